Background: an optimization exercise with open tools, aiming at small area, a short achievable clock period and few clock cycles. Do not read the settings as production practice. At most, simulation tests tie the RTL to the original design; equivalence was not proved. The runs stand in the order in which they began. Some may have run side by side, so a run need not build on the results above it, and the first need not be the original design. Not every run is shown, and edits may drop behaviour that the tests do not exercise. Only the layout flow was run in runs 15 and 16; the RTL was not checked for function there. Power figures rest on the tool's default switching activity, not on a simulated workload.

$ cat run.sh
#!/bin/bash
# synth_recipe.tcl (not shown) runs the flow's synth.tcl, then flattens the netlist and writes it again
# the make line also repeats each setting of config.mk as NAME=value (left out here)
make -C /OpenROAD-flow-scripts/flow DESIGN_CONFIG=/design/flow/config.mk WORK_HOME=/design/flow/orfs CLKGATE_MAP_FILE= SYNTH_SCRIPT=/design/flow/synth_recipe.tcl finish
$ cat config.mk
export PLATFORM = sky130hd
export DESIGN_NAME = top
export DESIGN_NICKNAME = top
export VERILOG_FILES = /design/flow/design.v
export SDC_FILE = /design/flow/constraint.sdc
export NUM_CORES = 4
export LEC_CHECK = 0
export CAP_MARGIN = 20
export CORE_MARGIN = 2
export CORE_UTILIZATION = 40
export SLEW_MARGIN = 20
$ cat constraint.sdc
create_clock -name core_clock -period 7.0 [get_ports {clk}]
set_input_delay 1.4000 -clock core_clock [delete_from_list [all_inputs] [get_ports {clk}]]
set_output_delay 1.4000 -clock core_clock [all_outputs]
set_load 0.01 [all_outputs]
$ cat design.v
module top (
	input		start,
	input		reset,
	input 	clk,
	input			load,
	input	[5:0]	load_addr,
	input	[7:0]	a_data,
	input	[7:0]	b_data,
	input	[5:0]	c_addr,
	output reg		done,
	output	[18:0]	c_data
	);
	reg [7:0] wa [0:63];
	reg [7:0] wb [0:63];
	reg [7:0] xa [0:63];
	reg [7:0] xb [0:63];
	reg busy;
	integer n;
	always @(posedge clk) begin
		if (load) begin
			wa[load_addr] <= a_data;
			wb[load_addr] <= b_data;
		end
		if (start)
			for (n = 0; n < 64; n = n + 1) begin
				xa[n] <= wa[n];
				xb[n] <= wb[n];
			end
	end
	always @(posedge clk) begin
		if (reset) begin
			done <= 1'b0;
			busy <= 1'b0;
		end else if (start) begin
			done <= 1'b0;
			busy <= 1'b1;
		end else if (busy) begin
			done <= 1'b1;
			busy <= 1'b0;
		end
	end
	wire [2:0] k = c_addr[2:0];
	wire [2:0] j = c_addr[5:3];
	reg signed [7:0] ra [0:7];
	reg signed [7:0] rb [0:7];
	reg signed [15:0] p [0:7];
	integer i;
	always @(*)
		for (i = 0; i < 8; i = i + 1) begin
			ra[i] = xa[{i[2:0], k}];
			rb[i] = xb[{j, i[2:0]}];
		end
	always @(posedge clk)
		for (i = 0; i < 8; i = i + 1)
			p[i] <= ra[i] * rb[i];
	assign c_data = p[0] + p[1] + p[2] + p[3] + p[4] + p[5] + p[6] + p[7];
endmodule
==> impl_metrics.tcl, run 1 <==
set metrics [dict create \
    status "finished clean" \
    r2r_cells 20 \
    vias_per_cell 5.06 \
    holdWs_ns 0.395 \
    regToRegSetupSlack_ns 1.50 \
    synth_cells 5900 \
    overflow 0 \
    cp_common_cell "fa_1" \
    cts_hold_buf 0 \
    drt_iter0_markers 5337 \
    relSlewSlack_pct 25.3 \
    numPortBuffers 51 \
    yosys.area_share.xor_xnor_pct 1.25 \
    path_cells "fa_1 > inv_1 > fa_1 > fa_1 > fa_2 > inv_1 > ha_1 > a211oi_2 > o21a_2 > a21oi_4 > a41oi_2 > o2bb2ai_1 > xnor2_1 > clkdlybuf4s50_1" \
    mostFrequentLayoutCells "edfxtp_1, inv_1, buf_4" \
    grt.total_usage_pct 19.9 \
    drc 0 \
    ys_seq_elements 2178 \
    first_pass_iters 6 \
    insertion_delay_ns 0.86 \
    r2r-end "p[1][14]$_DFF_P_" \
    synthFlopType "edfxtp_1" \
    fin_crit_ns 6.72 \
    die_x_um 494 \
    holdPathStages 0 \
    syn_area_um2 95900 \
    cts_tree "built" \
    cts_root_buffer "clkbuf_16" \
    synthAdderAreaFrac_pct 14.6 \
    yosysSeqAreaShare_pct 66.9 \
    antenna_found_initial 17 \
    wl_mm 242 \
    path_max_fanout 3 \
    tightest_slew_ns 1.12 \
    syn-num-nets 6722 \
    synth-compound-area-share_pct 4.78 \
    final_common_cell "edfxtp_1" \
    routedWlPerCell_um 24.3 \
    grt_pass1_wl_mm 353 \
    synth.area.top_cells "edfxtp_1, fa_1, ha_1" \
    synthSimpleGateAreaFrac_pct 4.87 \
    cp.required_ns 5.60 \
    worst_slack_ns 0.283 \
    areaGrowthSynthToFinish_pct 16.9 \
    fin_util_pct 47.1 \
    synth_top_family_by_area "adder cells" \
    slew_violations 0 \
    grt_max_degree 175 \
    die_y_um 494 \
    io_pins 52 \
    final.setup_skew_ns 0.0395 \
    cts_max_path_buffers 3 \
    cp_slowest_stage_delay_ns 0.60 \
    placed_cells 9583 \
    rsz0062_at_grt "yes" \
    start_kind "flip-flop" \
    min_path_type "reg -> reg" \
    multi_input_area_um2 28300 \
    crit_path_start "p[1][3]$_DFF_P_" \
    critPathKind "reg -> out" \
    critPathCapture "c_data[17]" \
    dp_slack_ns -0.110 \
    worstSetupEndpointType "output pin" \
    syn_avg_cell_area_um2 16.2 \
    path_clk_slew_ns 0.07 \
    htreeDepth 4 \
    fin_cells 9978 \
    antenna_left 0 \
    grt_pass1_vias 51800 \
    layout-drive-gt1-share_pct 19.7 \
    layout.nets 7448 \
    rows 179 \
    critical_path_buf_inv_count 3 \
    ys_types 87 \
    yosysWarnings 6 \
    gp_congestion 0.874 \
    cp_top_family "adder cells" \
    synth-edff-count 2048 \
    fillers 20100 \
    slowest_stage "fa_2" \
    path_depth 14 \
    synthArstFlopShare_pct 0 \
    period_share_pct 96.0 \
    cts_buffers 206 \
    regArea_um2 64100 \
    core-area_um2 238000 \
    cp.arrival_ns 5.32 \
    setup_viol 0 \
    hold_viol_final 0 \
    post-synth-top-area-cell "edfxtp_1" \
    num_vias 50500 \
    min_from "wb[41][5]$_DFFE_PP_" \
    max_clock_freq_ghz 0.149 \
    r2r-start "xb[57][0]$_DFFE_PP_" \
    drv_cap 0 \
    cts.sinks 2178 \
    synth_mux_area_share_pct 3.64 \
    yosys.area.top_type_share_pct 64.2 \
    hpwl_mm 168 \
    initial_utilization_pct 40.3 \
    dieArea_um2 244000 \
]
-- state kept, by name (all words and copies together), names as in the netlist --
name  cells
wa      512
p       128
busy      1
xb      512
xa      512
wb      512
done      1
-- repair_timing --
action,4_1_cts,5_1_grt
endpoints found under the setup margin,8,8
setup buffers,1,1
resized for setup,11,9
pin swaps,1,5
hold endpoints to repair,0,0
-- per-stage QoR --
stage,setup TNS [ns],instance area [um^2]
final,0,112000
after global routing,-0.00842,112000
after CTS,0,112000
after detailed placement,-0.218,105000
after global placement,-0.244,105000
after floorplan,0,95900
-- synth_stat cells (83+ instances only) --
master and number:
edfxtp_1 2048, inv_1 781, nor2_1 549, fa_1 546
ha_1 244, nand2_1 148, dfxtp_1 130, xnor2_1 120
o22ai_1 107, a21oi_1 101, mux2_2 83, nor2b_1 83
-- per-layer routing --
metal	part of all wire, %	vias up	track usage (%)
li1	-	22500	-
met1	43	26100	27.7
met2	48	1676	32.9
met3	6.4	308	2.73
met4	2.4	10	5.33
met5	0.027	-	0
-- final cells by class --
cell class | instances | area share, %
flip-flops and latches | 2178 | 57.2
multi-input cells | 2798 | 25.2
repair buffers | 651 | 5.07
clock buffers | 243 | 4.82
well taps | 3167 | 3.54
inverters | 791 | 2.65
clock inverters | 145 | 1.48
diodes | 5 | 0.0112
-- worst register-to-register path: cells and delay by family (launching register included) --
family | cells | cell delay, ns
muxes | 1 | 0.52
AOI/OAI and AO/OA | 6 | 1.02
and+or+nand+nor | 3 | 0.69
DFF | 1 | 0.37
buffers and inverters | 5 | 0.46
adders and majority gates | 5 | 2.36
-- cells by family (layout without fill, tap and decap cells) --
logic type	after synthesis	in the layout
compound gates	614	614
mux	226	226
flops	2178	2178
simple gates	1031	1031
buf+inv	924	1830
other cells	0	5
xor+xnor	137	137
fa+ha+maj	790	790
-- worst min path at each step --
stage | end | slack, ns
floorplan | xa[0][0]$_DFFE_PP_ | 0.40
global placement | xa[54][1]$_DFFE_PP_ | 0.40
detailed placement | xa[12][6]$_DFFE_PP_ | 0.40
CTS | xb[41][6]$_DFFE_PP_ | 0.40
global route | xb[41][6]$_DFFE_PP_ | 0.41
finish | xb[41][5]$_DFFE_PP_ | 0.39
Testbench counts, summed over its fixed seeds: cycles 3,680.
Power of run 1 is not shown: the default activity estimate is doubtful for this run.
==> run 2: changes to the inputs <==
==> design.v (replaced) <==
module top (
	input		start,
	input		reset,
	input 	clk,
	input			load,
	input	[5:0]	load_addr,
	input	[7:0]	a_data,
	input	[7:0]	b_data,
	input	[5:0]	c_addr,
	output reg		done,
	output	[18:0]	c_data
	);
	reg [7:0] wa [0:63];
	reg [7:0] wb [0:63];
	reg [7:0] xa [0:63];
	reg [7:0] xb [0:63];
	reg busy;
	integer n;
	always @(posedge clk) begin
		if (load) begin
			wa[load_addr] <= a_data;
			wb[load_addr] <= b_data;
		end
		if (start)
			for (n = 0; n < 64; n = n + 1) begin
				xa[n] <= wa[n];
				xb[n] <= wb[n];
			end
	end
	always @(posedge clk) begin
		if (reset) begin
			done <= 1'b0;
			busy <= 1'b0;
		end else if (start) begin
			done <= 1'b0;
			busy <= 1'b1;
		end else if (busy) begin
			done <= 1'b1;
			busy <= 1'b0;
		end
	end
	wire [2:0] k = c_addr[2:0];
	wire [2:0] j = c_addr[5:3];
	wire [7:0] ra0 = xa[{3'd0, k}], ra1 = xa[{3'd1, k}], ra2 = xa[{3'd2, k}], ra3 = xa[{3'd3, k}];
	wire [7:0] ra4 = xa[{3'd4, k}], ra5 = xa[{3'd5, k}], ra6 = xa[{3'd6, k}], ra7 = xa[{3'd7, k}];
	wire [7:0] rb0 = xb[{j, 3'd0}], rb1 = xb[{j, 3'd1}], rb2 = xb[{j, 3'd2}], rb3 = xb[{j, 3'd3}];
	wire [7:0] rb4 = xb[{j, 3'd4}], rb5 = xb[{j, 3'd5}], rb6 = xb[{j, 3'd6}], rb7 = xb[{j, 3'd7}];
	wire [8:0] pp0_0, pp0_1, pp0_2, pp0_3;
	wire [3:0] ng0;
	booth_row br0 (.a(ra0), .b(rb0), .p0(pp0_0), .p1(pp0_1), .p2(pp0_2), .p3(pp0_3), .ng(ng0));
	wire [8:0] pp1_0, pp1_1, pp1_2, pp1_3;
	wire [3:0] ng1;
	booth_row br1 (.a(ra1), .b(rb1), .p0(pp1_0), .p1(pp1_1), .p2(pp1_2), .p3(pp1_3), .ng(ng1));
	wire [8:0] pp2_0, pp2_1, pp2_2, pp2_3;
	wire [3:0] ng2;
	booth_row br2 (.a(ra2), .b(rb2), .p0(pp2_0), .p1(pp2_1), .p2(pp2_2), .p3(pp2_3), .ng(ng2));
	wire [8:0] pp3_0, pp3_1, pp3_2, pp3_3;
	wire [3:0] ng3;
	booth_row br3 (.a(ra3), .b(rb3), .p0(pp3_0), .p1(pp3_1), .p2(pp3_2), .p3(pp3_3), .ng(ng3));
	wire [8:0] pp4_0, pp4_1, pp4_2, pp4_3;
	wire [3:0] ng4;
	booth_row br4 (.a(ra4), .b(rb4), .p0(pp4_0), .p1(pp4_1), .p2(pp4_2), .p3(pp4_3), .ng(ng4));
	wire [8:0] pp5_0, pp5_1, pp5_2, pp5_3;
	wire [3:0] ng5;
	booth_row br5 (.a(ra5), .b(rb5), .p0(pp5_0), .p1(pp5_1), .p2(pp5_2), .p3(pp5_3), .ng(ng5));
	wire [8:0] pp6_0, pp6_1, pp6_2, pp6_3;
	wire [3:0] ng6;
	booth_row br6 (.a(ra6), .b(rb6), .p0(pp6_0), .p1(pp6_1), .p2(pp6_2), .p3(pp6_3), .ng(ng6));
	wire [8:0] pp7_0, pp7_1, pp7_2, pp7_3;
	wire [3:0] ng7;
	booth_row br7 (.a(ra7), .b(rb7), .p0(pp7_0), .p1(pp7_1), .p2(pp7_2), .p3(pp7_3), .ng(ng7));
	wire s1 = pp0_0[0] ^ ng0[0] ^ pp1_0[0];
	wire k2 = (pp0_0[0] & ng0[0]) | (pp0_0[0] & pp1_0[0]) | (ng0[0] & pp1_0[0]);
	wire s3 = ng1[0] ^ pp2_0[0] ^ ng2[0];
	wire k4 = (ng1[0] & pp2_0[0]) | (ng1[0] & ng2[0]) | (pp2_0[0] & ng2[0]);
	wire s5 = pp3_0[0] ^ ng3[0] ^ pp4_0[0];
	wire k6 = (pp3_0[0] & ng3[0]) | (pp3_0[0] & pp4_0[0]) | (ng3[0] & pp4_0[0]);
	wire s7 = ng4[0] ^ pp5_0[0] ^ ng5[0];
	wire k8 = (ng4[0] & pp5_0[0]) | (ng4[0] & ng5[0]) | (pp5_0[0] & ng5[0]);
	wire s9 = pp6_0[0] ^ ng6[0] ^ pp7_0[0];
	wire k10 = (pp6_0[0] & ng6[0]) | (pp6_0[0] & pp7_0[0]) | (ng6[0] & pp7_0[0]);
	wire s11 = pp0_0[1] ^ pp1_0[1] ^ pp2_0[1];
	wire k12 = (pp0_0[1] & pp1_0[1]) | (pp0_0[1] & pp2_0[1]) | (pp1_0[1] & pp2_0[1]);
	wire s13 = pp3_0[1] ^ pp4_0[1] ^ pp5_0[1];
	wire k14 = (pp3_0[1] & pp4_0[1]) | (pp3_0[1] & pp5_0[1]) | (pp4_0[1] & pp5_0[1]);
	wire s15 = pp0_0[2] ^ pp0_1[0] ^ ng0[1];
	wire k16 = (pp0_0[2] & pp0_1[0]) | (pp0_0[2] & ng0[1]) | (pp0_1[0] & ng0[1]);
	wire s17 = pp1_0[2] ^ pp1_1[0] ^ ng1[1];
	wire k18 = (pp1_0[2] & pp1_1[0]) | (pp1_0[2] & ng1[1]) | (pp1_1[0] & ng1[1]);
	wire s19 = pp2_0[2] ^ pp2_1[0] ^ ng2[1];
	wire k20 = (pp2_0[2] & pp2_1[0]) | (pp2_0[2] & ng2[1]) | (pp2_1[0] & ng2[1]);
	wire s21 = pp3_0[2] ^ pp3_1[0] ^ ng3[1];
	wire k22 = (pp3_0[2] & pp3_1[0]) | (pp3_0[2] & ng3[1]) | (pp3_1[0] & ng3[1]);
	wire s23 = pp4_0[2] ^ pp4_1[0] ^ ng4[1];
	wire k24 = (pp4_0[2] & pp4_1[0]) | (pp4_0[2] & ng4[1]) | (pp4_1[0] & ng4[1]);
	wire s25 = pp5_0[2] ^ pp5_1[0] ^ ng5[1];
	wire k26 = (pp5_0[2] & pp5_1[0]) | (pp5_0[2] & ng5[1]) | (pp5_1[0] & ng5[1]);
	wire s27 = pp6_0[2] ^ pp6_1[0] ^ ng6[1];
	wire k28 = (pp6_0[2] & pp6_1[0]) | (pp6_0[2] & ng6[1]) | (pp6_1[0] & ng6[1]);
	wire s29 = pp7_0[2] ^ pp7_1[0] ^ ng7[1];
	wire k30 = (pp7_0[2] & pp7_1[0]) | (pp7_0[2] & ng7[1]) | (pp7_1[0] & ng7[1]);
	wire s31 = pp0_0[3] ^ pp0_1[1] ^ pp1_0[3];
	wire k32 = (pp0_0[3] & pp0_1[1]) | (pp0_0[3] & pp1_0[3]) | (pp0_1[1] & pp1_0[3]);
	wire s33 = pp1_1[1] ^ pp2_0[3] ^ pp2_1[1];
	wire k34 = (pp1_1[1] & pp2_0[3]) | (pp1_1[1] & pp2_1[1]) | (pp2_0[3] & pp2_1[1]);
	wire s35 = pp3_0[3] ^ pp3_1[1] ^ pp4_0[3];
	wire k36 = (pp3_0[3] & pp3_1[1]) | (pp3_0[3] & pp4_0[3]) | (pp3_1[1] & pp4_0[3]);
	wire s37 = pp4_1[1] ^ pp5_0[3] ^ pp5_1[1];
	wire k38 = (pp4_1[1] & pp5_0[3]) | (pp4_1[1] & pp5_1[1]) | (pp5_0[3] & pp5_1[1]);
	wire s39 = pp6_0[3] ^ pp6_1[1] ^ pp7_0[3];
	wire k40 = (pp6_0[3] & pp6_1[1]) | (pp6_0[3] & pp7_0[3]) | (pp6_1[1] & pp7_0[3]);
	wire s41 = pp0_0[4] ^ pp0_1[2] ^ pp0_2[0];
	wire k42 = (pp0_0[4] & pp0_1[2]) | (pp0_0[4] & pp0_2[0]) | (pp0_1[2] & pp0_2[0]);
	wire s43 = ng0[2] ^ pp1_0[4] ^ pp1_1[2];
	wire k44 = (ng0[2] & pp1_0[4]) | (ng0[2] & pp1_1[2]) | (pp1_0[4] & pp1_1[2]);
	wire s45 = pp1_2[0] ^ ng1[2] ^ pp2_0[4];
	wire k46 = (pp1_2[0] & ng1[2]) | (pp1_2[0] & pp2_0[4]) | (ng1[2] & pp2_0[4]);
	wire s47 = pp2_1[2] ^ pp2_2[0] ^ ng2[2];
	wire k48 = (pp2_1[2] & pp2_2[0]) | (pp2_1[2] & ng2[2]) | (pp2_2[0] & ng2[2]);
	wire s49 = pp3_0[4] ^ pp3_1[2] ^ pp3_2[0];
	wire k50 = (pp3_0[4] & pp3_1[2]) | (pp3_0[4] & pp3_2[0]) | (pp3_1[2] & pp3_2[0]);
	wire s51 = ng3[2] ^ pp4_0[4] ^ pp4_1[2];
	wire k52 = (ng3[2] & pp4_0[4]) | (ng3[2] & pp4_1[2]) | (pp4_0[4] & pp4_1[2]);
	wire s53 = pp4_2[0] ^ ng4[2] ^ pp5_0[4];
	wire k54 = (pp4_2[0] & ng4[2]) | (pp4_2[0] & pp5_0[4]) | (ng4[2] & pp5_0[4]);
	wire s55 = pp5_1[2] ^ pp5_2[0] ^ ng5[2];
	wire k56 = (pp5_1[2] & pp5_2[0]) | (pp5_1[2] & ng5[2]) | (pp5_2[0] & ng5[2]);
	wire s57 = pp6_0[4] ^ pp6_1[2] ^ pp6_2[0];
	wire k58 = (pp6_0[4] & pp6_1[2]) | (pp6_0[4] & pp6_2[0]) | (pp6_1[2] & pp6_2[0]);
	wire s59 = ng6[2] ^ pp7_0[4] ^ pp7_1[2];
	wire k60 = (ng6[2] & pp7_0[4]) | (ng6[2] & pp7_1[2]) | (pp7_0[4] & pp7_1[2]);
	wire s61 = pp0_0[5] ^ pp0_1[3] ^ pp0_2[1];
	wire k62 = (pp0_0[5] & pp0_1[3]) | (pp0_0[5] & pp0_2[1]) | (pp0_1[3] & pp0_2[1]);
	wire s63 = pp1_0[5] ^ pp1_1[3] ^ pp1_2[1];
	wire k64 = (pp1_0[5] & pp1_1[3]) | (pp1_0[5] & pp1_2[1]) | (pp1_1[3] & pp1_2[1]);
	wire s65 = pp2_0[5] ^ pp2_1[3] ^ pp2_2[1];
	wire k66 = (pp2_0[5] & pp2_1[3]) | (pp2_0[5] & pp2_2[1]) | (pp2_1[3] & pp2_2[1]);
	wire s67 = pp3_0[5] ^ pp3_1[3] ^ pp3_2[1];
	wire k68 = (pp3_0[5] & pp3_1[3]) | (pp3_0[5] & pp3_2[1]) | (pp3_1[3] & pp3_2[1]);
	wire s69 = pp4_0[5] ^ pp4_1[3] ^ pp4_2[1];
	wire k70 = (pp4_0[5] & pp4_1[3]) | (pp4_0[5] & pp4_2[1]) | (pp4_1[3] & pp4_2[1]);
	wire s71 = pp5_0[5] ^ pp5_1[3] ^ pp5_2[1];
	wire k72 = (pp5_0[5] & pp5_1[3]) | (pp5_0[5] & pp5_2[1]) | (pp5_1[3] & pp5_2[1]);
	wire s73 = pp6_0[5] ^ pp6_1[3] ^ pp6_2[1];
	wire k74 = (pp6_0[5] & pp6_1[3]) | (pp6_0[5] & pp6_2[1]) | (pp6_1[3] & pp6_2[1]);
	wire s75 = pp7_0[5] ^ pp7_1[3] ^ pp7_2[1];
	wire k76 = (pp7_0[5] & pp7_1[3]) | (pp7_0[5] & pp7_2[1]) | (pp7_1[3] & pp7_2[1]);
	wire s77 = pp0_0[6] ^ pp0_1[4] ^ pp0_2[2];
	wire k78 = (pp0_0[6] & pp0_1[4]) | (pp0_0[6] & pp0_2[2]) | (pp0_1[4] & pp0_2[2]);
	wire s79 = pp0_3[0] ^ ng0[3] ^ pp1_0[6];
	wire k80 = (pp0_3[0] & ng0[3]) | (pp0_3[0] & pp1_0[6]) | (ng0[3] & pp1_0[6]);
	wire s81 = pp1_1[4] ^ pp1_2[2] ^ pp1_3[0];
	wire k82 = (pp1_1[4] & pp1_2[2]) | (pp1_1[4] & pp1_3[0]) | (pp1_2[2] & pp1_3[0]);
	wire s83 = ng1[3] ^ pp2_0[6] ^ pp2_1[4];
	wire k84 = (ng1[3] & pp2_0[6]) | (ng1[3] & pp2_1[4]) | (pp2_0[6] & pp2_1[4]);
	wire s85 = pp2_2[2] ^ pp2_3[0] ^ ng2[3];
	wire k86 = (pp2_2[2] & pp2_3[0]) | (pp2_2[2] & ng2[3]) | (pp2_3[0] & ng2[3]);
	wire s87 = pp3_0[6] ^ pp3_1[4] ^ pp3_2[2];
	wire k88 = (pp3_0[6] & pp3_1[4]) | (pp3_0[6] & pp3_2[2]) | (pp3_1[4] & pp3_2[2]);
	wire s89 = pp3_3[0] ^ ng3[3] ^ pp4_0[6];
	wire k90 = (pp3_3[0] & ng3[3]) | (pp3_3[0] & pp4_0[6]) | (ng3[3] & pp4_0[6]);
	wire s91 = pp4_1[4] ^ pp4_2[2] ^ pp4_3[0];
	wire k92 = (pp4_1[4] & pp4_2[2]) | (pp4_1[4] & pp4_3[0]) | (pp4_2[2] & pp4_3[0]);
	wire s93 = ng4[3] ^ pp5_0[6] ^ pp5_1[4];
	wire k94 = (ng4[3] & pp5_0[6]) | (ng4[3] & pp5_1[4]) | (pp5_0[6] & pp5_1[4]);
	wire s95 = pp5_2[2] ^ pp5_3[0] ^ ng5[3];
	wire k96 = (pp5_2[2] & pp5_3[0]) | (pp5_2[2] & ng5[3]) | (pp5_3[0] & ng5[3]);
	wire s97 = pp6_0[6] ^ pp6_1[4] ^ pp6_2[2];
	wire k98 = (pp6_0[6] & pp6_1[4]) | (pp6_0[6] & pp6_2[2]) | (pp6_1[4] & pp6_2[2]);
	wire s99 = pp6_3[0] ^ ng6[3] ^ pp7_0[6];
	wire k100 = (pp6_3[0] & ng6[3]) | (pp6_3[0] & pp7_0[6]) | (ng6[3] & pp7_0[6]);
	wire s101 = pp7_1[4] ^ pp7_2[2] ^ pp7_3[0];
	wire k102 = (pp7_1[4] & pp7_2[2]) | (pp7_1[4] & pp7_3[0]) | (pp7_2[2] & pp7_3[0]);
	wire s103 = pp0_0[7] ^ pp0_1[5] ^ pp0_2[3];
	wire k104 = (pp0_0[7] & pp0_1[5]) | (pp0_0[7] & pp0_2[3]) | (pp0_1[5] & pp0_2[3]);
	wire s105 = pp0_3[1] ^ pp1_0[7] ^ pp1_1[5];
	wire k106 = (pp0_3[1] & pp1_0[7]) | (pp0_3[1] & pp1_1[5]) | (pp1_0[7] & pp1_1[5]);
	wire s107 = pp1_2[3] ^ pp1_3[1] ^ pp2_0[7];
	wire k108 = (pp1_2[3] & pp1_3[1]) | (pp1_2[3] & pp2_0[7]) | (pp1_3[1] & pp2_0[7]);
	wire s109 = pp2_1[5] ^ pp2_2[3] ^ pp2_3[1];
	wire k110 = (pp2_1[5] & pp2_2[3]) | (pp2_1[5] & pp2_3[1]) | (pp2_2[3] & pp2_3[1]);
	wire s111 = pp3_0[7] ^ pp3_1[5] ^ pp3_2[3];
	wire k112 = (pp3_0[7] & pp3_1[5]) | (pp3_0[7] & pp3_2[3]) | (pp3_1[5] & pp3_2[3]);
	wire s113 = pp3_3[1] ^ pp4_0[7] ^ pp4_1[5];
	wire k114 = (pp3_3[1] & pp4_0[7]) | (pp3_3[1] & pp4_1[5]) | (pp4_0[7] & pp4_1[5]);
	wire s115 = pp4_2[3] ^ pp4_3[1] ^ pp5_0[7];
	wire k116 = (pp4_2[3] & pp4_3[1]) | (pp4_2[3] & pp5_0[7]) | (pp4_3[1] & pp5_0[7]);
	wire s117 = pp5_1[5] ^ pp5_2[3] ^ pp5_3[1];
	wire k118 = (pp5_1[5] & pp5_2[3]) | (pp5_1[5] & pp5_3[1]) | (pp5_2[3] & pp5_3[1]);
	wire s119 = pp6_0[7] ^ pp6_1[5] ^ pp6_2[3];
	wire k120 = (pp6_0[7] & pp6_1[5]) | (pp6_0[7] & pp6_2[3]) | (pp6_1[5] & pp6_2[3]);
	wire s121 = pp6_3[1] ^ pp7_0[7] ^ pp7_1[5];
	wire k122 = (pp6_3[1] & pp7_0[7]) | (pp6_3[1] & pp7_1[5]) | (pp7_0[7] & pp7_1[5]);
	wire s123 = ~pp0_0[8] ^ pp0_1[6] ^ pp0_2[4];
	wire k124 = (~pp0_0[8] & pp0_1[6]) | (~pp0_0[8] & pp0_2[4]) | (pp0_1[6] & pp0_2[4]);
	wire s125 = pp0_3[2] ^ ~pp1_0[8] ^ pp1_1[6];
	wire k126 = (pp0_3[2] & ~pp1_0[8]) | (pp0_3[2] & pp1_1[6]) | (~pp1_0[8] & pp1_1[6]);
	wire s127 = pp1_2[4] ^ pp1_3[2] ^ ~pp2_0[8];
	wire k128 = (pp1_2[4] & pp1_3[2]) | (pp1_2[4] & ~pp2_0[8]) | (pp1_3[2] & ~pp2_0[8]);
	wire s129 = pp2_1[6] ^ pp2_2[4] ^ pp2_3[2];
	wire k130 = (pp2_1[6] & pp2_2[4]) | (pp2_1[6] & pp2_3[2]) | (pp2_2[4] & pp2_3[2]);
	wire s131 = ~pp3_0[8] ^ pp3_1[6] ^ pp3_2[4];
	wire k132 = (~pp3_0[8] & pp3_1[6]) | (~pp3_0[8] & pp3_2[4]) | (pp3_1[6] & pp3_2[4]);
	wire s133 = pp3_3[2] ^ ~pp4_0[8] ^ pp4_1[6];
	wire k134 = (pp3_3[2] & ~pp4_0[8]) | (pp3_3[2] & pp4_1[6]) | (~pp4_0[8] & pp4_1[6]);
	wire s135 = pp4_2[4] ^ pp4_3[2] ^ ~pp5_0[8];
	wire k136 = (pp4_2[4] & pp4_3[2]) | (pp4_2[4] & ~pp5_0[8]) | (pp4_3[2] & ~pp5_0[8]);
	wire s137 = pp5_1[6] ^ pp5_2[4] ^ pp5_3[2];
	wire k138 = (pp5_1[6] & pp5_2[4]) | (pp5_1[6] & pp5_3[2]) | (pp5_2[4] & pp5_3[2]);
	wire s139 = ~pp6_0[8] ^ pp6_1[6] ^ pp6_2[4];
	wire k140 = (~pp6_0[8] & pp6_1[6]) | (~pp6_0[8] & pp6_2[4]) | (pp6_1[6] & pp6_2[4]);
	wire s141 = pp6_3[2] ^ ~pp7_0[8] ^ pp7_1[6];
	wire k142 = (pp6_3[2] & ~pp7_0[8]) | (pp6_3[2] & pp7_1[6]) | (~pp7_0[8] & pp7_1[6]);
	wire s143 = pp0_1[7] ^ pp0_2[5] ^ pp0_3[3];
	wire k144 = (pp0_1[7] & pp0_2[5]) | (pp0_1[7] & pp0_3[3]) | (pp0_2[5] & pp0_3[3]);
	wire s145 = pp1_1[7] ^ pp1_2[5] ^ pp1_3[3];
	wire k146 = (pp1_1[7] & pp1_2[5]) | (pp1_1[7] & pp1_3[3]) | (pp1_2[5] & pp1_3[3]);
	wire s147 = pp2_1[7] ^ pp2_2[5] ^ pp2_3[3];
	wire k148 = (pp2_1[7] & pp2_2[5]) | (pp2_1[7] & pp2_3[3]) | (pp2_2[5] & pp2_3[3]);
	wire s149 = pp3_1[7] ^ pp3_2[5] ^ pp3_3[3];
	wire k150 = (pp3_1[7] & pp3_2[5]) | (pp3_1[7] & pp3_3[3]) | (pp3_2[5] & pp3_3[3]);
	wire s151 = pp4_1[7] ^ pp4_2[5] ^ pp4_3[3];
	wire k152 = (pp4_1[7] & pp4_2[5]) | (pp4_1[7] & pp4_3[3]) | (pp4_2[5] & pp4_3[3]);
	wire s153 = pp5_1[7] ^ pp5_2[5] ^ pp5_3[3];
	wire k154 = (pp5_1[7] & pp5_2[5]) | (pp5_1[7] & pp5_3[3]) | (pp5_2[5] & pp5_3[3]);
	wire s155 = pp6_1[7] ^ pp6_2[5] ^ pp6_3[3];
	wire k156 = (pp6_1[7] & pp6_2[5]) | (pp6_1[7] & pp6_3[3]) | (pp6_2[5] & pp6_3[3]);
	wire s157 = pp7_1[7] ^ pp7_2[5] ^ pp7_3[3];
	wire k158 = (pp7_1[7] & pp7_2[5]) | (pp7_1[7] & pp7_3[3]) | (pp7_2[5] & pp7_3[3]);
	wire s159 = ~pp0_1[8] ^ pp0_2[6] ^ pp0_3[4];
	wire k160 = (~pp0_1[8] & pp0_2[6]) | (~pp0_1[8] & pp0_3[4]) | (pp0_2[6] & pp0_3[4]);
	wire s161 = ~pp1_1[8] ^ pp1_2[6] ^ pp1_3[4];
	wire k162 = (~pp1_1[8] & pp1_2[6]) | (~pp1_1[8] & pp1_3[4]) | (pp1_2[6] & pp1_3[4]);
	wire s163 = ~pp2_1[8] ^ pp2_2[6] ^ pp2_3[4];
	wire k164 = (~pp2_1[8] & pp2_2[6]) | (~pp2_1[8] & pp2_3[4]) | (pp2_2[6] & pp2_3[4]);
	wire s165 = ~pp3_1[8] ^ pp3_2[6] ^ pp3_3[4];
	wire k166 = (~pp3_1[8] & pp3_2[6]) | (~pp3_1[8] & pp3_3[4]) | (pp3_2[6] & pp3_3[4]);
	wire s167 = ~pp4_1[8] ^ pp4_2[6] ^ pp4_3[4];
	wire k168 = (~pp4_1[8] & pp4_2[6]) | (~pp4_1[8] & pp4_3[4]) | (pp4_2[6] & pp4_3[4]);
	wire s169 = ~pp5_1[8] ^ pp5_2[6] ^ pp5_3[4];
	wire k170 = (~pp5_1[8] & pp5_2[6]) | (~pp5_1[8] & pp5_3[4]) | (pp5_2[6] & pp5_3[4]);
	wire s171 = ~pp6_1[8] ^ pp6_2[6] ^ pp6_3[4];
	wire k172 = (~pp6_1[8] & pp6_2[6]) | (~pp6_1[8] & pp6_3[4]) | (pp6_2[6] & pp6_3[4]);
	wire s173 = ~pp7_1[8] ^ pp7_2[6] ^ pp7_3[4];
	wire k174 = (~pp7_1[8] & pp7_2[6]) | (~pp7_1[8] & pp7_3[4]) | (pp7_2[6] & pp7_3[4]);
	wire s175 = pp0_2[7] ^ pp0_3[5] ^ pp1_2[7];
	wire k176 = (pp0_2[7] & pp0_3[5]) | (pp0_2[7] & pp1_2[7]) | (pp0_3[5] & pp1_2[7]);
	wire s177 = pp1_3[5] ^ pp2_2[7] ^ pp2_3[5];
	wire k178 = (pp1_3[5] & pp2_2[7]) | (pp1_3[5] & pp2_3[5]) | (pp2_2[7] & pp2_3[5]);
	wire s179 = pp3_2[7] ^ pp3_3[5] ^ pp4_2[7];
	wire k180 = (pp3_2[7] & pp3_3[5]) | (pp3_2[7] & pp4_2[7]) | (pp3_3[5] & pp4_2[7]);
	wire s181 = pp4_3[5] ^ pp5_2[7] ^ pp5_3[5];
	wire k182 = (pp4_3[5] & pp5_2[7]) | (pp4_3[5] & pp5_3[5]) | (pp5_2[7] & pp5_3[5]);
	wire s183 = pp6_2[7] ^ pp6_3[5] ^ pp7_2[7];
	wire k184 = (pp6_2[7] & pp6_3[5]) | (pp6_2[7] & pp7_2[7]) | (pp6_3[5] & pp7_2[7]);
	wire s185 = ~pp0_2[8] ^ pp0_3[6] ^ ~pp1_2[8];
	wire k186 = (~pp0_2[8] & pp0_3[6]) | (~pp0_2[8] & ~pp1_2[8]) | (pp0_3[6] & ~pp1_2[8]);
	wire s187 = pp1_3[6] ^ ~pp2_2[8] ^ pp2_3[6];
	wire k188 = (pp1_3[6] & ~pp2_2[8]) | (pp1_3[6] & pp2_3[6]) | (~pp2_2[8] & pp2_3[6]);
	wire s189 = ~pp3_2[8] ^ pp3_3[6] ^ ~pp4_2[8];
	wire k190 = (~pp3_2[8] & pp3_3[6]) | (~pp3_2[8] & ~pp4_2[8]) | (pp3_3[6] & ~pp4_2[8]);
	wire s191 = pp4_3[6] ^ ~pp5_2[8] ^ pp5_3[6];
	wire k192 = (pp4_3[6] & ~pp5_2[8]) | (pp4_3[6] & pp5_3[6]) | (~pp5_2[8] & pp5_3[6]);
	wire s193 = ~pp6_2[8] ^ pp6_3[6] ^ ~pp7_2[8];
	wire k194 = (~pp6_2[8] & pp6_3[6]) | (~pp6_2[8] & ~pp7_2[8]) | (pp6_3[6] & ~pp7_2[8]);
	wire s195 = pp0_3[7] ^ pp1_3[7] ^ pp2_3[7];
	wire k196 = (pp0_3[7] & pp1_3[7]) | (pp0_3[7] & pp2_3[7]) | (pp1_3[7] & pp2_3[7]);
	wire s197 = pp3_3[7] ^ pp4_3[7] ^ pp5_3[7];
	wire k198 = (pp3_3[7] & pp4_3[7]) | (pp3_3[7] & pp5_3[7]) | (pp4_3[7] & pp5_3[7]);
	wire s199 = ~pp0_3[8] ^ ~pp1_3[8] ^ ~pp2_3[8];
	wire k200 = (~pp0_3[8] & ~pp1_3[8]) | (~pp0_3[8] & ~pp2_3[8]) | (~pp1_3[8] & ~pp2_3[8]);
	wire s201 = ~pp3_3[8] ^ ~pp4_3[8] ^ ~pp5_3[8];
	wire k202 = (~pp3_3[8] & ~pp4_3[8]) | (~pp3_3[8] & ~pp5_3[8]) | (~pp4_3[8] & ~pp5_3[8]);
	wire s203 = ~pp6_3[8] ^ ~pp7_3[8] ^ 1'b1;
	wire k204 = (~pp6_3[8] & ~pp7_3[8]) | (~pp6_3[8] & 1'b1) | (~pp7_3[8] & 1'b1);
	wire s205 = s1 ^ s3 ^ s5;
	wire k206 = (s1 & s3) | (s1 & s5) | (s3 & s5);
	wire s207 = s7 ^ s9 ^ ng7[0];
	wire k208 = (s7 & s9) | (s7 & ng7[0]) | (s9 & ng7[0]);
	wire s209 = k2 ^ k4 ^ k6;
	wire k210 = (k2 & k4) | (k2 & k6) | (k4 & k6);
	wire s211 = k8 ^ k10 ^ s11;
	wire k212 = (k8 & k10) | (k8 & s11) | (k10 & s11);
	wire s213 = s13 ^ pp6_0[1] ^ pp7_0[1];
	wire k214 = (s13 & pp6_0[1]) | (s13 & pp7_0[1]) | (pp6_0[1] & pp7_0[1]);
	wire s215 = k12 ^ k14 ^ s15;
	wire k216 = (k12 & k14) | (k12 & s15) | (k14 & s15);
	wire s217 = s17 ^ s19 ^ s21;
	wire k218 = (s17 & s19) | (s17 & s21) | (s19 & s21);
	wire s219 = s23 ^ s25 ^ s27;
	wire k220 = (s23 & s25) | (s23 & s27) | (s25 & s27);
	wire s221 = k16 ^ k18 ^ k20;
	wire k222 = (k16 & k18) | (k16 & k20) | (k18 & k20);
	wire s223 = k22 ^ k24 ^ k26;
	wire k224 = (k22 & k24) | (k22 & k26) | (k24 & k26);
	wire s225 = k28 ^ k30 ^ s31;
	wire k226 = (k28 & k30) | (k28 & s31) | (k30 & s31);
	wire s227 = s33 ^ s35 ^ s37;
	wire k228 = (s33 & s35) | (s33 & s37) | (s35 & s37);
	wire s229 = k32 ^ k34 ^ k36;
	wire k230 = (k32 & k34) | (k32 & k36) | (k34 & k36);
	wire s231 = k38 ^ k40 ^ s41;
	wire k232 = (k38 & k40) | (k38 & s41) | (k40 & s41);
	wire s233 = s43 ^ s45 ^ s47;
	wire k234 = (s43 & s45) | (s43 & s47) | (s45 & s47);
	wire s235 = s49 ^ s51 ^ s53;
	wire k236 = (s49 & s51) | (s49 & s53) | (s51 & s53);
	wire s237 = s55 ^ s57 ^ s59;
	wire k238 = (s55 & s57) | (s55 & s59) | (s57 & s59);
	wire s239 = k42 ^ k44 ^ k46;
	wire k240 = (k42 & k44) | (k42 & k46) | (k44 & k46);
	wire s241 = k48 ^ k50 ^ k52;
	wire k242 = (k48 & k50) | (k48 & k52) | (k50 & k52);
	wire s243 = k54 ^ k56 ^ k58;
	wire k244 = (k54 & k56) | (k54 & k58) | (k56 & k58);
	wire s245 = k60 ^ s61 ^ s63;
	wire k246 = (k60 & s61) | (k60 & s63) | (s61 & s63);
	wire s247 = s65 ^ s67 ^ s69;
	wire k248 = (s65 & s67) | (s65 & s69) | (s67 & s69);
	wire s249 = s71 ^ s73 ^ s75;
	wire k250 = (s71 & s73) | (s71 & s75) | (s73 & s75);
	wire s251 = k62 ^ k64 ^ k66;
	wire k252 = (k62 & k64) | (k62 & k66) | (k64 & k66);
	wire s253 = k68 ^ k70 ^ k72;
	wire k254 = (k68 & k70) | (k68 & k72) | (k70 & k72);
	wire s255 = k74 ^ k76 ^ s77;
	wire k256 = (k74 & k76) | (k74 & s77) | (k76 & s77);
	wire s257 = s79 ^ s81 ^ s83;
	wire k258 = (s79 & s81) | (s79 & s83) | (s81 & s83);
	wire s259 = s85 ^ s87 ^ s89;
	wire k260 = (s85 & s87) | (s85 & s89) | (s87 & s89);
	wire s261 = s91 ^ s93 ^ s95;
	wire k262 = (s91 & s93) | (s91 & s95) | (s93 & s95);
	wire s263 = s97 ^ s99 ^ s101;
	wire k264 = (s97 & s99) | (s97 & s101) | (s99 & s101);
	wire s265 = k78 ^ k80 ^ k82;
	wire k266 = (k78 & k80) | (k78 & k82) | (k80 & k82);
	wire s267 = k84 ^ k86 ^ k88;
	wire k268 = (k84 & k86) | (k84 & k88) | (k86 & k88);
	wire s269 = k90 ^ k92 ^ k94;
	wire k270 = (k90 & k92) | (k90 & k94) | (k92 & k94);
	wire s271 = k96 ^ k98 ^ k100;
	wire k272 = (k96 & k98) | (k96 & k100) | (k98 & k100);
	wire s273 = k102 ^ s103 ^ s105;
	wire k274 = (k102 & s103) | (k102 & s105) | (s103 & s105);
	wire s275 = s107 ^ s109 ^ s111;
	wire k276 = (s107 & s109) | (s107 & s111) | (s109 & s111);
	wire s277 = s113 ^ s115 ^ s117;
	wire k278 = (s113 & s115) | (s113 & s117) | (s115 & s117);
	wire s279 = s119 ^ s121 ^ pp7_2[3];
	wire k280 = (s119 & s121) | (s119 & pp7_2[3]) | (s121 & pp7_2[3]);
	wire s281 = k104 ^ k106 ^ k108;
	wire k282 = (k104 & k106) | (k104 & k108) | (k106 & k108);
	wire s283 = k110 ^ k112 ^ k114;
	wire k284 = (k110 & k112) | (k110 & k114) | (k112 & k114);
	wire s285 = k116 ^ k118 ^ k120;
	wire k286 = (k116 & k118) | (k116 & k120) | (k118 & k120);
	wire s287 = k122 ^ s123 ^ s125;
	wire k288 = (k122 & s123) | (k122 & s125) | (s123 & s125);
	wire s289 = s127 ^ s129 ^ s131;
	wire k290 = (s127 & s129) | (s127 & s131) | (s129 & s131);
	wire s291 = s133 ^ s135 ^ s137;
	wire k292 = (s133 & s135) | (s133 & s137) | (s135 & s137);
	wire s293 = s139 ^ s141 ^ pp7_2[4];
	wire k294 = (s139 & s141) | (s139 & pp7_2[4]) | (s141 & pp7_2[4]);
	wire s295 = k124 ^ k126 ^ k128;
	wire k296 = (k124 & k126) | (k124 & k128) | (k126 & k128);
	wire s297 = k130 ^ k132 ^ k134;
	wire k298 = (k130 & k132) | (k130 & k134) | (k132 & k134);
	wire s299 = k136 ^ k138 ^ k140;
	wire k300 = (k136 & k138) | (k136 & k140) | (k138 & k140);
	wire s301 = k142 ^ s143 ^ s145;
	wire k302 = (k142 & s143) | (k142 & s145) | (s143 & s145);
	wire s303 = s147 ^ s149 ^ s151;
	wire k304 = (s147 & s149) | (s147 & s151) | (s149 & s151);
	wire s305 = s153 ^ s155 ^ s157;
	wire k306 = (s153 & s155) | (s153 & s157) | (s155 & s157);
	wire s307 = k144 ^ k146 ^ k148;
	wire k308 = (k144 & k146) | (k144 & k148) | (k146 & k148);
	wire s309 = k150 ^ k152 ^ k154;
	wire k310 = (k150 & k152) | (k150 & k154) | (k152 & k154);
	wire s311 = k156 ^ k158 ^ s159;
	wire k312 = (k156 & k158) | (k156 & s159) | (k158 & s159);
	wire s313 = s161 ^ s163 ^ s165;
	wire k314 = (s161 & s163) | (s161 & s165) | (s163 & s165);
	wire s315 = s167 ^ s169 ^ s171;
	wire k316 = (s167 & s169) | (s167 & s171) | (s169 & s171);
	wire s317 = k160 ^ k162 ^ k164;
	wire k318 = (k160 & k162) | (k160 & k164) | (k162 & k164);
	wire s319 = k166 ^ k168 ^ k170;
	wire k320 = (k166 & k168) | (k166 & k170) | (k168 & k170);
	wire s321 = k172 ^ k174 ^ s175;
	wire k322 = (k172 & k174) | (k172 & s175) | (k174 & s175);
	wire s323 = s177 ^ s179 ^ s181;
	wire k324 = (s177 & s179) | (s177 & s181) | (s179 & s181);
	wire s325 = s183 ^ pp7_3[5] ^ 1'b1;
	wire k326 = (s183 & pp7_3[5]) | (s183 & 1'b1) | (pp7_3[5] & 1'b1);
	wire s327 = k176 ^ k178 ^ k180;
	wire k328 = (k176 & k178) | (k176 & k180) | (k178 & k180);
	wire s329 = k182 ^ k184 ^ s185;
	wire k330 = (k182 & k184) | (k182 & s185) | (k184 & s185);
	wire s331 = s187 ^ s189 ^ s191;
	wire k332 = (s187 & s189) | (s187 & s191) | (s189 & s191);
	wire s333 = s193 ^ pp7_3[6] ^ 1'b1;
	wire k334 = (s193 & pp7_3[6]) | (s193 & 1'b1) | (pp7_3[6] & 1'b1);
	wire s335 = k186 ^ k188 ^ k190;
	wire k336 = (k186 & k188) | (k186 & k190) | (k188 & k190);
	wire s337 = k192 ^ k194 ^ s195;
	wire k338 = (k192 & k194) | (k192 & s195) | (k194 & s195);
	wire s339 = s197 ^ pp6_3[7] ^ pp7_3[7];
	wire k340 = (s197 & pp6_3[7]) | (s197 & pp7_3[7]) | (pp6_3[7] & pp7_3[7]);
	wire s341 = k196 ^ k198 ^ s199;
	wire k342 = (k196 & k198) | (k196 & s199) | (k198 & s199);
	wire s343 = k200 ^ k202 ^ k204;
	wire k344 = (k200 & k202) | (k200 & k204) | (k202 & k204);
	wire s345 = k206 ^ k208 ^ s209;
	wire k346 = (k206 & k208) | (k206 & s209) | (k208 & s209);
	wire s347 = k210 ^ k212 ^ k214;
	wire k348 = (k210 & k212) | (k210 & k214) | (k212 & k214);
	wire s349 = s215 ^ s217 ^ s219;
	wire k350 = (s215 & s217) | (s215 & s219) | (s217 & s219);
	wire s351 = k216 ^ k218 ^ k220;
	wire k352 = (k216 & k218) | (k216 & k220) | (k218 & k220);
	wire s353 = s221 ^ s223 ^ s225;
	wire k354 = (s221 & s223) | (s221 & s225) | (s223 & s225);
	wire s355 = s227 ^ s39 ^ pp7_1[1];
	wire k356 = (s227 & s39) | (s227 & pp7_1[1]) | (s39 & pp7_1[1]);
	wire s357 = k222 ^ k224 ^ k226;
	wire k358 = (k222 & k224) | (k222 & k226) | (k224 & k226);
	wire s359 = k228 ^ s229 ^ s231;
	wire k360 = (k228 & s229) | (k228 & s231) | (s229 & s231);
	wire s361 = s233 ^ s235 ^ s237;
	wire k362 = (s233 & s235) | (s233 & s237) | (s235 & s237);
	wire s363 = k230 ^ k232 ^ k234;
	wire k364 = (k230 & k232) | (k230 & k234) | (k232 & k234);
	wire s365 = k236 ^ k238 ^ s239;
	wire k366 = (k236 & k238) | (k236 & s239) | (k238 & s239);
	wire s367 = s241 ^ s243 ^ s245;
	wire k368 = (s241 & s243) | (s241 & s245) | (s243 & s245);
	wire s369 = k240 ^ k242 ^ k244;
	wire k370 = (k240 & k242) | (k240 & k244) | (k242 & k244);
	wire s371 = k246 ^ k248 ^ k250;
	wire k372 = (k246 & k248) | (k246 & k250) | (k248 & k250);
	wire s373 = s251 ^ s253 ^ s255;
	wire k374 = (s251 & s253) | (s251 & s255) | (s253 & s255);
	wire s375 = s257 ^ s259 ^ s261;
	wire k376 = (s257 & s259) | (s257 & s261) | (s259 & s261);
	wire s377 = k252 ^ k254 ^ k256;
	wire k378 = (k252 & k254) | (k252 & k256) | (k254 & k256);
	wire s379 = k258 ^ k260 ^ k262;
	wire k380 = (k258 & k260) | (k258 & k262) | (k260 & k262);
	wire s381 = k264 ^ s265 ^ s267;
	wire k382 = (k264 & s265) | (k264 & s267) | (s265 & s267);
	wire s383 = s269 ^ s271 ^ s273;
	wire k384 = (s269 & s271) | (s269 & s273) | (s271 & s273);
	wire s385 = s275 ^ s277 ^ s279;
	wire k386 = (s275 & s277) | (s275 & s279) | (s277 & s279);
	wire s387 = k266 ^ k268 ^ k270;
	wire k388 = (k266 & k268) | (k266 & k270) | (k268 & k270);
	wire s389 = k272 ^ k274 ^ k276;
	wire k390 = (k272 & k274) | (k272 & k276) | (k274 & k276);
	wire s391 = k278 ^ k280 ^ s281;
	wire k392 = (k278 & k280) | (k278 & s281) | (k280 & s281);
	wire s393 = s283 ^ s285 ^ s287;
	wire k394 = (s283 & s285) | (s283 & s287) | (s285 & s287);
	wire s395 = s289 ^ s291 ^ s293;
	wire k396 = (s289 & s291) | (s289 & s293) | (s291 & s293);
	wire s397 = k282 ^ k284 ^ k286;
	wire k398 = (k282 & k284) | (k282 & k286) | (k284 & k286);
	wire s399 = k288 ^ k290 ^ k292;
	wire k400 = (k288 & k290) | (k288 & k292) | (k290 & k292);
	wire s401 = k294 ^ s295 ^ s297;
	wire k402 = (k294 & s295) | (k294 & s297) | (s295 & s297);
	wire s403 = s299 ^ s301 ^ s303;
	wire k404 = (s299 & s301) | (s299 & s303) | (s301 & s303);
	wire s405 = k296 ^ k298 ^ k300;
	wire k406 = (k296 & k298) | (k296 & k300) | (k298 & k300);
	wire s407 = k302 ^ k304 ^ k306;
	wire k408 = (k302 & k304) | (k302 & k306) | (k304 & k306);
	wire s409 = s307 ^ s309 ^ s311;
	wire k410 = (s307 & s309) | (s307 & s311) | (s309 & s311);
	wire s411 = s313 ^ s315 ^ s173;
	wire k412 = (s313 & s315) | (s313 & s173) | (s315 & s173);
	wire s413 = k308 ^ k310 ^ k312;
	wire k414 = (k308 & k310) | (k308 & k312) | (k310 & k312);
	wire s415 = k314 ^ k316 ^ s317;
	wire k416 = (k314 & k316) | (k314 & s317) | (k316 & s317);
	wire s417 = s319 ^ s321 ^ s323;
	wire k418 = (s319 & s321) | (s319 & s323) | (s321 & s323);
	wire s419 = k318 ^ k320 ^ k322;
	wire k420 = (k318 & k320) | (k318 & k322) | (k320 & k322);
	wire s421 = k324 ^ k326 ^ s327;
	wire k422 = (k324 & k326) | (k324 & s327) | (k326 & s327);
	wire s423 = s329 ^ s331 ^ s333;
	wire k424 = (s329 & s331) | (s329 & s333) | (s331 & s333);
	wire s425 = k328 ^ k330 ^ k332;
	wire k426 = (k328 & k330) | (k328 & k332) | (k330 & k332);
	wire s427 = k334 ^ s335 ^ s337;
	wire k428 = (k334 & s335) | (k334 & s337) | (s335 & s337);
	wire s429 = k336 ^ k338 ^ k340;
	wire k430 = (k336 & k338) | (k336 & k340) | (k338 & k340);
	wire s431 = s341 ^ s201 ^ s203;
	wire k432 = (s341 & s201) | (s341 & s203) | (s201 & s203);
	wire s433 = s345 ^ s211 ^ s213;
	wire k434 = (s345 & s211) | (s345 & s213) | (s211 & s213);
	wire s435 = k346 ^ s347 ^ s349;
	wire k436 = (k346 & s347) | (k346 & s349) | (s347 & s349);
	wire s437 = k348 ^ k350 ^ s351;
	wire k438 = (k348 & k350) | (k348 & s351) | (k350 & s351);
	wire s439 = k352 ^ k354 ^ k356;
	wire k440 = (k352 & k354) | (k352 & k356) | (k354 & k356);
	wire s441 = s357 ^ s359 ^ s361;
	wire k442 = (s357 & s359) | (s357 & s361) | (s359 & s361);
	wire s443 = k358 ^ k360 ^ k362;
	wire k444 = (k358 & k360) | (k358 & k362) | (k360 & k362);
	wire s445 = s363 ^ s365 ^ s367;
	wire k446 = (s363 & s365) | (s363 & s367) | (s365 & s367);
	wire s447 = k364 ^ k366 ^ k368;
	wire k448 = (k364 & k366) | (k364 & k368) | (k366 & k368);
	wire s449 = s369 ^ s371 ^ s373;
	wire k450 = (s369 & s371) | (s369 & s373) | (s371 & s373);
	wire s451 = s375 ^ s263 ^ ng7[3];
	wire k452 = (s375 & s263) | (s375 & ng7[3]) | (s263 & ng7[3]);
	wire s453 = k370 ^ k372 ^ k374;
	wire k454 = (k370 & k372) | (k370 & k374) | (k372 & k374);
	wire s455 = k376 ^ s377 ^ s379;
	wire k456 = (k376 & s377) | (k376 & s379) | (s377 & s379);
	wire s457 = s381 ^ s383 ^ s385;
	wire k458 = (s381 & s383) | (s381 & s385) | (s383 & s385);
	wire s459 = k378 ^ k380 ^ k382;
	wire k460 = (k378 & k380) | (k378 & k382) | (k380 & k382);
	wire s461 = k384 ^ k386 ^ s387;
	wire k462 = (k384 & k386) | (k384 & s387) | (k386 & s387);
	wire s463 = s389 ^ s391 ^ s393;
	wire k464 = (s389 & s391) | (s389 & s393) | (s391 & s393);
	wire s465 = k388 ^ k390 ^ k392;
	wire k466 = (k388 & k390) | (k388 & k392) | (k390 & k392);
	wire s467 = k394 ^ k396 ^ s397;
	wire k468 = (k394 & k396) | (k394 & s397) | (k396 & s397);
	wire s469 = s399 ^ s401 ^ s403;
	wire k470 = (s399 & s401) | (s399 & s403) | (s401 & s403);
	wire s471 = k398 ^ k400 ^ k402;
	wire k472 = (k398 & k400) | (k398 & k402) | (k400 & k402);
	wire s473 = k404 ^ s405 ^ s407;
	wire k474 = (k404 & s405) | (k404 & s407) | (s405 & s407);
	wire s475 = k406 ^ k408 ^ k410;
	wire k476 = (k406 & k408) | (k406 & k410) | (k408 & k410);
	wire s477 = k412 ^ s413 ^ s415;
	wire k478 = (k412 & s413) | (k412 & s415) | (s413 & s415);
	wire s479 = k414 ^ k416 ^ k418;
	wire k480 = (k414 & k416) | (k414 & k418) | (k416 & k418);
	wire s481 = s419 ^ s421 ^ s423;
	wire k482 = (s419 & s421) | (s419 & s423) | (s421 & s423);
	wire s483 = k420 ^ k422 ^ k424;
	wire k484 = (k420 & k422) | (k420 & k424) | (k422 & k424);
	wire s485 = s425 ^ s427 ^ s339;
	wire k486 = (s425 & s427) | (s425 & s339) | (s427 & s339);
	wire s487 = k426 ^ k428 ^ s429;
	wire k488 = (k426 & k428) | (k426 & s429) | (k428 & s429);
	wire s489 = k430 ^ k432 ^ k342;
	wire k490 = (k430 & k432) | (k430 & k342) | (k432 & k342);
	wire s491 = k434 ^ s435 ^ s29;
	wire k492 = (k434 & s435) | (k434 & s29) | (s435 & s29);
	wire s493 = k436 ^ s437 ^ s353;
	wire k494 = (k436 & s437) | (k436 & s353) | (s437 & s353);
	wire s495 = k438 ^ s439 ^ s441;
	wire k496 = (k438 & s439) | (k438 & s441) | (s439 & s441);
	wire s497 = k440 ^ k442 ^ s443;
	wire k498 = (k440 & k442) | (k440 & s443) | (k442 & s443);
	wire s499 = s445 ^ s247 ^ s249;
	wire k500 = (s445 & s247) | (s445 & s249) | (s247 & s249);
	wire s501 = k444 ^ k446 ^ s447;
	wire k502 = (k444 & k446) | (k444 & s447) | (k446 & s447);
	wire s503 = k448 ^ k450 ^ k452;
	wire k504 = (k448 & k450) | (k448 & k452) | (k450 & k452);
	wire s505 = s453 ^ s455 ^ s457;
	wire k506 = (s453 & s455) | (s453 & s457) | (s455 & s457);
	wire s507 = k454 ^ k456 ^ k458;
	wire k508 = (k454 & k456) | (k454 & k458) | (k456 & k458);
	wire s509 = s459 ^ s461 ^ s463;
	wire k510 = (s459 & s461) | (s459 & s463) | (s461 & s463);
	wire s511 = k460 ^ k462 ^ k464;
	wire k512 = (k460 & k462) | (k460 & k464) | (k462 & k464);
	wire s513 = s465 ^ s467 ^ s469;
	wire k514 = (s465 & s467) | (s465 & s469) | (s467 & s469);
	wire s515 = k466 ^ k468 ^ k470;
	wire k516 = (k466 & k468) | (k466 & k470) | (k468 & k470);
	wire s517 = s471 ^ s473 ^ s409;
	wire k518 = (s471 & s473) | (s471 & s409) | (s473 & s409);
	wire s519 = k472 ^ k474 ^ s475;
	wire k520 = (k472 & k474) | (k472 & s475) | (k474 & s475);
	wire s521 = s477 ^ s417 ^ s325;
	wire k522 = (s477 & s417) | (s477 & s325) | (s417 & s325);
	wire s523 = k476 ^ k478 ^ s479;
	wire k524 = (k476 & k478) | (k476 & s479) | (k478 & s479);
	wire s525 = k480 ^ k482 ^ s483;
	wire k526 = (k480 & k482) | (k480 & s483) | (k482 & s483);
	wire s527 = k484 ^ k486 ^ s487;
	wire k528 = (k484 & k486) | (k484 & s487) | (k486 & s487);
	wire s529 = k488 ^ s489 ^ s343;
	wire k530 = (k488 & s489) | (k488 & s343) | (s489 & s343);
	wire s531 = k490 ^ k344 ^ 1'b1;
	wire k532 = (k490 & k344) | (k490 & 1'b1) | (k344 & 1'b1);
	reg q0;
	reg q1;
	reg q2;
	reg q3;
	reg q4;
	reg q5;
	reg q6;
	reg q7;
	reg q8;
	reg q9;
	reg q10;
	reg q11;
	reg q12;
	reg q13;
	reg q14;
	reg q15;
	reg q16;
	reg q17;
	reg q18;
	reg q19;
	reg q20;
	reg q21;
	reg q22;
	reg q23;
	reg q24;
	reg q25;
	reg q26;
	reg q27;
	reg q28;
	reg q29;
	reg q30;
	reg q31;
	reg q32;
	reg q33;
	reg q34;
	reg q35;
	reg q36;
	reg q37;
	reg q38;
	reg q39;
	reg q40;
	reg q41;
	reg q42;
	reg q43;
	reg q44;
	reg q45;
	reg q46;
	reg q47;
	reg q48;
	reg q49;
	reg q50;
	reg q51;
	reg q52;
	reg q53;
	reg q54;
	reg q55;
	reg q56;
	reg q57;
	always @(posedge clk) begin
		q0 <= s205;
		q1 <= s207;
		q2 <= s433;
		q3 <= s491;
		q4 <= k492;
		q5 <= s493;
		q6 <= s355;
		q7 <= k494;
		q8 <= s495;
		q9 <= pp7_2[0];
		q10 <= ng7[2];
		q11 <= k496;
		q12 <= s497;
		q13 <= s499;
		q14 <= k498;
		q15 <= k500;
		q16 <= s501;
		q17 <= s449;
		q18 <= s451;
		q19 <= k502;
		q20 <= s503;
		q21 <= s505;
		q22 <= pp7_3[1];
		q23 <= k504;
		q24 <= k506;
		q25 <= s507;
		q26 <= s509;
		q27 <= s395;
		q28 <= pp7_3[2];
		q29 <= k508;
		q30 <= k510;
		q31 <= s511;
		q32 <= s513;
		q33 <= s305;
		q34 <= k512;
		q35 <= k514;
		q36 <= s515;
		q37 <= s517;
		q38 <= s411;
		q39 <= k516;
		q40 <= k518;
		q41 <= s519;
		q42 <= s521;
		q43 <= k520;
		q44 <= k522;
		q45 <= s523;
		q46 <= s481;
		q47 <= k524;
		q48 <= s525;
		q49 <= s485;
		q50 <= k526;
		q51 <= s527;
		q52 <= s431;
		q53 <= k528;
		q54 <= s529;
		q55 <= k530;
		q56 <= s531;
		q57 <= k532;
	end
	wire s533 = q14 ^ q15;
	wire k534 = q14 & q15;
	wire s535 = q19 ^ q20;
	wire k536 = q19 & q20;
	wire s537 = q23 ^ q24 ^ q25;
	wire k538 = (q23 & q24) | (q23 & q25) | (q24 & q25);
	wire s539 = q26 ^ q27;
	wire k540 = q26 & q27;
	wire s541 = q29 ^ q30 ^ q31;
	wire k542 = (q29 & q30) | (q29 & q31) | (q30 & q31);
	wire s543 = q32 ^ q33;
	wire k544 = q32 & q33;
	wire s545 = q34 ^ q35 ^ q36;
	wire k546 = (q34 & q35) | (q34 & q36) | (q35 & q36);
	wire s547 = q37 ^ q38;
	wire k548 = q37 & q38;
	wire s549 = q39 ^ q40 ^ q41;
	wire k550 = (q39 & q40) | (q39 & q41) | (q40 & q41);
	wire s551 = q43 ^ q44;
	wire k552 = q43 & q44;
	wire s553 = q7 ^ q8;
	wire k554 = q7 & q8;
	wire s555 = q11 ^ q12;
	wire k556 = q11 & q12;
	wire s557 = s533 ^ q16 ^ q17;
	wire k558 = (s533 & q16) | (s533 & q17) | (q16 & q17);
	wire s559 = k534 ^ s535 ^ q21;
	wire k560 = (k534 & s535) | (k534 & q21) | (s535 & q21);
	wire s561 = k536 ^ s537 ^ s539;
	wire k562 = (k536 & s537) | (k536 & s539) | (s537 & s539);
	wire s563 = k538 ^ k540 ^ s541;
	wire k564 = (k538 & k540) | (k538 & s541) | (k540 & s541);
	wire s565 = k542 ^ k544 ^ s545;
	wire k566 = (k542 & k544) | (k542 & s545) | (k544 & s545);
	wire s567 = k546 ^ k548 ^ s549;
	wire k568 = (k546 & k548) | (k546 & s549) | (k548 & s549);
	wire s569 = k550 ^ s551 ^ q45;
	wire k570 = (k550 & s551) | (k550 & q45) | (s551 & q45);
	wire s571 = k552 ^ q47 ^ q48;
	wire k572 = (k552 & q47) | (k552 & q48) | (q47 & q48);
	wire s573 = q50 ^ q51;
	wire k574 = q50 & q51;
	wire s575 = q4 ^ q5;
	wire k576 = q4 & q5;
	wire s577 = s553 ^ q9 ^ q10;
	wire k578 = (s553 & q9) | (s553 & q10) | (q9 & q10);
	wire s579 = k554 ^ s555 ^ q13;
	wire k580 = (k554 & s555) | (k554 & q13) | (s555 & q13);
	wire s581 = k556 ^ s557 ^ q18;
	wire k582 = (k556 & s557) | (k556 & q18) | (s557 & q18);
	wire s583 = k558 ^ s559 ^ q22;
	wire k584 = (k558 & s559) | (k558 & q22) | (s559 & q22);
	wire s585 = k560 ^ s561 ^ q28;
	wire k586 = (k560 & s561) | (k560 & q28) | (s561 & q28);
	wire s587 = k562 ^ s563 ^ s543;
	wire k588 = (k562 & s563) | (k562 & s543) | (s563 & s543);
	wire s589 = k564 ^ s565 ^ s547;
	wire k590 = (k564 & s565) | (k564 & s547) | (s565 & s547);
	wire s591 = k566 ^ s567 ^ q42;
	wire k592 = (k566 & s567) | (k566 & q42) | (s567 & q42);
	wire s593 = k568 ^ s569 ^ q46;
	wire k594 = (k568 & s569) | (k568 & q46) | (s569 & q46);
	wire s595 = k570 ^ s571 ^ q49;
	wire k596 = (k570 & s571) | (k570 & q49) | (s571 & q49);
	wire s597 = k572 ^ s573 ^ q52;
	wire k598 = (k572 & s573) | (k572 & q52) | (s573 & q52);
	wire s599 = k574 ^ q53 ^ q54;
	wire k600 = (k574 & q53) | (k574 & q54) | (q53 & q54);
	wire s601 = q55 ^ q56;
	wire k602 = q55 & q56;
	assign c_data = {1'b1, k602, k600, k598, k596, k594, k592, k590, k588, k586, k584, k582, k580, k578, k576, s575, q3, q2, q0} + {1'b0, q57, s601, s599, s597, s595, s593, s591, s589, s587, s585, s583, s581, s579, s577, q6, 1'b0, 1'b0, q1};
endmodule
module booth_row (
	input	[7:0]	a,
	input	[7:0]	b,
	output	[8:0]	p0, p1, p2, p3,
	output	[3:0]	ng
	);
	wire [8:0] b9 = {b, 1'b0};
	wire [8:0] a1 = {a[7], a};
	wire [8:0] a2 = {a, 1'b0};
	wire [8:0] p [0:3];
	genvar r;
	generate
		for (r = 0; r < 4; r = r + 1) begin : g
			wire lo = b9[2*r], mid = b9[2*r+1], hi = b9[2*r+2];
			wire one = lo ^ mid;
			wire two = (hi & ~mid & ~lo) | (~hi & mid & lo);
			wire [8:0] mag = one ? a1 : (two ? a2 : 9'd0);
			assign p[r] = mag ^ {9{hi}};
			assign ng[r] = hi;
		end
	endgenerate
	assign p0 = p[0];
	assign p1 = p[1];
	assign p2 = p[2];
	assign p3 = p[3];
endmodule
==> impl_metrics.tcl, run 2 <==
set metrics [dict create \
    status "finished clean" \
    min_path_type "reg -> reg" \
    synthFlopType "edfxtp_1" \
    start_kind "flip-flop" \
    hpwl_mm 193 \
    wl_mm 277 \
    path_max_fanout 6 \
    slowest_stage "fa_1" \
    drt_iter0_markers 7056 \
    power_leakage_uw 0.0360 \
    setup_viol 0 \
    cp_common_cell "fa_1" \
    syn_area_um2 87700 \
    worstSetupEndpointType "output pin" \
    gp_congestion 0.952 \
    yosysSeqAreaShare_pct 71.5 \
    dp_slack_ns -0.142 \
    areaGrowthSynthToFinish_pct 17.7 \
    post-synth-top-area-cell "edfxtp_1" \
    path_cells "fa_1 > fa_1 > inv_1 > fa_1 > inv_1 > ha_1 > a21o_1 > a21o_1 > a21oi_1 > o21ai_0 > a2111oi_0 > nor3_1 > xor2_1 > clkdlybuf4s50_1" \
    cts_root_buffer "clkbuf_16" \
    initial_utilization_pct 40.3 \
    cts_setup_buffers 0 \
    critical_path_buf_inv_count 3 \
    syn_avg_cell_area_um2 16.4 \
    period_share_pct 92.3 \
    antenna_left 0 \
    grt_pass1_wl_mm 385 \
    placed_cells 8553 \
    slew_violations 0 \
    holdPathStages 0 \
    rows 171 \
    antenna_found_initial 12 \
    layout.nets 6232 \
    cts_resized 0 \
    synth.area.top_cells "edfxtp_1, fa_1, mux4_2" \
    drv_cap 0 \
    routedWlPerCell_um 31.0 \
    path_clk_slew_ns 0.07 \
    fin_cells 8933 \
    crit_path_start "q34$_DFF_P_" \
    vdd_drop_max_mv 0.946 \
    stdcell_area_um2 103000 \
    fin_util_pct 47.4 \
    rsz0062_at_grt "no" \
    max_clock_freq_ghz 0.155 \
    regToRegSetupSlack_ns 1.48 \
    cts_hold_buf 0 \
    layout-drive-gt1-share_pct 20.4 \
    min_from "wb[37][0]$_DFFE_PP_" \
    critPathKind "reg -> out" \
    final.setup_skew_ns 0.0507 \
    yosysWarnings 4 \
    r2r-end "q26$_DFF_P_" \
    grt_pass1_vias 49400 \
    overflow 0 \
    final_common_cell "edfxtp_1" \
    grt_max_degree 195 \
    fillers 18200 \
    hold_viol_final 0 \
    yosys.area.top_type_share_pct 70.1 \
    cp_slowest_stage_delay_ns 0.58 \
    synth-edff-count 2048 \
    mostFrequentLayoutCells "edfxtp_1, buf_4, inv_1" \
    core-area_um2 218000 \
    tns_ns 0 \
    power.density_nw_per_um2 397 \
    drc 0 \
    postPlaceCellArea_um2 96200 \
    ys_types 95 \
    relSlewSlack_pct 19.7 \
    insertion_delay_ns 0.87 \
    ys_seq_elements 2108 \
    htreeDepth 4 \
    yosysMostFrequentCell "edfxtp_1" \
    vias_per_cell 5.71 \
    worst_slack_ns 0.537 \
    die_y_um 472 \
    cts.sinks 2108 \
    cp.required_ns 5.60 \
    first_pass_iters 6 \
    synth_cells 5337 \
    grt.total_usage_pct 24.6 \
    synthTopCellsByCount "edfxtp_1, inv_1, nor2_1" \
    fin_crit_ns 6.46 \
    cts_max_path_buffers 3 \
    io_pins 52 \
    numPortBuffers 51 \
    min_to "xb[37][0]$_DFFE_PP_" \
    tightest_slew_ns 1.20 \
    r2r-start "xb[32][3]$_DFFE_PP_" \
    r2r_cells 16 \
    dieArea_um2 223000 \
    synthArstFlopShare_pct 0 \
    cts_tree "built" \
    syn-num-nets 5665 \
    die_x_um 472 \
    cts_buffers 203 \
    num_vias 51000 \
    cp_top_family "adder cells" \
    cp.arrival_ns 5.06 \
]
run 2: cell types whose count changed after synthesis, moves of 58 or more:
cell | before | now
a21oi_1 | 101 | 218
a221oi_1 | 11 | 121
dfxtp_1 | 130 | 60
nand2_1 | 148 | 243
mux2i_1 | 53 | 127
nor2b_1 | 83 | 25
inv_1 | 781 | 293
clkbuf_1 | 24 | 149
fa_1 | 546 | 264
nor2_1 | 549 | 279
a22oi_1 | 21 | 105
ha_1 | 244 | 32
o21ai_0 | 78 | 178
run 2: logic make-up (layout without fill, tap and decap cells):
group	Yosys count	count (layout)	synth area share [%]
AOI/OAI and AO/OA	1127	1127	9.13
xor gates and xnor gates	92	92	0.919
adders and majority gates	333	333	6.91
buffers and inverters	590	1328	2.87
DFF	2108	2108	71.5
muxes	291	291	4.50
other	0	4	0
and+or+nand+nor	796	796	4.19
run 2: stage by stage:
step                      hold slack (ns)  power, uW
after floorplan                     0.400      23600
after global placement              0.400      30000
after detailed placement            0.405      30100
after CTS                           0.372      41300
after global routing                0.393      43400
final                               0.367      41000
run 2: final cells by class:
cell class	instances	area, um^2	share of cell area (%)
Timing Repair Buffer	653	5920	5.73
Clock buffer	235	5280	5.12
Antenna cell	4	10.0	0.00970
Sequential cell	2108	62700	60.8
Inverter	299	1120	1.09
Tap cell	2854	3570	3.46
Multi-Input combinational cell	2639	22900	22.2
Clock inverter	141	1660	1.61
run 2: worst max path at each step:
stage                  end  depth (start not counted)
2_1_floorplan  q26$_DFF_P_                         19
3_3_place_gp   q16$_DFF_P_                         19
3_5_place_dp   q13$_DFF_P_                         19
4_1_cts         c_data[17]                         14
5_1_grt         c_data[17]                         14
6_report        c_data[17]                         14
run 2: layer usage:
metal | share of wire [%] | global-route usage [%] | routed length [um] | vias to the layer above
li1 | - | - | - | 21800
met1 | 43 | 35.4 | 118000 | 26500
met2 | 46 | 38.8 | 128000 | 2398
met3 | 7.9 | 3.66 | 22000 | 345
met4 | 3.1 | 7.43 | 8520 | 6
met5 | 0.015 | 0 | 41 | -
run 2: power breakdown:
group	leakage [uW]	internal [uW]	switching (uW)
Clock	0.00338	6460	4830
Sequential	0.0197	14400	137
Combinational	0.0128	6610	8530
Total	0.0360	27500	13500
Testbench counts for the RTL of run 2, summed over its fixed seeds: cycles 3,680.
==> run 3: changes to the inputs <==
--- a/config.mk
+++ b/config.mk
@@ -7,5 +7,7 @@
 export LEC_CHECK = 0
 export CAP_MARGIN = 20
 export CORE_MARGIN = 2
-export CORE_UTILIZATION = 40
+export CORE_UTILIZATION = 60
+export CTS_BUF_LIST = sky130_fd_sc_hd__clkbuf_4 sky130_fd_sc_hd__clkbuf_8
+export PLACE_DENSITY = 0.72
 export SLEW_MARGIN = 20
==> impl_metrics.tcl, run 3 <==
set metrics [dict create \
    path_clk_slew_ns 0.06 \
    vdd_drop_max_mv 0.476 \
    rows 140 \
    initial_utilization_pct 60.3 \
    synthFlopType "edfxtp_1" \
    routedWlPerCell_um 32.6 \
    critPathKind "reg -> out" \
    worst_slack_ns 0.531 \
    hpwl_mm 186 \
    core-area_um2 145000 \
    cp_slowest_stage_delay_ns 0.56 \
    r2r-start "xb[28][3]$_DFFE_PP_" \
    min_path_type "reg -> reg" \
    syn_avg_cell_area_um2 16.4 \
    max_clock_freq_ghz 0.155 \
    numPortBuffers 51 \
    htreeDepth 5 \
    cts.sinks 2108 \
    final_common_cell "edfxtp_1" \
    relSlewSlack_pct 17.4 \
    cp_top_family "adder cells" \
    regToRegSetupSlack_ns 1.55 \
    cp_common_cell "fa_1" \
    yosysSeqAreaShare_pct 71.5 \
    worstSetupEndpointType "output pin" \
    critical_path_buf_inv_count 3 \
    areaGrowthSynthToFinish_pct 14.9 \
    syn_area_um2 87700 \
    grt_pass1_vias 50000 \
    r2r_cells 16 \
    drt_iter0_markers 8423 \
    drc 0 \
    num_vias 52900 \
    yosysWarnings 4 \
    yosysMostFrequentCell "edfxtp_1" \
    synthTopCellsByCount "edfxtp_1, inv_1, nor2_1" \
    slew_violations 0 \
    synthArstFlopShare_pct 0 \
    min_to "xb[42][5]$_DFFE_PP_" \
    layout.nets 6347 \
    vias_per_cell 6.48 \
    cts_setup_buffers 0 \
    ys_seq_elements 2108 \
    cts_resized 0 \
    dp_slack_ns -0.0216 \
    yosys.area.top_type_share_pct 70.1 \
    holdPathStages 0 \
    grt_max_degree 158 \
    postPlaceCellArea_um2 94500 \
    synth_cells 5337 \
    final.setup_skew_ns 0.108 \
    path_cells "fa_1 > fa_1 > inv_1 > fa_1 > inv_1 > ha_1 > a21o_1 > a21o_1 > a21oi_1 > o21ai_0 > a2111oi_0 > nor3_1 > xor2_1 > clkdlybuf4s50_1" \
    io_pins 52 \
    start_kind "flip-flop" \
    cts_max_path_buffers 4 \
    cts_root_buffer "clkbuf_8" \
    first_pass_iters 6 \
    antenna_left 0 \
    insertion_delay_ns 1.05 \
    drv_cap 0 \
    gp_congestion 1.02 \
    hold_viol_final 0 \
    slowest_stage "clkdlybuf4s50_1" \
    power_leakage_uw 0.0357 \
    post-synth-top-area-cell "edfxtp_1" \
    setup_viol 0 \
    cts_tree "built" \
    ys_types 95 \
    overflow 0 \
    path_max_fanout 6 \
    min_from "wb[42][5]$_DFFE_PP_" \
    layout-drive-gt1-share_pct 22.4 \
    synth.area.top_cells "edfxtp_1, fa_1, mux4_2" \
    cp.required_ns 5.60 \
    period_share_pct 92.4 \
    mostFrequentLayoutCells "edfxtp_1, buf_4, clkbuf_8" \
    die_y_um 386 \
    cts_hold_buf 0 \
    rsz0062_at_grt "no" \
    fin_crit_ns 6.47 \
    cts_buffers 338 \
    syn-num-nets 5665 \
    power.density_nw_per_um2 393 \
    cp.arrival_ns 5.07 \
    wl_mm 266 \
    grt.total_usage_pct 35.8 \
    dieArea_um2 149000 \
    antenna_found_initial 10 \
    stdcell_area_um2 101000 \
    die_x_um 386 \
    r2r-end "q45$_DFF_P_" \
    fin_util_pct 69.3 \
    status "finished clean" \
    synth-edff-count 2048 \
    crit_path_start "q34$_DFF_P_" \
    tightest_slew_ns 1.24 \
    grt_pass1_wl_mm 369 \
]
run 3: cell count changes in the layout (fill, tap and decap cells not counted), sizes merged:
cell | before | now
clkbuf | 236 | 439
bufinv | 27 | 5
buf | 624 | 604
clkinv | 100 | 115
clkinvlp | 8 | 4
inv | 305 | 301
diode | 4 | 5
run 3: worst max-delay path by stage:
stage               slack (ns)          end  cells past startpoint
finish                    0.53   c_data[17]                     14
global route              0.21   c_data[17]                     14
CTS                       0.44   c_data[17]                     14
detailed placement       -0.02  q32$_DFF_P_                     19
global placement         -0.15  q21$_DFF_P_                     15
floorplan                 0.75  q26$_DFF_P_                     19
run 3: metal layers:
layer	GRT usage, %	share of wire [%]	vias up
li1	-	-	22000
met1	52.6	39	26700
met2	53.3	45	3637
met3	7.81	12	580
met4	13.3	4.0	2
met5	0	0.0049	-
run 3: per-stage QoR:
stage	cells	hold slack, ns	TNS [ns]	power, uW
after floorplan	5337	0.400	0	23600
after global placement	7591	0.400	-0.273	29600
after detailed placement	7593	0.405	-0.0216	30100
after CTS	8157	0.315	0	39700
after global routing	8162	0.343	0	42000
final	8165	0.325	0	39600
run 3: kinds of logic after synthesis:
kind of cell | Yosys count | synth area share (%)
flip-flops | 2108 | 71.5
AO/OA/AOI/OAI | 1127 | 9.13
AND/OR/NAND/NOR | 796 | 4.19
buffers and inverters | 590 | 2.87
adder cells (fa/ha/maj) | 333 | 6.91
multiplexers | 291 | 4.50
XOR/XNOR | 92 | 0.919
run 3: area by class of cell:
class                   instances  area [um^2]
diodes                          5         12.5
clock buffers                 438         5430
clock inverters               126          742
fillers                      9375        44600
inverters                     299         1120
multi-input cells            2639        22900
flip-flops and latches       2108        62700
well taps                    1917         2400
repair buffers                633         5500
run 3: where the power goes:
part	switching, uW	internal [uW]
Combinational	8560	6640
Sequential	153	14400
Clock	4600	5220
Total	13300	26300
==> run 4: changes to the inputs <==
--- a/config.mk
+++ b/config.mk
@@ -7,7 +7,6 @@
 export LEC_CHECK = 0
 export CAP_MARGIN = 20
 export CORE_MARGIN = 2
-export CORE_UTILIZATION = 60
-export CTS_BUF_LIST = sky130_fd_sc_hd__clkbuf_4 sky130_fd_sc_hd__clkbuf_8
-export PLACE_DENSITY = 0.72
+export CORE_UTILIZATION = 40
+export SETUP_SLACK_MARGIN = 1.0
 export SLEW_MARGIN = 20
==> impl_metrics.tcl, run 4 <==
set metrics [dict create \
    status "finished clean" \
    routedWlPerCell_um 31.1 \
    num_vias 51200 \
    grt.total_usage_pct 24.7 \
    synth_cells 5337 \
    slowest_stage "o31ai_1" \
    synthSimpleGateAreaFrac_pct 4.19 \
    critPathCapture "q54$_DFF_P_" \
    ys_types 95 \
    rsz0062_at_grt "yes" \
    regToRegSetupSlack_ns 1.63 \
    cts_max_path_buffers 3 \
    multi_input_area_um2 23600 \
    fin_cells 8970 \
    gp_congestion 0.988 \
    cp_top_family "adder cells" \
    synth_top_family_by_area "compound AO/OA/AOI/OAI gates" \
    fin_crit_ns 5.96 \
    final.setup_skew_ns 0.0473 \
    power.density_nw_per_um2 401 \
    cp.required_ns 7.71 \
    syn_area_um2 87700 \
    cp_common_cell "fa_1" \
    die_y_um 472 \
    htreeDepth 4 \
    fin_util_pct 47.8 \
    synthTopCellsByCount "edfxtp_1, inv_1, nor2_1" \
    cts_root_buffer "clkbuf_16" \
    start_kind "input pin" \
    yosysSeqAreaShare_pct 71.5 \
    yosys.area.top_type_share_pct 70.1 \
    post-synth-top-area-cell "edfxtp_1" \
    yosysWarnings 4 \
    relSlewSlack_pct 21.0 \
    first_pass_iters 6 \
    io_pins 52 \
    hold_viol_final 0 \
    ys_seq_elements 2108 \
    grt_max_degree 170 \
    path_depth 18 \
    rows 171 \
    overflow 0 \
    holdWs_ns 0.400 \
    layout.nets 6273 \
    crit_path_start "c_addr[3]" \
    tns_ns 0 \
    wl_mm 279 \
    synthAdderAreaFrac_pct 6.91 \
    insertion_delay_ns 0.88 \
    vias_per_cell 5.70 \
    max_clock_freq_ghz 0.168 \
    antenna_found_initial 7 \
    syn-num-nets 5665 \
    grt_pass1_wl_mm 386 \
    layout-drive-gt1-share_pct 22.6 \
    synth-compound-area-share_pct 9.13 \
    power_leakage_uw 0.0363 \
    cp_slowest_stage_delay_ns 0.77 \
    cts_buffers 201 \
    min_path_type "reg -> reg" \
    synth_mux_area_share_pct 4.50 \
    critPathKind "in -> reg" \
    critical_path_buf_inv_count 7 \
    vdd_drop_max_mv 0.614 \
    core-area_um2 218000 \
    r2r_cells 16 \
    yosysMostFrequentCell "edfxtp_1" \
    tightest_slew_ns 1.18 \
    die_x_um 472 \
    yosys.area_share.xor_xnor_pct 0.919 \
    setup_viol 0 \
    path_cells "clkbuf_8 > buf_12 > mux2i_4 > o22ai_1 > a221o_1 > buf_12 > nor2_2 > buf_4 > nor2_1 > buf_4 > o31ai_1 > fa_1 > inv_1 > fa_1 > fa_1 > fa_1 > inv_1 > fa_1" \
    cts_tree "built" \
    areaGrowthSynthToFinish_pct 18.6 \
    drt_iter0_markers 6260 \
    path_max_fanout 14 \
    synthFlopType "edfxtp_1" \
    drc 0 \
    final_common_cell "edfxtp_1" \
    path_clk_slew_ns 0.06 \
    synth.area.top_cells "edfxtp_1, fa_1, mux4_2" \
    antenna_left 0 \
    regArea_um2 62700 \
    cts_hold_buf 0 \
    period_share_pct 85.2 \
    hpwl_mm 196 \
    cp.arrival_ns 6.67 \
    drv_cap 0 \
    synthArstFlopShare_pct 0 \
    worstSetupEndpointType "flip-flop" \
    holdPathStages 0 \
    slew_violations 0 \
    dieArea_um2 223000 \
    cts.sinks 2108 \
    syn_avg_cell_area_um2 16.4 \
    r2r-end "q54$_DFF_P_" \
    initial_utilization_pct 40.3 \
    r2r-start "xb[18][5]$_DFFE_PP_" \
    mostFrequentLayoutCells "edfxtp_1, buf_4, inv_1" \
    numPortBuffers 51 \
    placed_cells 8573 \
    synth-edff-count 2048 \
    grt_pass1_vias 49700 \
    fillers 18100 \
]
-- run 4: repair_timing --
item                       in CTS  in global routing
setup endpoints to repair      12                 37
resized for setup              24                 84
setup buffers                   3                 18
pin swaps                       6                 17
gates cloned                    0                  1
hold endpoints to repair        0                  0
-- run 4: layout make-up --
| cell class | count | area share, % |
|---|---|---|
| Clock inverter | 140 | 1.42 |
| Sequential cell | 2108 | 60.3 |
| Timing Repair Buffer | 696 | 6.13 |
| Clock buffer | 232 | 4.97 |
| Multi-Input combinational cell | 2639 | 22.7 |
| Inverter | 299 | 1.08 |
| Antenna cell | 2 | 0.00481 |
| Tap cell | 2854 | 3.43 |
-- run 4: power by group --
group          switching [uW]  total (uW)  leakage (uW)  internal [uW]
combinational            9180       16100        0.0133           6950
sequential                153       14600        0.0197          14400
clock                    4780       11000       0.00325           6210
-- run 4: stage by stage --
stage / cell area (um^2) / setup WS [ns] / total power [uW]
2_1_floorplan: 88200 / 0.988 / 23700
3_3_place_gp: 96700 / 0.0496 / 30300
3_5_place_dp: 96800 / 0.0743 / 30600
4_1_cts: 103000 / 0.848 / 41600
5_1_grt: 104000 / 0.908 / 44000
6_report: 104000 / 1.04 / 41700
-- run 4: worst min-delay path by stage --
stage / startpoint / endpoint / slack [ns]
after floorplan: wa[0][0]$_DFFE_PP_ / xa[0][0]$_DFFE_PP_ / 0.40
after global placement: wb[32][3]$_DFFE_PP_ / xb[32][3]$_DFFE_PP_ / 0.40
after detailed placement: wa[11][6]$_DFFE_PP_ / xa[11][6]$_DFFE_PP_ / 0.40
after CTS: wb[31][5]$_DFFE_PP_ / xb[31][5]$_DFFE_PP_ / 0.40
after global routing: wb[31][5]$_DFFE_PP_ / xb[31][5]$_DFFE_PP_ / 0.40
final: wb[40][1]$_DFFE_PP_ / xb[40][1]$_DFFE_PP_ / 0.40
-- run 4: cell families after synthesis --
family / count (synthesis)
xor gates and xnor gates: 92
and+or+nand+nor: 796
buffers and inverters: 590
DFF: 2108
AOI/OAI and AO/OA: 1127
adders and majority gates: 333
muxes: 291
-- run 4: worst reg2reg max path: stages, from the launching register on --
cell and delay [ns]:
edfxtp_1 0.42, mux2i_4 0.19, o22ai_1 0.11, a221o_1 0.41
buf_12 0.16, nor2_2 0.11, buf_4 0.17, nor2_1 0.10
buf_4 0.17, o31ai_1 0.77, fa_1 0.57, inv_1 0.13
fa_1 0.44, fa_1 0.42, fa_1 0.54, inv_1 0.06
fa_1 0.45
-- run 4: layer usage --
metal	wire length (um)	GRT usage [%]	vias to the layer above
li1	-	-	21900
met4	10400	8.24	2
met5	13	0	-
met1	119000	35.1	26600
met2	129000	38.7	2332
met3	20900	3.98	397
==> run 5: changes to the inputs <==
--- a/config.mk
+++ b/config.mk
@@ -8,5 +8,5 @@
 export CAP_MARGIN = 20
 export CORE_MARGIN = 2
 export CORE_UTILIZATION = 40
-export SETUP_SLACK_MARGIN = 1.0
+export SETUP_SLACK_MARGIN = 2.0
 export SLEW_MARGIN = 20
==> impl_metrics.tcl, run 5 <==
set metrics [dict create \
    status "finished clean" \
    path_max_fanout 8 \
    period_share_pct 81.6 \
    cp.required_ns 7.81 \
    cp_top_family "adder cells" \
    rows 171 \
    power.density_nw_per_um2 396 \
    cts_buffers 203 \
    slew_violations 0 \
    r2r-end "q32$_DFF_P_" \
    die_x_um 472 \
    cts_tree "built" \
    regToRegSetupSlack_ns 1.83 \
    final.setup_skew_ns 0.0445 \
    clockPowerShare_pct 24.7 \
    tightest_slew_ns 1.21 \
    yosysSeqAreaShare_pct 71.5 \
    path_cells "clkbuf_16 > buf_12 > buf_12 > buf_16 > mux2i_4 > mux4_2 > nand2_4 > nand2b_4 > buf_6 > buf_6 > o21ai_2 > nor2_1 > a221o_1 > fa_2 > inv_2 > fa_2 > fa_2 > inv_2 > fa_2 > inv_1 > fa_2" \
    cp_common_cell "fa_2" \
    critical_path_buf_inv_count 9 \
    power_leakage_uw 0.0384 \
    slowest_stage "mux4_2" \
    grt.total_usage_pct 25.9 \
    multi_input_area_um2 26800 \
    fin_util_pct 50.7 \
    hold_viol_final 0 \
    worst_slack_ns 1.28 \
    drt_iter0_markers 6928 \
    r2r-start "xb[40][5]$_DFFE_PP_" \
    fin_crit_ns 5.72 \
    yosysWarnings 4 \
    yosysMostFrequentCell "edfxtp_1" \
    synth.area.top_cells "edfxtp_1, fa_1, mux4_2" \
    power_uw 43700 \
    htreeDepth 4 \
    fillers 17600 \
    ys_types 95 \
    intPower_uw 28900 \
    dp_slack_ns -0.258 \
    layout.nets 6482 \
    io_pins 52 \
    wl_mm 294 \
    final_common_cell "edfxtp_1" \
    post-synth-top-area-cell "edfxtp_1" \
    grt_max_degree 171 \
    cts.sinks 2108 \
    min_to "xa[19][1]$_DFFE_PP_" \
    holdPathStages 0 \
    ys_seq_elements 2108 \
    vias_per_cell 5.78 \
    synthFlopType "edfxtp_1" \
    syn_area_um2 87700 \
    pwr-share-seq_pct 33.4 \
    comb_power_share_pct 41.9 \
    grt_pass1_vias 51400 \
    initial_utilization_pct 40.3 \
    tns_ns 0 \
    p_switching_uw 14800 \
    synth-edff-count 2048 \
    cp_slowest_stage_delay_ns 0.65 \
    dieArea_um2 223000 \
    path_clk_slew_ns 0.06 \
    drv_cap 0 \
    rsz0062_at_grt "yes" \
    insertion_delay_ns 0.88 \
    start_kind "input pin" \
    regArea_um2 62700 \
    mostFrequentLayoutCells "edfxtp_1, buf_4, clkbuf_16" \
    numPortBuffers 51 \
    synthArstFlopShare_pct 0 \
    max_clock_freq_ghz 0.175 \
    overflow 0 \
    switching_share_pct 33.8 \
    r2r_cells 17 \
    vdd_drop_max_mv 0.876 \
    yosys.area.top_type_share_pct 70.1 \
    cts_hold_buf 0 \
    cp.arrival_ns 6.52 \
    synth_cells 5337 \
    routedWlPerCell_um 32.0 \
    min_path_type "reg -> reg" \
    syn-num-nets 5665 \
    hpwl_mm 196 \
    first_pass_iters 5 \
    cts_max_path_buffers 3 \
    layout-drive-gt1-share_pct 34.7 \
    die_y_um 472 \
    syn_avg_cell_area_um2 16.4 \
    antenna_left 0 \
    grt_pass1_wl_mm 403 \
    gp_congestion 0.966 \
    areaGrowthSynthToFinish_pct 25.9 \
    num_vias 53100 \
    worstSetupEndpointType "flip-flop" \
    relSlewSlack_pct 19.5 \
    drc 0 \
    cts_root_buffer "clkbuf_16" \
    min_from "wa[19][1]$_DFFE_PP_" \
    antenna_found_initial 9 \
    core-area_um2 218000 \
    synthTopCellsByCount "edfxtp_1, inv_1, nor2_1" \
    critPathKind "in -> reg" \
    setup_viol 0 \
]
## run 5: metal layers
layer,GRT usage (%),vias up,part of all wire [%]
li1,-,22300,-
met1,36.7,27800,42
met2,41.5,2499,47
met3,4.44,431,8.3
met4,7.16,10,3.3
met5,0,-,0.022
## run 5: layout make-up
cell class	instances	share of cell area (%)
Antenna cell	1	0.00227
Clock buffer	247	4.87
Clock inverter	131	1.05
Inverter	299	1.06
Multi-Input combinational cell	2640	24.3
Sequential cell	2108	56.8
Tap cell	2854	3.23
Timing Repair Buffer	902	8.72
## run 5: worst max path at each step
stage / startpoint / end / slack (ns) / cells past startpoint
finish: c_addr[3] / q32$_DFF_P_ / 1.28 / 21
global route: q14$_DFF_P_ / c_data[17] / 1.19 / 14
CTS: q19$_DFF_P_ / c_data[16] / 1.30 / 15
detailed placement: c_addr[4] / q41$_DFF_P_ / -0.26 / 20
global placement: c_addr[4] / q41$_DFF_P_ / -0.16 / 20
floorplan: c_addr[4] / q32$_DFF_P_ / 1.10 / 19
## run 5: power groups by stage
stage	combinational, uW	sequential [uW]	clock, uW
floorplan	9070	14800	0
global placement	15000	14800	0
detailed placement	15200	14900	0
CTS	17000	14600	10900
global route	20100	14600	11400
finish	18300	14600	10800
## run 5: cell families after synthesis
| kind of cell | after synthesis | synth area share, % |
|---|---|---|
| and+or+nand+nor | 796 | 4.19 |
| xor gates and xnor gates | 92 | 0.919 |
| buffers and inverters | 590 | 2.87 |
| muxes | 291 | 4.50 |
| DFF | 2108 | 71.5 |
| AOI/OAI and AO/OA | 1127 | 9.13 |
| adders and majority gates | 333 | 6.91 |
## run 5: through the flow
step                      hold slack [ns]  area, um^2  cells
after global routing                0.393      110000   9182
final                               0.393      110000   9182
after floorplan                     0.400       89000   5337
after CTS                           0.394      109000   9081
after global placement              0.400       96200   8474
after detailed placement            0.405       96300   8477
## run 5: repair_timing
action,4_1_cts,5_1_grt
cloned,28,3
setup buffers,198,97
endpoints found under the setup margin,63,56
pin swaps,205,217
resized for setup,786,265
==> run 6: changes to the inputs <==
==> flow/run.sh (new file) <==
#!/bin/bash
# The standard layout, with Yosys's synth run without its early ABC pass
# (-noabc). That pass remaps the compressor tree before extract_fa and leaves
# inverters between the full-adder cells; the flow's own later ABC pass still
# maps all remaining logic. Everything else is the standard flow.
set -euo pipefail
bash standard.sh SYNTH_ARGS=-noabc finish > standard_flow.log 2>&1
==> standard.sh (new file) <==
#!/bin/bash
# synth_recipe.tcl (not shown) runs the flow's synth.tcl, then flattens the netlist and writes it again
# the make line also repeats each setting of config.mk as NAME=value (left out here)
make -C /OpenROAD-flow-scripts/flow DESIGN_CONFIG=/design/flow/config.mk WORK_HOME=/design/flow/orfs CLKGATE_MAP_FILE= SYNTH_SCRIPT=/design/flow/synth_recipe.tcl "${@:-finish}"
--- a/config.mk
+++ b/config.mk
@@ -8,5 +8,5 @@
 export CAP_MARGIN = 20
 export CORE_MARGIN = 2
 export CORE_UTILIZATION = 40
-export SETUP_SLACK_MARGIN = 2.0
+export SETUP_SLACK_MARGIN = 1.0
 export SLEW_MARGIN = 20
removed: run.sh
==> impl_metrics.tcl, run 6 <==
set metrics [dict create \
    power_leakage_uw 0.0353 \
    slowest_stage "fa_1" \
    cp_top_family "adder cells" \
    areaGrowthSynthToFinish_pct 17.1 \
    hold_viol_final 0 \
    first_pass_iters 8 \
    holdWs_ns 0.390 \
    power.density_nw_per_um2 400 \
    post-synth-top-area-cell "edfxtp_1" \
    path_cells "buf_4 > buf_12 > buf_12 > mux2i_1 > o22ai_1 > or3_1 > buf_4 > xnor2_1 > and2_1 > a211oi_1 > buf_4 > fa_1 > fa_1 > fa_1 > fa_1 > fa_1" \
    cts_hold_buf 0 \
    die_y_um 472 \
    postPlaceCellArea_um2 95700 \
    path_max_fanout 18 \
    cts.sinks 2108 \
    dieArea_um2 223000 \
    htreeDepth 4 \
    num_vias 50300 \
    rsz0062_at_grt "yes" \
    ys_types 110 \
    syn_avg_cell_area_um2 17.2 \
    max_clock_freq_ghz 0.165 \
    grt.total_usage_pct 24.4 \
    wl_mm 275 \
    cts_root_buffer "clkbuf_16" \
    path_clk_slew_ns 0.06 \
    drt_iter0_markers 6672 \
    stdcell_area_um2 103000 \
    tns_ns 0 \
    holdPathStages 0 \
    min_path_type "reg -> reg" \
    grt_max_degree 164 \
    critical_path_buf_inv_count 5 \
    numPortBuffers 51 \
    synthFlopType "edfxtp_1" \
    syn-num-nets 5462 \
    hpwl_mm 192 \
    synth_cells 5090 \
    placed_cells 8299 \
    grt_pass1_vias 48500 \
    drc 0 \
    r2r-start "xb[57][1]$_DFFE_PP_" \
    period_share_pct 86.3 \
    r2r-end "q21$_DFF_P_" \
    cp_slowest_stage_delay_ns 0.57 \
    final.setup_skew_ns 0.0409 \
    relSlewSlack_pct 23.3 \
    start_kind "input pin" \
    core-area_um2 217000 \
    mostFrequentLayoutCells "edfxtp_1, buf_4, fa_1" \
    cp_common_cell "fa_1" \
    synth-edff-count 2048 \
    synthArstFlopShare_pct 0 \
    vias_per_cell 5.78 \
    antenna_left 0 \
    fin_util_pct 47.2 \
    yosysMostFrequentCell "edfxtp_1" \
    ys_seq_elements 2108 \
    critPathKind "in -> reg" \
    fin_cells 8694 \
    slew_violations 0 \
    syn_area_um2 87600 \
    worstSetupEndpointType "flip-flop" \
    cts_max_path_buffers 3 \
    cp.arrival_ns 6.76 \
    cts_tree "built" \
    io_pins 52 \
    synth.area.top_cells "edfxtp_1, fa_1, mux2i_1" \
    r2r_cells 12 \
    yosysWarnings 4 \
    grt_pass1_wl_mm 380 \
    layout.nets 6033 \
    fin_crit_ns 6.04 \
    cp.required_ns 7.71 \
    yosysSeqAreaShare_pct 71.6 \
    antenna_found_initial 11 \
    yosys.area.top_type_share_pct 70.2 \
    insertion_delay_ns 0.86 \
    tightest_slew_ns 1.15 \
    cts_buffers 205 \
    final_common_cell "edfxtp_1" \
    status "finished clean" \
    synthTopCellsByCount "edfxtp_1, fa_1, nand2_1" \
    gp_congestion 0.974 \
    routedWlPerCell_um 31.6 \
    layout-drive-gt1-share_pct 21.9 \
    rows 171 \
    die_x_um 472 \
    setup_viol 0 \
    vdd_drop_max_mv 0.717 \
    min_to "xb[4][1]$_DFFE_PP_" \
    overflow 0 \
    drv_cap 0 \
    initial_utilization_pct 40.3 \
    min_from "wb[4][1]$_DFFE_PP_" \
    regToRegSetupSlack_ns 1.66 \
]
-- run 6: cell types whose count changed after synthesis, moves of 38 or more --
cell | before | now
inv_1 | 293 | 129
nor2_1 | 279 | 198
a22oi_1 | 105 | 48
clkbuf_1 | 149 | 99
mux2i_1 | 127 | 175
a21oi_1 | 218 | 175
xnor2_1 | 74 | 36
-- run 6: logic make-up (layout without fill, tap and decap cells) --
| family | Yosys count | count (layout) | share of synthesized area [%] |
|---|---|---|---|
| adders and majority gates | 346 | 346 | 7.38 |
| and+or+nand+nor | 727 | 727 | 4.03 |
| xor gates and xnor gates | 43 | 43 | 0.447 |
| buffers and inverters | 416 | 1162 | 2.19 |
| other | 0 | 4 | 0 |
| DFF | 2108 | 2108 | 71.6 |
| muxes | 347 | 347 | 4.88 |
| AOI/OAI and AO/OA | 1103 | 1103 | 9.47 |
-- run 6: power breakdown --
group / internal [uW] / total (uW) / switching [uW]
logic: 6970 / 15500 / 8570
clock network: 6120 / 10900 / 4770
registers: 14500 / 14600 / 153
total: 27500 / 41000 / 13500
-- run 6: worst reg2reg max path: cells and delay by family, from the launching register on --
kind / cells / cell delay, ns
AOI/OAI and AO/OA: 3 / 1.34
muxes: 1 / 0.39
buffers and inverters: 1 / 0.22
and+or+nand+nor: 1 / 0.20
DFF: 1 / 0.35
xor gates and xnor gates: 1 / 0.23
adders and majority gates: 5 / 2.50
-- run 6: layout make-up --
cell class | instances | area, um^2
inverters | 140 | 529
clock buffers | 247 | 5330
repair buffers | 640 | 5550
multi-input cells | 2566 | 23600
clock inverters | 135 | 1310
diodes | 4 | 10.0
fillers | 18400 | 115000
flip-flops and latches | 2108 | 62700
well taps | 2854 | 3570
-- run 6: how the worst max path moves through the flow --
stage,from,endpoint,slack (ns),cells after the start
after detailed placement,c_addr[3],q42$_DFF_P_,-0.20,16
final,c_addr[4],q21$_DFF_P_,0.96,16
after global routing,c_addr[3],q21$_DFF_P_,0.93,15
after global placement,c_addr[3],q42$_DFF_P_,-0.16,16
after CTS,q23$_DFF_P_,c_data[17],0.99,11
after floorplan,c_addr[5],q21$_DFF_P_,0.97,14
-- run 6: metal layers --
metal	share of wire, %	up-vias	routed length [um]	track usage, %
met5	0.020	-	56	0
met4	3.7	8	10300	8.64
met3	7.6	395	21000	3.93
met2	46	2374	126000	37.6
met1	43	26100	118000	35.1
li1	-	21400	-	-
-- run 6: timing repair --
item | CTS | global route
resized for setup | 21 | 34
endpoints found under the setup margin | 27 | 46
pin swaps | 4 | 9
setup buffers | 5 | 4
-- run 6: stage by stage --
step	power [uW]	setup slack, ns
2_1_floorplan	23500	0.966
3_3_place_gp	29900	-0.161
3_5_place_dp	30200	-0.197
4_1_cts	41100	0.990
5_1_grt	43300	0.932
6_report	41000	0.956
==> run 7: changes to the inputs <==
==> run.sh (new file) <==
#!/bin/bash
# synth_recipe.tcl (not shown) runs the flow's synth.tcl, then flattens the netlist and writes it again
# the make line also repeats each setting of config.mk as NAME=value (left out here)
make -C /OpenROAD-flow-scripts/flow DESIGN_CONFIG=/design/flow/config.mk WORK_HOME=/design/flow/orfs CLKGATE_MAP_FILE= SYNTH_SCRIPT=/design/flow/synth_recipe.tcl finish
--- a/config.mk
+++ b/config.mk
@@ -8,5 +8,7 @@
 export CAP_MARGIN = 20
 export CORE_MARGIN = 2
 export CORE_UTILIZATION = 40
+export CTS_CLUSTER_DIAMETER = 90
+export CTS_CLUSTER_SIZE = 28
 export SETUP_SLACK_MARGIN = 1.0
 export SLEW_MARGIN = 20
removed: flow/run.sh
removed: standard.sh
==> impl_metrics.tcl, run 7 <==
set metrics [dict create \
    synth.area.top_cells "edfxtp_1, fa_1, mux4_2" \
    dp_slack_ns 0.0743 \
    first_pass_iters 6 \
    mostFrequentLayoutCells "edfxtp_1, buf_4, inv_1" \
    r2r-end "q21$_DFF_P_" \
    power_uw 36900 \
    dieArea_um2 223000 \
    yosys.area_share.xor_xnor_pct 0.919 \
    synth_mux_area_share_pct 4.50 \
    status "finished clean" \
    cts_root_buffer "clkbuf_16" \
    ys_types 95 \
    stdcell_area_um2 100000 \
    tns_ns 0 \
    max_clock_freq_ghz 0.167 \
    critPathKind "in -> reg" \
    gp_congestion 0.988 \
    power_leakage_uw 0.0344 \
    postPlaceCellArea_um2 96800 \
    overflow 0 \
    worstSetupEndpointType "flip-flop" \
    final.setup_skew_ns 0.0646 \
    die_y_um 472 \
    synthSimpleGateAreaFrac_pct 4.19 \
    synthArstFlopShare_pct 0 \
    numPortBuffers 51 \
    cts_max_path_buffers 3 \
    grt_pass1_vias 48600 \
    path_max_fanout 13 \
    synth_cells 5337 \
    layout-drive-gt1-share_pct 20.9 \
    hold_viol_final 0 \
    drv_cap 0 \
    cts.sinks 2108 \
    drc 0 \
    layout.nets 6166 \
    num_vias 50400 \
    syn-num-nets 5665 \
    insertion_delay_ns 0.81 \
    wl_mm 276 \
    synthFlopType "edfxtp_1" \
    regToRegSetupSlack_ns 1.74 \
    post-synth-top-area-cell "edfxtp_1" \
    cts_buffers 89 \
    r2r_cells 17 \
    slew_violations 0 \
    synth-compound-area-share_pct 9.13 \
    min_from "wb[43][0]$_DFFE_PP_" \
    period_share_pct 85.7 \
    tightest_slew_ns 1.19 \
    grt_pass1_wl_mm 381 \
    rows 171 \
    synthAdderAreaFrac_pct 6.91 \
    synthTopCellsByCount "edfxtp_1, inv_1, nor2_1" \
    synth_top_family_by_area "compound AO/OA/AOI/OAI gates" \
    yosysMostFrequentCell "edfxtp_1" \
    r2r-start "xb[18][5]$_DFFE_PP_" \
    htreeDepth 3 \
    drt_iter0_markers 6289 \
    grt.total_usage_pct 24.3 \
    vdd_drop_max_mv 0.639 \
    power.density_nw_per_um2 368 \
    start_kind "input pin" \
    hpwl_mm 196 \
    synth-edff-count 2048 \
    fin_crit_ns 6.00 \
    vias_per_cell 5.78 \
    core-area_um2 218000 \
    die_x_um 472 \
    min_to "xb[43][0]$_DFFE_PP_" \
    areaGrowthSynthToFinish_pct 14.3 \
    io_pins 52 \
    antenna_found_initial 11 \
    yosysWarnings 4 \
    relSlewSlack_pct 20.9 \
    min_path_type "reg -> reg" \
    syn_avg_cell_area_um2 16.4 \
    yosys.area.top_type_share_pct 70.1 \
    antenna_left 0 \
    routedWlPerCell_um 31.7 \
    ys_seq_elements 2108 \
    cts_tree "built" \
    syn_area_um2 87700 \
    grt_max_degree 170 \
    yosysSeqAreaShare_pct 71.5 \
    path_clk_slew_ns 0.11 \
    rsz0062_at_grt "yes" \
    setup_viol 0 \
    initial_utilization_pct 40.3 \
    cp.arrival_ns 6.63 \
    holdPathStages 0 \
    worst_slack_ns 0.998 \
    final_common_cell "edfxtp_1" \
    cp.required_ns 7.63 \
]
## run 7: power breakdown
group	internal [uW]	total [uW]	switching (uW)
registers	14400	14600	152
clock network	2490	6290	3800
logic	6920	16000	9090
## run 7: critical path, stage by stage
cell	delay, ns
buf_8	0.18
buf_12	0.18
buf_16	0.14
mux2_2	0.37
a221o_1	0.33
a221o_1	0.44
buf_12	0.19
xnor2_4	0.19
nand2_2	0.14
o221ai_2	0.23
buf_4	0.16
fa_2	0.46
fa_2	0.64
fa_1	0.46
fa_1	0.55
inv_1	0.05
fa_1	0.48
## run 7: worst max path at each step
stage / startpoint / endpoint / slack [ns]
after global placement: c_addr[4] / q32$_DFF_P_ / 0.05
after detailed placement: c_addr[4] / q26$_DFF_P_ / 0.07
final: c_addr[3] / q21$_DFF_P_ / 1.0
after global routing: c_addr[3] / q21$_DFF_P_ / 0.92
after floorplan: c_addr[0] / q8$_DFF_P_ / 0.99
after CTS: q19$_DFF_P_ / c_data[16] / 0.88
## run 7: area by class of cell
class                      instances  area (um^2)
tap                             2854         3570
sequential                      2108        62700
clock inverter                    23          359
timing repair buffer             701         6550
inverter                         299         1130
fill                           18400       117000
multi-input combinational       2639        23700
clock buffer                      93         2240
antenna                            3         7.51
## run 7: routing by layer
metal / global-route usage, % / part of all wire (%) / vias to the layer above
met5: 0 / 0.0098 / -
met4: 7.08 / 3.1 / 4
met3: 3.11 / 7.2 / 309
met2: 38.8 / 47 / 2143
met1: 35.0 / 43 / 26500
li1: - / - / 21500
## run 7: repair_timing
| action | 4_1_cts | 5_1_grt |
|---|---|---|
| buffers inserted | 4 | 19 |
| endpoints found under the setup margin | 20 | 39 |
| pin swaps | 5 | 20 |
| hold endpoints to repair | 0 | 0 |
| cloned | 0 | 4 |
| hold buffers | 0 | 0 |
| gates resized for setup | 35 | 108 |
## run 7: through the flow
stage                     util, %  hold WS [ns]  std cells
final                        46.1         0.381       8720
after detailed placement     44.5         0.405       8573
after floorplan                 -         0.400       5337
after CTS                    45.7         0.391       8693
after global routing         46.1         0.395       8718
after global placement       44.4         0.400       8570
## run 7: kinds of logic after synthesis
| family | Yosys count |
|---|---|
| xor gates and xnor gates | 92 |
| muxes | 291 |
| adders and majority gates | 333 |
| AOI/OAI and AO/OA | 1127 |
| and+or+nand+nor | 796 |
| DFF | 2108 |
| buffers and inverters | 590 |
==> run 8: changes to the inputs <==
==> flow/run.sh (new file) <==
#!/bin/bash
# The standard layout, with Yosys's synth run without its early ABC pass
# (-noabc). That pass remaps the compressor tree before extract_fa and leaves
# inverters between the full-adder cells; the flow's own later ABC pass still
# maps all remaining logic. Everything else is the standard flow.
set -euo pipefail
bash standard.sh SYNTH_ARGS=-noabc finish > standard_flow.log 2>&1
==> standard.sh (new file) <==
#!/bin/bash
# synth_recipe.tcl (not shown) runs the flow's synth.tcl, then flattens the netlist and writes it again
# the make line also repeats each setting of config.mk as NAME=value (left out here)
make -C /OpenROAD-flow-scripts/flow DESIGN_CONFIG=/design/flow/config.mk WORK_HOME=/design/flow/orfs CLKGATE_MAP_FILE= SYNTH_SCRIPT=/design/flow/synth_recipe.tcl "${@:-finish}"
removed: run.sh
==> impl_metrics.tcl, run 8 <==
set metrics [dict create \
    vdd_drop_max_mv 0.718 \
    gp_congestion 0.974 \
    power_uw 36500 \
    top_layer "met5" \
    final_common_cell "edfxtp_1" \
    synthArstFlopShare_pct 0 \
    syn-num-nets 5462 \
    cts_root_buffer "clkbuf_16" \
    cp.required_ns 7.65 \
    placed_cells 8299 \
    htreeDepth 3 \
    cp.arrival_ns 6.62 \
    period_share_pct 85.3 \
    slew_violations 0 \
    tightest_slew_ns 1.16 \
    hold_viol_final 0 \
    cts_tree "built" \
    critPathKind "in -> reg" \
    wl_met1_mm 119 \
    worst_slack_ns 1.03 \
    hpwl_mm 192 \
    met3_length_mm 18.7 \
    synth.area.top_cells "edfxtp_1, fa_1, mux2i_1" \
    status "finished clean" \
    drc 0 \
    rsz0062_at_grt "yes" \
    dp_slack_ns -0.197 \
    antenna_left 0 \
    wl_mm 272 \
    power_leakage_uw 0.0334 \
    drt_iter0_markers 6723 \
    dieArea_um2 223000 \
    min_to "xb[30][5]$_DFFE_PP_" \
    min_path_type "reg -> reg" \
    syn_avg_cell_area_um2 17.2 \
    grt_pass1_vias 47400 \
    ys_types 110 \
    holdWs_ns 0.385 \
    path_cells "buf_6 > buf_4 > and2_1 > buf_12 > a22oi_1 > o221ai_1 > a21oi_1 > a221oi_1 > o221ai_1 > fa_1 > fa_1 > fa_1 > fa_1 > fa_1" \
    cp_common_cell "fa_1" \
    relSlewSlack_pct 22.2 \
    max_clock_freq_ghz 0.168 \
    core-area_um2 217000 \
    cts_max_path_buffers 3 \
    grt_pass1_wl_mm 376 \
    io_pins 52 \
    wl_met2_mm 125 \
    final.setup_skew_ns 0.0576 \
    cp_slowest_stage_delay_ns 0.59 \
    worstSetupEndpointType "flip-flop" \
    yosysWarnings 4 \
    stdcell_area_um2 99000 \
    post-synth-top-area-cell "edfxtp_1" \
    power.density_nw_per_um2 369 \
    synth-edff-count 2048 \
    start_kind "input pin" \
    rows 171 \
    holdPathStages 0 \
    die_x_um 472 \
    drv_cap 0 \
    initial_utilization_pct 40.3 \
    antenna_found_initial 9 \
    postPlaceCellArea_um2 95700 \
    routedWlPerCell_um 32.2 \
    min_from "wb[30][5]$_DFFE_PP_" \
    ys_seq_elements 2108 \
    fin_crit_ns 5.97 \
    mostFrequentLayoutCells "edfxtp_1, buf_4, fa_1" \
    regToRegSetupSlack_ns 1.71 \
    first_pass_iters 6 \
    cts.sinks 2108 \
    path_clk_slew_ns 0.10 \
    r2r-start "xb[43][1]$_DFFE_PP_" \
    grt.total_usage_pct 24.0 \
    syn_area_um2 87600 \
    setup_viol 0 \
    layout-drive-gt1-share_pct 20.3 \
    num_vias 49400 \
    yosysMostFrequentCell "edfxtp_1" \
    synth_cells 5090 \
    layout.nets 5928 \
    yosys.area.top_type_share_pct 70.2 \
    numPortBuffers 51 \
    insertion_delay_ns 0.81 \
    cts_hold_buf 0 \
    synthFlopType "edfxtp_1" \
    grt_max_degree 164 \
    r2r_cells 15 \
    path_max_fanout 13 \
    yosysSeqAreaShare_pct 71.6 \
    slowest_stage "fa_1" \
    die_y_um 472 \
    fin_cells 8443 \
    vias_per_cell 5.85 \
    areaGrowthSynthToFinish_pct 13.0 \
    r2r-end "q32$_DFF_P_" \
    cts_buffers 92 \
    synthTopCellsByCount "edfxtp_1, fa_1, nand2_1" \
    overflow 0 \
]
-- run 8: cell count changes after synthesis, moves of 34 or more --
cell and delta:
inv_1 -164, nor2_1 -81, a22oi_1 -57, clkbuf_1 -50, mux2i_1 +48, a21oi_1 -43, xnor2_1 -38, nand2_1 -34
-- run 8: repair_timing --
| item | CTS | global route |
|---|---|---|
| buffers inserted | 5 | 12 |
| endpoints found under the setup margin | 35 | 44 |
| pin swaps | 4 | 15 |
| endpoints found under the hold margin | 0 | 0 |
| resized for setup | 23 | 70 |
-- run 8: metal layers --
layer / up-vias / track usage [%]
li1: 21000 / -
met1: 25900 / 35.4
met2: 2168 / 37.2
met3: 302 / 2.58
met4: 6 / 8.30
met5: - / 0
-- run 8: critical path, delay by kind of cell --
kind	cells	cell delay, ns
fa+ha+maj	5	2.64
compound gates	5	1.38
buf+inv	3	0.75
simple gates	1	0.36
-- run 8: cell families (layout without fill, tap and decap cells) --
kind of cell / after synthesis / in the layout / share of synthesized area, %
flip-flops: 2108 / 2108 / 71.6
AO/OA/AOI/OAI: 1103 / 1103 / 9.47
AND/OR/NAND/NOR: 727 / 727 / 4.03
buffers and inverters: 416 / 912 / 2.19
multiplexers: 347 / 347 / 4.88
adder cells (fa/ha/maj): 346 / 346 / 7.38
XOR/XNOR: 43 / 43 / 0.447
other: 0 / 3 / 0
-- run 8: worst max-delay path by stage --
stage / start / end / depth (start not counted)
final: c_addr[1] / q21$_DFF_P_ / 14
after CTS: c_addr[3] / q42$_DFF_P_ / 15
after floorplan: c_addr[5] / q21$_DFF_P_ / 14
after detailed placement: c_addr[3] / q42$_DFF_P_ / 16
after global placement: c_addr[3] / q42$_DFF_P_ / 16
after global routing: c_addr[1] / q21$_DFF_P_ / 14
-- run 8: per-stage QoR --
stage / utilization (%) / TNS, ns
after floorplan: - / 0
after global placement: 44.0 / -1.25
after detailed placement: 44.0 / -1.53
after CTS: 45.3 / 0
after global routing: 45.5 / 0
final: 45.5 / 0
-- run 8: report_power, final --
group / switching (uW) / total [uW] / internal [uW]
combinational: 8520 / 15500 / 6950
sequential: 153 / 14600 / 14400
clock: 3890 / 6470 / 2590
total: 12600 / 36500 / 24000
-- run 8: final cells by class --
| type | count | area (um^2) |
|---|---|---|
| tap | 2854 | 3570 |
| inverter | 140 | 533 |
| clock buffer | 99 | 2350 |
| sequential | 2108 | 62700 |
| antenna | 3 | 7.51 |
| timing repair buffer | 648 | 5680 |
| multi-input combinational | 2566 | 23700 |
| clock inverter | 25 | 423 |
| fill | 18700 | 118000 |
==> run 9: changes to the inputs <==
--- a/config.mk
+++ b/config.mk
@@ -10,5 +10,5 @@
 export CORE_UTILIZATION = 40
 export CTS_CLUSTER_DIAMETER = 90
 export CTS_CLUSTER_SIZE = 28
-export SETUP_SLACK_MARGIN = 1.0
+export SETUP_SLACK_MARGIN = 1.4
 export SLEW_MARGIN = 20
==> impl_metrics.tcl, run 9 <==
set metrics [dict create \
    status "finished clean" \
    die_x_um 472 \
    antenna_found_initial 4 \
    core-area_um2 217000 \
    insertion_delay_ns 0.80 \
    yosysSeqAreaShare_pct 71.6 \
    final_common_cell "edfxtp_1" \
    overflow 0 \
    synth_cells 5090 \
    routedWlPerCell_um 33.6 \
    start_kind "flip-flop" \
    period_share_pct 83.2 \
    htreeDepth 3 \
    gp_congestion 0.935 \
    first_pass_iters 5 \
    synth-edff-count 2048 \
    min_path_type "reg -> reg" \
    drv_cap 0 \
    path_max_fanout 7 \
    grt_pass1_wl_mm 388 \
    io_pins 52 \
    fillers 18200 \
    r2r-end "q21$_DFF_P_" \
    vdd_drop_max_mv 0.979 \
    mostFrequentLayoutCells "edfxtp_1, buf_4, fa_1" \
    cts_max_path_buffers 3 \
    ys_types 110 \
    post-synth-top-area-cell "edfxtp_1" \
    min_from "wa[2][1]$_DFFE_PP_" \
    num_vias 50200 \
    power_uw 38700 \
    grt_max_degree 176 \
    antenna_left 0 \
    fin_util_pct 47.3 \
    ys_seq_elements 2108 \
    cts_root_buffer "clkbuf_16" \
    rsz0062_at_grt "yes" \
    min_to "xa[2][1]$_DFFE_PP_" \
    grt.total_usage_pct 25.0 \
    power_leakage_uw 0.0349 \
    path_clk_slew_ns 0.10 \
    syn_avg_cell_area_um2 17.2 \
    yosys.area.top_type_share_pct 70.2 \
    r2r_cells 12 \
    tightest_slew_ns 1.23 \
    cp.arrival_ns 4.42 \
    hold_viol_final 0 \
    die_y_um 472 \
    tns_ns 0 \
    r2r-start "xb[50][5]$_DFFE_PP_" \
    relSlewSlack_pct 17.7 \
    syn_area_um2 87600 \
    dieArea_um2 223000 \
    setup_viol 0 \
    wl_mm 288 \
    critPathKind "reg -> out" \
    layout-drive-gt1-share_pct 27.3 \
    drt_iter0_markers 6467 \
    layout.nets 6065 \
    drc 0 \
    worstSetupEndpointType "output pin" \
    cts_buffers 95 \
    synthFlopType "edfxtp_1" \
    yosysMostFrequentCell "edfxtp_1" \
    synth.area.top_cells "edfxtp_1, fa_1, mux2i_1" \
    regToRegSetupSlack_ns 1.96 \
    rows 171 \
    fin_crit_ns 5.82 \
    cp.required_ns 5.60 \
    grt_pass1_vias 48100 \
    holdPathStages 0 \
    cts_tree "built" \
    yosysWarnings 4 \
    initial_utilization_pct 40.3 \
    cts.sinks 2108 \
    power.density_nw_per_um2 376 \
    hpwl_mm 201 \
    final.setup_skew_ns 0.0429 \
    vias_per_cell 5.85 \
    numPortBuffers 51 \
    syn-num-nets 5462 \
    max_clock_freq_ghz 0.172 \
    slew_violations 0 \
    areaGrowthSynthToFinish_pct 17.5 \
    synthArstFlopShare_pct 0 \
    synthTopCellsByCount "edfxtp_1, fa_1, nand2_1" \
]
-- run 9: cell counts after synthesis --
No cell type changed its count.
-- run 9: power by group --
part           internal, uW  total [uW]  switching (uW)  leakage [uW]
registers             14400       14600             163        0.0197
logic                  7890       17400            9470        0.0137
clock network          2790        6780            3990       0.00144
total                 25100       38700           13600        0.0349
-- run 9: layer usage --
metal  part of all wire [%]  global-route usage, %
met3                    6.9                   2.81
met1                     43                   36.7
met5                      0                      0
met2                     47                   40.2
met4                    2.4                   5.75
-- run 9: cell families (layout without fill, tap and decap cells) --
logic type,count (synthesis),in the layout,share of synthesized area [%]
adder cells (fa/ha/maj),346,346,7.38
AO/OA/AOI/OAI,1103,1103,9.47
other,0,1,0
XOR/XNOR,43,43,0.447
multiplexers,347,347,4.88
buffers and inverters,416,1054,2.19
flip-flops,2108,2108,71.6
AND/OR/NAND/NOR,727,727,4.03
-- run 9: cell type report --
class,instances,area [um^2],share of cell area (%)
well taps,2854,3570,3.47
repair buffers,782,7740,7.52
clock inverters,28,571,0.554
multi-input cells,2566,25300,24.6
flip-flops and latches,2108,62700,60.9
clock buffers,104,2420,2.35
diodes,1,2.50,0.00243
inverters,140,574,0.558
-- run 9: worst max-delay path: stages (launching register included) --
cell	delay (ns)
dfxtp_2	0.33
fa_2	0.60
fa_1	0.44
fa_2	0.58
ha_4	0.23
and3_4	0.15
o211a_1	0.12
or3_4	0.41
a21oi_4	0.21
o21a_1	0.23
buf_6	0.13
a211oi_4	0.05
buf_2	0.16
-- run 9: worst max-delay path by stage --
stage | startpoint | to | slack [ns] | depth (start not counted)
detailed placement | c_addr[4] | q21$_DFF_P_ | 0.04 | 16
floorplan | c_addr[5] | q21$_DFF_P_ | 1.15 | 14
global route | q39$_DFF_P_ | c_data[17] | 1.07 | 11
finish | q29$_DFF_P_ | c_data[15] | 1.18 | 12
global placement | c_addr[4] | q21$_DFF_P_ | 0.02 | 16
CTS | q31$_DFF_P_ | c_data[17] | 1.11 | 11
-- run 9: repair_timing --
item | in CTS | in global routing
setup endpoints to repair | 54 | 46
pin swaps | 43 | 125
buffers inserted | 33 | 86
hold endpoints to repair | 0 | 0
cloned | 7 | 13
hold buffers | 0 | 0
resized for setup | 182 | 241
-- run 9: stage by stage --
stage / worst slack (ns) / hold WS (ns) / instances / instance area (um^2)
detailed placement: 0.0394 / 0.405 / 8311 / 96700
global placement: 0.0169 / 0.400 / 8309 / 96600
global route: 1.07 / 0.386 / 8582 / 103000
floorplan: 1.15 / 0.400 / 5090 / 88700
finish: 1.18 / 0.387 / 8583 / 103000
CTS: 1.11 / 0.393 / 8483 / 101000
==> run 10: changes to the inputs <==
--- a/config.mk
+++ b/config.mk
@@ -5,10 +5,11 @@
 export SDC_FILE = /design/flow/constraint.sdc
 export NUM_CORES = 4
 export LEC_CHECK = 0
+export ABC_AREA = 1
 export CAP_MARGIN = 20
 export CORE_MARGIN = 2
 export CORE_UTILIZATION = 40
 export CTS_CLUSTER_DIAMETER = 90
 export CTS_CLUSTER_SIZE = 28
-export SETUP_SLACK_MARGIN = 1.4
+export SETUP_SLACK_MARGIN = 1.0
 export SLEW_MARGIN = 20
==> impl_metrics.tcl, run 10 <==
set metrics [dict create \
    max_clock_freq_ghz 0.172 \
    drv_cap 0 \
    rsz0062_at_grt "yes" \
    io_pins 52 \
    antenna_left 0 \
    final_common_cell "nand2_1" \
    yosysWarnings 4 \
    worstSetupEndpointType "flip-flop" \
    hold_viol_final 0 \
    grt_pass1_wl_mm 366 \
    vdd_drop_max_mv 1.03 \
    mostFrequentLayoutCells "nand2_1, edfxtp_1, nand3_1" \
    tightest_slew_ns 1.22 \
    cts_buffers 93 \
    cp.required_ns 7.66 \
    min_path_type "reg -> reg" \
    layout.nets 7289 \
    areaGrowthSynthToFinish_pct 10.7 \
    slew_violations 0 \
    overflow 0 \
    grt_max_degree 152 \
    stdcell_area_um2 96900 \
    vias_per_cell 5.34 \
    synth-edff-count 2048 \
    die_y_um 472 \
    power.density_nw_per_um2 376 \
    cts_max_path_buffers 3 \
    tns_ns 0 \
    routedWlPerCell_um 26.3 \
    ys_types 44 \
    postPlaceCellArea_um2 94000 \
    grt_pass1_vias 50000 \
    drt_iter0_markers 6757 \
    insertion_delay_ns 0.79 \
    yosysMostFrequentCell "nand2_1" \
    final.setup_skew_ns 0.0568 \
    power_leakage_uw 0.0366 \
    post-synth-top-area-cell "edfxtp_1" \
    ys_seq_elements 2108 \
    syn-num-nets 6989 \
    dieArea_um2 223000 \
    syn_area_um2 87500 \
    drc 0 \
    gp_congestion 0.925 \
    wl_mm 258 \
    status "finished clean" \
    cp.arrival_ns 6.49 \
    setup_viol 0 \
    path_clk_slew_ns 0.11 \
    fin_crit_ns 5.83 \
    relSlewSlack_pct 18.4 \
    yosys.area.top_type_share_pct 70.3 \
    synthFlopType "edfxtp_1" \
    start_kind "input pin" \
    syn_avg_cell_area_um2 13.2 \
    power_uw 36400 \
    numPortBuffers 51 \
    num_vias 52400 \
    cts_tree "built" \
    synthArstFlopShare_pct 0 \
    holdWs_ns 0.392 \
    synth.area.top_cells "edfxtp_1, nand2_1, fa_1" \
    path_max_fanout 18 \
    grt.total_usage_pct 23.0 \
    cts_root_buffer "clkbuf_16" \
    yosysSeqAreaShare_pct 71.6 \
    critPathKind "in -> reg" \
    cts.sinks 2108 \
    cts_hold_buf 0 \
    period_share_pct 83.2 \
    initial_utilization_pct 40.3 \
    rows 171 \
    antenna_found_initial 11 \
    hpwl_mm 179 \
    synth_cells 6617 \
    synthTopCellsByCount "nand2_1, edfxtp_1, nand3_1" \
    layout-drive-gt1-share_pct 10.2 \
    die_x_um 472 \
    first_pass_iters 6 \
    core-area_um2 217000 \
    htreeDepth 3 \
]
[run 10: stage by stage]
step | cells | util, % | setup slack (ns)
floorplan | 6617 | - | 1.42
global placement | 9674 | 43.2 | 0.246
detailed placement | 9674 | 43.2 | 0.268
CTS | 9801 | 44.5 | 0.986
global route | 9803 | 44.6 | 0.981
finish | 9805 | 44.6 | 1.17
[run 10: worst max-delay path: stages]
cell and delay [ns]:
clkdlybuf4s50_1 0.59, nor2_1 0.09, nand2_1 0.21, inv_2 0.11
buf_12 0.18, nand2_1 0.07, nand2_1 0.06, nor2_1 0.30
nand2_2 0.24, buf_4 0.24, inv_1 0.07, nand2_1 0.06
nand3_1 0.08, nand2_1 0.11, fa_1 0.60, fa_1 0.65
fa_1 0.45, fa_1 0.51, fa_1 0.43
[run 10: worst paths after layout]
kind,from,endpoint,slack [ns],cells past startpoint
hold reg to reg,wb[50][3]$_DFFE_PP_,xb[50][3]$_DFFE_PP_,0.39,0
setup / recovery,c_addr[0],q21$_DFF_P_,1.17,19
setup reg to reg,xa[34][3]$_DFFE_PP_,q32$_DFF_P_,2.30,14
hold / removal,wb[50][3]$_DFFE_PP_,xb[50][3]$_DFFE_PP_,0.39,0
[run 10: cell families after synthesis]
kind of cell	synth area share, %
AND/OR/NAND/NOR	16.6
flip-flops	71.6
buffers and inverters	2.64
adder cells (fa/ha/maj)	7.31
AO/OA/AOI/OAI	1.54
XOR/XNOR	0.260
[run 10: final cells by class]
cell class,count,area [um^2]
inverter,333,1250
fill,19300,121000
sequential,2108,62700
tap,2854,3570
clock buffer,101,2380
timing repair buffer,393,3700
antenna,2,5.00
clock inverter,26,393
multi-input combinational,3988,22900
[run 10: repair_timing]
action,4_1_cts,5_1_grt
endpoints found under the setup margin,2,30
resized for setup,1,18
endpoints found under the hold margin,0,0
pin swaps,0,2
buffers inserted,0,1
[run 10: routing by layer]
metal	GRT usage [%]	wire (um)	share of wire (%)
met1	33.6	113000	44
met2	36.0	118000	46
met3	2.90	18900	7.3
met4	7.37	8580	3.3
met5	0	48	0.019
[run 10: power breakdown]
group	switching (uW)	internal (uW)	total (uW)	leakage, uW
Sequential	164	14400	14600	0.0197
Clock	3870	2610	6470	0.00134
Combinational	8670	6660	15300	0.0155
==> run 11: changes to the inputs <==
==> config.mk (replaced) <==
export PLATFORM = sky130hd
export DESIGN_NAME = top
export DESIGN_NICKNAME = top
export VERILOG_FILES = /design/flow/design.v
export SDC_FILE = /design/flow/constraint.sdc
export NUM_CORES = 4
export LEC_CHECK = 0
export CAP_MARGIN = 20
export CORE_MARGIN = 2
export CORE_UTILIZATION = 55
export CTS_CLUSTER_DIAMETER = 90
export CTS_CLUSTER_SIZE = 28
export PLACE_DENSITY = 0.68
export SETUP_SLACK_MARGIN = 1.2
export SLEW_MARGIN = 20
==> impl_metrics.tcl, run 11 <==
set metrics [dict create \
    rows 146 \
    status "finished clean" \
    initial_utilization_pct 55.4 \
    dp_slack_ns -0.0631 \
    yosysMostFrequentCell "edfxtp_1" \
    yosysWarnings 4 \
    path_clk_slew_ns 0.10 \
    regToRegSetupSlack_ns 1.78 \
    ys_types 110 \
    cp.required_ns 7.62 \
    drt_iter0_markers 7753 \
    vias_per_cell 6.62 \
    synthTopCellsByCount "edfxtp_1, fa_1, nand2_1" \
    cp.arrival_ns 6.43 \
    htreeDepth 3 \
    io_pins 52 \
    hold_viol_final 0 \
    setup_viol 0 \
    stdcell_area_um2 98500 \
    synthFlopType "edfxtp_1" \
    syn-num-nets 5462 \
    period_share_pct 83.0 \
    cts_max_path_buffers 3 \
    mostFrequentLayoutCells "edfxtp_1, buf_4, fa_1" \
    layout-drive-gt1-share_pct 21.6 \
    slew_violations 0 \
    relSlewSlack_pct 21.3 \
    num_vias 50400 \
    cts_buffers 88 \
    power.density_nw_per_um2 373 \
    synth_top_family_by_area "compound AO/OA/AOI/OAI gates" \
    synthSimpleGateAreaFrac_pct 4.03 \
    drv_cap 0 \
    path_max_fanout 19 \
    vdd_drop_max_mv 1.76 \
    synth-edff-count 2048 \
    yosys.area_share.xor_xnor_pct 0.447 \
    postPlaceCellArea_um2 94700 \
    synth_cells 5090 \
    yosysSeqAreaShare_pct 71.6 \
    r2r_cells 13 \
    insertion_delay_ns 0.77 \
    cts.sinks 2108 \
    r2r-end "q5$_DFF_P_" \
    cts_tree "built" \
    holdPathStages 0 \
    layout.nets 5880 \
    tns_ns 0 \
    syn_avg_cell_area_um2 17.2 \
    worstSetupEndpointType "flip-flop" \
    ys_seq_elements 2108 \
    antenna_left 0 \
    grt_pass1_wl_mm 379 \
    antenna_found_initial 11 \
    max_clock_freq_ghz 0.172 \
    numPortBuffers 51 \
    drc 0 \
    gp_congestion 1.02 \
    grt.total_usage_pct 33.8 \
    fin_util_pct 62.2 \
    die_x_um 403 \
    overflow 0 \
    rsz0062_at_grt "yes" \
    first_pass_iters 6 \
    post-synth-top-area-cell "edfxtp_1" \
    r2r-start "xb[57][1]$_DFFE_PP_" \
    grt_max_degree 168 \
    die_y_um 403 \
    p_switching_uw 12600 \
    critPathKind "in -> reg" \
    final_common_cell "edfxtp_1" \
    syn_area_um2 87600 \
    dieArea_um2 162000 \
    synth-compound-area-share_pct 9.47 \
    areaGrowthSynthToFinish_pct 12.4 \
    synthAdderAreaFrac_pct 7.38 \
    synth.area.top_cells "edfxtp_1, fa_1, mux2i_1" \
    switching_share_pct 34.3 \
    worst_slack_ns 1.19 \
    routedWlPerCell_um 36.3 \
    clockPowerShare_pct 16.9 \
    min_from "wb[63][1]$_DFFE_PP_" \
    yosys.area.top_type_share_pct 70.2 \
    fin_crit_ns 5.81 \
    intPower_uw 24100 \
    start_kind "input pin" \
    power_leakage_uw 0.0334 \
    min_path_type "reg -> reg" \
    grt_pass1_vias 47900 \
    hpwl_mm 196 \
    min_to "xb[63][1]$_DFFE_PP_" \
    cts_root_buffer "clkbuf_16" \
    synthArstFlopShare_pct 0 \
    wl_mm 276 \
    tightest_slew_ns 1.18 \
    core-area_um2 158000 \
    synth_mux_area_share_pct 4.88 \
    comb_power_share_pct 43.3 \
    pwr-share-seq_pct 39.8 \
    final.setup_skew_ns 0.0591 \
]
## run 11: cell types whose count changed after synthesis, moves of 58 or more
| cell | change |
|---|---|
| nand2_1 | -1869 |
| nand2_2 | -70 |
| o21ai_0 | +58 |
| nor2_1 | -209 |
| mux2i_1 | +175 |
| inv_1 | -169 |
| nand4_1 | -265 |
| o22ai_1 | +81 |
| nand3_1 | -402 |
| o221ai_1 | +58 |
| mux2_2 | +115 |
| a221o_1 | +70 |
| a21oi_1 | +97 |
| a221oi_1 | +125 |
## run 11: layout make-up
cell class              count  area [um^2]
repair buffers            603         5660
fillers                 11300        59700
flip-flops and latches   2108        62700
diodes                      2         5.00
multi-input cells        2567        24400
clock inverters            16          249
inverters                 140          533
clock buffers             101         2340
well taps                2072         2590
## run 11: power by group through the flow
| stage | Sequential, uW | Clock [uW] | Combinational, uW |
|---|---|---|---|
| 2_1_floorplan | 14800 | 0 | 8790 |
| 3_3_place_gp | 14900 | 0 | 15000 |
| 3_5_place_dp | 14900 | 0 | 15300 |
| 4_1_cts | 14600 | 6270 | 15400 |
| 5_1_grt | 14600 | 6660 | 17300 |
| 6_report | 14600 | 6200 | 15900 |
## run 11: metal layers
metal,up-vias,track usage [%],wire [um]
met3,416,4.86,25600
met4,2,13.2,12300
met2,2855,51.4,125000
met1,26200,50.1,113000
met5,-,0,8
li1,20900,-,-
## run 11: worst max-delay path, stage by stage
cell	delay, ns
buf_12	0.15
buf_4	0.21
buf_4	0.20
and4b_1	0.22
a2111oi_4	0.44
buf_6	0.21
a21o_1	0.23
and2_0	0.25
nor3_4	0.09
a221o_1	0.35
fa_1	0.56
inv_1	0.09
fa_1	0.48
fa_1	0.48
fa_1	0.59
fa_2	0.43
## run 11: kinds of logic after synthesis
group | count (synthesis)
DFF | 2108
AOI/OAI and AO/OA | 1103
and+or+nand+nor | 727
buffers and inverters | 416
muxes | 347
adders and majority gates | 346
xor gates and xnor gates | 43
## run 11: timing repair
item,4_1_cts,5_1_grt
pin swaps,16,16
resized for setup,103,100
endpoints found under the setup margin,49,45
hold buffers,0,0
gates cloned,3,3
setup buffers,13,13
## run 11: how the worst max path moves through the flow
stage / startpoint / end / slack (ns) / cells after the start
global route: c_addr[1] / q32$_DFF_P_ / 1.12 / 16
detailed placement: c_addr[4] / q48$_DFF_P_ / -0.06 / 15
floorplan: c_addr[5] / q21$_DFF_P_ / 1.14 / 15
finish: c_addr[5] / q32$_DFF_P_ / 1.19 / 16
global placement: c_addr[4] / q48$_DFF_P_ / -0.11 / 15
CTS: q23$_DFF_P_ / c_data[17] / 1.05 / 11
## run 11: through the flow
step                std cells  hold slack [ns]  power [uW]
floorplan                5090            0.400       23600
global placement         7454            0.400       29900
detailed placement       7458            0.405       30200
CTS                      7591            0.399       36300
global route             7607            0.411       38600
finish                   7609            0.402       36700
==> run 12: changes to the inputs <==
==> config.mk (replaced) <==
export PLATFORM = sky130hd
export DESIGN_NAME = top
export DESIGN_NICKNAME = top
export VERILOG_FILES = /design/flow/design.v
export SDC_FILE = /design/flow/constraint.sdc
export NUM_CORES = 4
export LEC_CHECK = 0
export ABC_AREA = 1
export CAP_MARGIN = 5
export CORE_MARGIN = 2
export CORE_UTILIZATION = 40
export CTS_CLUSTER_DIAMETER = 90
export CTS_CLUSTER_SIZE = 28
export SETUP_SLACK_MARGIN = 1.0
export SLEW_MARGIN = 5
==> impl_metrics.tcl, run 12 <==
set metrics [dict create \
    dp_slack_ns 0.269 \
    r2r-end "q3$_DFF_P_" \
    insertion_delay_ns 0.79 \
    core-area_um2 217000 \
    regToRegSetupSlack_ns 2.30 \
    r2r_cells 15 \
    drv_cap 0 \
    cts_buffers 92 \
    routedWlPerCell_um 26.3 \
    cts_setup_buffers 0 \
    yosysSeqAreaShare_pct 71.6 \
    status "finished clean" \
    cts_tree "built" \
    overflow 0 \
    period_share_pct 84.1 \
    worst_slack_ns 1.11 \
    cp.arrival_ns 6.56 \
    fillers 19300 \
    grt.total_usage_pct 23.0 \
    min_to "xb[50][3]$_DFFE_PP_" \
    min_path_type "reg -> reg" \
    worstSetupEndpointType "flip-flop" \
    syn-num-nets 6989 \
    holdPathStages 0 \
    grt_pass1_wl_mm 365 \
    rows 171 \
    antenna_left 0 \
    crit_path_start "c_addr[0]" \
    relSlewSlack_pct 10.5 \
    cp_top_family "adder cells" \
    fin_crit_ns 5.89 \
    io_pins 52 \
    drt_iter0_markers 6966 \
    die_y_um 472 \
    critPathKind "in -> reg" \
    critical_path_buf_inv_count 5 \
    power_uw 36400 \
    power_leakage_uw 0.0365 \
    slowest_stage "fa_1" \
    ys_types 44 \
    layout-drive-gt1-share_pct 9.98 \
    wl_mm 258 \
    final_common_cell "nand2_1" \
    cts_max_path_buffers 3 \
    cts.sinks 2108 \
    grt_max_degree 152 \
    layout.nets 7286 \
    synthTopCellsByCount "nand2_1, edfxtp_1, nand3_1" \
    gp_congestion 0.925 \
    vias_per_cell 5.33 \
    synth.area.top_cells "edfxtp_1, nand2_1, fa_1" \
    holdWs_ns 0.389 \
    synth-edff-count 2048 \
    mostFrequentLayoutCells "nand2_1, edfxtp_1, nand3_1" \
    hpwl_mm 179 \
    syn_area_um2 87500 \
    dieArea_um2 223000 \
    path_cells "clkdlybuf4s50_1 > nor2_1 > nand2_1 > inv_2 > buf_12 > buf_4 > nand2_1 > nand3b_1 > buf_4 > nand3_1 > nand2_1 > nand2_1 > nand2_1 > fa_1 > fa_1 > fa_1 > fa_1 > fa_1" \
    cp.required_ns 7.68 \
    tightest_slew_ns 1.34 \
    synthArstFlopShare_pct 0 \
    cts_hold_buf 0 \
    vdd_drop_max_mv 0.872 \
    path_max_fanout 18 \
    htreeDepth 3 \
    areaGrowthSynthToFinish_pct 10.6 \
    grt_pass1_vias 49800 \
    synthFlopType "edfxtp_1" \
    yosysMostFrequentCell "nand2_1" \
    yosys.area.top_type_share_pct 70.3 \
    hold_viol_final 0 \
    power.density_nw_per_um2 376 \
    synth_cells 6617 \
    cp_slowest_stage_delay_ns 0.70 \
    min_from "wb[50][3]$_DFFE_PP_" \
    path_clk_slew_ns 0.11 \
    ys_seq_elements 2108 \
    die_x_um 472 \
    initial_utilization_pct 40.3 \
    rsz0062_at_grt "no" \
    final.setup_skew_ns 0.0501 \
    drc 0 \
    cts_root_buffer "clkbuf_16" \
    numPortBuffers 51 \
    post-synth-top-area-cell "edfxtp_1" \
    yosysWarnings 4 \
    first_pass_iters 8 \
    start_kind "input pin" \
    slew_violations 0 \
    max_clock_freq_ghz 0.170 \
    setup_viol 0 \
    antenna_found_initial 13 \
    r2r-start "xb[1][1]$_DFFE_PP_" \
    num_vias 52300 \
    syn_avg_cell_area_um2 13.2 \
    tns_ns 0 \
]
-- run 12: cell count changes after synthesis, sizes merged, moves of 51 or more --
cell,delta
a21oi,-97
a221o,-70
a221oi,-133
buf,-55
inv,+197
mux2,-118
mux2i,-179
nand2,+1949
nand3,+414
nand4,+266
nor2,+226
nor3,-51
o221ai,-60
o22ai,-83
-- run 12: timing repair --
action                                 in CTS  in global routing
endpoints found under the hold margin       0                  0
setup endpoints to repair                   1                 22
pin swaps                                   0                  0
gates resized for setup                     1                 17
-- run 12: where the power goes --
group | internal, uW | switching (uW)
Clock | 2550 | 3880
Combinational | 6650 | 8700
Sequential | 14400 | 164
Total | 23600 | 12700
-- run 12: cell type report --
class	instances	area, um^2	share of cell area [%]
multi-input combinational	3988	22900	23.6
sequential	2108	62700	64.8
antenna	2	5.00	0.00517
inverter	333	1250	1.30
clock inverter	23	403	0.416
clock buffer	101	2360	2.44
tap	2854	3570	3.69
timing repair buffer	391	3650	3.78
-- run 12: worst max-delay path by stage --
stage / endpoint / slack (ns) / cells past startpoint
finish: q51$_DFF_P_ / 1.11 / 18
global route: q26$_DFF_P_ / 1.00 / 20
CTS: c_data[17] / 1.02 / 10
detailed placement: q32$_DFF_P_ / 0.27 / 16
global placement: q32$_DFF_P_ / 0.25 / 16
floorplan: q21$_DFF_P_ / 1.42 / 21
-- run 12: stage by stage --
| stage | area (um^2) | cells | utilization (%) |
|---|---|---|---|
| 2_1_floorplan | 87500 | 6617 | - |
| 3_3_place_gp | 94000 | 9674 | 43.2 |
| 3_5_place_dp | 94000 | 9674 | 43.2 |
| 4_1_cts | 96700 | 9798 | 44.5 |
| 5_1_grt | 96800 | 9799 | 44.5 |
| 6_report | 96800 | 9800 | 44.5 |
-- run 12: worst register-to-register path: stages, from the launching register on --
cell and delay [ns]:
edfxtp_1 0.38, nand3_1 0.08, o21ai_0 0.13, inv_1 0.09, nand2_1 0.07, nor2_2 0.40, nand2_2 0.25, nand2_4 0.20
nand2_1 0.07, ha_1 0.29, inv_1 0.05, fa_1 0.59, fa_1 0.62, fa_1 0.45, fa_1 0.52, fa_1 0.41
-- run 12: cell families (layout without fill, tap and decap cells) --
logic type | count (synthesis) | after routing | synth area share (%)
flops | 2108 | 2108 | 71.6
xor+xnor | 26 | 26 | 0.260
other cells | 0 | 2 | 0
buf+inv | 521 | 848 | 2.64
fa+ha+maj | 340 | 340 | 7.31
compound gates | 246 | 246 | 1.54
simple gates | 3376 | 3376 | 16.6
-- run 12: routing by layer --
metal / track usage, % / wire length, um
met4: 6.96 / 7960
met1: 33.4 / 112000
met5: 0 / 49
met3: 3.05 / 20000
met2: 36.2 / 118000
==> run 13: changes to the inputs <==
==> flow/run.sh (replaced) <==
#!/bin/bash
# The standard layout with two changes to how it is made:
#  - Yosys's synth runs without its early ABC pass (-noabc), which otherwise
#    remaps the compressor tree before extract_fa and leaves inverters between
#    the full-adder cells (the flow's later ABC pass still maps the rest);
#  - the port buffers that placement inserts on every input and output are
#    buf_4 cells instead of the delay cells buffer_ports picks by default.
# Everything else, from floorplan to the final DEF, is the standard flow.
set -euo pipefail
bash standard.sh SYNTH_ARGS=-noabc "BUFFER_PORTS_ARGS=-buffer_cell sky130_fd_sc_hd__buf_4" finish > standard_flow.log 2>&1
--- a/config.mk
+++ b/config.mk
@@ -6,10 +6,10 @@
 export NUM_CORES = 4
 export LEC_CHECK = 0
 export ABC_AREA = 1
-export CAP_MARGIN = 5
+export CAP_MARGIN = 20
 export CORE_MARGIN = 2
 export CORE_UTILIZATION = 40
 export CTS_CLUSTER_DIAMETER = 90
 export CTS_CLUSTER_SIZE = 28
 export SETUP_SLACK_MARGIN = 1.0
-export SLEW_MARGIN = 5
+export SLEW_MARGIN = 20
==> impl_metrics.tcl, run 13 <==
set metrics [dict create \
    min_from "wb[53][7]$_DFFE_PP_" \
    period_share_pct 84.1 \
    fillers 19400 \
    slowest_stage "fa_1" \
    syn_area_um2 87500 \
    final_common_cell "nand2_1" \
    routedWlPerCell_um 26.5 \
    cts.sinks 2108 \
    vdd_drop_max_mv 0.603 \
    switching_share_pct 35.9 \
    cts_max_path_buffers 3 \
    status "finished clean" \
    syn-num-nets 6989 \
    setup_viol 0 \
    drc 0 \
    drv_cap 0 \
    synth-edff-count 2048 \
    cts_buffers 93 \
    post-synth-top-area-cell "edfxtp_1" \
    fin_util_pct 44.2 \
    vias_per_cell 5.37 \
    initial_utilization_pct 40.3 \
    synth_cells 6617 \
    htreeDepth 3 \
    synthTopCellsByCount "nand2_1, edfxtp_1, nand3_1" \
    die_x_um 472 \
    critPathKind "in -> reg" \
    grt_pass1_vias 49800 \
    ys_types 44 \
    final.setup_skew_ns 0.0729 \
    intPower_uw 22900 \
    power_uw 35800 \
    gp_congestion 0.936 \
    wl_mm 258 \
    cts_hold_buf 0 \
    rsz0062_at_grt "no" \
    path_max_fanout 18 \
    hpwl_mm 176 \
    first_pass_iters 8 \
    antenna_left 0 \
    grt_pass1_wl_mm 362 \
    syn_avg_cell_area_um2 13.2 \
    power.density_nw_per_um2 373 \
    synthFlopType "edfxtp_1" \
    yosysSeqAreaShare_pct 71.6 \
    yosysMostFrequentCell "nand2_1" \
    comb_power_share_pct 41.2 \
    p_switching_uw 12800 \
    min_path_type "reg -> reg" \
    path_cells "buf_6 > inv_2 > nand3_4 > inv_2 > buf_12 > nand2_1 > nand2_1 > nor2_1 > nand2_1 > inv_1 > buf_4 > nand2_1 > nand4_1 > nand3_1 > nand2_1 > fa_1 > fa_1 > fa_1 > fa_1 > fa_1" \
    cp_slowest_stage_delay_ns 0.72 \
    ys_seq_elements 2108 \
    tns_ns 0 \
    power_leakage_uw 0.0362 \
    insertion_delay_ns 0.80 \
    r2r-start "xa[34][4]$_DFFE_PP_" \
    holdPathStages 0 \
    drt_iter0_markers 7054 \
    synthArstFlopShare_pct 0 \
    io_pins 52 \
    num_vias 52300 \
    die_y_um 472 \
    fin_cells 9730 \
    tightest_slew_ns 1.21 \
    regToRegSetupSlack_ns 2.23 \
    cts_root_buffer "clkbuf_16" \
    fin_crit_ns 5.88 \
    numPortBuffers 51 \
    pwr-share-seq_pct 40.9 \
    hold_viol_final 0 \
    clockPowerShare_pct 18.0 \
    rows 171 \
    areaGrowthSynthToFinish_pct 9.72 \
    synth.area.top_cells "edfxtp_1, nand2_1, fa_1" \
    placed_cells 9589 \
    cp.arrival_ns 6.50 \
    mostFrequentLayoutCells "nand2_1, edfxtp_1, nand3_1" \
    grt.total_usage_pct 22.8 \
    start_kind "input pin" \
    slew_violations 0 \
    dieArea_um2 223000 \
    overflow 0 \
    min_to "xb[53][7]$_DFFE_PP_" \
    r2r_cells 13 \
    relSlewSlack_pct 19.3 \
    layout-drive-gt1-share_pct 9.53 \
    antenna_found_initial 5 \
    r2r-end "q21$_DFF_P_" \
    path_clk_slew_ns 0.10 \
    cp.required_ns 7.62 \
    cts_tree "built" \
    layout.nets 7217 \
    yosys.area.top_type_share_pct 70.3 \
    max_clock_freq_ghz 0.170 \
    worstSetupEndpointType "flip-flop" \
    core-area_um2 217000 \
    grt_max_degree 192 \
    yosysWarnings 4 \
]
## run 13: kinds of logic (layout without fill, tap and decap cells)
| logic type | after synthesis | after routing | share of synthesized area [%] |
|---|---|---|---|
| simple gates | 3376 | 3376 | 16.6 |
| flops | 2108 | 2108 | 71.6 |
| buf+inv | 521 | 775 | 2.64 |
| fa+ha+maj | 340 | 340 | 7.31 |
| compound gates | 246 | 246 | 1.54 |
| xor+xnor | 26 | 26 | 0.260 |
| other cells | 0 | 5 | 0 |
## run 13: layout make-up
class,instances,area (um^2),area share (%)
Antenna cell,5,12.5,0.0130
Clock buffer,96,2340,2.44
Clock inverter,25,438,0.456
Inverter,333,1260,1.31
Multi-Input combinational cell,3988,22800,23.7
Sequential cell,2108,62700,65.3
Tap cell,2854,3570,3.72
Timing Repair Buffer,321,2910,3.03
## run 13: worst max-delay path by stage
stage / start / to / slack [ns] / cells past startpoint
floorplan: c_addr[5] / q21$_DFF_P_ / 1.42 / 21
global route: c_addr[5] / q21$_DFF_P_ / 1.00 / 20
CTS: c_addr[5] / q21$_DFF_P_ / 1.08 / 18
detailed placement: c_addr[5] / q21$_DFF_P_ / 0.28 / 19
global placement: c_addr[4] / q32$_DFF_P_ / 0.27 / 20
finish: c_addr[5] / q21$_DFF_P_ / 1.12 / 20
## run 13: repair_timing
item	4_1_cts	5_1_grt
gates resized for setup	0	14
hold endpoints to repair	0	0
endpoints found under the setup margin	0	27
setup buffers	0	12
## run 13: layer usage
metal  up-vias  track usage (%)  share of wire (%)
li1      23400                -                  -
met1     26400             33.2                 43
met2      2160             36.3                 46
met3       278             2.67                7.4
met4         2             6.21                2.9
met5         -                0             0.0050
## run 13: power groups by stage
stage / Combinational, uW / Sequential (uW) / Clock (uW)
3_3_place_gp: 14400 / 14900 / 0
5_1_grt: 16300 / 14700 / 6940
3_5_place_dp: 14800 / 14900 / 0
2_1_floorplan: 8740 / 14800 / 0
4_1_cts: 14800 / 14600 / 6570
6_report: 14700 / 14600 / 6440
## run 13: metrics by stage
stage / hold slack, ns / area, um^2 / setup slack [ns]
after floorplan: 0.400 / 87500 / 1.42
after global placement: 0.400 / 93000 / 0.273
after detailed placement: 0.405 / 93000 / 0.278
after CTS: 0.382 / 95800 / 1.08
after global routing: 0.387 / 96000 / 1.00
final: 0.395 / 96000 / 1.12
## run 13: worst max-delay path, delay by kind of cell
kind	cells	cell delay, ns
buf+inv	6	1.27
simple gates	9	1.05
fa+ha+maj	5	2.73
==> run 14: changes to the inputs <==
--- a/config.mk
+++ b/config.mk
@@ -8,8 +8,9 @@
 export ABC_AREA = 1
 export CAP_MARGIN = 20
 export CORE_MARGIN = 2
-export CORE_UTILIZATION = 40
+export CORE_UTILIZATION = 55
 export CTS_CLUSTER_DIAMETER = 90
 export CTS_CLUSTER_SIZE = 28
-export SETUP_SLACK_MARGIN = 1.0
+export PLACE_DENSITY = 0.68
+export SETUP_SLACK_MARGIN = 1.2
 export SLEW_MARGIN = 20
==> impl_metrics.tcl, run 14 <==
set metrics [dict create \
    max_clock_freq_ghz 0.175 \
    vdd_drop_max_mv 1.33 \
    postPlaceCellArea_um2 92000 \
    setup_viol 0 \
    grt_pass1_wl_mm 353 \
    tns_ns 0 \
    ys_types 44 \
    first_pass_iters 9 \
    period_share_pct 81.7 \
    gp_congestion 1.02 \
    min_path_type "reg -> reg" \
    synth_cells 6617 \
    path_clk_slew_ns 0.10 \
    post-synth-top-area-cell "edfxtp_1" \
    overflow 0 \
    mostFrequentLayoutCells "nand2_1, edfxtp_1, nand3_1" \
    antenna_found_initial 3 \
    r2r_cells 16 \
    hpwl_mm 170 \
    layout.nets 7231 \
    fin_crit_ns 5.72 \
    cts_max_path_buffers 3 \
    drv_cap 0 \
    cts_buffers 91 \
    numPortBuffers 51 \
    syn-num-nets 6989 \
    areaGrowthSynthToFinish_pct 8.71 \
    hold_viol_final 0 \
    syn_avg_cell_area_um2 13.2 \
    critPathKind "in -> reg" \
    synth-edff-count 2048 \
    cts_hold_buf 0 \
    cts_tree "built" \
    stdcell_area_um2 95200 \
    initial_utilization_pct 55.3 \
    cp.arrival_ns 6.34 \
    antenna_left 0 \
    synthArstFlopShare_pct 0 \
    yosys.area.top_type_share_pct 70.3 \
    drc 0 \
    core-area_um2 158000 \
    n_antenna_cell 0 \
    synthTopCellsByCount "nand2_1, edfxtp_1, nand3_1" \
    wl_mm 247 \
    status "finished clean" \
    vias_per_cell 5.90 \
    final_common_cell "nand2_1" \
    grt_pass1_vias 50500 \
    synthFlopType "edfxtp_1" \
    worstSetupEndpointType "flip-flop" \
    grt.total_usage_pct 30.5 \
    drt_iter0_markers 7578 \
    htreeDepth 3 \
    power.density_nw_per_um2 372 \
    final.setup_skew_ns 0.0489 \
    io_pins 52 \
    power_leakage_uw 0.0363 \
    slew_violations 0 \
    r2r-end "q42$_DFF_P_" \
    dieArea_um2 162000 \
    cp.required_ns 7.62 \
    grt_max_degree 167 \
    rsz0062_at_grt "yes" \
    num_vias 52900 \
    regToRegSetupSlack_ns 2.23 \
    ys_seq_elements 2108 \
    min_from "wa[15][6]$_DFFE_PP_" \
    tightest_slew_ns 1.20 \
    yosysWarnings 4 \
    yosysMostFrequentCell "nand2_1" \
    routedWlPerCell_um 27.6 \
    die_y_um 403 \
    start_kind "input pin" \
    syn_area_um2 87500 \
    rows 146 \
    synth.area.top_cells "edfxtp_1, nand2_1, fa_1" \
    cts.sinks 2108 \
    relSlewSlack_pct 19.8 \
    cts_root_buffer "clkbuf_16" \
    yosysSeqAreaShare_pct 71.6 \
    path_max_fanout 74 \
    layout-drive-gt1-share_pct 10.0 \
    holdPathStages 0 \
    fillers 12000 \
    r2r-start "xb[29][1]$_DFFE_PP_" \
    die_x_um 403 \
    insertion_delay_ns 0.76 \
    min_to "xa[15][6]$_DFFE_PP_" \
]
run 14: changes by cell type in the layout (fill, tap and decap cells not counted), moves of 6 or more:
cell       delta
nand2_4       +6
buf_4        +20
inv_2        -10
nor2_2        +8
nand2_1       -7
clkinv_16     -6
nor2_1        -6
inv_6         +6
run 14: routing by layer:
metal | wire [um] | GRT usage [%] | vias up
li1 | - | - | 23400
met2 | 112000 | 46.8 | 2790
met3 | 23900 | 4.38 | 409
met5 | 13 | 0 | -
met1 | 99500 | 44.3 | 26300
met4 | 11600 | 13.1 | 2
run 14: power breakdown:
group | switching, uW | total [uW] | leakage (uW) | internal [uW]
sequential | 154 | 14600 | 0.0197 | 14400
clock | 3760 | 6340 | 0.00132 | 2580
combinational | 8590 | 14500 | 0.0152 | 5890
run 14: cell type report:
class	instances	area (um^2)	area share [%]
clock buffers	103	2410	2.53
well taps	2072	2590	2.72
flip-flops and latches	2108	62700	65.9
repair buffers	337	2930	3.08
clock inverters	20	300	0.316
inverters	333	1300	1.37
multi-input cells	3988	22900	24.1
run 14: worst max-delay path by stage:
| stage | end | cells past startpoint | from | slack, ns |
|---|---|---|---|---|
| after floorplan | q21$_DFF_P_ | 21 | c_addr[5] | 1.42 |
| after global placement | q42$_DFF_P_ | 20 | c_addr[4] | 0.23 |
| after CTS | q42$_DFF_P_ | 20 | c_addr[4] | 1.13 |
| after global routing | q42$_DFF_P_ | 18 | c_addr[3] | 1.18 |
| after detailed placement | q42$_DFF_P_ | 20 | c_addr[4] | 0.21 |
| final | q21$_DFF_P_ | 17 | c_addr[5] | 1.28 |
run 14: critical path: stages:
cell	delay, ns
buf_4	0.13
buf_12	0.24
buf_12	0.32
nand4_1	0.23
nand2_1	0.12
nor2_1	0.05
nand3_1	0.31
nand2_2	0.25
nand2_2	0.28
nand2_1	0.10
nand3_1	0.11
nand2_1	0.09
fa_1	0.54
fa_1	0.60
fa_1	0.44
fa_1	0.54
fa_1	0.40
run 14: stage by stage:
| step | std cells | util [%] | hold WS [ns] | total power [uW] | worst slack [ns] |
|---|---|---|---|---|---|
| floorplan | 6617 | - | 0.400 | 23600 | 1.42 |
| detailed placement | 8820 | 58.2 | 0.405 | 29300 | 0.205 |
| finish | 8961 | 60.1 | 0.410 | 35400 | 1.28 |
| global route | 8961 | 60.1 | 0.417 | 37500 | 1.18 |
| global placement | 8820 | 58.2 | 0.400 | 28800 | 0.229 |
| CTS | 8943 | 59.9 | 0.409 | 35400 | 1.13 |
run 14: repair_timing:
| item | CTS | global route |
|---|---|---|
| pin swaps | 0 | 6 |
| setup endpoints to repair | 29 | 40 |
| buffers inserted | 0 | 18 |
| resized for setup | 12 | 64 |
run 14: cell families after synthesis:
kind of cell / synth area share (%)
xor+xnor: 0.260
buf+inv: 2.64
simple gates: 16.6
flops: 71.6
compound gates: 1.54
fa+ha+maj: 7.31
==> run 15: changes to the inputs <==
--- a/design.v
+++ b/design.v
@@ -10,6 +10,9 @@
 	output reg		done,
 	output	[18:0]	c_data
 	);
+	wire [8:0] b9 = {b_data, 1'b0};
+	wire [7:0] b_enc = {b9[8] ^ b9[6], b9[7] ^ b9[6], b9[6] ^ b9[4], b9[5] ^ b9[4],
+	                    b9[4] ^ b9[2], b9[3] ^ b9[2], b9[2] ^ b9[0], b9[1] ^ b9[0]};
 	reg [7:0] wa [0:63];
 	reg [7:0] wb [0:63];
 	reg [7:0] xa [0:63];
@@ -19,7 +22,7 @@
 	always @(posedge clk) begin
 		if (load) begin
 			wa[load_addr] <= a_data;
-			wb[load_addr] <= b_data;
+			wb[load_addr] <= b_enc;
 		end
 		if (start)
 			for (n = 0; n < 64; n = n + 1) begin
@@ -797,19 +800,18 @@
 	output	[8:0]	p0, p1, p2, p3,
 	output	[3:0]	ng
 	);
-	wire [8:0] b9 = {b, 1'b0};
 	wire [8:0] a1 = {a[7], a};
 	wire [8:0] a2 = {a, 1'b0};
+	wire [3:0] one = {b[6], b[4], b[2], b[0]};
+	wire [3:0] t = {b[7], b[5], b[3], b[1]};
+	wire [3:0] neg = {t[3] ^ t[2] ^ t[1] ^ t[0], t[2] ^ t[1] ^ t[0], t[1] ^ t[0], t[0]};
 	wire [8:0] p [0:3];
 	genvar r;
 	generate
 		for (r = 0; r < 4; r = r + 1) begin : g
-			wire lo = b9[2*r], mid = b9[2*r+1], hi = b9[2*r+2];
-			wire one = lo ^ mid;
-			wire two = (hi & ~mid & ~lo) | (~hi & mid & lo);
-			wire [8:0] mag = one ? a1 : (two ? a2 : 9'd0);
-			assign p[r] = mag ^ {9{hi}};
-			assign ng[r] = hi;
+			wire [8:0] mag = one[r] ? a1 : (t[r] ? a2 : 9'd0);
+			assign p[r] = mag ^ {9{neg[r]}};
+			assign ng[r] = neg[r];
 		end
 	endgenerate
 	assign p0 = p[0];
--- a/config.mk
+++ b/config.mk
@@ -8,9 +8,8 @@
 export ABC_AREA = 1
 export CAP_MARGIN = 20
 export CORE_MARGIN = 2
-export CORE_UTILIZATION = 55
+export CORE_UTILIZATION = 40
 export CTS_CLUSTER_DIAMETER = 90
 export CTS_CLUSTER_SIZE = 28
-export PLACE_DENSITY = 0.68
-export SETUP_SLACK_MARGIN = 1.2
+export SETUP_SLACK_MARGIN = 1.0
 export SLEW_MARGIN = 20
==> impl_metrics.tcl, run 15 <==
set metrics [dict create \
    synth.area.top_cells "edfxtp_1, nand2_1, fa_1" \
    syn-num-nets 7006 \
    cts_hold_buf 0 \
    overflow 0 \
    antenna_left 0 \
    die_x_um 471 \
    vias_per_cell 5.19 \
    cp.required_ns 7.67 \
    cts_root_buffer "clkbuf_16" \
    hold_viol_final 0 \
    drv_cap 0 \
    slew_violations 0 \
    core-area_um2 217000 \
    numPortBuffers 51 \
    first_pass_iters 6 \
    layout.nets 7267 \
    vdd_drop_max_mv 0.489 \
    holdPathStages 0 \
    syn_area_um2 87300 \
    synth_mux_area_share_pct 0 \
    yosysWarnings 4 \
    path_clk_slew_ns 0.12 \
    power_leakage_uw 0.0366 \
    setup_viol 0 \
    yosys.area.top_type_share_pct 70.4 \
    r2r_cells 15 \
    ys_seq_elements 2108 \
    placed_cells 9652 \
    drc 0 \
    status "finished clean" \
    initial_utilization_pct 40.2 \
    cts_tree "built" \
    tns_ns 0 \
    rsz0062_at_grt "yes" \
    die_y_um 471 \
    yosysMostFrequentCell "edfxtp_1" \
    insertion_delay_ns 0.78 \
    wl_mm 261 \
    ys_types 53 \
    power.density_nw_per_um2 391 \
    synth_cells 6634 \
    grt_pass1_vias 48800 \
    worstSetupEndpointType "flip-flop" \
    synth-compound-area-share_pct 2.46 \
    cts_max_path_buffers 3 \
    gp_congestion 0.919 \
    dieArea_um2 222000 \
    holdWs_ns 0.397 \
    max_clock_freq_ghz 0.168 \
    path_max_fanout 23 \
    cp.arrival_ns 6.63 \
    antenna_found_initial 14 \
    synthAdderAreaFrac_pct 7.33 \
    tightest_slew_ns 1.21 \
    post-synth-top-area-cell "edfxtp_1" \
    cts_buffers 89 \
    synthTopCellsByCount "edfxtp_1, nand2_1, inv_1" \
    grt_pass1_wl_mm 364 \
    grt.total_usage_pct 23.1 \
    rows 171 \
    synthSimpleGateAreaFrac_pct 14.2 \
    final_common_cell "edfxtp_1" \
    syn_avg_cell_area_um2 13.2 \
    htreeDepth 3 \
    fin_crit_ns 5.96 \
    yosysSeqAreaShare_pct 71.8 \
    synth_top_family_by_area "simple AND/OR/NAND/NOR gates" \
    final.setup_skew_ns 0.0525 \
    period_share_pct 85.1 \
    mostFrequentLayoutCells "edfxtp_1, nand2_1, inv_1" \
    cts.sinks 2108 \
    drt_iter0_markers 6893 \
    grt_max_degree 178 \
    start_kind "input pin" \
    power_uw 37500 \
    fin_cells 9791 \
    layout-drive-gt1-share_pct 9.29 \
    routedWlPerCell_um 26.6 \
    synthFlopType "edfxtp_1" \
    synth-edff-count 2048 \
    fillers 19500 \
    areaGrowthSynthToFinish_pct 9.88 \
    relSlewSlack_pct 19.3 \
    num_vias 50800 \
    yosys.area_share.xor_xnor_pct 0.582 \
    io_pins 52 \
    synthArstFlopShare_pct 0 \
    critPathKind "in -> reg" \
    hpwl_mm 180 \
    min_path_type "reg -> reg" \
]
## run 15: cell types whose count changed after synthesis, sizes merged, moves of 7 or more
| cell | before | now |
|---|---|---|
| o21ai | 120 | 215 |
| xor2 | 24 | 49 |
| xnor2 | 2 | 9 |
| nand3b | 20 | 34 |
| buf | 122 | 99 |
| inv | 332 | 624 |
| nand2 | 2160 | 2064 |
| nand3 | 479 | 331 |
| a21oi | 81 | 108 |
| clkbuf | 66 | 49 |
| nand4 | 270 | 63 |
| o22ai | 1 | 22 |
| nor2 | 429 | 439 |
## run 15: metrics by stage
stage | area [um^2] | util, % | setup slack [ns]
global placement | 93200 | 42.9 | 0.174
global route | 96000 | 44.2 | 0.941
detailed placement | 93300 | 43.0 | 0.0835
CTS | 95900 | 44.1 | 1.09
finish | 96000 | 44.2 | 1.04
floorplan | 87300 | - | 1.31
## run 15: area by class of cell
class | instances | area [um^2] | area share (%)
Clock buffer | 109 | 2300 | 2.40
Inverter | 627 | 2360 | 2.46
Tap cell | 2854 | 3570 | 3.72
Clock inverter | 20 | 260 | 0.271
Sequential cell | 2108 | 62700 | 65.3
Multi-Input combinational cell | 3751 | 21900 | 22.8
Timing Repair Buffer | 318 | 2870 | 2.99
Antenna cell | 4 | 10.0 | 0.0104
## run 15: final timing paths
kind	from	endpoint	slack [ns]
max	c_addr[5]	q21$_DFF_P_	1.04
min	wb[51][7]$_DFFE_PP_	xb[51][7]$_DFFE_PP_	0.40
max reg2reg	xb[40][1]$_DFFE_PP_	q21$_DFF_P_	2.09
min reg2reg	wb[51][7]$_DFFE_PP_	xb[51][7]$_DFFE_PP_	0.40
## run 15: per-layer routing
| metal | part of all wire [%] | vias up | global-route usage (%) |
|---|---|---|---|
| met1 | 43 | 25700 | 33.1 |
| met2 | 47 | 1920 | 37.2 |
| li1 | - | 22900 | - |
| met3 | 7.0 | 286 | 2.63 |
| met5 | 0.0038 | - | 0 |
| met4 | 3.2 | 2 | 6.93 |
## run 15: critical path: stages
cell       delay, ns
buf_4           0.22
buf_4           0.29
nor3_4          0.07
clkbuf_16       0.22
buf_4           0.23
a21oi_2         0.22
nand2_1         0.09
nor2_1          0.29
nand2_1         0.12
nand2_2         0.25
nand2_4         0.15
nand2_4         0.15
ha_1            0.25
inv_1           0.08
fa_1            0.46
fa_1            0.57
fa_1            0.46
fa_1            0.58
fa_1            0.44
## run 15: cells by family (layout without fill, tap and decap cells)
group	after synthesis	count (layout)
xor+xnor	58	58
simple gates	2961	2961
fa+ha+maj	340	340
compound gates	392	392
buf+inv	775	1074
flops	2108	2108
other cells	0	4
## run 15: where the power goes
group	internal, uW	switching, uW
clock network	2450	3820
logic	6710	9800
registers	14500	159
## run 15: what timing repair did
action                                  4_1_cts  5_1_grt
hold endpoints to repair                      0        0
setup buffers                                 0        4
endpoints found under the setup margin        3       28
gates cloned                                  0        2
pin swaps                                     0        1
gates resized for setup                       1       13
==> run 16: changes to the inputs <==
--- a/config.mk
+++ b/config.mk
@@ -8,8 +8,9 @@
 export ABC_AREA = 1
 export CAP_MARGIN = 20
 export CORE_MARGIN = 2
-export CORE_UTILIZATION = 40
+export CORE_UTILIZATION = 55
 export CTS_CLUSTER_DIAMETER = 90
 export CTS_CLUSTER_SIZE = 28
-export SETUP_SLACK_MARGIN = 1.0
+export PLACE_DENSITY = 0.68
+export SETUP_SLACK_MARGIN = 1.2
 export SLEW_MARGIN = 20
==> impl_metrics.tcl, run 16 <==
set metrics [dict create \
    rows 146 \
    grt_max_degree 182 \
    syn_avg_cell_area_um2 13.2 \
    fin_crit_ns 5.77 \
    status "finished clean" \
    synthArstFlopShare_pct 0 \
    final.setup_skew_ns 0.0355 \
    gp_congestion 1.01 \
    insertion_delay_ns 0.75 \
    die_x_um 403 \
    routedWlPerCell_um 26.9 \
    path_cells "buf_4 > nor2_1 > nand2_1 > inv_2 > buf_12 > nand2_1 > nand2_1 > nor2_1 > nand3_2 > buf_4 > nand2_1 > nor2_1 > nor2_1 > nand3_1 > nand2_1 > fa_1 > fa_1 > fa_1 > fa_1 > fa_1" \
    grt_pass1_wl_mm 342 \
    cts_root_buffer "clkbuf_16" \
    cts_tree "built" \
    io_pins 52 \
    r2r-start "xa[3][5]$_DFFE_PP_" \
    cp.arrival_ns 6.41 \
    slowest_stage "fa_1" \
    post-synth-top-area-cell "edfxtp_1" \
    regToRegSetupSlack_ns 2.15 \
    regArea_um2 62700 \
    rsz0062_at_grt "yes" \
    multi_input_area_um2 22000 \
    tns_ns 0 \
    setup_viol 0 \
    drt_iter0_markers 6636 \
    num_vias 50800 \
    power.density_nw_per_um2 387 \
    vias_per_cell 5.64 \
    layout.nets 7271 \
    grt_pass1_vias 48200 \
    postPlaceCellArea_um2 92100 \
    overflow 0 \
    min_path_type "reg -> reg" \
    cp_slowest_stage_delay_ns 0.53 \
    cts.sinks 2108 \
    hold_viol_final 0 \
    min_from "wb[19][0]$_DFFE_PP_" \
    drc 0 \
    htreeDepth 3 \
    synth_cells 6634 \
    syn_area_um2 87300 \
    synthTopCellsByCount "edfxtp_1, nand2_1, inv_1" \
    tightest_slew_ns 1.17 \
    vdd_drop_max_mv 1.54 \
    drv_cap 0 \
    fillers 12000 \
    relSlewSlack_pct 22.1 \
    path_clk_slew_ns 0.11 \
    core-area_um2 158000 \
    synthFlopType "edfxtp_1" \
    stdcell_area_um2 95000 \
    critical_path_buf_inv_count 4 \
    antenna_left 0 \
    numPortBuffers 51 \
    cts_buffers 89 \
    antenna_found_initial 8 \
    cp.required_ns 7.64 \
    critPathKind "in -> reg" \
    crit_path_start "c_addr[0]" \
    max_clock_freq_ghz 0.173 \
    final_common_cell "edfxtp_1" \
    power_leakage_uw 0.0367 \
    start_kind "input pin" \
    cts_hold_buf 0 \
    hpwl_mm 168 \
    initial_utilization_pct 55.3 \
    yosysMostFrequentCell "edfxtp_1" \
    dieArea_um2 162000 \
    yosysSeqAreaShare_pct 71.8 \
    slew_violations 0 \
    path_max_fanout 36 \
    layout-drive-gt1-share_pct 9.34 \
    ys_seq_elements 2108 \
    grt.total_usage_pct 29.9 \
    first_pass_iters 8 \
    areaGrowthSynthToFinish_pct 8.82 \
    yosys.area.top_type_share_pct 70.4 \
    cts_max_path_buffers 3 \
    period_share_pct 82.4 \
    cp_top_family "adder cells" \
    synth-edff-count 2048 \
    syn-num-nets 7006 \
    ys_types 53 \
    worstSetupEndpointType "flip-flop" \
    wl_mm 243 \
    synth.area.top_cells "edfxtp_1, nand2_1, fa_1" \
    yosysWarnings 4 \
    mostFrequentLayoutCells "edfxtp_1, nand2_1, inv_1" \
    die_y_um 403 \
]
==> run 16: cell counts after synthesis <==
No cell type changed its count.
==> run 16: final timing paths <==
| path | cells past startpoint | end |
|---|---|---|
| setup / recovery | 20 | q51$_DFF_P_ |
| hold / removal | 0 | xb[19][0]$_DFFE_PP_ |
| setup reg to reg | 15 | q32$_DFF_P_ |
| hold reg to reg | 0 | xb[19][0]$_DFFE_PP_ |
==> run 16: layer usage <==
metal | global-route usage (%) | vias to the layer above | routed length (um)
li1 | - | 22900 | -
met3 | 3.71 | 306 | 21400
met4 | 10.8 | 0 | 9580
met2 | 46.5 | 2323 | 112000
met5 | 0 | - | 0
met1 | 44.1 | 25300 | 100000
==> run 16: power breakdown <==
| group | internal [uW] | total, uW | switching, uW |
|---|---|---|---|
| clock network | 2450 | 6180 | 3730 |
| logic | 6590 | 15900 | 9350 |
| registers | 14500 | 14700 | 164 |
==> run 16: stage by stage <==
step                utilization (%)  cells  total power, uW  hold WS [ns]  worst slack [ns]
floorplan                         -   6634            24700         0.400              1.31
global placement               58.3   8864            30300         0.400             0.283
detailed placement             58.3   8865            30900         0.405             0.269
CTS                            59.9   8984            36900         0.400              1.20
global route                   60.1   8997            39200         0.416              1.17
finish                         60.2   9000            36800         0.413              1.23
==> run 16: worst register-to-register path, stage by stage, from the launching register on <==
cell and delay (ns):
edfxtp_1 0.38, inv_1 0.06, nor2_1 0.04, nor3_1 0.42, nand3_1 0.59, inv_1 0.22, nand2_1 0.07, nand2_1 0.09
inv_1 0.04, nand2_1 0.05, nand2_1 0.12, fa_1 0.71, fa_1 0.49, fa_1 0.51, fa_1 0.52, fa_1 0.42
==> run 16: logic make-up (layout without fill, tap and decap cells) <==
| kind of cell | Yosys count | after routing | share of synthesized area [%] |
|---|---|---|---|
| adders and majority gates | 340 | 340 | 7.33 |
| and+or+nand+nor | 2961 | 2961 | 14.2 |
| DFF | 2108 | 2108 | 71.8 |
| AOI/OAI and AO/OA | 392 | 392 | 2.46 |
| buffers and inverters | 775 | 1066 | 3.65 |
| other | 0 | 3 | 0 |
| xor gates and xnor gates | 58 | 58 | 0.582 |
==> run 16: repair_timing <==
item / in CTS / in global routing
cloned: 0 / 1
pin swaps: 1 / 4
endpoints found under the setup margin: 8 / 42
setup buffers: 2 / 12
hold endpoints to repair: 0 / 0
gates resized for setup: 3 / 65
==> run 16: final cells by class <==
type	instances	area share [%]
Clock buffer	100	2.41
Inverter	627	2.49
Tap cell	2072	2.73
Sequential cell	2108	66.0
Multi-Input combinational cell	3751	23.1
Clock inverter	17	0.271
Timing Repair Buffer	322	3.01
Antenna cell	3	0.00790
==> run 17: changes to the inputs <==
--- a/design.v
+++ b/design.v
@@ -10,9 +10,6 @@
 	output reg		done,
 	output	[18:0]	c_data
 	);
-	wire [8:0] b9 = {b_data, 1'b0};
-	wire [7:0] b_enc = {b9[8] ^ b9[6], b9[7] ^ b9[6], b9[6] ^ b9[4], b9[5] ^ b9[4],
-	                    b9[4] ^ b9[2], b9[3] ^ b9[2], b9[2] ^ b9[0], b9[1] ^ b9[0]};
 	reg [7:0] wa [0:63];
 	reg [7:0] wb [0:63];
 	reg [7:0] xa [0:63];
@@ -22,7 +19,7 @@
 	always @(posedge clk) begin
 		if (load) begin
 			wa[load_addr] <= a_data;
-			wb[load_addr] <= b_enc;
+			wb[load_addr] <= b_data;
 		end
 		if (start)
 			for (n = 0; n < 64; n = n + 1) begin
@@ -800,18 +797,19 @@
 	output	[8:0]	p0, p1, p2, p3,
 	output	[3:0]	ng
 	);
+	wire [8:0] b9 = {b, 1'b0};
 	wire [8:0] a1 = {a[7], a};
 	wire [8:0] a2 = {a, 1'b0};
-	wire [3:0] one = {b[6], b[4], b[2], b[0]};
-	wire [3:0] t = {b[7], b[5], b[3], b[1]};
-	wire [3:0] neg = {t[3] ^ t[2] ^ t[1] ^ t[0], t[2] ^ t[1] ^ t[0], t[1] ^ t[0], t[0]};
 	wire [8:0] p [0:3];
 	genvar r;
 	generate
 		for (r = 0; r < 4; r = r + 1) begin : g
-			wire [8:0] mag = one[r] ? a1 : (t[r] ? a2 : 9'd0);
-			assign p[r] = mag ^ {9{neg[r]}};
-			assign ng[r] = neg[r];
+			wire lo = b9[2*r], mid = b9[2*r+1], hi = b9[2*r+2];
+			wire one = lo ^ mid;
+			wire two = (hi & ~mid & ~lo) | (~hi & mid & lo);
+			wire [8:0] mag = one ? a1 : (two ? a2 : 9'd0);
+			assign p[r] = mag ^ {9{hi}};
+			assign ng[r] = hi;
 		end
 	endgenerate
 	assign p0 = p[0];
--- a/config.mk
+++ b/config.mk
@@ -12,5 +12,5 @@
 export CTS_CLUSTER_DIAMETER = 90
 export CTS_CLUSTER_SIZE = 28
 export PLACE_DENSITY = 0.68
-export SETUP_SLACK_MARGIN = 1.2
+export SETUP_SLACK_MARGIN = 2.0
 export SLEW_MARGIN = 20
==> impl_metrics.tcl, run 17 <==
set metrics [dict create \
    status "finished clean" \
    syn_avg_cell_area_um2 13.2 \
    max_clock_freq_ghz 0.187 \
    fillers 11200 \
    yosysSeqAreaShare_pct 71.6 \
    critPathKind "in -> reg" \
    numPortBuffers 51 \
    cp_slowest_stage_delay_ns 0.62 \
    overflow 0 \
    core-area_um2 158000 \
    use_met1_pct 46.4 \
    cp.arrival_ns 6.04 \
    met3_usage_pct 4.71 \
    drt_iter0_markers 8109 \
    synth-edff-count 2048 \
    mostFrequentLayoutCells "edfxtp_1, nand2_1, nand3_1" \
    yosysMostFrequentCell "nand2_1" \
    r2r-start "xb[29][1]$_DFFE_PP_" \
    initial_utilization_pct 55.3 \
    drv_cap 0 \
    synthTopCellsByCount "nand2_1, edfxtp_1, nand3_1" \
    gp_congestion 0.973 \
    post-synth-top-area-cell "edfxtp_1" \
    synthFlopType "edfxtp_1" \
    vdd_drop_max_mv 2.46 \
    busiest_layer "met2" \
    period_share_pct 76.4 \
    final_common_cell "edfxtp_1" \
    ys_seq_elements 2108 \
    htreeDepth 3 \
    power_leakage_uw 0.0388 \
    synth_cells 6617 \
    setup_viol 0 \
    syn-num-nets 6989 \
    worstSetupEndpointType "flip-flop" \
    layout.nets 7504 \
    hpwl_mm 171 \
    die_x_um 403 \
    wl_mm 267 \
    tns_ns 0 \
    cp_common_cell "fa_2" \
    start_kind "input pin" \
    yosysWarnings 4 \
    slowest_stage "fa_2" \
    power.density_nw_per_um2 382 \
    drc 0 \
    power_uw 39200 \
    layout-drive-gt1-share_pct 23.0 \
    routedWlPerCell_um 28.9 \
    insertion_delay_ns 0.79 \
    cts_buffers 91 \
    cts_hold_buf 0 \
    cts_tree "built" \
    path_clk_slew_ns 0.10 \
    final.setup_skew_ns 0.0705 \
    grt_pass1_vias 51700 \
    syn_area_um2 87500 \
    rsz0062_at_grt "yes" \
    synth.area.top_cells "edfxtp_1, nand2_1, fa_1" \
    slew_violations 0 \
    die_y_um 403 \
    num_vias 55500 \
    min_path_type "reg -> reg" \
    multi_input_area_um2 26200 \
    first_pass_iters 8 \
    min_from "wb[57][3]$_DFFE_PP_" \
    areaGrowthSynthToFinish_pct 17.1 \
    fin_crit_ns 5.35 \
    holdWs_ns 0.396 \
    path_cells "buf_16 > buf_12 > nor3_4 > buf_12 > buf_8 > nand2_1 > nand2_4 > nor2_4 > nand2_8 > buf_12 > nand2_8 > nand2_4 > nand2_1 > ha_1 > inv_1 > fa_2 > fa_1 > fa_2 > fa_2 > fa_2" \
    io_pins 52 \
    antenna_left 0 \
    grt_util_met2_pct 50.2 \
    cts_max_path_buffers 3 \
    hold_viol_final 0 \
    regArea_um2 62700 \
    grt_pass1_wl_mm 368 \
    antenna_found_initial 8 \
    rows 146 \
    crit_path_start "c_addr[5]" \
    tightest_slew_ns 1.19 \
    dieArea_um2 162000 \
    yosys.area.top_type_share_pct 70.3 \
    grt_max_degree 175 \
    cp.required_ns 7.69 \
    ys_types 44 \
    cts_root_buffer "clkbuf_16" \
    path_max_fanout 7 \
    grt.total_usage_pct 32.1 \
    vias_per_cell 6.01 \
    synthArstFlopShare_pct 0 \
    cts.sinks 2108 \
    relSlewSlack_pct 20.7 \
]
[run 17: cell count changes after synthesis, sizes merged, moves of 21 or more]
cell   change
nand4    +207
buf       +23
xor2      -25
a21oi     -27
o21ai     -95
nand2     +96
inv      -292
o22ai     -21
nand3    +148
[run 17: report_power, final]
group | switching [uW] | internal (uW)
Sequential | 169 | 14500
Clock | 3840 | 2520
Combinational | 10100 | 8110
Total | 14100 | 25100
[run 17: cell families after synthesis]
kind of cell / after synthesis / synth area share [%]
AND/OR/NAND/NOR: 3376 / 16.6
AO/OA/AOI/OAI: 246 / 1.54
adder cells (fa/ha/maj): 340 / 7.31
flip-flops: 2108 / 71.6
buffers and inverters: 521 / 2.64
XOR/XNOR: 26 / 0.260
[run 17: per-layer routing]
layer  up-vias  share of wire [%]
met5         -                  0
met4         0                4.7
met3       504                 10
met2      3341                 46
met1     27700                 39
li1      24000                  -
[run 17: path summary, 6_finish.rpt]
| check | to | slack [ns] | depth (start not counted) |
|---|---|---|---|
| min | xb[57][3]$_DFFE_PP_ | 0.40 | 0 |
| min reg2reg | xb[57][3]$_DFFE_PP_ | 0.40 | 0 |
| max reg2reg | q3$_DFF_P_ | 2.42 | 15 |
| max | q8$_DFF_P_ | 1.65 | 20 |
[run 17: repair_timing]
action	in CTS	in global routing
endpoints found under the hold margin	0	0
pin swaps	261	227
gates resized for setup	800	384
buffers inserted	215	96
endpoints found under the setup margin	57	51
cloned	24	12
[run 17: layout make-up]
cell class,count,area share [%]
repair buffers,602,6.44
clock inverters,20,0.360
inverters,333,1.48
clock buffers,100,2.28
multi-input cells,3989,25.6
flip-flops and latches,2108,61.2
well taps,2072,2.53
diodes,3,0.00733
repair inverters,7,0.109
[run 17: per-stage QoR]
step | utilization (%) | setup slack [ns] | std cells | instance area [um^2]
5_1_grt | 64.8 | 1.60 | 9232 | 102000
4_1_cts | 63.2 | 1.69 | 9123 | 100000
3_3_place_gp | 58.1 | 0.322 | 8764 | 91900
6_report | 64.8 | 1.65 | 9234 | 102000
3_5_place_dp | 58.1 | 0.314 | 8764 | 91900
2_1_floorplan | - | 1.61 | 6617 | 88000
[run 17: worst max-delay path: cells and delay by family]
family	cells	cell delay [ns]
AND/OR/NAND/NOR	8	0.86
buffers and inverters	6	0.80
adder cells (fa/ha/maj)	6	2.93
Testbench counts for the RTL of run 17, summed over its fixed seeds: cycles 3,680.
==> run 18: changes to the inputs <==
--- a/config.mk
+++ b/config.mk
@@ -12,5 +12,5 @@
 export CTS_CLUSTER_DIAMETER = 90
 export CTS_CLUSTER_SIZE = 28
 export PLACE_DENSITY = 0.68
-export SETUP_SLACK_MARGIN = 2.0
+export SETUP_SLACK_MARGIN = 1.5
 export SLEW_MARGIN = 20
==> impl_metrics.tcl, run 18 <==
set metrics [dict create \
    gp_congestion 0.976 \
    start_kind "input pin" \
    tns_ns 0 \
    multi_input_area_um2 23300 \
    drc 0 \
    io_pins 52 \
    hpwl_mm 175 \
    regToRegSetupSlack_ns 2.43 \
    yosysWarnings 4 \
    top_layer "met4" \
    insertion_delay_ns 0.75 \
    first_pass_iters 6 \
    synth.area.top_cells "edfxtp_1, nand2_1, fa_1" \
    r2r-end "q21$_DFF_P_" \
    min_to "xb[33][7]$_DFFE_PP_" \
    cp_common_cell "fa_1" \
    layout.nets 7258 \
    worstSetupEndpointType "flip-flop" \
    status "finished clean" \
    numPortBuffers 51 \
    r2r_cells 15 \
    synthTopCellsByCount "nand2_1, edfxtp_1, nand3_1" \
    synthArstFlopShare_pct 0 \
    wl_mm 254 \
    grt_max_degree 176 \
    slowest_stage "fa_1" \
    core-area_um2 158000 \
    grt_pass1_vias 49900 \
    rows 146 \
    dieArea_um2 162000 \
    max_clock_freq_ghz 0.184 \
    power_leakage_uw 0.0366 \
    path_clk_slew_ns 0.11 \
    wl_met2_mm 119 \
    slew_violations 0 \
    ys_types 44 \
    die_x_um 403 \
    met3_length_mm 22.1 \
    overflow 0 \
    critical_path_buf_inv_count 4 \
    syn_avg_cell_area_um2 13.2 \
    cts_root_buffer "clkbuf_16" \
    relSlewSlack_pct 20.5 \
    fin_crit_ns 5.44 \
    period_share_pct 77.7 \
    syn-num-nets 6989 \
    num_vias 53100 \
    drv_cap 0 \
    grt.total_usage_pct 31.1 \
    synth_cells 6617 \
    tightest_slew_ns 1.19 \
    r2r-start "xb[46][5]$_DFFE_PP_" \
    path_max_fanout 18 \
    cp_top_family "adder cells" \
    min_path_type "reg -> reg" \
    power_uw 35700 \
    synth-edff-count 2048 \
    final.setup_skew_ns 0.0526 \
    antenna_left 0 \
    drt_iter0_markers 8221 \
    hold_viol_final 0 \
    power.density_nw_per_um2 371 \
    setup_viol 0 \
    final_common_cell "edfxtp_1" \
    mostFrequentLayoutCells "edfxtp_1, nand2_1, nand3_1" \
    fillers 12000 \
    cts.sinks 2108 \
    path_cells "buf_12 > inv_6 > nand3_4 > buf_8 > nor2_2 > a21oi_2 > and2_1 > nand2_1 > nand2_1 > nand2_4 > nand2_1 > nand3_1 > nand2_1 > fa_1 > inv_1 > fa_1 > fa_1 > fa_1 > fa_1" \
    critPathKind "in -> reg" \
    cp.required_ns 7.61 \
    cts_buffers 90 \
    syn_area_um2 87500 \
    ys_seq_elements 2108 \
    routedWlPerCell_um 28.3 \
    initial_utilization_pct 55.3 \
    htreeDepth 3 \
    cts_tree "built" \
    rsz0062_at_grt "yes" \
    areaGrowthSynthToFinish_pct 9.80 \
    cp.arrival_ns 6.05 \
    vdd_drop_max_mv 2.44 \
    layout-drive-gt1-share_pct 11.4 \
    min_from "wb[33][7]$_DFFE_PP_" \
    antenna_found_initial 3 \
    cts_max_path_buffers 3 \
    grt_pass1_wl_mm 357 \
    yosysMostFrequentCell "nand2_1" \
    synthFlopType "edfxtp_1" \
    die_y_um 403 \
    yosysSeqAreaShare_pct 71.6 \
    holdPathStages 0 \
    cp_slowest_stage_delay_ns 0.59 \
    wl_met1_mm 102 \
    yosys.area.top_type_share_pct 70.3 \
    regArea_um2 62700 \
    post-synth-top-area-cell "edfxtp_1" \
    vias_per_cell 5.91 \
]
[run 18: worst max path at each step]
stage              start           to  slack (ns)  cells after the start
4_1_cts        c_addr[5]  q32$_DFF_P_        1.50                     21
2_1_floorplan  c_addr[5]   q8$_DFF_P_        1.51                     19
5_1_grt        c_addr[0]  q48$_DFF_P_        1.48                     19
3_5_place_dp   c_addr[5]  q32$_DFF_P_        0.16                     19
6_report       c_addr[5]  q42$_DFF_P_        1.56                     19
3_3_place_gp   c_addr[5]  q32$_DFF_P_        0.19                     19
[run 18: cell type report]
class                      count  area share (%)
timing repair buffer         364            3.60
clock inverter                17           0.289
clock buffer                 101            2.47
sequential                  2108            65.2
antenna                        1         0.00260
inverter                     333            1.41
multi-input combinational   3989            24.3
tap                         2072            2.70
[run 18: logic make-up (layout without fill, tap and decap cells)]
logic type               count (synthesis)  after routing  share of synthesized area, %
buffers and inverters                  521            815                          2.64
adder cells (fa/ha/maj)                340            340                          7.31
AND/OR/NAND/NOR                       3376           3377                          16.6
AO/OA/AOI/OAI                          246            246                          1.54
flip-flops                            2108           2108                          71.6
XOR/XNOR                                26             26                         0.260
other                                    0              1                             0
[run 18: where the power goes]
group          switching (uW)  internal, uW  total, uW
clock                    3730          2540       6270
sequential                161         14400      14600
combinational            8710          6100      14800
total                   12600         23100      35700
[run 18: worst register-to-register path: stages (launching register included)]
cell and delay [ns]:
edfxtp_1 0.38, nand4_1 0.22, o21ai_2 0.18, nor2_1 0.20, nand2_4 0.18, inv_8 0.18, nand2_1 0.10, nand2_4 0.13
nand2_1 0.07, ha_1 0.29, inv_1 0.12, fa_1 0.45, fa_1 0.46, fa_1 0.52, fa_1 0.57, fa_1 0.40
[run 18: metrics by stage]
step	std cells	utilization (%)	setup WS, ns	hold WS [ns]	instance area (um^2)
finish	8985	60.7	1.56	0.409	96100
global route	8984	60.7	1.48	0.414	96100
CTS	8946	60.2	1.50	0.410	95200
detailed placement	8809	58.2	0.161	0.405	92000
global placement	8808	58.2	0.188	0.400	92000
floorplan	6617	-	1.51	0.400	87600
[run 18: per-layer routing]
metal	track usage, %	up-vias
li1	-	23500
met1	45.6	26500
met2	49.0	2749
met3	3.12	373
met4	11.4	0
met5	0	-
[run 18: what timing repair did]
item | CTS | global route
hold buffers | 0 | 0
endpoints found under the hold margin | 0 | 0
endpoints found under the setup margin | 41 | 44
gates cloned | 1 | 5
pin swaps | 17 | 26
setup buffers | 18 | 32
gates resized for setup | 98 | 129
==> run 19: changes to the inputs <==
--- a/config.mk
+++ b/config.mk
@@ -8,9 +8,9 @@
 export ABC_AREA = 1
 export CAP_MARGIN = 20
 export CORE_MARGIN = 2
-export CORE_UTILIZATION = 55
+export CORE_UTILIZATION = 65
 export CTS_CLUSTER_DIAMETER = 90
 export CTS_CLUSTER_SIZE = 28
-export PLACE_DENSITY = 0.68
+export PLACE_DENSITY = 0.78
 export SETUP_SLACK_MARGIN = 1.5
 export SLEW_MARGIN = 20
==> impl_metrics.tcl, run 19 <==
set metrics [dict create \
    syn_area_um2 87500 \
    gp_congestion 1.03 \
    overflow 0 \
    vdd_drop_max_mv 1.14 \
    cp.arrival_ns 6.15 \
    grt_pass1_wl_mm 351 \
    path_clk_slew_ns 0.10 \
    final.setup_skew_ns 0.0493 \
    grt_pass1_vias 51200 \
    grt.total_usage_pct 36.4 \
    insertion_delay_ns 0.76 \
    yosysWarnings 4 \
    syn-num-nets 6989 \
    first_pass_iters 6 \
    ys_types 44 \
    routedWlPerCell_um 28.7 \
    tns_ns 0 \
    antenna_found_initial 5 \
    grt_max_degree 160 \
    regToRegSetupSlack_ns 2.48 \
    cts_root_buffer "clkbuf_16" \
    wl_mm 249 \
    synth_cells 6617 \
    drt_iter0_markers 8412 \
    hold_viol_final 0 \
    die_y_um 371 \
    max_clock_freq_ghz 0.181 \
    num_vias 54200 \
    numPortBuffers 51 \
    path_max_fanout 14 \
    fillers 8427 \
    yosys.area.top_type_share_pct 70.3 \
    period_share_pct 79.1 \
    rows 134 \
    syn_avg_cell_area_um2 13.2 \
    die_x_um 371 \
    areaGrowthSynthToFinish_pct 9.58 \
    setup_viol 0 \
    fin_crit_ns 5.54 \
    synth-edff-count 2048 \
    drv_cap 0 \
    tightest_slew_ns 1.20 \
    layout-drive-gt1-share_pct 12.0 \
    cp.required_ns 7.61 \
    power_leakage_uw 0.0367 \
    initial_utilization_pct 65.5 \
    yosysSeqAreaShare_pct 71.6 \
    synthFlopType "edfxtp_1" \
    core-area_um2 134000 \
    mostFrequentLayoutCells "edfxtp_1, nand2_1, nand3_1" \
    vias_per_cell 6.24 \
    rsz0062_at_grt "yes" \
    final_common_cell "edfxtp_1" \
    io_pins 52 \
    status "finished clean" \
    min_path_type "reg -> reg" \
    power.density_nw_per_um2 383 \
    synthTopCellsByCount "nand2_1, edfxtp_1, nand3_1" \
    multi_input_area_um2 23500 \
    post-synth-top-area-cell "edfxtp_1" \
    regArea_um2 62700 \
    yosysMostFrequentCell "nand2_1" \
    htreeDepth 3 \
    relSlewSlack_pct 19.7 \
    synthArstFlopShare_pct 0 \
    drc 0 \
    antenna_left 0 \
    slew_violations 0 \
    cts_tree "built" \
    layout.nets 7278 \
    cts_max_path_buffers 3 \
    power_uw 36800 \
    dieArea_um2 138000 \
    cts_buffers 89 \
    worstSetupEndpointType "flip-flop" \
    start_kind "input pin" \
    cts.sinks 2108 \
    ys_seq_elements 2108 \
    synth.area.top_cells "edfxtp_1, nand2_1, fa_1" \
    critPathKind "in -> reg" \
    hpwl_mm 169 \
]
[run 19: cell counts after synthesis]
No cell type changed its count.
[run 19: cell type report]
type	count	area share (%)
diodes	6	0.0157
clock buffers	91	2.37
well taps	1768	2.31
multi-input cells	3988	24.5
clock inverters	13	0.241
repair buffers	386	3.79
inverters	333	1.39
flip-flops and latches	2108	65.4
[run 19: metrics by stage]
stage               utilization [%]  std cells  instance area [um^2]  hold slack, ns  setup slack (ns)
floorplan                         -       6617                 87600           0.400              1.51
CTS                            70.9       8632                 94700           0.410              1.50
finish                         71.8       8693                 95900           0.408              1.46
global route                   71.8       8688                 95900           0.424              1.42
detailed placement             68.6       8509                 91700           0.405             0.367
global placement               68.6       8508                 91700           0.400             0.408
[run 19: logic make-up after synthesis]
family	count (synthesis)	synth area share, %
DFF	2108	71.6
buffers and inverters	521	2.64
adders and majority gates	340	7.31
AOI/OAI and AO/OA	246	1.54
xor gates and xnor gates	26	0.260
and+or+nand+nor	3376	16.6
[run 19: what timing repair did]
| action | CTS | global route |
|---|---|---|
| pin swaps | 12 | 42 |
| cloned | 2 | 2 |
| hold buffers | 0 | 0 |
| resized for setup | 79 | 192 |
| setup buffers | 17 | 52 |
| endpoints found under the setup margin | 41 | 45 |
[run 19: final timing paths]
| path | startpoint | end | depth (start not counted) |
|---|---|---|---|
| max | c_addr[4] | q3$_DFF_P_ | 20 |
| min | wa[7][2]$_DFFE_PP_ | xa[7][2]$_DFFE_PP_ | 0 |
| max reg2reg | xa[15][1]$_DFFE_PP_ | q13$_DFF_P_ | 13 |
| min reg2reg | wa[7][2]$_DFFE_PP_ | xa[7][2]$_DFFE_PP_ | 0 |
[run 19: critical path, stage by stage]
cell      delay (ns)
buf_6           0.15
nor2_4          0.26
nand2_1         0.18
clkinv_4        0.16
buf_12          0.20
nand2_1         0.07
nand2_1         0.27
inv_1           0.08
nand2_1         0.14
nor2_4          0.08
inv_2           0.16
nand2_1         0.10
o211ai_1        0.09
o21ai_1         0.09
buf_4           0.14
fa_1            0.59
fa_1            0.51
fa_2            0.57
fa_1            0.42
fa_1            0.44
[run 19: routing by layer]
metal  up-vias  share of wire [%]  track usage [%]  routed length, um
met5         -             0.0052                0                 13
met4         2                5.0             15.3              12400
met3       574                 13             7.21              32300
met2      3806                 45             54.8             112000
met1     26400                 37             52.8              92600
li1      23500                  -                -                  -
[run 19: report_power, final]
group | internal, uW | switching [uW] | leakage [uW]
logic | 6830 | 9230 | 0.0157
registers | 14400 | 168 | 0.0197
clock network | 2410 | 3680 | 0.00122
==> run 20: changes to the inputs <==
--- a/config.mk
+++ b/config.mk
@@ -8,9 +8,9 @@
 export ABC_AREA = 1
 export CAP_MARGIN = 20
 export CORE_MARGIN = 2
-export CORE_UTILIZATION = 65
+export CORE_UTILIZATION = 55
 export CTS_CLUSTER_DIAMETER = 90
 export CTS_CLUSTER_SIZE = 28
-export PLACE_DENSITY = 0.78
-export SETUP_SLACK_MARGIN = 1.5
+export PLACE_DENSITY = 0.68
+export SETUP_SLACK_MARGIN = 1.7
 export SLEW_MARGIN = 20
==> impl_metrics.tcl, run 20 <==
set metrics [dict create \
    yosysMostFrequentCell "nand2_1" \
    status "finished clean" \
    htreeDepth 3 \
    grt_pass1_wl_mm 356 \
    syn-num-nets 6989 \
    max_clock_freq_ghz 0.187 \
    path_cells "buf_16 > clkinv_16 > nand3_4 > buf_12 > clkinv_8 > clkbuf_16 > nand2_1 > nand2_1 > nor2_2 > nand2_2 > nand2_1 > nand2_4 > nand3_1 > nand2_1 > nand2_1 > nand2_1 > fa_2 > fa_1 > fa_1 > fa_1 > fa_1" \
    insertion_delay_ns 0.79 \
    r2r-end "q21$_DFF_P_" \
    synth_cells 6617 \
    vias_per_cell 5.92 \
    cts.sinks 2108 \
    mostFrequentLayoutCells "edfxtp_1, nand2_1, nand3_1" \
    start_kind "input pin" \
    die_x_um 403 \
    wl_mm 257 \
    met3_length_mm 25.0 \
    cp_slowest_stage_delay_ns 0.65 \
    wl_met1_mm 99.9 \
    cts_root_buffer "clkbuf_16" \
    placed_cells 8778 \
    final.setup_skew_ns 0.0981 \
    hpwl_mm 171 \
    power.density_nw_per_um2 377 \
    initial_utilization_pct 55.3 \
    areaGrowthSynthToFinish_pct 12.4 \
    period_share_pct 76.4 \
    synth.area.top_cells "edfxtp_1, nand2_1, fa_1" \
    slowest_stage "fa_2" \
    grt_pass1_vias 50100 \
    core-area_um2 158000 \
    drc 0 \
    slew_violations 0 \
    tightest_slew_ns 1.19 \
    yosysWarnings 4 \
    min_from "wa[61][1]$_DFFE_PP_" \
    holdPathStages 0 \
    antenna_found_initial 3 \
    rsz0062_at_grt "yes" \
    overflow 0 \
    antenna_left 0 \
    first_pass_iters 7 \
    path_max_fanout 13 \
    power_uw 37100 \
    routedWlPerCell_um 28.4 \
    syn_avg_cell_area_um2 13.2 \
    drv_cap 0 \
    ys_seq_elements 2108 \
    synthArstFlopShare_pct 0 \
    holdWs_ns 0.393 \
    r2r_cells 16 \
    wl_met2_mm 118 \
    drt_iter0_markers 7832 \
    post-synth-top-area-cell "edfxtp_1" \
    io_pins 52 \
    r2r-start "xb[43][5]$_DFFE_PP_" \
    yosysSeqAreaShare_pct 71.6 \
    layout-drive-gt1-share_pct 15.4 \
    numPortBuffers 51 \
    cts_buffers 91 \
    fin_crit_ns 5.35 \
    worstSetupEndpointType "flip-flop" \
    synth-edff-count 2048 \
    path_clk_slew_ns 0.10 \
    tns_ns 0 \
    ys_types 44 \
    grt_max_degree 182 \
    min_to "xa[61][1]$_DFFE_PP_" \
    syn_area_um2 87500 \
    num_vias 53600 \
    cp.required_ns 7.59 \
    cts_max_path_buffers 3 \
    setup_viol 0 \
    relSlewSlack_pct 20.8 \
    dp_slack_ns 0.401 \
    top_layer "met4" \
    worst_slack_ns 1.65 \
    synthFlopType "edfxtp_1" \
    cts_hold_buf 0 \
    dieArea_um2 162000 \
    gp_congestion 0.989 \
    die_y_um 403 \
    yosys.area.top_type_share_pct 70.3 \
    cts_tree "built" \
    min_path_type "reg -> reg" \
    critPathKind "in -> reg" \
    final_common_cell "edfxtp_1" \
    hold_viol_final 0 \
    regToRegSetupSlack_ns 2.45 \
    grt.total_usage_pct 31.0 \
    fin_cells 9060 \
    rows 146 \
    layout.nets 7337 \
    vdd_drop_max_mv 2.19 \
    synthTopCellsByCount "nand2_1, edfxtp_1, nand3_1" \
    cp_common_cell "nand2_1" \
    cp.arrival_ns 5.94 \
    power_leakage_uw 0.0374 \
]
run 20: power by group:
part	total (uW)	switching [uW]	internal, uW
logic	16100	9250	6880
registers	14600	161	14500
clock network	6310	3800	2510
run 20: repair_timing:
action	CTS	global route
setup buffers	50	95
endpoints found under the setup margin	46	48
gates cloned	6	15
gates resized for setup	223	270
pin swaps	39	106
run 20: cell families after synthesis:
| kind of cell | synth area share, % |
|---|---|
| and+or+nand+nor | 16.6 |
| DFF | 71.6 |
| buffers and inverters | 2.64 |
| adders and majority gates | 7.31 |
| AOI/OAI and AO/OA | 1.54 |
| xor gates and xnor gates | 0.260 |
run 20: worst max path at each step:
stage | from | end | cells after the start
after floorplan | c_addr[5] | q8$_DFF_P_ | 19
after global placement | c_addr[5] | q45$_DFF_P_ | 20
after detailed placement | c_addr[5] | q45$_DFF_P_ | 20
after CTS | c_addr[1] | q26$_DFF_P_ | 20
after global routing | c_addr[5] | q21$_DFF_P_ | 19
final | c_addr[5] | q21$_DFF_P_ | 21
run 20: critical path: cells and delay by family:
kind,cells,cell delay [ns]
adder cells (fa/ha/maj),5,2.63
AND/OR/NAND/NOR,11,1.16
buffers and inverters,5,0.68
run 20: final cells by class:
class                      count  area (um^2)
antenna                        1         2.50
inverter                     333         1460
sequential                  2108        62700
multi-input combinational   3990        24400
timing repair inverter         4         45.0
tap                         2072         2590
clock inverter                21          405
timing repair buffer         437         4410
fill                       11600        59900
clock buffer                  94         2310
run 20: stage by stage:
step                util (%)  cell area (um^2)
CTS                     60.9             96300
detailed placement      58.2             92100
finish                  62.2             98300
global placement        58.2             92100
global route            62.2             98300
floorplan                  -             88000
run 20: routing by layer:
metal / vias up / global-route usage [%]
met5: - / 0
met4: 0 / 13.7
met3: 471 / 4.72
met2: 3028 / 47.9
met1: 26500 / 44.1
li1: 23600 / -
==> run 21: changes to the inputs <==
==> run.sh (new file) <==
#!/bin/bash
# synth_recipe.tcl (not shown) runs the flow's synth.tcl, then flattens the netlist and writes it again
# the make line also repeats each setting of config.mk as NAME=value (left out here)
make -C /OpenROAD-flow-scripts/flow DESIGN_CONFIG=/design/flow/config.mk WORK_HOME=/design/flow/orfs CLKGATE_MAP_FILE= SYNTH_SCRIPT=/design/flow/synth_recipe.tcl finish
--- a/config.mk
+++ b/config.mk
@@ -12,5 +12,5 @@
 export CTS_CLUSTER_DIAMETER = 90
 export CTS_CLUSTER_SIZE = 28
 export PLACE_DENSITY = 0.68
-export SETUP_SLACK_MARGIN = 1.7
+export SETUP_SLACK_MARGIN = 1.5
 export SLEW_MARGIN = 20
removed: flow/run.sh
removed: standard.sh
==> impl_metrics.tcl, run 21 <==
set metrics [dict create \
    cts_root_buffer "clkbuf_16" \
    stdcell_area_um2 100000 \
    mostFrequentLayoutCells "edfxtp_1, nand2_1, inv_1" \
    hold_viol_final 0 \
    yosysWarnings 4 \
    power_leakage_uw 0.0390 \
    hpwl_mm 174 \
    ys_seq_elements 2108 \
    dieArea_um2 163000 \
    first_pass_iters 6 \
    synth.area.top_cells "edfxtp_1, nand2_1, fa_1" \
    cts_tree "built" \
    setup_viol 0 \
    syn_area_um2 87700 \
    path_cells "buf_4 > inv_6 > buf_4 > nand3_4 > inv_4 > buf_12 > buf_4 > a21oi_1 > nand4_1 > buf_4 > o211ai_1 > fa_2 > fa_1 > fa_1 > fa_1 > inv_1 > fa_1" \
    cp.arrival_ns 6.21 \
    slew_violations 0 \
    synthFlopType "edfxtp_1" \
    syn_avg_cell_area_um2 13.2 \
    grt_pass1_vias 50500 \
    final.setup_skew_ns 0.0700 \
    yosysMostFrequentCell "edfxtp_1" \
    synthArstFlopShare_pct 0 \
    max_clock_freq_ghz 0.179 \
    synthSimpleGateAreaFrac_pct 14.5 \
    period_share_pct 79.7 \
    htreeDepth 3 \
    critical_path_buf_inv_count 8 \
    insertion_delay_ns 0.79 \
    wl_mm 258 \
    vdd_drop_max_mv 1.57 \
    initial_utilization_pct 55.4 \
    overflow 0 \
    worstSetupEndpointType "flip-flop" \
    layout-drive-gt1-share_pct 18.0 \
    synthTopCellsByCount "edfxtp_1, nand2_1, inv_1" \
    rows 146 \
    drv_cap 0 \
    drc 0 \
    numPortBuffers 51 \
    synth_mux_area_share_pct 0 \
    fin_util_pct 63.4 \
    rsz0062_at_grt "yes" \
    core-area_um2 158000 \
    path_clk_slew_ns 0.10 \
    synthAdderAreaFrac_pct 6.48 \
    start_kind "input pin" \
    vias_per_cell 5.73 \
    layout.nets 7590 \
    yosys.area_share.xor_xnor_pct 0.749 \
    cp.required_ns 7.63 \
    cts.sinks 2108 \
    synth_top_family_by_area "simple AND/OR/NAND/NOR gates" \
    die_x_um 403 \
    cp_slowest_stage_delay_ns 0.62 \
    antenna_found_initial 6 \
    path_max_fanout 36 \
    cts_buffers 91 \
    tightest_slew_ns 1.21 \
    power.density_nw_per_um2 378 \
    min_path_type "reg -> reg" \
    yosys.area.top_type_share_pct 70.1 \
    n_antenna_cell 0 \
    areaGrowthSynthToFinish_pct 14.6 \
    antenna_left 0 \
    grt_max_degree 172 \
    holdWs_ns 0.417 \
    grt.total_usage_pct 31.4 \
    die_y_um 403 \
    syn-num-nets 6976 \
    routedWlPerCell_um 27.5 \
    num_vias 53600 \
    ys_types 58 \
    synth-edff-count 2048 \
    cts_max_path_buffers 3 \
    yosysSeqAreaShare_pct 71.5 \
    post-synth-top-area-cell "edfxtp_1" \
    synth_cells 6648 \
    gp_congestion 0.989 \
    io_pins 52 \
    drt_iter0_markers 6956 \
    cp_top_family "adder cells" \
    final_common_cell "edfxtp_1" \
    critPathKind "in -> reg" \
    fin_crit_ns 5.58 \
    relSlewSlack_pct 19.3 \
    status "finished clean" \
    slowest_stage "fa_2" \
    tns_ns 0 \
    cts_hold_buf 0 \
    postPlaceCellArea_um2 94500 \
    synth-compound-area-share_pct 2.53 \
    grt_pass1_wl_mm 359 \
]
run 21: worst reg2reg max path, cell delays in order (launching register included):
cell and delay, ns:
edfxtp_1 0.40, inv_1 0.07, nor2_1 0.04, a21oi_1 0.31
nand2_1 0.16, nor2_2 0.17, buf_6 0.17, inv_1 0.12
nand3_1 0.12, nand2_1 0.06, nand2_1 0.07, nand2_2 0.08
fa_2 0.64, inv_1 0.08, fa_2 0.41, fa_1 0.55
inv_1 0.06, fa_1 0.53, inv_1 0.05, fa_1 0.42
run 21: layer usage:
layer	part of all wire [%]	wire length [um]	vias to the layer above	GRT usage [%]
met4	4.7	12100	2	12.0
met2	46	117000	2641	48.8
met1	40	102000	26700	45.1
li1	-	-	23900	-
met3	10	25700	389	5.30
met5	0.0054	14	-	0
run 21: report_power, final:
| part | switching, uW | internal [uW] | total (uW) | leakage, uW |
|---|---|---|---|---|
| Clock | 3760 | 2540 | 6300 | 0.00131 |
| Combinational | 10000 | 7080 | 17100 | 0.0180 |
| Sequential | 140 | 14500 | 14600 | 0.0197 |
run 21: repair_timing:
action	in CTS	in global routing
buffers inserted	88	47
gates resized for setup	298	177
endpoints found under the setup margin	56	49
gates cloned	18	6
pin swaps	93	104
run 21: final cells by class:
class	count	area, um^2
flip-flops and latches	2108	62700
fillers	11600	57900
multi-input cells	3669	23000
repair buffers	685	6740
inverters	707	2740
well taps	2072	2590
clock buffers	95	2360
clock inverters	17	379
run 21: final timing paths:
path / endpoint / depth (start not counted) / start / slack, ns
setup / recovery: q3$_DFF_P_ / 17 / c_addr[3] / 1.42
hold / removal: xa[10][5]$_DFFE_PP_ / 0 / wa[10][5]$_DFFE_PP_ / 0.42
hold reg to reg: xa[10][5]$_DFFE_PP_ / 0 / wa[10][5]$_DFFE_PP_ / 0.42
setup reg to reg: q32$_DFF_P_ / 19 / xa[47][1]$_DFFE_PP_ / 2.33
run 21: stage by stage:
stage	std cells	power, uW	worst slack [ns]
after floorplan	6648	24300	1.39
after global placement	9082	30500	0.124
after detailed placement	9082	30900	0.0518
after CTS	9300	37700	1.45
after global routing	9353	40300	1.34
final	9353	38000	1.42
run 21: cells by family after synthesis:
family | Yosys count
buffers and inverters | 877
XOR/XNOR | 75
flip-flops | 2108
adder cells (fa/ha/maj) | 296
AO/OA/AOI/OAI | 363
AND/OR/NAND/NOR | 2929
==> run 22: changes to the inputs <==
==> flow/run.sh (new file) <==
#!/bin/bash
# The standard layout with two changes to how it is made:
#  - Yosys's synth runs without its early ABC pass (-noabc), which otherwise
#    remaps the compressor tree before extract_fa and leaves inverters between
#    the full-adder cells (the flow's later ABC pass still maps the rest);
#  - the port buffers that placement inserts on every input and output are
#    buf_4 cells instead of the delay cells buffer_ports picks by default.
# Everything else, from floorplan to the final DEF, is the standard flow.
set -euo pipefail
bash standard.sh SYNTH_ARGS=-noabc "BUFFER_PORTS_ARGS=-buffer_cell sky130_fd_sc_hd__buf_4" finish > standard_flow.log 2>&1
==> standard.sh (new file) <==
#!/bin/bash
# synth_recipe.tcl (not shown) runs the flow's synth.tcl, then flattens the netlist and writes it again
# the make line also repeats each setting of config.mk as NAME=value (left out here)
make -C /OpenROAD-flow-scripts/flow DESIGN_CONFIG=/design/flow/config.mk WORK_HOME=/design/flow/orfs CLKGATE_MAP_FILE= SYNTH_SCRIPT=/design/flow/synth_recipe.tcl "${@:-finish}"
--- a/config.mk
+++ b/config.mk
@@ -8,9 +8,9 @@
 export ABC_AREA = 1
 export CAP_MARGIN = 20
 export CORE_MARGIN = 2
-export CORE_UTILIZATION = 55
+export CORE_UTILIZATION = 50
 export CTS_CLUSTER_DIAMETER = 90
 export CTS_CLUSTER_SIZE = 28
-export PLACE_DENSITY = 0.68
+export PLACE_DENSITY = 0.64
 export SETUP_SLACK_MARGIN = 1.5
 export SLEW_MARGIN = 20
removed: run.sh
==> impl_metrics.tcl, run 22 <==
set metrics [dict create \
    grt_pass1_wl_mm 359 \
    ys_types 44 \
    r2r-start "xb[30][5]$_DFFE_PP_" \
    drv_cap 0 \
    die_y_um 422 \
    slowest_stage "fa_2" \
    worstSetupEndpointType "flip-flop" \
    cts.sinks 2108 \
    holdWs_ns 0.401 \
    power.density_nw_per_um2 378 \
    overflow 0 \
    rsz0062_at_grt "yes" \
    routedWlPerCell_um 27.7 \
    placed_cells 9043 \
    antenna_left 0 \
    synth_cells 6617 \
    synthFlopType "edfxtp_1" \
    yosysSeqAreaShare_pct 71.6 \
    path_max_fanout 14 \
    cts_hold_buf 0 \
    n_antenna_cell 0 \
    layout-drive-gt1-share_pct 11.7 \
    tightest_slew_ns 1.16 \
    hold_viol_final 0 \
    insertion_delay_ns 0.76 \
    io_pins 52 \
    stdcell_area_um2 96800 \
    yosysMostFrequentCell "nand2_1" \
    post-synth-top-area-cell "edfxtp_1" \
    start_kind "input pin" \
    cp_slowest_stage_delay_ns 0.64 \
    crit_path_start "c_addr[5]" \
    cts_tree "built" \
    multi_input_area_um2 23400 \
    vias_per_cell 5.72 \
    vdd_drop_max_mv 1.04 \
    cts_buffers 92 \
    grt.total_usage_pct 28.3 \
    syn_area_um2 87500 \
    cp_top_family "adder cells" \
    max_clock_freq_ghz 0.183 \
    hpwl_mm 174 \
    core-area_um2 174000 \
    cts_max_path_buffers 3 \
    die_x_um 422 \
    fin_crit_ns 5.47 \
    cts_root_buffer "clkbuf_16" \
    numPortBuffers 51 \
    cp.arrival_ns 6.11 \
    mostFrequentLayoutCells "edfxtp_1, nand2_1, nand3_1" \
    cp_common_cell "buf_4" \
    synthTopCellsByCount "nand2_1, edfxtp_1, nand3_1" \
    power_leakage_uw 0.0367 \
    htreeDepth 3 \
    regArea_um2 62700 \
    layout.nets 7261 \
    cp.required_ns 7.64 \
    drc 0 \
    setup_viol 0 \
    critPathKind "in -> reg" \
    wl_mm 256 \
    grt_pass1_vias 49600 \
    postPlaceCellArea_um2 92300 \
    path_clk_slew_ns 0.11 \
    dieArea_um2 178000 \
    grt_max_degree 169 \
    final.setup_skew_ns 0.0316 \
    yosysWarnings 4 \
    antenna_found_initial 5 \
    critical_path_buf_inv_count 7 \
    num_vias 52900 \
    path_cells "buf_4 > inv_4 > nand3_4 > clkinv_8 > buf_4 > buf_4 > a21oi_1 > nand4_1 > buf_4 > inv_1 > nand2_1 > o211ai_1 > fa_1 > fa_2 > fa_2 > fa_1 > fa_1" \
    fin_cells 9244 \
    synth-edff-count 2048 \
    ys_seq_elements 2108 \
    drt_iter0_markers 7356 \
    yosys.area.top_type_share_pct 70.3 \
    final_common_cell "edfxtp_1" \
    areaGrowthSynthToFinish_pct 10.6 \
    syn-num-nets 6989 \
    first_pass_iters 6 \
    fillers 14000 \
    min_from "wa[20][6]$_DFFE_PP_" \
    period_share_pct 78.2 \
    synth.area.top_cells "edfxtp_1, nand2_1, fa_1" \
    relSlewSlack_pct 22.6 \
    tns_ns 0 \
    fin_util_pct 55.7 \
    status "finished clean" \
    gp_congestion 0.998 \
    syn_avg_cell_area_um2 13.2 \
    rows 153 \
    min_path_type "reg -> reg" \
    slew_violations 0 \
    synthArstFlopShare_pct 0 \
    initial_utilization_pct 50.4 \
]
==> run 22: path summary, 6_finish.rpt <==
check / cells after the start / to / slack [ns]
max: 17 / q20$_DFF_P_ / 1.53
min: 0 / xa[20][6]$_DFFE_PP_ / 0.40
max reg2reg: 15 / q21$_DFF_P_ / 2.34
min reg2reg: 0 / xa[20][6]$_DFFE_PP_ / 0.40
==> run 22: logic make-up (layout without fill, tap and decap cells) <==
kind of cell,count (synthesis),after routing,share of synthesized area (%)
compound gates,246,246,1.54
xor+xnor,26,26,0.260
fa+ha+maj,340,340,7.31
buf+inv,521,823,2.64
flops,2108,2108,71.6
simple gates,3376,3376,16.6
==> run 22: where the power goes <==
group	internal (uW)	switching, uW	leakage, uW
combinational	6560	9050	0.0156
sequential	14400	157	0.0197
clock	2550	3850	0.00132
==> run 22: cell type report <==
| cell class | count | share of cell area, % |
|---|---|---|
| Sequential cell | 2108 | 64.8 |
| Clock buffer | 101 | 2.45 |
| Inverter | 333 | 1.42 |
| Tap cell | 2325 | 3.01 |
| Clock inverter | 23 | 0.363 |
| Timing Repair Buffer | 365 | 3.75 |
| Multi-Input combinational cell | 3988 | 24.2 |
| Timing Repair inverter | 1 | 0.00905 |
==> run 22: worst register-to-register path, delay by kind of cell, from the launching register on <==
kind	cells	cell delay [ns]
buffers and inverters	2	0.22
AO/OA/AOI/OAI	1	0.15
flip-flops	1	0.47
AND/OR/NAND/NOR	6	1.00
adder cells (fa/ha/maj)	6	2.70
==> run 22: stage by stage <==
stage,power [uW],setup WS [ns]
after floorplan,23600,1.51
after CTS,36100,1.50
after global routing,38800,1.47
after global placement,29400,0.127
after detailed placement,29800,0.187
final,36600,1.53
==> run 22: routing by layer <==
metal | up-vias | GRT usage (%) | routed length, um
li1 | 23500 | - | -
met1 | 26500 | 41.6 | 106000
met2 | 2481 | 44.0 | 118000
met3 | 364 | 3.41 | 21700
met4 | 2 | 9.72 | 10100
met5 | - | 0 | 13
==> run 22: what timing repair did <==
item / in CTS / in global routing
resized for setup: 92 / 157
setup buffers: 15 / 53
gates cloned: 3 / 5
pin swaps: 11 / 45
endpoints found under the setup margin: 40 / 45

separate check: timing with driven ports:
The flow's constraints put no driver on any port. The routed layouts listed below were extracted and timed again, unchanged, in two steps. Step 1: set_driving_cell puts a clkbuf_16 on clk and a buf_2 on each other input, an assumption about the parent block. Step 2, shift: input delay + t, output delay - t, t = (earliest + latest rising clock arrival at the registers) / 2. This alone moves slack from input paths to output paths. Slacks: ideal / step 1 / step 2; pairs: ideal / step 1.
run	shift t [ns]	setup slack, ns	hold WS [ns]
run 1	0.938	0.283 / 0.184 / -0.173	0.395 / 0.395 / 0.395
run 2	0.933	0.537 / 0.453 / -0.198	0.367 / 0.367 / 0.367
run 3	1.061	0.531 / 0.455 / -0.290	0.325 / 0.325 / 0.325
run 4	0.939	1.037 / 1.004 / 0.144	0.400 / 0.400 / 0.400
run 5	0.955	1.285 / 1.260 / 0.327	0.393 / 0.393 / 0.393
run 6	0.927	0.956 / 0.966 / 0.039	0.390 / 0.390 / 0.390
run 7	0.853	0.998 / 1.029 / 0.176	0.381 / 0.381 / 0.381
run 8	0.862	1.030 / 1.020 / 0.198	0.385 / 0.385 / 0.385
run 9	0.872	1.177 / 1.087 / 0.336	0.387 / 0.387 / 0.387
run 10	0.847	1.175 / 1.113 / 0.351	0.392 / 0.392 / 0.392
run 11	0.822	1.192 / 1.150 / 0.329	0.402 / 0.402 / 0.402
run 12	0.851	1.114 / 1.129 / 0.278	0.389 / 0.389 / 0.389
run 13	0.844	1.115 / 1.117 / 0.274	0.395 / 0.395 / 0.395
run 14	0.824	1.282 / 1.336 / 0.513	0.410 / 0.410 / 0.410
run 15	0.852	1.040 / 1.083 / 0.231	0.397 / 0.397 / 0.397
run 16	0.825	1.233 / 1.282 / 0.457	0.413 / 0.413 / 0.413
run 17	0.834	1.652 / 1.534 / 0.700	0.396 / 0.396 / 0.396
run 18	0.817	1.559 / 1.523 / 0.767	0.409 / 0.409 / 0.409
run 19	0.816	1.460 / 1.509 / 0.693	0.408 / 0.408 / 0.408
run 20	0.822	1.649 / 1.558 / 0.736	0.393 / 0.393 / 0.393
run 21	0.842	1.421 / 1.476 / 0.634	0.417 / 0.417 / 0.417
run 22	0.832	1.528 / 1.567 / 0.735	0.401 / 0.401 / 0.401
Met with ideal ports but missed after step 2: setup timing in run 1, run 2 and run 3. The setup slack of run 5, which loses most, moves by -0.025 ns with the drivers and by -0.958 ns with both steps.
